Background: an optimization exercise with open tools, aiming at small area and a short achievable clock period. Do not read the settings as production practice.
The RTL was checked by simulation tests, not by an equivalence proof against the original design.
Runs are listed by start time; runs that overlapped did not see each other's results, and the first one shown may already differ from the original design.
Not every run is shown, and edits may drop behaviour that the tests do not exercise.
Power is estimated from default activity; no workload was simulated.

==> flow/design.v <==
module mux2to1_16b(ip0, ip1, ctrl_sig, op);
input wire [15:0] ip1, ip0;
input wire ctrl_sig;
output reg [15:0] op;
always @(*)
begin
 op = (ctrl_sig) ? ip1: ip0;
 end
endmodule
module mux2to1_3b (ip0,ip1, ctrl_sig, op);
input wire [2:0] ip1,ip0;
input wire  ctrl_sig ;
output reg [2:0] op;
always @(*)
begin
case(ctrl_sig)
 1:begin op=ip1; end
 0:begin op=ip0; end
endcase
end
endmodule
module mux2to1_9b (ip0,ip1, ctrl_sig, op);
input wire [8:0] ip1,ip0;
input wire  ctrl_sig ;
output reg [8:0] op;
always @(*)
begin
case(ctrl_sig)
 1:begin op=ip1; end
 0:begin op=ip0; end
endcase
end
endmodule
module mux4to1_16b (ip0,ip1,ip2,ip3,ctrl_sig, op);
input wire [15:0] ip0,ip1,ip2,ip3;
input wire [1:0]ctrl_sig ;
output reg [15:0] op;
always @(*)
begin
case(ctrl_sig)
 2'b01:begin op=ip1; end
 2'b10:begin op=ip2; end
 2'b11:begin op=ip3; end
 2'b00:begin op=ip0; end
endcase
end
endmodule
module mux8to1_16b(ip0,ip1,ip2,ip3,ip4,ip5,ip6,ip7,ctrl_sig,op);
input wire [15:0] ip0,ip1,ip2,ip3,ip4,ip5,ip6,ip7;
input wire [2:0]ctrl_sig;
output reg [15:0]op;
always @ (*) 
begin
	case (ctrl_sig)
			3'b000:
			begin
				op=ip0;
			end
		3'b001:
			begin
				op=ip1;
			end
		3'b010:
			begin
				op=ip2;
			end
		3'b011:
			begin
				op=ip3;
			end
			3'b100:
			begin
				op=ip4;
			end
			3'b101:
			begin
				op=ip5;
			end
			default:
			begin
				op=3'b000;
			end
endcase
end
endmodule
module se79_16(in,out);
input wire [8:0] in;
output reg [15:0] out;
reg [6:0] pad;
always @(*) 
begin 
if (in[8])begin
	pad= 7'b1111111;
	end
	else begin
	pad= 7'b0;
	end
	out = {pad,in};
end
endmodule
module se97_16(in,out);
input wire [8:0] in;
output reg [15:0] out;
wire [6:0] pad = 7'b0;	
always @(*) 
begin 
	out = {in,pad};
end
endmodule
module priority_encoder (enable,inData,vbit,outAddr, temp);
input wire enable;
input wire [8:0] inData;
output wire [8:0] temp;
output reg vbit;
output wire [2:0] outAddr;
always @(* ) begin
		if(enable)begin
		vbit = inData[0]|inData[1]|inData[2]|inData[3]|inData[4]|inData[5]|inData[6]|inData[6]|inData[7];
	   end
		else 
		begin
		vbit = 0;
		end
	end
assign   outAddr = ( ! enable) ? 0 : (
      (inData[7]) ? 0 : 
      (inData[6]) ? 1 : 
      (inData[5]) ? 2 : 
      (inData[4]) ? 3 : 
      (inData[3]) ? 4 : 
      (inData[2]) ? 5 : 
      (inData[1]) ? 6 :
	   (inData[0]) ? 7 :	0);
assign   temp = ( ! enable) ? 9'b0 : (
      (inData[7]) ? inData&9'b101111111 : 
      (inData[6]) ? inData&9'b110111111 : 
      (inData[5]) ? inData&9'b111011111 : 
      (inData[4]) ? inData&9'b111101111 : 
      (inData[3]) ? inData&9'b111110111 : 
      (inData[2]) ? inData&9'b111111011 : 
      (inData[1]) ? inData&9'b111111101:
	   (inData[0]) ? inData&9'b111111110 :	9'b000000000);
endmodule
module ALU1(
 In_ALU_opcode,
 In_ALUA_data,
 In_ALUB_data,
 Out_ALU_CFlag,
 Out_ALU_ZFlag,
 Out_ALU_result,
 In_reset,
 clk
 );
 input [5:0] In_ALU_opcode;
 input wire [15:0] In_ALUA_data;
 input wire [15:0] In_ALUB_data;
 output reg Out_ALU_CFlag;
 output reg Out_ALU_ZFlag;
 output reg [15:0] Out_ALU_result;
 input In_reset;
 input clk;
 reg Out_ALU_CFlag_q, Out_ALU_ZFlag_q;
 reg [15:0] Out_ALU_result_q;
 parameter nop = 2'b00;
 parameter add = 2'b01;
 parameter comp = 2'b10;
 parameter nan = 2'b11;
 always @(*)
 begin
	Out_ALU_CFlag = Out_ALU_CFlag_q;
	Out_ALU_ZFlag = Out_ALU_ZFlag_q;
	Out_ALU_result = Out_ALU_result_q;
	case (In_ALU_opcode[5:4])
		2'b00:
		begin end
		2'b01:
		begin
			if(In_ALU_opcode[3])
			 begin
				{Out_ALU_CFlag, Out_ALU_result} = In_ALUA_data + In_ALUB_data;
			 end
			 else begin
				Out_ALU_result = In_ALUA_data + In_ALUB_data;
			 end
			if(In_ALU_opcode[2]) begin
				if(Out_ALU_result == 0) Out_ALU_ZFlag = 1;
				else Out_ALU_ZFlag = 0;
			end
		end
		2'b10:
		begin
			if(In_ALU_opcode[3])
			 begin
				{Out_ALU_CFlag, Out_ALU_result} = ~(In_ALUA_data && In_ALUB_data);
			 end
			 else begin
				Out_ALU_result = In_ALUA_data + In_ALUB_data;
			 end
			if(In_ALU_opcode[2]) begin
				if(Out_ALU_result == 0) Out_ALU_ZFlag = 1;
				else Out_ALU_ZFlag = 0;
			end
		end
		2'b11:
		begin
			if(In_ALUA_data == In_ALUB_data) Out_ALU_ZFlag = 1;
			else Out_ALU_ZFlag = 0;
		end
	endcase
	if(In_reset) begin
   Out_ALU_CFlag = 0;
	Out_ALU_ZFlag = 0;
	end
 end
 always @(posedge clk)
 begin
	if(In_reset) begin
		Out_ALU_CFlag_q <= 0;
		Out_ALU_ZFlag_q <= 0;
		Out_ALU_result_q <= 0;
	end
	else begin
		Out_ALU_CFlag_q <= Out_ALU_CFlag;
		Out_ALU_ZFlag_q <= Out_ALU_ZFlag;
		Out_ALU_result_q <= Out_ALU_result;
	end
 end
endmodule
module RegisterFile( A1,A2,A3,RF1,RF2,RF3,RF4,reset, clk, rf3_wr_en, rf4_wr_en,
							R0, R1, R2, R3, R4, R5, R6, R7);
integer i;
input  wire [2:0] A1,A2,A3;
input wire reset, clk, rf3_wr_en, rf4_wr_en;
input wire [15:0] RF3,RF4;
output reg [15:0] RF1,RF2;
reg [15:0] register [0:7];
output wire [15:0] R0, R1, R2, R3, R4, R5, R6, R7;
assign R0 = register[0];
assign R1 = register[1];
assign R2 = register[2];
assign R3 = register[3];
assign R4 = register[4];
assign R5 = register[5];
assign R6 = register[6];
assign R7 = register[7];
reg [15:0] RF1_q, RF2_q;
always @(posedge clk)
begin
	if(reset) begin
		RF1_q <= 16'b0;
		RF2_q <= 16'b0;
	end
	else begin
		RF1_q <= RF1;
		RF2_q <= RF2;
	end
end
always @(*)
begin
	RF1 = RF1_q;
	if(!reset && (!rf3_wr_en || (rf3_wr_en &&(A3!=A1) )))
	begin
		RF1 = register[A1];
	end
	else if (rf3_wr_en &&(A3==A1)&&(A1!=7) )begin
		RF1 = RF3;
	end
	else if (A1==7)begin
		RF1 = RF4;
	end
end
always @(*)
begin
	RF2 = RF2_q;
	if(!reset && (!rf3_wr_en || (rf3_wr_en &&(A3!= A2) )))
	begin
		RF2 = register[A2];
	end
	else if (rf3_wr_en &&(A3==A2)&&(A2!=7) )begin
		RF2 = RF3;
	end
	else if (A1==7)begin
		RF2 = RF4;
	end
end
always @(posedge clk)
begin
	if(!reset && rf3_wr_en)begin
		register [A3] <= RF3;
	end
	if(!reset && rf4_wr_en && A3 !=7)begin
	register[7]<=RF4;
	end
	if(reset) begin
	 for (i = 0; i<8; i = i+1) begin
		register [i] <= 16'b0;
		end
	end
end
endmodule
module forwarding_unit (reg_efct_RE, reg_efct_EM,reg_efct_MW, flush_RE, flush_EM,flush_MW,
							load_EM,load_MW,store_RE, Rs1_RE, Rs2_RE, Rd_EM,Rd_MW,
								forward_muxA_ctrl, forward_muxB_ctrl, T2_dash_ctrl, clk, reset);
input wire [2:0] reg_efct_EM, reg_efct_RE,reg_efct_MW;
input wire flush_EM, flush_RE,flush_MW, load_EM,load_MW,store_RE;
input wire [2:0] Rs1_RE, Rs2_RE, Rd_EM,Rd_MW;
output reg [1:0] forward_muxA_ctrl, forward_muxB_ctrl;
output reg T2_dash_ctrl;
reg tempA, tempB;
input wire clk, reset;
reg T2_dash_ctrl_q;
always @(posedge clk)
begin
	if(reset) T2_dash_ctrl_q <= 0;
	else T2_dash_ctrl_q <= T2_dash_ctrl;
end
always @(*) begin
tempA = 0; tempB = 0;
forward_muxA_ctrl = 2'b00;
forward_muxB_ctrl = 2'b00;
T2_dash_ctrl = T2_dash_ctrl_q;
 if(store_RE==0) begin 
	if(!flush_EM && !flush_RE)
	begin
		if(reg_efct_EM[0]==1 && reg_efct_RE[1]==1 && Rs2_RE==Rd_EM) begin
			if(!load_EM) begin
			forward_muxB_ctrl = 2'b10;
			tempB = 1;
			end
		end
		if(reg_efct_EM[0]==1 && reg_efct_RE[2]==1 && Rs1_RE==Rd_EM) begin
			if(!load_EM) begin
			forward_muxA_ctrl = 2'b10;
			tempA = 1;
			end
		end		
	end
	if(!flush_MW && !flush_RE)
	begin
		if(reg_efct_MW[0]==1 && reg_efct_RE[1]==1 && Rs2_RE==Rd_MW) begin
			if(load_MW) begin
			forward_muxB_ctrl = 2'b01;
			tempB = 1;
			end
		end
		if(reg_efct_MW[0]==1 && reg_efct_RE[2]==1 && Rs1_RE==Rd_MW) begin
			if(load_MW) begin
			forward_muxA_ctrl = 2'b01;
			tempA = 1;
			end
		end		
	end
end
else 
begin
	if(!flush_EM && !flush_RE)
	begin
		if(reg_efct_EM[0]==1 && reg_efct_RE[1]==1 && Rs2_RE==Rd_EM) begin
			if(!load_EM) begin
			forward_muxB_ctrl = 2'b00;
			T2_dash_ctrl = 1;
			end
		end
		if(reg_efct_EM[0]==1 && reg_efct_RE[2]==1 && Rs1_RE==Rd_EM) begin
			if(!load_EM) begin
			forward_muxA_ctrl = 2'b10;
			T2_dash_ctrl = 0;
			tempA = 1;
			end
		end		
	end
	if(!flush_MW && !flush_RE)
	begin
		if(reg_efct_MW[0]==1 && reg_efct_RE[1]==1 && Rs2_RE==Rd_MW) begin
			if(load_MW) begin
			forward_muxB_ctrl = 2'b00;
			T2_dash_ctrl = 1;
			end
		end
		if(reg_efct_MW[0]==1 && reg_efct_RE[2]==1 && Rs1_RE==Rd_MW) begin
			if(load_MW) begin
			forward_muxA_ctrl = 2'b01;
			T2_dash_ctrl = 0;
			tempA = 1;
			end
		end		
	end
	else begin
		forward_muxA_ctrl = 2'b00;
		forward_muxB_ctrl = 2'b00;
		T2_dash_ctrl = 0;
	end
end
	if(!tempA) forward_muxA_ctrl = 2'b00;
	if(!tempB) forward_muxB_ctrl = 2'b00;
end
endmodule
module hazard_unit (IR_FD, flush_FD, flush_DR, flush_RE, flush_EM, flush_MW,
							flush_FD_in,flush_DR_in, flush_RE_in,flush_EM_in,flush_MW_in,
						  ALU_pc_muxA_ctrl, ALU_pc_muxB_ctrl, PC_mux_ctrl, 
						  PC_en, FD_en, DR_en, RE_en, EM_en, MW_en, vbit_LM,vbit_SM, T3_ctrl, 
						  R7_dest_RE, R7_dest_EM, R7_dest_MW,load_RE, load_EM, load_MW,LM_RE, LM_EM, LM_MW, SM_DR,SM_EM,
						  jump_bits_DR,jump_bits_RE, jump_bits_EM, imm9FDctrl, imm9EMctrl, 
						  zero_flag, store_RE, reg_efct_RE, reg_efct_EM, Rd_MW, Rd_EM,
						  Rs1_RE, Rs2_RE,prio_enc_LM_en,prio_enc_SM_en, clk, reset);
input wire [15:0] IR_FD;
input wire vbit_LM, vbit_SM,zero_flag,store_RE;
input wire R7_dest_RE, R7_dest_EM, R7_dest_MW,load_RE, load_EM,load_MW, LM_RE, LM_EM, LM_MW, SM_DR,SM_EM;
input wire [1:0] jump_bits_DR,jump_bits_RE, jump_bits_EM;
input wire [2:0] reg_efct_RE, reg_efct_EM;
input wire [2:0] Rd_EM, Rd_MW,Rs1_RE, Rs2_RE;
input wire flush_FD_in,flush_DR_in, flush_RE_in,flush_EM_in,flush_MW_in;
output reg flush_FD, flush_DR, flush_RE, flush_EM, flush_MW;
output reg ALU_pc_muxA_ctrl, ALU_pc_muxB_ctrl;
output reg [2:0] PC_mux_ctrl;
output reg PC_en,FD_en, DR_en, RE_en, EM_en, MW_en,T3_ctrl;
output reg imm9EMctrl,imm9FDctrl;
output reg prio_enc_LM_en, prio_enc_SM_en;
input wire clk, reset;
reg FD_en_q, DR_en_q, RE_en_q, EM_en_q, ALU_pc_muxB_ctrl_q;
always @(posedge clk)
begin
	if(reset) begin
		FD_en_q <= 1;
		DR_en_q <= 1;
		RE_en_q <= 1;
		EM_en_q <= 1;
		ALU_pc_muxB_ctrl_q <= 0;
	end
	else begin
		FD_en_q <= FD_en;
		DR_en_q <= DR_en;
		RE_en_q <= RE_en;
		EM_en_q <= EM_en;
		ALU_pc_muxB_ctrl_q <= ALU_pc_muxB_ctrl;
	end
end
always @(*)
begin
FD_en = FD_en_q;
DR_en = DR_en_q;
RE_en = RE_en_q;
EM_en = EM_en_q;
MW_en = 1;
ALU_pc_muxB_ctrl = ALU_pc_muxB_ctrl_q;
	if (R7_dest_MW&&load_MW==1&&flush_MW_in==0)  
	begin
		PC_mux_ctrl = 3'b100;
		ALU_pc_muxA_ctrl = 0;
		ALU_pc_muxB_ctrl = 0;
		PC_en = 1;
		flush_FD=1;
		flush_DR=1;
		flush_RE=1;
		flush_EM=1;
		flush_MW=1;
	end
	else if (flush_RE_in==0&&jump_bits_RE==2'b00&&zero_flag)  
	begin
		PC_mux_ctrl = 3'b001;
		ALU_pc_muxA_ctrl = 1;
		ALU_pc_muxB_ctrl = 1;
		PC_en = 1;
		flush_FD=1;
		flush_DR=1;
		flush_RE=1;
		flush_EM=flush_RE_in;
		flush_MW=flush_EM_in;
	end 
	else if (R7_dest_RE&&load_RE==0&&flush_RE_in==0 
	&&jump_bits_RE==2'b11) 
	begin
		PC_mux_ctrl = 3'b010;
		ALU_pc_muxA_ctrl = 0;
		ALU_pc_muxA_ctrl = 0;
		PC_en = 1;
		flush_FD=1;
		flush_DR=1;
		flush_RE=1;
		flush_EM=flush_RE_in;
		flush_MW=flush_EM_in;
	end
	else if (flush_DR_in==0&&jump_bits_DR==2'b10)  
	begin
			PC_mux_ctrl = 3'b011;
			ALU_pc_muxA_ctrl = 0;
			ALU_pc_muxA_ctrl = 0;
			PC_en = 1;
			flush_FD=1;
			flush_DR=1;
			flush_RE=flush_DR_in;
			flush_EM=flush_RE_in;
			flush_MW=flush_EM_in;
	end
	else if (flush_FD_in==0&&IR_FD[15:12] == 4'b1000)  
	begin
		flush_FD=1;
			PC_mux_ctrl = 3'b001;
			ALU_pc_muxA_ctrl = 0;
			ALU_pc_muxB_ctrl = 0;
			PC_en = 1;
			flush_DR=flush_FD_in;
			flush_RE=flush_DR_in;
			flush_EM=flush_RE_in;
			flush_MW=flush_EM_in;
	end
	else begin    
			PC_mux_ctrl = 3'b000;
			ALU_pc_muxA_ctrl = 0;
			ALU_pc_muxA_ctrl = 0;
			PC_en = 1;
			flush_FD=0;
			flush_DR=flush_FD_in;
			flush_RE=flush_DR_in;
			flush_EM=flush_RE_in;
			flush_MW=flush_EM_in;
	end
	if(reg_efct_EM[0]==1 && reg_efct_RE[2]==1 && Rs1_RE==Rd_EM && load_EM
		&&(!flush_EM_in && !flush_RE_in)||
		(reg_efct_EM[0]==1 && reg_efct_RE[1]==1 && Rs2_RE==Rd_EM && load_EM
		&&(!flush_EM_in && !flush_RE_in))) 
	begin
		PC_en = 0; 
		FD_en = 0;
		DR_en = 0;
		RE_en = 0;
		EM_en = 0;
		flush_EM = 1;		
	end
	else if (reg_efct_EM[0]==1 && reg_efct_RE[2]==1 && Rs1_RE==Rd_EM && load_EM
		&&(flush_EM_in && !flush_RE_in)||
		(reg_efct_EM[0]==1 && reg_efct_RE[1]==1 && Rs2_RE==Rd_EM && load_EM
		&&(flush_EM_in && !flush_RE_in))) 
    begin
		PC_en = 1; 
		FD_en = 1;
		DR_en = 1;
		RE_en = 1;
		EM_en = 1;
		flush_EM = 0;	
	 end
	if(flush_RE_in == 0 && LM_RE)  begin
			PC_en = 0; 
			FD_en = 0;
			DR_en = 0;
			RE_en = 0;
			EM_en = 1;
			flush_RE = 1;
			end
	if (LM_EM && flush_EM_in==0)
	begin
		prio_enc_LM_en=1;
	end
	else
	begin
		prio_enc_LM_en=0;
	end
	if (flush_EM_in == 0 && LM_EM ) begin
			PC_en = 0; 
			FD_en = 0;
			DR_en = 0;
			RE_en = 0;
			EM_en = 0;
			end
	if (flush_MW_in == 0 && LM_MW ) begin
			if(!vbit_LM) begin
			PC_en = 1; 
			FD_en = 1;
			DR_en = 1;
			RE_en = 1;
			EM_en = 1;
			MW_en = 1;
			end
	end
	if ( IR_FD[15:12] == 4'b0111&& flush_FD_in==0)
	begin
		prio_enc_SM_en=1;
	end
	else 
	begin
		prio_enc_SM_en = 0;
	end
	if (flush_FD_in == 0 && IR_FD[15:12] == 4'b0111)
	begin
		if(vbit_SM) begin
		PC_en = 0;
		FD_en = 0;
		end
		else 
		begin
		PC_en = 1; FD_en = 1; flush_DR = 1;
		end
	end
	if (IR_FD[15:12] == 4'b0111 && vbit_SM) begin
		imm9FDctrl = 1;
	end
	else  imm9FDctrl = 0;
	if (LM_EM && vbit_LM) begin
		imm9EMctrl = 1;
	end
	else  imm9EMctrl = 0;
	if (LM_EM && vbit_LM || SM_EM && flush_EM_in==0) begin
		T3_ctrl = 1;
	end
	else begin T3_ctrl = 0; end	 
end
endmodule
module controller (clock, reset,
	imem_addr, imem_data,
	dmem_en, dmem_we, dmem_addr, dmem_wdata, dmem_rdata,
	rf_we, rf_waddr, rf_wdata);
input wire clock;
input wire reset;
output wire [15:0] imem_addr;
input wire [15:0] imem_data;
output wire dmem_en, dmem_we;
output wire [15:0] dmem_addr, dmem_wdata;
input wire [15:0] dmem_rdata;
output wire rf_we;
output wire [2:0] rf_waddr;
output wire [15:0] rf_wdata;
reg [15:0] PC;
wire PC_en;
wire [15:0] PC_next, PC_new;
wire [15:0]ALU_PC_out,IR_FD_se6_16,IR_RE_se6_16;
wire [15:0] ALU_PC_A, ALU_PC_B;
wire [2:0] PC_mux_ctrl;
reg [15:0] IR_FD;
wire [15:0] F_D_in;
reg [15:0] PC_FD;
reg flush_FD; 
wire [32:0] F_D;
wire imm9FDctrl;
wire [8:0] imm9FDout;
wire [2:0] Rs2_FD_wire;
reg [15:0] PC_DR;
reg [2:0] Rs1_DR, Rs2_DR, Rd_DR;
reg [5:0] ALU_op_DR;
reg [8:0] Imm9_DR;
reg R7_dest_DR, flush_DR, load_DR, store_DR, LM_DR, SM_DR;
reg ALU_MuxA_DR;
reg [2:0] ALU_MuxB_DR;
reg a1_ctrl;
wire a2_ctrl;
reg a3_ctrl_DR;
reg [1:0] jump_DR;
wire[57:0] D_R ;
reg [2:0] reg_efct_DR;
wire [2:0] Rs2_DR_wire;
reg [15:0] PC_RE, T1, T2;
reg [2:0] Rs1_RE,Rs2_RE,Rd_RE;
reg flush_RE, load_RE, R7_dest_RE, LM_RE, SM_RE, store_RE, a3_ctrl_RE;
reg [8:0] Imm9_RE;
reg ALU_MuxA_RE;
reg [2:0] ALU_MuxB_RE;
reg [5:0] ALU_op_RE;
reg [1:0] jump_RE;
wire [15:0] se97_16out, se79_16out;
wire [15:0] aluA, aluB, aluOut, aluForwardA,aluForwardB;
wire [1:0] forwardCtrlA, forwardCtrlB;
wire [2:0] a1, a2;
wire [15:0] rf1, rf2,rf3;
reg[15:0] rf4;
wire rf3_wr_en;
reg rf4_wr_en;
wire [87:0]R_E;
reg [2:0] reg_efct_RE;
wire  T3_ctrl, T2_dash_ctrl;
wire [15:0] T2_dash_in;
wire [15:0]T3_inc_out, edbout, T3_in;
wire carry_flag,zero_flag; 
reg [15:0]  T2_dash, T3;
reg [2:0]Rd_EM;
reg LM_EM,SM_EM, flush_EM, R7_dest_EM, load_EM,store_EM,WB_en_EM;
reg a3_ctrl_EM;
reg [1:0] CR;
reg [1:0] jump_EM;
wire [64:0]E_M;
wire mem_en;
reg [2:0] reg_efct_EM;
reg [8:0] Imm9_EM;
wire imm9EMctrl;
wire [8:0] imm9EMout;
wire FD_en,DR_en,RE_en,EM_en,MW_en;
reg R7_dest_MW,load_MW, flush_MW, store_MW,a3_ctrl_MW,WB_en_MW;
reg [15:0] T4, mdr;
reg[2:0] Rd_MW;
wire [37:0] M_W;
reg LM_MW;
reg [2:0]reg_efct_MW;
wire [2:0] a3_MW_wire;
wire vbit_LM; 
wire [2:0]prio_enc_LM_out_addr;
wire prio_enc_LM_en;
wire [8:0]prio_enc_LM_op;
wire vbit_SM; 
wire [2:0]prio_enc_SM_out_addr;
wire prio_enc_SM_en;
wire [8:0] prio_enc_SM_op;
wire flush_DR_wire, flush_EM_wire, flush_MW_wire, flush_RE_wire, flush_FD_wire;
se79_16 signExtender79_16_PC_FD(IR_FD[8:0], IR_FD_se6_16);
se79_16 signExtender79_16_PC_RE(Imm9_RE, IR_RE_se6_16);
mux2to1_16b ALU_PC_MUXA (PC_FD, PC_RE, alu_pc_A_ctrl,ALU_PC_A);
mux2to1_16b ALU_PC_MUXB (IR_FD_se6_16, IR_RE_se6_16, alu_pc_B_ctrl,ALU_PC_B);
mux8to1_16b  PC_mux(PC_new, ALU_PC_out, aluOut, rf2, edbout, 16'b0,16'b0,16'b0,PC_mux_ctrl, PC_next);
assign ALU_PC_out=ALU_PC_A + ALU_PC_B;
assign PC_new = PC + 1;
assign imem_addr = PC;
assign F_D_in = imem_data;
assign F_D[32] = flush_FD;
assign F_D[31:16] = IR_FD;
assign F_D[15:0] = PC_FD;
assign D_R = {jump_DR, a3_ctrl_DR, a2_ctrl, a1_ctrl, ALU_MuxA_DR, ALU_MuxB_DR,
						R7_dest_DR, flush_DR, load_DR, store_DR, LM_DR, SM_DR,
						Imm9_DR, ALU_op_DR, Rd_DR, Rs2_DR, Rs1_DR, PC_DR,reg_efct_DR};
wire [15:0] R0, R1, R2, R3, R4, R5, R6, R7;
mux2to1_3b a1_mux(3'b111, Rs1_DR,a1_ctrl, a1);
mux2to1_3b a2_DR_mux(prio_enc_SM_out_addr, Rs2_FD_wire,a2_ctrl, Rs2_DR_wire);
RegisterFile regFile (a1,Rs2_DR,Rd_MW, rf1, rf2, rf3, rf4, reset, clock, rf3_wr_en, rf4_wr_en,
								R0,R1, R2, R3, R4, R5, R6, R7);
assign R_E={jump_RE,ALU_op_RE,ALU_MuxB_RE,ALU_MuxA_RE,Imm9_RE,
flush_RE, load_RE, R7_dest_RE, LM_RE, SM_RE, store_RE, a3_ctrl_RE,
Rs1_RE,Rs2_RE,Rd_RE, T1, T2,PC_RE,reg_efct_RE};
se97_16 signExtender97_16(Imm9_RE, se97_16out);
se79_16 signExtender79_16(Imm9_RE, se79_16out);
mux2to1_16b aluSrcAMux(16'b0, T1, ALU_MuxA_RE, aluA);
mux8to1_16b aluSrcBMux(16'b1, se97_16out, se79_16out, T2,16'b0,16'b0,16'b0,16'b0, ALU_MuxB_RE, aluB);
mux4to1_16b forwardMuxA(aluA, rf3, T3, 16'b0, forwardCtrlA, aluForwardA);
mux4to1_16b forwardMuxB(aluB, rf3, T3, 16'b0, forwardCtrlB, aluForwardB);
ALU1 alu1(ALU_op_RE,aluForwardA,aluForwardB,carry_flag, zero_flag,aluOut, reset, clock);
mux2to1_16b T3_mux(aluOut,T3_inc_out,T3_ctrl, T3_in);
mux2to1_16b T2_dash_mux(T2, mdr, T2_dash_ctrl, T2_dash_in);
assign E_M={a3_ctrl_EM,LM_EM,SM_EM, flush_EM, R7_dest_EM, 
load_EM,store_EM,Rd_EM, T2_dash, T3,WB_en_EM,reg_efct_EM,Imm9_EM};
assign mem_en= (load_EM || store_EM)&&!flush_EM;
reg [15:0] edbout_q;
assign edbout = (!reset && mem_en) ? dmem_rdata : edbout_q;
always @(posedge clock)
begin
	if(reset) edbout_q <= 16'b0;
	else edbout_q <= edbout;
end
assign dmem_en = !reset && mem_en;
assign dmem_we = !reset && mem_en && store_EM;
assign dmem_addr = T3;
assign dmem_wdata = T2_dash;
assign T3_inc_out= T3 +1;
assign M_W={R7_dest_MW,load_MW, flush_MW, store_MW,a3_ctrl_MW,T4, mdr, Rd_MW,WB_en_MW};
mux2to1_3b a3_mux_MW( prio_enc_LM_out_addr,Rd_EM, a3_ctrl_EM, a3_MW_wire);
mux2to1_16b WB_mux(T4,mdr, load_MW, rf3);
assign rf3_wr_en = (!LM_EM && WB_en_MW && !flush_MW) || (LM_EM && WB_en_MW && !flush_EM);
priority_encoder prio_enc_LM(prio_enc_LM_en,Imm9_EM, vbit_LM, prio_enc_LM_out_addr, prio_enc_LM_op);
priority_encoder prio_enc_SM(prio_enc_SM_en, IR_FD[8:0], vbit_SM, prio_enc_SM_out_addr, prio_enc_SM_op);
mux2to1_9b imm9FDmux (F_D_in[8:0],prio_enc_SM_op,imm9FDctrl, imm9FDout);
mux2to1_9b imm9EMmux (Imm9_RE,prio_enc_LM_op,imm9EMctrl, imm9EMout);
forwarding_unit forwarding_unit_0 (reg_efct_RE, reg_efct_EM,reg_efct_MW, flush_RE, flush_EM,flush_MW,
							load_EM,load_MW,store_RE, Rs1_RE, Rs2_RE, Rd_EM,Rd_MW,
							forwardCtrlA, forwardCtrlB, T2_dash_ctrl, clock, reset);
hazard_unit hazard_unit_0 (IR_FD, flush_FD_wire, flush_DR_wire, flush_RE_wire, flush_EM_wire, flush_MW_wire,
							flush_FD,flush_DR, flush_RE,flush_EM,flush_MW,
						  alu_pc_A_ctrl, alu_pc_B_ctrl, PC_mux_ctrl, 
						  PC_en, FD_en, DR_en, RE_en, EM_en, MW_en, vbit_LM,vbit_SM, T3_ctrl, 
						  R7_dest_RE, R7_dest_EM, R7_dest_MW,load_RE, load_EM, load_MW,LM_RE, LM_EM, LM_MW, SM_DR,SM_EM,
						  jump_DR,jump_RE, jump_EM, imm9FDctrl, imm9EMctrl, 
						  zero_flag, store_RE, reg_efct_RE, reg_efct_EM, Rd_MW, Rd_EM,
						  Rs1_RE, Rs2_RE,prio_enc_LM_en,prio_enc_SM_en, clock, reset);
assign rf_we = rf3_wr_en;
assign rf_waddr = Rd_MW;
assign rf_wdata = rf3;
assign   Rs2_FD_wire = ( (IR_FD[15:12]==4'b0000 )|| (IR_FD[15:12] == 4'b0010)||
								 (IR_FD[15:12]==4'b1100)||(IR_FD[15:12]==4'b1001)	) ? IR_FD[8:6] : (
      (IR_FD[15:12]==4'b0101) ? IR_FD[11:9] : 3'b000);
assign a2_ctrl= (IR_FD[15:12]==4'b0111) ? 0 :1;
always @(posedge clock) 
begin
	if(reset) begin
		PC <= 16'b0;
		IR_FD <= 16'b0; PC_FD <= 16'b0; flush_FD <= 1;
		PC_DR <= 16'b0; flush_DR <= 1;
		Rs1_DR <= 3'b0; Rs2_DR <= 3'b0; Rd_DR <= 3'b0;
		ALU_op_DR <= 6'b000011; Imm9_DR <= 9'b0;
		R7_dest_DR <= 0; load_DR <= 0; store_DR <= 0; LM_DR <= 0; SM_DR <= 0;
		ALU_MuxA_DR <= 0; ALU_MuxB_DR <= 3'b0; a1_ctrl <= 0; a3_ctrl_DR <= 0;
		reg_efct_DR <= 3'b0; jump_DR <= 2'b11;
		rf4_wr_en <= 0; rf4 <= 16'b0;
		PC_RE <= 16'b0; T1 <= 16'b0; T2 <= 16'b0; flush_RE <= 1;
		Rs1_RE <= 3'b0; Rs2_RE <= 3'b0; Rd_RE <= 3'b0;
		load_RE <= 0; R7_dest_RE <= 0; LM_RE <= 0; SM_RE <= 0; store_RE <= 0; a3_ctrl_RE <= 0;
		Imm9_RE <= 9'b0; ALU_MuxA_RE <= 0; ALU_MuxB_RE <= 3'b0; ALU_op_RE <= 6'b000011;
		jump_RE <= 2'b11; reg_efct_RE <= 3'b0;
		CR <= 2'b0; WB_en_EM <= 0;
		T2_dash <= 16'b0; T3 <= 16'b0; Rd_EM <= 3'b0;
		LM_EM <= 0; SM_EM <= 0; flush_EM <= 1; R7_dest_EM <= 0; load_EM <= 0; store_EM <= 0;
		a3_ctrl_EM <= 0; jump_EM <= 2'b11; reg_efct_EM <= 3'b0; Imm9_EM <= 9'b0;
		T4 <= 16'b0; mdr <= 16'b0; Rd_MW <= 3'b0;
		R7_dest_MW <= 0; load_MW <= 0; flush_MW <= 1; store_MW <= 0; a3_ctrl_MW <= 0;
		WB_en_MW <= 0; LM_MW <= 0; reg_efct_MW <= 3'b0;
	end
	else begin
	if(PC_en) begin
		PC<= PC_next;
	end
	if(FD_en) begin
		PC_FD<=PC;
		IR_FD[15:9]<=F_D_in[15:9];
		IR_FD[8:0]<=imm9FDout;
		flush_FD<=flush_FD_wire;
	end
	else if (IR_FD[15:12]==4'b0111) begin
		IR_FD[8:0]<=imm9FDout;
		end
	if (DR_en)begin
		PC_DR<=PC_FD;
		flush_DR<=flush_DR_wire;
	case (IR_FD[15:12])
	4'b0000: 
		begin
			Rs1_DR<=IR_FD[11:9];
			Rs2_DR<=Rs2_DR_wire;
			Rd_DR<=IR_FD[5:3];
			if(IR_FD[1:0] == 2'b00) begin
				ALU_op_DR <= 6'b011100;
			end
			if(IR_FD[1:0] == 2'b10) begin
				ALU_op_DR <= 6'b011110;
			end
			if(IR_FD[1:0] == 2'b01) begin
				ALU_op_DR <= 6'b011101;
			end
			if(IR_FD[5:3]==7) R7_dest_DR <= 1;
			else begin R7_dest_DR<=0;
			load_DR<=0;
			ALU_MuxA_DR<=1;
			ALU_MuxB_DR<=2'b011;
			a1_ctrl<=1;
			a3_ctrl_DR<=1;
			LM_DR<=0;
			SM_DR<=0;
			store_DR<=0;	
			reg_efct_DR<=3'b111;
			jump_DR<=2'b11;
			end
		end
	4'b0010: 
		begin
			Rs1_DR<=IR_FD[11:9];
			Rs2_DR<=Rs2_DR_wire;
			Rd_DR<=IR_FD[5:3];
			if(IR_FD[1:0] == 2'b00) begin
				ALU_op_DR <= 6'b101100;
			end
			if(IR_FD[1:0] == 2'b10) begin
				ALU_op_DR <= 6'b101110;
			end
			if(IR_FD[1:0] == 2'b01) begin
				ALU_op_DR <= 6'b101101;
			end
			if(IR_FD[5:3]==7) R7_dest_DR <= 1;
			else begin R7_dest_DR<=0;
			load_DR<=0;
			ALU_MuxA_DR<=1;
			ALU_MuxB_DR<=3'b011;
			a1_ctrl<=1;
			a3_ctrl_DR<=1;
			LM_DR<=0;
			SM_DR<=0;
			store_DR<=0;	
			reg_efct_DR<=3'b111;
			jump_DR<=2'b11;
			end
		end
	4'b0001: 
		begin
			Rs1_DR<=IR_FD[11:9];
			Rs2_DR<=Rs2_DR_wire;
			Rd_DR<=IR_FD[8:6];
			Imm9_DR<={IR_FD[5],IR_FD[5],IR_FD[5],IR_FD[5:0]};
			ALU_op_DR <= 6'b011100;
			if(IR_FD[8:6]==7) R7_dest_DR <= 1;
			else R7_dest_DR<=0;
			load_DR<=0;
			ALU_MuxA_DR<=1;
			ALU_MuxB_DR<=3'b010;
			a1_ctrl<=1;
			a3_ctrl_DR<=1;
			LM_DR<=0;
			SM_DR<=0;
			store_DR<=0;
			reg_efct_DR<=3'b101;
			jump_DR<=2'b11;
		end
	4'b0011: 
		begin
			Rd_DR<=IR_FD[11:9];
			Rs2_DR<=Rs2_DR_wire;
			Imm9_DR<=IR_FD[8:0];
			ALU_op_DR <= 6'b011100;
			if(IR_FD[11:9]==7) R7_dest_DR <= 1;
			else R7_dest_DR<=0;
			load_DR<=0;
			ALU_MuxA_DR<=0;
			ALU_MuxB_DR<=3'b010;
			a3_ctrl_DR<=1;
			LM_DR<=0;
			SM_DR<=0;
			store_DR<=0;
			reg_efct_DR<=3'b001;
			jump_DR<=2'b11;
		end
	4'b0100: 
		begin
			Rs1_DR<=IR_FD[8:6];
			Rs2_DR<=Rs2_DR_wire;
			Rd_DR<=IR_FD[11:9];
			Imm9_DR<={IR_FD[5],IR_FD[5],IR_FD[5],IR_FD[5:0]};
			ALU_op_DR <= 6'b010100;
			if(IR_FD[11:9]==7) R7_dest_DR <= 1;
			else R7_dest_DR<=0;
			load_DR<=1;
			ALU_MuxA_DR<=1;
			ALU_MuxB_DR<=3'b010;
			LM_DR<=0;	
			a3_ctrl_DR<=1;
			SM_DR<=0;
			store_DR<=0;
			reg_efct_DR<=3'b101;
			jump_DR<=2'b11;
		end
	4'b0101: 
		begin
			Rs1_DR<=IR_FD[8:6];
			Rs2_DR<=Rs2_DR_wire;
			Imm9_DR<={IR_FD[5],IR_FD[5],IR_FD[5],IR_FD[5:0]};
			ALU_op_DR <= 6'b010011;
			R7_dest_DR<=0;
			load_DR<=0;
			ALU_MuxA_DR<=1;
			ALU_MuxB_DR<=3'b010;
			a1_ctrl<=1;
			LM_DR<=0;
			SM_DR<=0;
			store_DR<=1;
			reg_efct_DR<=3'b110;
			jump_DR<=2'b11;
		end
	4'b0110: 
		begin
			Rs1_DR<=IR_FD[11:9];
			Rs2_DR<=Rs2_DR_wire;
			Imm9_DR<=IR_FD[8:0];
			ALU_op_DR <= 6'b010000;
			if(IR_FD[0]==1) R7_dest_DR <= 1;
			else R7_dest_DR<=0;
			load_DR<=1;
			ALU_MuxA_DR<=1;
			ALU_MuxB_DR<=3'b100;
			a1_ctrl<=1;
			a3_ctrl_DR<=0;
			LM_DR<=1;
			SM_DR<=0;
			store_DR<=0;
			reg_efct_DR<=3'b100;
			jump_DR<=2'b11;
		end
	4'b0111: 
		begin
			Rs1_DR<=IR_FD[11:9];
			Rs2_DR<=Rs2_DR_wire;
			Imm9_DR<=IR_FD[8:0];
			ALU_op_DR <= 6'b010011;
			R7_dest_DR<=0;
			load_DR<=0;
			ALU_MuxA_DR<=1;
			ALU_MuxB_DR<=3'b100;
			a1_ctrl<=1;
			LM_DR<=0;
			SM_DR<=1;
			store_DR<=1;
			reg_efct_DR<=3'b100;
			jump_DR<=2'b11;
		end
		4'b1100: 
		begin
			Rs1_DR<=IR_FD[11:9];
			Rs2_DR<=Rs2_DR_wire;
			Imm9_DR<=IR_FD[8:0];
			ALU_op_DR <= 6'b110111;
			R7_dest_DR<=0;
			load_DR<=0;
			ALU_MuxA_DR<=1;
			ALU_MuxB_DR<=3'b011;
			a1_ctrl<=1;
			LM_DR<=0;
			SM_DR<=0;
			store_DR<=0;
			reg_efct_DR<=3'b110;
			jump_DR<=2'b00;
		end	
		4'b1000: 
		begin
			Rs1_DR<=7;
			Rs2_DR<=Rs2_DR_wire;
			Rd_DR<=IR_FD[11:9];
			Imm9_DR<=IR_FD[8:0];
			ALU_op_DR <= 6'b010000;
			if(IR_FD[11:9]==7) R7_dest_DR <= 1;
			else R7_dest_DR<=0;
			load_DR<=0;
			ALU_MuxA_DR<=1;
			ALU_MuxB_DR<=3'b000;
			a1_ctrl<=1;
			LM_DR<=0;
			SM_DR<=0;
			store_DR<=0;
			reg_efct_DR<=3'b001;
			jump_DR<=2'b01;
		end	
		4'b1001: 
		begin
			Rs1_DR<=7;
			Rs2_DR<=Rs2_DR_wire;
			Rd_DR<=IR_FD[11:9];
			Imm9_DR<=IR_FD[8:0];
			ALU_op_DR <= 6'b010000;
			if(IR_FD[11:9]==7) R7_dest_DR <= 1;
			else R7_dest_DR<=0;
			load_DR<=0;
			ALU_MuxA_DR<=1;
			ALU_MuxB_DR<=3'b000;
			a1_ctrl<=1;
			LM_DR<=0;
			SM_DR<=0;
			store_DR<=0;
			reg_efct_DR<=3'b101;
			jump_DR<=2'b10;
		end
	endcase
end
	rf4_wr_en<=1;
	rf4<= PC_FD;
	if (!RE_en&&(flush_RE == 0 && LM_RE)) begin
		flush_RE<=flush_RE_wire;
	end
	if(RE_en)begin
		PC_RE<=PC_DR;
		flush_RE<=flush_RE_wire;
		T1<=rf1;
		T2<=rf2;
		a3_ctrl_RE<=a3_ctrl_DR;
		Imm9_RE<=Imm9_DR;
		load_RE<=load_DR;
		R7_dest_RE<=R7_dest_DR;
		LM_RE<=LM_DR;
		SM_RE<=SM_DR;
		store_RE<=store_DR;
		Rs1_RE<=Rs1_DR;
		Rs2_RE<=Rs2_DR;
		Rd_RE<=Rd_DR;
		ALU_MuxA_RE<=ALU_MuxA_DR;
		ALU_MuxB_RE<=ALU_MuxB_DR;
		ALU_op_RE<=ALU_op_DR;
		reg_efct_RE<=reg_efct_DR;
		jump_RE<=jump_DR;
	end
	CR[1]<=carry_flag;
	CR[0]<=zero_flag;
	if(ALU_op_RE[1:0]==2'b0) WB_en_EM<=1;
	else if(ALU_op_RE[1:0]==2'b10 && CR[1]) WB_en_EM<=1;
	else if(ALU_op_RE[1:0]==2'b10 && !CR[1])WB_en_EM<=0;
	else if(ALU_op_RE[1:0]==2'b01 && CR[0])WB_en_EM<=1;
	else if(ALU_op_RE[1:0]==2'b01 && !CR[0])WB_en_EM<=0;
	else if (ALU_op_RE[1:0]==2'b11) WB_en_EM<=0;
	if (!EM_en&&(reg_efct_EM[0]==1 && reg_efct_RE[2]==1 && Rs1_RE==Rd_EM && load_EM
		&&(!flush_EM && !flush_RE)||
		(reg_efct_EM[0]==1 && reg_efct_RE[1]==1 && Rs2_RE==Rd_EM && load_EM
		&&(!flush_EM && !flush_RE))))begin
		flush_EM<=flush_EM_wire;
		end
	if (!EM_en && LM_EM && flush_EM==0)	
	begin
	T3<=T3_in;
	Imm9_EM<=imm9EMout;
	end
	if (SM_EM&& flush_EM==0)
	begin
	T3<=T3_in;
	end
	if(EM_en)begin
	 T3<=T3_in;
	 T2_dash<=T2_dash_in;
	 Rd_EM<=Rd_RE;
	 LM_EM<=LM_RE;
	 SM_EM<=SM_RE;
	 flush_EM<=flush_EM_wire;
	 load_EM<=load_RE;
	 a3_ctrl_EM<=a3_ctrl_RE;
	 store_EM<=store_RE;
	 R7_dest_EM<=R7_dest_RE;
	 reg_efct_EM<=reg_efct_RE;
	 jump_EM<=jump_RE;
	 Imm9_EM<=imm9EMout;
	end
	if(MW_en) begin
		mdr<=edbout;
		T4<=T3;
		R7_dest_MW<=R7_dest_EM;
		load_MW<=load_EM;
		store_MW<=store_EM;
		a3_ctrl_MW<=a3_ctrl_EM;
		flush_MW<=flush_MW_wire;
		store_MW<=store_EM;
		WB_en_MW<=WB_en_EM;
		Rd_MW<=a3_MW_wire;
		LM_MW<=LM_EM;
		reg_efct_MW<=reg_efct_EM;
	end
	end
	end
endmodule
==> flow/run.sh <==
#!/bin/bash
# synth_recipe.tcl (not shown) runs the flow's synth.tcl, then flattens the netlist and writes it again
# the make line also repeats each setting of config.mk as NAME=value (left out here)
make -C /OpenROAD-flow-scripts/flow DESIGN_CONFIG=/design/flow/config.mk WORK_HOME=/design/flow/orfs CLKGATE_MAP_FILE= SYNTH_SCRIPT=/design/flow/synth_recipe.tcl finish
==> flow/config.mk <==
export PLATFORM = sky130hd
export DESIGN_NAME = controller
export DESIGN_NICKNAME = controller
export VERILOG_FILES = /design/flow/design.v
export SDC_FILE = /design/flow/constraint.sdc
export NUM_CORES = 4
export LEC_CHECK = 0
export ABC_AREA = 1
export CAP_MARGIN = 20
export CORE_MARGIN = 2
export CORE_UTILIZATION = 40
export SLEW_MARGIN = 20
==> flow/constraint.sdc <==
create_clock -name core_clock -period 9.0 [get_ports {clock}]
set_input_delay 1.8000 -clock core_clock [delete_from_list [all_inputs] [get_ports {clock}]]
set_output_delay 1.8000 -clock core_clock [all_outputs]
set_load 0.01 [all_outputs]
==> run summary, run 1 <==
- After synthesis the netlist holds a flip-flop and latch count of 479.
- The total wirelength of the detailed-routed design is 98500 µm.
- For this configuration, the core starts out at a cell density of 40.7%.
- The largest fanout on the critical path is 17.
- Together, buffers and inverters on the worst path number 5.
- The first global-routing pass estimated 148000 µm of wire.
- The number of cells on the critical path is 50.
- The final total negative setup slack is 0 ps.
- The most used flip-flop cell after synthesis is dfxtp_1.
- The cell depth of the worst flop-to-flop path is 50.
- The total leakage power is 11.5 nW.
- The area added between synthesis and finish is 13.2%.
- The yosys synthesis warning count is 15.
- The worst vdd rail ir drop is 0.161 mV.
- The number of clock buffers inserted by TritonCTS is 53.
- Counting the fill cells in the layout gives 6470.
- The post-route netlist has 6.24% of its cells at a drive strength greater than 1.
- The violation count after the first detailed-routing iteration is 2756.
- The number of clock sinks is 479.
- The area of the core region is 61900 µm².
- The cell count after synthesis came out at 3691.
- The via count of the first global-routing pass is 23356.
- The number of gates given a new drive strength after cts is 0.
- Counting instances, the worst hold path has a depth of 2.
- Across the run, the number of max-cap violations was 0.
- STA classifies the critical path startpoint as a flip-flop.
- The weighted congestion at the end of routability-driven global placement is 0.995.
- Of the available clock period, the critical path in the final layout requires 83.5%.
- STA classifies the critical path endpoint as a flip-flop.
- Derived from the worst setup path, the maximum achievable clock frequency is 0.133 GHz.
- In this design, the stage delay of the slowest critical-path cell is 540 ps.
- The slew at the pin closest to its max-slew limit is 1020 ps.
- The relative slew slack is 31.7%.
- The async set-reset flop share out of synthesis is 0%.
- The floorplan step defined a die boundary enclosing 65000 µm².
- The initial antenna violation count is 4.
- In this run the cell area of the synthesized design comes to 25200 µm².
- After legalization and detailed placement, the total HPWL measured 71200 µm.
- The number of hold buffers added after CTS was 0.
- Across all hold checks on the routed design, the worst slack comes to 414 ps.
- In the routed design, unresolved DRC markers number 0.
- The final layout contains 3733 nets.
- The floorplan step set the die height to 255 µm.
- The number of hold violations in the final report is 0.
- 104 I/O pins were placed.
- The category of the critical setup timing path is reg -> reg.
- The total via count after detailed routing is 25435.
- After detailed routing, the number of vias per cell comes to 5.60.
- The run finished with no timing, DRC or antenna violations.
- The sequential cell area fraction in the yosys report is 38.7%.
- Once the clock tree was built, the setup fixing pass inserted 0 buffers.
- Clock latency on the worst-skew pair, taken at its later pin, is 630 ps.
- The min-delay analysis places its worst path in the category reg -> reg.
- The cell count after placement is 4439.
- For this run, the share of the core covered by cells in the final layout is 46.1%.
- After the flow finishes, the layout carries non-filler instances totaling 4538.
- The clock transition at the registers of the reported paths is 60 ps.
- The number of enable flip-flop cells after synthesis is 16.
- The final critical-path required period is 7520 ps.
- The average wire per standard cell is 21.7 µm.
- The library cell used most frequently in the layout, excluding fill and tap cells, is nand2_1.
- After floorplanning, the core was divided into 91 placement rows.
- Power spread over the standard cell area amounts to 190 nW/µm².
- The root buffer selected by CTS is clkbuf_16.
- Setup repair after global routing left no endpoint under its margin.
- For flop-to-flop paths, the worst setup slack is 1480 ps.
- The deepest clock path buffer count is 3.
- The leftover overflow at the end of global routing is 0.
- Entering global routing, the biggest net connects 101 pins.
- The most frequent cell on the critical path is nand2_1.
- The level count of the clock H-tree is 2.
- Between clock sinks in the finished design, the worst skew comes to 29.9 ps.
- The post-detailed-route count of antenna-violating nets is 0.
- The global router's overall resource usage is 30.0%.
- The die is 255 µm wide.
- In the layout the commonest cells are nand2_1 (571), o21ai_0 (533), dfxtp_1 (462), inv_1 (436), a21oi_1 (418).
- The final number of max-transition violations came to 0.
- For this run, the detailed router's first-pass iteration total came to 5.
- The arrival time reported for the critical path endpoint is 8080 ps.
- In this run the tool buffered the top-level ports with 103 buffer cells.
- The CTS tree is built.
- The average instance in the mapped netlist occupies 6.82 µm².
- The number of nets in the synthesized netlist is 3767.
- The cell at the slowest stage of the critical path is dfxtp_1.
- The family with the most delay on the worst path is simple AND/OR/NAND/NOR gates.
- The count of distinct cell types in the synthesized netlist is 57.
- The setup-violating endpoint count in the final report is 0.
- STA puts the critical path data required time at 9560 ps.
- The number of antenna diodes in the final layout is 0.
==> routing by layer <==
metal / GRT usage [%] / routed length [µm]
met1: 40.4 / 42600
met2: 47.6 / 44200
met3: 5.54 / 7880
met4: 11.2 / 3710
met5: 0 / 41
==> power breakdown <==
group | switching [mW] | leakage, nW | internal [mW]
Combinational | 0.496 | 6.66 | 0.220
Sequential | 0.0649 | 3.94 | 2.21
Clock | 0.985 | 0.954 | 1.43
Total | 1.55 | 11.5 | 3.86
==> state kept, by name, indices dropped and copies added, names as in the netlist, 4 cells and up, named ones only <==
signal and cells:
Imm9_DR 9, PC 16, rf4 16, T2 16, T3 16, regFile.RF1_q 4, T2_dash 16, ALU_op_RE 6
IR_FD 16, PC_RE 16, regFile.register 128, Imm9_EM 8, alu1.Out_ALU_result_q 16, PC_FD 16, T1 16, regFile.RF2_q 16
T4 16, Imm9_RE 9, mdr 16, PC_DR 16, ALU_op_DR 6
==> kinds of logic (layout without fill, tap and decap cells) <==
logic type | count (synthesis) | after routing | share of synthesized area (%)
adders and majority gates | 42 | 42 | 2.15
xor gates and xnor gates | 21 | 21 | 0.760
AOI/OAI and AO/OA | 1198 | 1198 | 26.3
DFF | 479 | 479 | 38.7
and+or+nand+nor | 1238 | 1238 | 20.7
buffers and inverters | 713 | 723 | 11.3
==> synthesized netlist by cell type, types with 13 or more instances <==
cell         n  area [µm²]
nand2_1    572        2150
o21ai_0    534        2670
dfxtp_1    463        9270
inv_1      436        1640
a21oi_1    419        2100
nor2_1     379        1420
clkbuf_1   169         634
nand3_1    155         776
a211oi_1    49         368
o211ai_1    49         368
ha_1        40         500
buf_4       38         285
o22ai_1     38         238
nor3_1      34         170
nand4_1     29         181
inv_2       22        82.6
a31oi_1     19         119
o221ai_1    19         166
buf_2       17        85.1
xor2_1      17         149
buf_1       16        60.1
edfxtp_1    16         480
o2111ai_1   14         123
clkinv_1    13        48.8
or2_2       13        81.3
==> stage by stage <==
stage          worst slack (ps)  power [mW]  cell area [µm²]
2_1_floorplan              2880        2.74            25200
3_3_place_gp               1630        3.02            26600
3_5_place_dp               1590        3.02            26600
4_1_cts                    1550        5.41            28500
5_1_grt                     601        5.58            28500
6_report                   1480        5.41            28500
==> cell type report <==
cell class,count,area (µm²),area share [%]
Clock buffer,70,1570,5.49
Inverter,471,1770,6.22
Clock inverter,29,362,1.27
Tap cell,837,1050,3.67
Timing Repair Buffer,153,1410,4.93
Multi-Input combinational cell,2499,12600,44.2
Sequential cell,479,9750,34.2
==> worst min-delay path, cell delays in order, from the launching register on <==
cell     delay (ps)
dfxtp_1         300
inv_1            40
nor2_1           40
==> final timing paths <==
| kind | start | to |
|---|---|---|
| worst max-delay path | Rd_MW[1]$_SDFF_PP0_ | PC[14]$_SDFFE_PP0P_ |
| worst min-delay path | WB_en_EM$_SDFFE_PP0P_ | WB_en_MW$_SDFF_PP0_ |
| worst max register to register | Rd_MW[1]$_SDFF_PP0_ | PC[14]$_SDFFE_PP0P_ |
| worst min register to register | WB_en_EM$_SDFFE_PP0P_ | WB_en_MW$_SDFF_PP0_ |
==> inputs of run 2 (changes only) <==
==> flow/design.v (replaced) <==
module controller (clock, reset,
	imem_addr, imem_data,
	dmem_en, dmem_we, dmem_addr, dmem_wdata, dmem_rdata,
	rf_we, rf_waddr, rf_wdata);
input wire clock;
input wire reset;
output wire [15:0] imem_addr;
input wire [15:0] imem_data;
output wire dmem_en, dmem_we;
output wire [15:0] dmem_addr, dmem_wdata;
input wire [15:0] dmem_rdata;
output wire rf_we;
output wire [2:0] rf_waddr;
output wire [15:0] rf_wdata;
reg [15:0] PC;
reg [15:0] IR_FD, PC_FD;
reg flush_FD;
reg [15:0] PC_DR;
reg [2:0] Rs1_DR, Rs2_DR, Rd_DR;
reg [5:0] ALU_op_DR;
reg [8:0] Imm9_DR;
reg R7_dest_DR, flush_DR, load_DR, store_DR, LM_DR, SM_DR;
reg ALU_MuxA_DR;
reg [2:0] ALU_MuxB_DR;
reg a1_ctrl, a3_ctrl_DR;
reg [2:0] reg_efct_DR;
reg [1:0] jump_DR;
reg rf4_wr_en;
reg [15:0] rf4;
reg [15:0] PC_RE, T1, T2;
reg [2:0] Rs1_RE, Rs2_RE, Rd_RE;
reg flush_RE, load_RE, R7_dest_RE, LM_RE, SM_RE, store_RE, a3_ctrl_RE;
reg [8:0] Imm9_RE;
reg ALU_MuxA_RE;
reg [2:0] ALU_MuxB_RE;
reg [5:0] ALU_op_RE;
reg [1:0] jump_RE;
reg [2:0] reg_efct_RE;
reg WB_en_EM;
reg [15:0] T2_dash, T3;
reg [2:0] Rd_EM;
reg LM_EM, SM_EM, flush_EM, R7_dest_EM, load_EM, store_EM, a3_ctrl_EM;
reg [2:0] reg_efct_EM;
reg [8:0] Imm9_EM;
reg [15:0] T4, mdr;
reg [2:0] Rd_MW;
reg R7_dest_MW, load_MW, flush_MW, WB_en_MW, LM_MW;
reg [2:0] reg_efct_MW;
reg [15:0] alu_res_q, RF2_q;
reg alu_c_q, alu_z_q;
reg T2_dash_ctrl_q;
reg FD_en_q, DR_en_q, RE_en_q, EM_en_q;
reg [15:0] regs [0:7];
reg [7:0] rvalid;
wire [3:0] opFD = IR_FD[15:12];
wire [15:0] rf3 = load_MW ? mdr : T4;
wire rf3_wr_en = WB_en_MW && (LM_EM ? !flush_EM : !flush_MW);
assign rf_we = rf3_wr_en;
assign rf_waddr = Rd_MW;
assign rf_wdata = rf3;
wire fwd_ok_EM = !flush_EM && !flush_RE && reg_efct_EM[0];
wire fwd_ok_MW = !flush_MW && !flush_RE && reg_efct_MW[0];
wire eqA_EM = Rs1_RE == Rd_EM;
wire eqB_EM = Rs2_RE == Rd_EM;
wire eqA_MW = Rs1_RE == Rd_MW;
wire eqB_MW = Rs2_RE == Rd_MW;
wire cEM_A = fwd_ok_EM && reg_efct_RE[2] && eqA_EM && !load_EM;
wire cEM_B = fwd_ok_EM && reg_efct_RE[1] && eqB_EM && !load_EM;
wire cMW_A = fwd_ok_MW && reg_efct_RE[2] && eqA_MW && load_MW;
wire cMW_B = fwd_ok_MW && reg_efct_RE[1] && eqB_MW && load_MW;
wire fA_MW = cMW_A;
wire fA_EM = cEM_A && !cMW_A && !(store_RE && flush_MW);
wire fB_MW = !store_RE && cMW_B;
wire fB_EM = !store_RE && cEM_B && !cMW_B;
reg T2_dash_ctrl;
always @(*) begin
	T2_dash_ctrl = T2_dash_ctrl_q;
	if (store_RE) begin
		if (cEM_B) T2_dash_ctrl = 1;
		if (cEM_A) T2_dash_ctrl = 0;
		if (!flush_MW && !flush_RE) begin
			if (cMW_B) T2_dash_ctrl = 1;
			if (cMW_A) T2_dash_ctrl = 0;
		end
		else T2_dash_ctrl = 0;
	end
end
wire [15:0] aluA0 = ALU_MuxA_RE ? T1 : 16'b0;
wire [15:0] se79 = {{7{Imm9_RE[8]}}, Imm9_RE};
reg [15:0] aluB0;
always @(*) begin
	case (ALU_MuxB_RE)
	3'b000: aluB0 = 16'd1;
	3'b001: aluB0 = {Imm9_RE, 7'b0};
	3'b010: aluB0 = se79;
	3'b011: aluB0 = T2;
	default: aluB0 = 16'b0;
	endcase
end
wire [15:0] A = fA_MW ? mdr : fA_EM ? T3 : aluA0;
wire [15:0] B = fB_MW ? mdr : fB_EM ? T3 : aluB0;
wire [5:0] op = ALU_op_RE;
wire [16:0] sum = A + B;
wire z_add = !(A[0] ^ B[0]) && &(~((A[15:1] ^ B[15:1]) ^ (A[14:0] | B[14:0])));
wire nand_l = !(|A && |B);
reg [15:0] aluOut;
reg carry_flag, zero_flag;
always @(*) begin
	aluOut = alu_res_q;
	carry_flag = alu_c_q;
	zero_flag = alu_z_q;
	case (op[5:4])
	2'b01: begin
		aluOut = sum[15:0];
		if (op[3]) carry_flag = sum[16];
		if (op[2]) zero_flag = z_add;
	end
	2'b10: begin
		if (op[3]) begin
			aluOut = {15'h7fff, nand_l};
			carry_flag = 1'b1;
			if (op[2]) zero_flag = 1'b0;
		end
		else begin
			aluOut = sum[15:0];
			if (op[2]) zero_flag = z_add;
		end
	end
	2'b11: zero_flag = (A == B);
	default: ;
	endcase
end
wire LM_act = LM_EM && !flush_EM;
wire SM_act = (opFD == 4'b0111) && !flush_FD;
function [2:0] penc_addr;
	input [8:0] d;
	begin
		casez (d[7:0])
		8'b1???????: penc_addr = 3'd0;
		8'b01??????: penc_addr = 3'd1;
		8'b001?????: penc_addr = 3'd2;
		8'b0001????: penc_addr = 3'd3;
		8'b00001???: penc_addr = 3'd4;
		8'b000001??: penc_addr = 3'd5;
		8'b0000001?: penc_addr = 3'd6;
		8'b00000001: penc_addr = 3'd7;
		default: penc_addr = 3'd0;
		endcase
	end
endfunction
function [8:0] penc_clr;
	input [8:0] d;
	begin
		casez (d[7:0])
		8'b1???????: penc_clr = d & 9'b101111111;
		8'b01??????: penc_clr = d & 9'b110111111;
		8'b001?????: penc_clr = d & 9'b111011111;
		8'b0001????: penc_clr = d & 9'b111101111;
		8'b00001???: penc_clr = d & 9'b111110111;
		8'b000001??: penc_clr = d & 9'b111111011;
		8'b0000001?: penc_clr = d & 9'b111111101;
		8'b00000001: penc_clr = d & 9'b111111110;
		default: penc_clr = 9'b0;
		endcase
	end
endfunction
wire vbit_LM = LM_act && |Imm9_EM[7:0];
wire vbit_SM = SM_act && |IR_FD[7:0];
wire [2:0] LM_addr = LM_act ? penc_addr(Imm9_EM) : 3'd0;
wire [2:0] SM_addr = SM_act ? penc_addr(IR_FD[8:0]) : 3'd0;
wire [8:0] LM_next = LM_act ? penc_clr(Imm9_EM) : 9'd0;
wire [8:0] SM_next = SM_act ? penc_clr(IR_FD[8:0]) : 9'd0;
wire B1 = R7_dest_MW && load_MW && !flush_MW;
wire B2 = !flush_RE && jump_RE == 2'b00 && zero_flag;
wire B3 = R7_dest_RE && !load_RE && !flush_RE && jump_RE == 2'b11;
wire B4 = !flush_DR && jump_DR == 2'b10;
wire B5 = !flush_FD && opFD == 4'b1000;
wire hazEM = reg_efct_EM[0] && load_EM &&
	((reg_efct_RE[2] && eqA_EM) || (reg_efct_RE[1] && eqB_EM));
wire S1 = hazEM && !flush_EM && !flush_RE;
wire S2 = hazEM && flush_EM && !flush_RE;
wire LM_RE_act = !flush_RE && LM_RE;
wire LM_MW_done = !flush_MW && LM_MW && !vbit_LM;
wire flush_FD_wire = B1 || B2 || B3 || B4 || B5;
wire flush_DR_wire = B1 || B2 || B3 || B4 || flush_FD || (SM_act && !vbit_SM);
wire flush_RE_wire = B1 || B2 || B3 || flush_DR || LM_RE_act;
wire flush_EM_wire = S1 || (!S2 && (B1 || flush_RE));
wire flush_MW_wire = B1 || flush_EM;
reg PC_en, FD_en, DR_en, RE_en, EM_en;
always @(*) begin
	PC_en = 1; FD_en = FD_en_q; DR_en = DR_en_q; RE_en = RE_en_q; EM_en = EM_en_q;
	if (S1) begin
		PC_en = 0; FD_en = 0; DR_en = 0; RE_en = 0; EM_en = 0;
	end
	else if (S2) begin
		PC_en = 1; FD_en = 1; DR_en = 1; RE_en = 1; EM_en = 1;
	end
	if (LM_RE_act) begin
		PC_en = 0; FD_en = 0; DR_en = 0; RE_en = 0; EM_en = 1;
	end
	if (LM_act) begin
		PC_en = 0; FD_en = 0; DR_en = 0; RE_en = 0; EM_en = 0;
	end
	if (LM_MW_done) begin
		PC_en = 1; FD_en = 1; DR_en = 1; RE_en = 1; EM_en = 1;
	end
	if (SM_act) begin
		PC_en = !vbit_SM; FD_en = !vbit_SM;
	end
end
wire imm9FDctrl = vbit_SM;
wire imm9EMctrl = vbit_LM;
wire T3_ctrl = vbit_LM || (SM_EM && !flush_EM);
wire [15:0] beq_target = PC_RE + se79;
wire [15:0] jal_target = PC_FD + {{7{IR_FD[8]}}, IR_FD[8:0]};
wire mem_en = (load_EM || store_EM) && !flush_EM;
wire [15:0] edbout = mem_en ? dmem_rdata : mdr;
wire [2:0] a1 = a1_ctrl ? Rs1_DR : 3'd7;
wire [2:0] a2 = Rs2_DR;
wire [15:0] rd1 = rvalid[a1] ? regs[a1] : 16'b0;
wire [15:0] rd2 = rvalid[a2] ? regs[a2] : 16'b0;
wire wr_hit1 = rf3_wr_en && (Rd_MW == a1);
wire wr_hit2 = rf3_wr_en && (Rd_MW == a2);
wire [15:0] rf1 = !wr_hit1 ? rd1 : (a1 != 3'd7) ? rf3 : rf4;
wire [15:0] rf2 = !wr_hit2 ? rd2 : (a2 != 3'd7) ? rf3 : (a1 == 3'd7) ? rf4 : RF2_q;
reg [15:0] PC_next;
always @(*) begin
	if (B1) PC_next = edbout;
	else if (B2) PC_next = beq_target;
	else if (B3) PC_next = aluOut;
	else if (B4) PC_next = rf2;
	else if (B5) PC_next = jal_target;
	else PC_next = PC + 16'd1;
end
assign imem_addr = PC;
assign dmem_en = mem_en;
assign dmem_we = mem_en && store_EM;
assign dmem_addr = T3;
assign dmem_wdata = T2_dash;
wire [8:0] imm9FDout = imm9FDctrl ? SM_next : imem_data[8:0];
wire [8:0] imm9EMout = imm9EMctrl ? LM_next : Imm9_RE;
wire [15:0] T3_in = T3_ctrl ? T3 + 16'd1 : aluOut;
wire [15:0] T2_dash_in = T2_dash_ctrl ? mdr : T2;
wire [2:0] Rs2_FD_wire = (opFD == 4'b0000 || opFD == 4'b0010 || opFD == 4'b1100 || opFD == 4'b1001) ? IR_FD[8:6] :
	(opFD == 4'b0101) ? IR_FD[11:9] : 3'b000;
wire [2:0] Rs2_DR_wire = (opFD == 4'b0111) ? SM_addr : Rs2_FD_wire;
integer i;
always @(posedge clock) begin
	if (reset) begin
		rvalid <= 8'b0;
	end
	else begin
		if (rf3_wr_en) begin
			regs[Rd_MW] <= rf3;
			rvalid[Rd_MW] <= 1'b1;
		end
		if (rf4_wr_en && Rd_MW != 3'd7) begin
			regs[7] <= rf4;
			rvalid[7] <= 1'b1;
		end
	end
end
always @(posedge clock) begin
	if (reset) begin
		PC <= 16'b0;
		IR_FD <= 16'b0; PC_FD <= 16'b0; flush_FD <= 1;
		PC_DR <= 16'b0; flush_DR <= 1;
		Rs1_DR <= 3'b0; Rs2_DR <= 3'b0; Rd_DR <= 3'b0;
		ALU_op_DR <= 6'b000011; Imm9_DR <= 9'b0;
		R7_dest_DR <= 0; load_DR <= 0; store_DR <= 0; LM_DR <= 0; SM_DR <= 0;
		ALU_MuxA_DR <= 0; ALU_MuxB_DR <= 3'b0; a1_ctrl <= 0; a3_ctrl_DR <= 0;
		reg_efct_DR <= 3'b0; jump_DR <= 2'b11;
		rf4_wr_en <= 0; rf4 <= 16'b0;
		PC_RE <= 16'b0; T1 <= 16'b0; T2 <= 16'b0; flush_RE <= 1;
		Rs1_RE <= 3'b0; Rs2_RE <= 3'b0; Rd_RE <= 3'b0;
		load_RE <= 0; R7_dest_RE <= 0; LM_RE <= 0; SM_RE <= 0; store_RE <= 0; a3_ctrl_RE <= 0;
		Imm9_RE <= 9'b0; ALU_MuxA_RE <= 0; ALU_MuxB_RE <= 3'b0; ALU_op_RE <= 6'b000011;
		jump_RE <= 2'b11; reg_efct_RE <= 3'b0;
		WB_en_EM <= 0;
		T2_dash <= 16'b0; T3 <= 16'b0; Rd_EM <= 3'b0;
		LM_EM <= 0; SM_EM <= 0; flush_EM <= 1; R7_dest_EM <= 0; load_EM <= 0; store_EM <= 0;
		a3_ctrl_EM <= 0; reg_efct_EM <= 3'b0; Imm9_EM <= 9'b0;
		T4 <= 16'b0; mdr <= 16'b0; Rd_MW <= 3'b0;
		R7_dest_MW <= 0; load_MW <= 0; flush_MW <= 1;
		WB_en_MW <= 0; LM_MW <= 0; reg_efct_MW <= 3'b0;
		alu_res_q <= 16'b0; alu_c_q <= 0; alu_z_q <= 0;
		RF2_q <= 16'b0; T2_dash_ctrl_q <= 0;
		FD_en_q <= 1; DR_en_q <= 1; RE_en_q <= 1; EM_en_q <= 1;
	end
	else begin
		alu_res_q <= aluOut; alu_c_q <= carry_flag; alu_z_q <= zero_flag;
		RF2_q <= rf2; T2_dash_ctrl_q <= T2_dash_ctrl;
		FD_en_q <= FD_en; DR_en_q <= DR_en; RE_en_q <= RE_en; EM_en_q <= EM_en;
		if (PC_en) PC <= PC_next;
		if (FD_en) begin
			PC_FD <= PC;
			IR_FD[15:9] <= imem_data[15:9];
			IR_FD[8:0] <= imm9FDout;
			flush_FD <= flush_FD_wire;
		end
		else if (opFD == 4'b0111) begin
			IR_FD[8:0] <= imm9FDout;
		end
		if (DR_en) begin
			PC_DR <= PC_FD;
			flush_DR <= flush_DR_wire;
			case (opFD)
			4'b0000, 4'b0010: begin  
				Rs1_DR <= IR_FD[11:9];
				Rs2_DR <= Rs2_DR_wire;
				Rd_DR <= IR_FD[5:3];
				if (IR_FD[1:0] == 2'b00) ALU_op_DR <= {opFD[1] ? 2'b10 : 2'b01, 4'b1100};
				if (IR_FD[1:0] == 2'b10) ALU_op_DR <= {opFD[1] ? 2'b10 : 2'b01, 4'b1110};
				if (IR_FD[1:0] == 2'b01) ALU_op_DR <= {opFD[1] ? 2'b10 : 2'b01, 4'b1101};
				if (IR_FD[5:3] == 3'd7) R7_dest_DR <= 1;
				else begin
					R7_dest_DR <= 0;
					load_DR <= 0;
					ALU_MuxA_DR <= 1;
					ALU_MuxB_DR <= 3'b011;
					a1_ctrl <= 1;
					a3_ctrl_DR <= 1;
					LM_DR <= 0;
					SM_DR <= 0;
					store_DR <= 0;
					reg_efct_DR <= 3'b111;
					jump_DR <= 2'b11;
				end
			end
			4'b0001: begin  
				Rs1_DR <= IR_FD[11:9];
				Rs2_DR <= Rs2_DR_wire;
				Rd_DR <= IR_FD[8:6];
				Imm9_DR <= {IR_FD[5], IR_FD[5], IR_FD[5], IR_FD[5:0]};
				ALU_op_DR <= 6'b011100;
				R7_dest_DR <= IR_FD[8:6] == 3'd7;
				load_DR <= 0; ALU_MuxA_DR <= 1; ALU_MuxB_DR <= 3'b010;
				a1_ctrl <= 1; a3_ctrl_DR <= 1; LM_DR <= 0; SM_DR <= 0; store_DR <= 0;
				reg_efct_DR <= 3'b101; jump_DR <= 2'b11;
			end
			4'b0011: begin  
				Rd_DR <= IR_FD[11:9];
				Rs2_DR <= Rs2_DR_wire;
				Imm9_DR <= IR_FD[8:0];
				ALU_op_DR <= 6'b011100;
				R7_dest_DR <= IR_FD[11:9] == 3'd7;
				load_DR <= 0; ALU_MuxA_DR <= 0; ALU_MuxB_DR <= 3'b010;
				a3_ctrl_DR <= 1; LM_DR <= 0; SM_DR <= 0; store_DR <= 0;
				reg_efct_DR <= 3'b001; jump_DR <= 2'b11;
			end
			4'b0100: begin  
				Rs1_DR <= IR_FD[8:6];
				Rs2_DR <= Rs2_DR_wire;
				Rd_DR <= IR_FD[11:9];
				Imm9_DR <= {IR_FD[5], IR_FD[5], IR_FD[5], IR_FD[5:0]};
				ALU_op_DR <= 6'b010100;
				R7_dest_DR <= IR_FD[11:9] == 3'd7;
				load_DR <= 1; ALU_MuxA_DR <= 1; ALU_MuxB_DR <= 3'b010;
				LM_DR <= 0; a3_ctrl_DR <= 1; SM_DR <= 0; store_DR <= 0;
				reg_efct_DR <= 3'b101; jump_DR <= 2'b11;
			end
			4'b0101: begin  
				Rs1_DR <= IR_FD[8:6];
				Rs2_DR <= Rs2_DR_wire;
				Imm9_DR <= {IR_FD[5], IR_FD[5], IR_FD[5], IR_FD[5:0]};
				ALU_op_DR <= 6'b010011;
				R7_dest_DR <= 0;
				load_DR <= 0; ALU_MuxA_DR <= 1; ALU_MuxB_DR <= 3'b010;
				a1_ctrl <= 1; LM_DR <= 0; SM_DR <= 0; store_DR <= 1;
				reg_efct_DR <= 3'b110; jump_DR <= 2'b11;
			end
			4'b0110: begin  
				Rs1_DR <= IR_FD[11:9];
				Rs2_DR <= Rs2_DR_wire;
				Imm9_DR <= IR_FD[8:0];
				ALU_op_DR <= 6'b010000;
				R7_dest_DR <= IR_FD[0];
				load_DR <= 1; ALU_MuxA_DR <= 1; ALU_MuxB_DR <= 3'b100;
				a1_ctrl <= 1; a3_ctrl_DR <= 0; LM_DR <= 1; SM_DR <= 0; store_DR <= 0;
				reg_efct_DR <= 3'b100; jump_DR <= 2'b11;
			end
			4'b0111: begin  
				Rs1_DR <= IR_FD[11:9];
				Rs2_DR <= Rs2_DR_wire;
				Imm9_DR <= IR_FD[8:0];
				ALU_op_DR <= 6'b010011;
				R7_dest_DR <= 0;
				load_DR <= 0; ALU_MuxA_DR <= 1; ALU_MuxB_DR <= 3'b100;
				a1_ctrl <= 1; LM_DR <= 0; SM_DR <= 1; store_DR <= 1;
				reg_efct_DR <= 3'b100; jump_DR <= 2'b11;
			end
			4'b1100: begin  
				Rs1_DR <= IR_FD[11:9];
				Rs2_DR <= Rs2_DR_wire;
				Imm9_DR <= IR_FD[8:0];
				ALU_op_DR <= 6'b110111;
				R7_dest_DR <= 0;
				load_DR <= 0; ALU_MuxA_DR <= 1; ALU_MuxB_DR <= 3'b011;
				a1_ctrl <= 1; LM_DR <= 0; SM_DR <= 0; store_DR <= 0;
				reg_efct_DR <= 3'b110; jump_DR <= 2'b00;
			end
			4'b1000: begin  
				Rs1_DR <= 3'd7;
				Rs2_DR <= Rs2_DR_wire;
				Rd_DR <= IR_FD[11:9];
				Imm9_DR <= IR_FD[8:0];
				ALU_op_DR <= 6'b010000;
				R7_dest_DR <= IR_FD[11:9] == 3'd7;
				load_DR <= 0; ALU_MuxA_DR <= 1; ALU_MuxB_DR <= 3'b000;
				a1_ctrl <= 1; LM_DR <= 0; SM_DR <= 0; store_DR <= 0;
				reg_efct_DR <= 3'b001; jump_DR <= 2'b01;
			end
			4'b1001: begin  
				Rs1_DR <= 3'd7;
				Rs2_DR <= Rs2_DR_wire;
				Rd_DR <= IR_FD[11:9];
				Imm9_DR <= IR_FD[8:0];
				ALU_op_DR <= 6'b010000;
				R7_dest_DR <= IR_FD[11:9] == 3'd7;
				load_DR <= 0; ALU_MuxA_DR <= 1; ALU_MuxB_DR <= 3'b000;
				a1_ctrl <= 1; LM_DR <= 0; SM_DR <= 0; store_DR <= 0;
				reg_efct_DR <= 3'b101; jump_DR <= 2'b10;
			end
			default: ;
			endcase
		end
		rf4_wr_en <= 1;
		rf4 <= PC_FD;
		if (!RE_en && LM_RE_act) flush_RE <= flush_RE_wire;
		if (RE_en) begin
			PC_RE <= PC_DR;
			flush_RE <= flush_RE_wire;
			T1 <= rf1;
			T2 <= rf2;
			a3_ctrl_RE <= a3_ctrl_DR;
			Imm9_RE <= Imm9_DR;
			load_RE <= load_DR;
			R7_dest_RE <= R7_dest_DR;
			LM_RE <= LM_DR;
			SM_RE <= SM_DR;
			store_RE <= store_DR;
			Rs1_RE <= Rs1_DR;
			Rs2_RE <= Rs2_DR;
			Rd_RE <= Rd_DR;
			ALU_MuxA_RE <= ALU_MuxA_DR;
			ALU_MuxB_RE <= ALU_MuxB_DR;
			ALU_op_RE <= ALU_op_DR;
			reg_efct_RE <= reg_efct_DR;
			jump_RE <= jump_DR;
		end
		case (ALU_op_RE[1:0])
		2'b00: WB_en_EM <= 1;
		2'b10: WB_en_EM <= alu_c_q;
		2'b01: WB_en_EM <= alu_z_q;
		2'b11: WB_en_EM <= 0;
		endcase
		if (!EM_en && S1) flush_EM <= flush_EM_wire;
		if (!EM_en && LM_act) begin
			T3 <= T3_in;
			Imm9_EM <= imm9EMout;
		end
		if (SM_EM && !flush_EM) T3 <= T3_in;
		if (EM_en) begin
			T3 <= T3_in;
			T2_dash <= T2_dash_in;
			Rd_EM <= Rd_RE;
			LM_EM <= LM_RE;
			SM_EM <= SM_RE;
			flush_EM <= flush_EM_wire;
			load_EM <= load_RE;
			a3_ctrl_EM <= a3_ctrl_RE;
			store_EM <= store_RE;
			R7_dest_EM <= R7_dest_RE;
			reg_efct_EM <= reg_efct_RE;
			Imm9_EM <= imm9EMout;
		end
		mdr <= edbout;
		T4 <= T3;
		R7_dest_MW <= R7_dest_EM;
		load_MW <= load_EM;
		flush_MW <= flush_MW_wire;
		WB_en_MW <= WB_en_EM;
		Rd_MW <= a3_ctrl_EM ? Rd_EM : LM_addr;
		LM_MW <= LM_EM;
		reg_efct_MW <= reg_efct_EM;
	end
end
endmodule
==> run summary, run 2 <==
- Dividing the detail-routed via count by the number of cells gives 5.61.
- The path class of the tightest hold or removal check is reg -> reg.
- The tree is rooted in a clkbuf_16.
- The number of clock buffers inserted by TritonCTS is 54.
- Of the available clock period, the critical path in the final layout requires 56.5%.
- The area of the mapped netlist is 26300 µm².
- Setup repair after global routing left no endpoint under its margin.
- In the synthesized netlist, the cells that appear most often are nand2_1 (651), o21ai_0 (440), inv_1 (396), nor2_1 (372), a21oi_1 (368).
- The total die area is 67700 µm².
- For this design the static power due to leakage is 12.3 nW.
- OpenSTA, run right after detailed placement, puts the worst setup slack at 4140 ps.
- The register name with the most flops is regs.
- The overall die height is 260 µm.
- The synthesized instance count is 3620.
- The number of enable flip-flop cells after synthesis is 128.
- The number of gates given a new drive strength after cts is 0.
- In this run, post-CTS hold repair placed 0 buffers.
- In this run the deepest clock path goes through 3 buffers.
- The leftover overflow at the end of global routing is 0.
- The number of synthesized register bits is 482.
- Of the cells placed in the final design, the portion with a size suffix greater than 1 is 6.03%.
- The flop-to-flop setup slack is 4010 ps.
- For hold timing, the worst endpoint is WB_en_MW$_SDFF_PP0_.
- Counting the fill cells in the layout gives 6705.
- STA classifies the critical path startpoint as a flip-flop.
- For this run, the leading register cell type out of synthesis is dfxtp_1.
- The cell type contributing the most total cell area after synthesis is dfxtp_1.
- The final number of max-transition violations is 0.
- The peak clock frequency supported by timing is 0.197 GHz.
- The worst hold path startpoint is WB_en_EM$_SDFF_PP0_.
- The worst-case IR drop observed on VDD is 0.118 mV.
- The core region is 64700 µm².
- The dominant cell by count in the synthesized netlist is nand2_1.
- The setup-violating endpoint count in the final report is 0.
- The total via count after detailed routing is 25379.
- Clock skew on the completed layout was measured at 28.4 ps.
- After detailed routing, the number of remaining DRC violations is 0.
- The first TritonRoute pass finished after 6 iterations.
- The number of hold violations in the final report is 0.
- The average wire per standard cell is 21.9 µm.
- For this design the ratio of total power to cell area is 176 nW/µm².
- In the layout the commonest cells are nand2_1 (651), o21ai_0 (439), inv_1 (395), nor2_1 (370), a21oi_1 (366).
- The async set-reset flop share out of synthesis is 0%.
- Leaving out fill and tap cells, the most frequent cell in the layout is nand2_1.
- The global router's overall resource usage is 28.8%.
- The initial antenna violation count is 3.
- The effective utilization at floorplan is 40.6%.
- The clock reaches the later pin of the worst-skew pair after 620 ps.
- The yosys synthesis warning count is 1.
- Routability-driven placement finished with a final weighted congestion of 0.954.
- 104 I/O pins were placed.
- For the pin with the worst max-slew slack, the measured transition is 1120 ps.
- STA classifies the critical path endpoint as a primary output.
- The largest fanout on the critical path is 33.
- The violation count after the first detailed-routing iteration is 2706.
- The register with the most flip-flops in the layout has 128 of them.
- At the end of the flow, the number of nets in the layout was 3726.
- The first-pass GRT wire length is 147000 µm.
- The post-synth net total is 3726.
- The multi-input combinational cells in the finished layout cover a total of 13000 µm².
- The via count of the first global-routing pass is 23579.
- Dividing the synthesized area by the synthesized cell count gives 7.26 µm².
- The relative slew slack is 25.2%.
- The count of distinct cell types in the synthesized netlist is 65.
- The reg-to-reg critical path endpoint is PC[8]$_SDFFE_PP0P_.
- The post-DP HPWL is 72400 µm.
- TritonCTS built the clock tree.
- The category of the critical setup timing path is reg -> out.
- The number of instances on the worst hold path is 2.
- The post-detailed-route count of antenna-violating nets is 0.
- At the worst endpoint, the arrival time is 3290 ps.
- The cell depth of the worst flop-to-flop path is 21.
- The data required time of the worst path is 7200 ps.
- Wires add up to 99000 µm.
- The critical register-to-register path startpoint is Rd_MW[0]$_SDFF_PP0_.
- After clock tree synthesis, the setup repair step added 0 buffers.
- After synthesis, the cell types taking the most area are dfxtp_1 (27%), edfxtp_1 (15%), nand2_1 (9.3%).
- The clock drives 482 sinks.
- The flow ran to the end and the layout has no timing, DRC or antenna violations.
- Setup slack closes at 3910 ps.
- The number of rows created at floorplan is 93.
- For the final routed database, the setup TNS stands at 0 ps.
- The H-tree was split into 2 levels.
- From left edge to right edge, the die measures 260 µm.
- The top cell type by area accounts for 27.0% of the synthesized area.
- The largest net degree at the start of global routing is 88.
- The area added between synthesis and finish is 13.0%.
- The clock transition at the registers of the reported paths is 60 ps.
- Sequential elements use 41.6% of the synthesized area.
- The number of input and output port buffers inserted is 103.
- The final critical-path required period is 5090 ps.
- The count of max-cap constraint violations is 0.
- Summing all flip-flop and latch instances after layout gives 10900 µm².
==> run 2: area by class of cell <==
cell class | count | area share, %
clock buffer | 84 | 5.57
tap | 855 | 3.61
clock inverter | 18 | 0.658
sequential | 482 | 36.9
multi-input combinational | 2521 | 43.7
inverter | 429 | 5.45
antenna | 2 | 0.0169
timing repair buffer | 132 | 4.20
==> run 2: worst max-delay path: stages, from the launching register on <==
cell             delay, ps
dfxtp_1                310
inv_1                  100
a21oi_1                520
inv_1                  590
nor2_1                 530
clkdlybuf4s50_1        620
==> run 2: logic make-up after synthesis <==
kind of cell | share of synthesized area [%]
and+or+nand+nor | 22.1
AOI/OAI and AO/OA | 21.9
buffers and inverters | 9.22
DFF | 41.6
adders and majority gates | 3.52
xor gates and xnor gates | 1.63
==> run 2: per-stage QoR <==
step | utilization [%] | power (mW) | instance area, µm² | cells | hold slack, ps
2_1_floorplan | - | 2.73 | 26300 | 3620 | 388
4_1_cts | 45.8 | 5.23 | 29700 | 4521 | 402
5_1_grt | 45.9 | 5.39 | 29700 | 4521 | 413
6_report | 45.9 | 5.22 | 29700 | 4523 | 403
3_5_place_dp | 43.0 | 2.96 | 27800 | 4419 | 393
3_3_place_gp | 43.0 | 2.96 | 27800 | 4419 | 391
==> run 2: worst max-delay path by stage <==
stage	from	endpoint	slack [ps]
2_1_floorplan	reset	regs[7][0]$_DFFE_PP_	5160
3_3_place_gp	load_MW$_SDFF_PP0_	PC[8]$_SDFFE_PP0P_	4190
3_5_place_dp	Rd_MW[0]$_SDFF_PP0_	PC[8]$_SDFFE_PP0P_	4140
4_1_cts	load_EM$_SDFFE_PP0P_	dmem_we	4010
5_1_grt	Rd_MW[0]$_SDFF_PP0_	PC[9]$_SDFFE_PP0P_	3530
6_report	load_EM$_SDFFE_PP0P_	dmem_we	3910
==> run 2: where the power goes <==
group          internal, mW  switching [mW]
clock network          1.35           0.944
registers              2.28          0.0651
logic                 0.176           0.410
total                  3.80            1.42
==> run 2: metal layers <==
layer	wire [µm]	up-vias	global-route usage (%)
li1	-	12216	-
met1	43500	11882	40.1
met2	42600	1108	44.2
met3	8500	173	4.58
met4	4380	0	12.0
met5	0	-	0
==> inputs of run 3 (changes only) <==
--- a/flow/design.v
+++ b/flow/design.v
@@ -44,6 +44,7 @@
 reg [8:0] Imm9_EM;
-reg [15:0] T4, mdr;
+reg [15:0] rf3, mdr;    
 reg [2:0] Rd_MW;
-reg R7_dest_MW, load_MW, flush_MW, WB_en_MW, LM_MW;
-reg [2:0] reg_efct_MW;
+reg R7_dest_MW, load_MW, flush_MW, LM_MW;
+reg rf3_wr_en, mem_en, mem_we;
+reg pEM_A, pEM_B, pMW_A, pMW_B, pHaz;
 reg [15:0] alu_res_q, RF2_q;
@@ -55,4 +56,2 @@
 wire [3:0] opFD = IR_FD[15:12];
-wire [15:0] rf3 = load_MW ? mdr : T4;
-wire rf3_wr_en = WB_en_MW && (LM_EM ? !flush_EM : !flush_MW);
 assign rf_we = rf3_wr_en;
@@ -60,12 +59,6 @@
 assign rf_wdata = rf3;
-wire fwd_ok_EM = !flush_EM && !flush_RE && reg_efct_EM[0];
-wire fwd_ok_MW = !flush_MW && !flush_RE && reg_efct_MW[0];
-wire eqA_EM = Rs1_RE == Rd_EM;
-wire eqB_EM = Rs2_RE == Rd_EM;
-wire eqA_MW = Rs1_RE == Rd_MW;
-wire eqB_MW = Rs2_RE == Rd_MW;
-wire cEM_A = fwd_ok_EM && reg_efct_RE[2] && eqA_EM && !load_EM;
-wire cEM_B = fwd_ok_EM && reg_efct_RE[1] && eqB_EM && !load_EM;
-wire cMW_A = fwd_ok_MW && reg_efct_RE[2] && eqA_MW && load_MW;
-wire cMW_B = fwd_ok_MW && reg_efct_RE[1] && eqB_MW && load_MW;
+wire cEM_A = pEM_A && !flush_RE;
+wire cEM_B = pEM_B && !flush_RE;
+wire cMW_A = pMW_A && !flush_RE;
+wire cMW_B = pMW_B && !flush_RE;
 wire fA_MW = cMW_A;
@@ -102,3 +95,21 @@
 wire [5:0] op = ALU_op_RE;
-wire [16:0] sum = A + B;
+function [16:0] fast_add;
+	input [15:0] a, b;
+	reg [15:0] g, p, gn, pn;
+	integer i, k;
+	begin
+		g = a & b; p = a | b;
+		for (k = 1; k < 16; k = k * 2) begin
+			gn = g; pn = p;
+			for (i = 0; i < 16; i = i + 1)
+				if ((i / k) % 2 == 1) begin
+					gn[i] = g[i] | (p[i] & g[(i / k) * k - 1]);
+					pn[i] = p[i] & p[(i / k) * k - 1];
+				end
+			g = gn; p = pn;
+		end
+		fast_add = {g[15], (a ^ b) ^ {g[14:0], 1'b0}};
+	end
+endfunction
+wire [16:0] sum = fast_add(A, B);
 wire z_add = !(A[0] ^ B[0]) && &(~((A[15:1] ^ B[15:1]) ^ (A[14:0] | B[14:0])));
@@ -177,4 +188,3 @@
 wire B5 = !flush_FD && opFD == 4'b1000;
-wire hazEM = reg_efct_EM[0] && load_EM &&
-	((reg_efct_RE[2] && eqA_EM) || (reg_efct_RE[1] && eqB_EM));
+wire hazEM = pHaz;
 wire S1 = hazEM && !flush_EM && !flush_RE;
@@ -215,3 +225,2 @@
 wire [15:0] jal_target = PC_FD + {{7{IR_FD[8]}}, IR_FD[8:0]};
-wire mem_en = (load_EM || store_EM) && !flush_EM;
 wire [15:0] edbout = mem_en ? dmem_rdata : mdr;
@@ -236,3 +245,3 @@
 assign dmem_en = mem_en;
-assign dmem_we = mem_en && store_EM;
+assign dmem_we = mem_we;
 assign dmem_addr = T3;
@@ -246,16 +255,20 @@
 wire [2:0] Rs2_DR_wire = (opFD == 4'b0111) ? SM_addr : Rs2_FD_wire;
-integer i;
+wire [2:0] n_Rs1_RE = RE_en ? Rs1_DR : Rs1_RE;
+wire [2:0] n_Rs2_RE = RE_en ? Rs2_DR : Rs2_RE;
+wire [2:0] n_eff_RE = RE_en ? reg_efct_DR : reg_efct_RE;
+wire [2:0] n_Rd_EM = EM_en ? Rd_RE : Rd_EM;
+wire n_load_EM = EM_en ? load_RE : load_EM;
+wire n_store_EM = EM_en ? store_RE : store_EM;
+wire n_LM_EM = EM_en ? LM_RE : LM_EM;
+wire [2:0] n_eff_EM = EM_en ? reg_efct_RE : reg_efct_EM;
+wire n_fEM = (EM_en || S1) ? flush_EM_wire : flush_EM;
+wire [2:0] n_Rd_MW = a3_ctrl_EM ? Rd_EM : LM_addr;
+wire n_fMW = flush_MW_wire;
 always @(posedge clock) begin
-	if (reset) begin
-		rvalid <= 8'b0;
-	end
+	if (rf3_wr_en) regs[Rd_MW] <= rf3;
+	if (rf4_wr_en && Rd_MW != 3'd7) regs[7] <= rf4;
+	if (reset) rvalid <= 8'b0;
 	else begin
-		if (rf3_wr_en) begin
-			regs[Rd_MW] <= rf3;
-			rvalid[Rd_MW] <= 1'b1;
-		end
-		if (rf4_wr_en && Rd_MW != 3'd7) begin
-			regs[7] <= rf4;
-			rvalid[7] <= 1'b1;
-		end
+		if (rf3_wr_en) rvalid[Rd_MW] <= 1'b1;
+		if (rf4_wr_en && Rd_MW != 3'd7) rvalid[7] <= 1'b1;
 	end
@@ -263,2 +276,16 @@
 always @(posedge clock) begin
+	rf4 <= PC_FD;
+	alu_res_q <= aluOut;
+	RF2_q <= rf2;
+	if (DR_en) PC_DR <= PC_FD;
+	if (RE_en) begin
+		PC_RE <= PC_DR;
+		T1 <= rf1;
+		T2 <= rf2;
+	end
+	if ((!EM_en && LM_act) || (SM_EM && !flush_EM) || EM_en) T3 <= T3_in;
+	if (EM_en) T2_dash <= T2_dash_in;
+	rf3 <= load_EM ? edbout : T3;
+end
+always @(posedge clock) begin
 	if (reset) begin
@@ -266,3 +293,3 @@
 		IR_FD <= 16'b0; PC_FD <= 16'b0; flush_FD <= 1;
-		PC_DR <= 16'b0; flush_DR <= 1;
+		flush_DR <= 1;
 		Rs1_DR <= 3'b0; Rs2_DR <= 3'b0; Rd_DR <= 3'b0;
@@ -272,4 +299,4 @@
 		reg_efct_DR <= 3'b0; jump_DR <= 2'b11;
-		rf4_wr_en <= 0; rf4 <= 16'b0;
-		PC_RE <= 16'b0; T1 <= 16'b0; T2 <= 16'b0; flush_RE <= 1;
+		rf4_wr_en <= 0; 
+		flush_RE <= 1;
 		Rs1_RE <= 3'b0; Rs2_RE <= 3'b0; Rd_RE <= 3'b0;
@@ -279,10 +306,12 @@
 		WB_en_EM <= 0;
-		T2_dash <= 16'b0; T3 <= 16'b0; Rd_EM <= 3'b0;
+		Rd_EM <= 3'b0;
 		LM_EM <= 0; SM_EM <= 0; flush_EM <= 1; R7_dest_EM <= 0; load_EM <= 0; store_EM <= 0;
 		a3_ctrl_EM <= 0; reg_efct_EM <= 3'b0; Imm9_EM <= 9'b0;
-		T4 <= 16'b0; mdr <= 16'b0; Rd_MW <= 3'b0;
+		mdr <= 16'b0; Rd_MW <= 3'b0;
 		R7_dest_MW <= 0; load_MW <= 0; flush_MW <= 1;
-		WB_en_MW <= 0; LM_MW <= 0; reg_efct_MW <= 3'b0;
-		alu_res_q <= 16'b0; alu_c_q <= 0; alu_z_q <= 0;
-		RF2_q <= 16'b0; T2_dash_ctrl_q <= 0;
+		LM_MW <= 0;
+		rf3_wr_en <= 0; mem_en <= 0; mem_we <= 0;
+		pEM_A <= 0; pEM_B <= 0; pMW_A <= 0; pMW_B <= 0; pHaz <= 0;
+		alu_c_q <= 0; alu_z_q <= 0;
+		T2_dash_ctrl_q <= 0;
 		FD_en_q <= 1; DR_en_q <= 1; RE_en_q <= 1; EM_en_q <= 1;
@@ -290,4 +319,4 @@
 	else begin
-		alu_res_q <= aluOut; alu_c_q <= carry_flag; alu_z_q <= zero_flag;
-		RF2_q <= rf2; T2_dash_ctrl_q <= T2_dash_ctrl;
+		alu_c_q <= carry_flag; alu_z_q <= zero_flag;
+		T2_dash_ctrl_q <= T2_dash_ctrl;
 		FD_en_q <= FD_en; DR_en_q <= DR_en; RE_en_q <= RE_en; EM_en_q <= EM_en;
@@ -304,3 +333,2 @@
 		if (DR_en) begin
-			PC_DR <= PC_FD;
 			flush_DR <= flush_DR_wire;
@@ -427,9 +455,5 @@
 		rf4_wr_en <= 1;
-		rf4 <= PC_FD;
 		if (!RE_en && LM_RE_act) flush_RE <= flush_RE_wire;
 		if (RE_en) begin
-			PC_RE <= PC_DR;
 			flush_RE <= flush_RE_wire;
-			T1 <= rf1;
-			T2 <= rf2;
 			a3_ctrl_RE <= a3_ctrl_DR;
@@ -456,11 +480,6 @@
 		endcase
-		if (!EM_en && S1) flush_EM <= flush_EM_wire;
 		if (!EM_en && LM_act) begin
-			T3 <= T3_in;
-			Imm9_EM <= imm9EMout;
+Imm9_EM <= imm9EMout;
 		end
-		if (SM_EM && !flush_EM) T3 <= T3_in;
 		if (EM_en) begin
-			T3 <= T3_in;
-			T2_dash <= T2_dash_in;
 			Rd_EM <= Rd_RE;
@@ -468,3 +487,2 @@
 			SM_EM <= SM_RE;
-			flush_EM <= flush_EM_wire;
 			load_EM <= load_RE;
@@ -477,10 +495,16 @@
 		mdr <= edbout;
-		T4 <= T3;
 		R7_dest_MW <= R7_dest_EM;
 		load_MW <= load_EM;
-		flush_MW <= flush_MW_wire;
-		WB_en_MW <= WB_en_EM;
-		Rd_MW <= a3_ctrl_EM ? Rd_EM : LM_addr;
+		flush_EM <= n_fEM;
+		flush_MW <= n_fMW;
+		Rd_MW <= n_Rd_MW;
+		rf3_wr_en <= WB_en_EM && (n_LM_EM ? !n_fEM : !n_fMW);
+		mem_en <= (n_load_EM || n_store_EM) && !n_fEM;
+		mem_we <= n_store_EM && !n_fEM;
+		pEM_A <= n_eff_EM[0] && n_eff_RE[2] && (n_Rs1_RE == n_Rd_EM) && !n_load_EM && !n_fEM;
+		pEM_B <= n_eff_EM[0] && n_eff_RE[1] && (n_Rs2_RE == n_Rd_EM) && !n_load_EM && !n_fEM;
+		pMW_A <= reg_efct_EM[0] && n_eff_RE[2] && (n_Rs1_RE == n_Rd_MW) && load_EM && !n_fMW;
+		pMW_B <= reg_efct_EM[0] && n_eff_RE[1] && (n_Rs2_RE == n_Rd_MW) && load_EM && !n_fMW;
+		pHaz <= n_eff_EM[0] && n_load_EM && ((n_eff_RE[2] && n_Rs1_RE == n_Rd_EM) || (n_eff_RE[1] && n_Rs2_RE == n_Rd_EM));
 		LM_MW <= LM_EM;
-		reg_efct_MW <= reg_efct_EM;
 	end
--- a/flow/config.mk
+++ b/flow/config.mk
@@ -11,2 +11,3 @@
 export CORE_UTILIZATION = 40
+export SETUP_SLACK_MARGIN = 5
 export SLEW_MARGIN = 20
==> run summary, run 3 <==
- The number of nets in the finished design is 3356.
- The topmost layer with routed signal wires is met4.
- The via-per-instance ratio is 5.54.
- The area added between synthesis and finish is 15.1%.
- The total area inside the core boundary comes to 63100 µm².
- The deepest clock path buffer count is 3.
- Across the run, the number of max-cap violations was 0.
- After layout, the worst setup slack is 5140 ps.
- The flop-to-flop setup slack is 5260 ps.
- After clock tree synthesis, the clock-pin slew on the worst setup and hold paths is 60 ps.
- The number of synthesized register bits is 488.
- The detailed-router iteration count before antenna repair is 6.
- The met2 wire length is 38900 µm.
- The detailed router finished its first iteration with 2711 violations.
- Setup repair after global routing left no endpoint under its margin.
- The number of clock sinks is 488.
- The number of top-level design ports is 104.
- For this run, asynchronously set or reset flops after synthesis account for 0%.
- The most frequent standard cell in the layout excluding fill and tap cells is nand2_1.
- On the critical path, the stage with the largest delay is an instance of dfxtp_1.
- The final critical-path required period is 3860 ps.
- The cell depth of the worst flop-to-flop path is 22.
- The leftover overflow at the end of global routing is 0.
- In this run the most critical hold path is launched from PC_DR[2]$_DFFE_PP_.
- In this run the vertical extent of the chip is 256 µm.
- The utilization after layout is 46.5%.
- In this run the clock root is driven by a clkbuf_16.
- The final number of max-transition violations was 0.
- The largest fanout on the critical path is 12.
- The global router's overall resource usage is 26.3%.
- The dominant cell by count in the synthesized netlist is nand2_1.
- After synthesis, the mean cell area works out to 8.01 µm².
- In the final routed layout, each cell accounts on average for 21.5 µm.
- In this run the static leakage power is 12.1 nW.
- The die covers 65800 µm².
- The clock arrives with 35.5 ps of skew.
- The combined buffer and inverter count along the critical path is 1.
- The total wirelength of the detailed-routed design is 89000 µm.
- After legalization and detailed placement, the total HPWL measured 65000 µm.
- When the netlist entered floorplanning its net count stood at 3291.
- Hold is met by 417 ps.
- The kind of capture point of the worst setup path is a primary output.
- The post-route netlist has 7.64% of its cells at a drive strength greater than 1.
- The initial utilization of the core area, before any placement, comes to 40.4%.
- The kind of start point of the critical path is a flip-flop.
- The primary flip-flop cell chosen by synthesis mapping is dfxtp_1.
- Yosys mapped the design onto 73 distinct sky130hd cell types.
- Dividing the final minimum period by the clock period gives 42.9%.
- The CTS tree is built.
- The clock reaches the later pin of the worst-skew pair after 620 ps.
- The final total negative setup slack is 0 ps.
- The worst hold path passes through 0 cells.
- After filler insertion, the fill cell instance count of the layout stands at 6300.
- The arrival time reported for the critical path endpoint is 2060 ps.
- Synthesis produced a netlist whose cell count is 3182.
- The category of the critical setup timing path is reg -> out.
- The worst min-delay path endpoint is PC_RE[2]$_DFFE_PN_.
- Sorting the synthesized cells by area gives the leading types as edfxtp_1 (26%), dfxtp_1 (21%), o21ai_0 (7.6%).
- The power density of the placed cells is 210 nW/µm².
- Entering global routing, the biggest net connects 103 pins.
- The routed layout has 22908 vias.
- In the detailed route, the total length drawn on met3 is 7410 µm.
- Traced cell by cell, the critical path runs through clkdlybuf4s50_1.
- The initial antenna violation count is 0.
- The area of the mapped netlist is 25500 µm².
- The level count of the clock H-tree is 2.
- The number of hold violations in the final report is 0.
- The cell type contributing the most total cell area after synthesis is edfxtp_1.
- Summing the sequential cell areas from Yosys gives 47.1% of the chip area.
- The library cells used most frequently in the layout, excluding fill and tap cells, are nand2_1 (487), inv_1 (404), o21ai_0 (382), a21oi_1 (353), dfxtp_1 (256).
- The relative slew slack is 25.3%.
- Yosys mapped a number of flops with a built-in enable equal to 224.
- The weighted congestion at the end of routability-driven global placement is 0.986.
- Once detail routing completed, the nets flagged for antenna violations numbered 0.
- For this block, wires on met1 add up to 40000 µm.
- The register name with the most flops is regs.
- The minimum setup slack after placement is 4500 ps.
- The number of clock buffers inserted by TritonCTS is 51.
- The largest stage delay on the critical path is 740 ps.
- The remaining design rule violation count is 0.
- The peak clock frequency supported by timing is 0.259 GHz.
- Port buffering added 103 buffers.
- After synthesis, the most frequently instantiated cells are nand2_1 (487), inv_1 (407), o21ai_0 (388), a21oi_1 (354), dfxtp_1 (264).
- The family with the most delay on the worst path is flip-flops.
- For this run, the number of Yosys warnings is 1.
- Setup violations remaining at the end of the flow were counted as 0.
- The count of antenna diodes in the layout is 0.
- For the pin with the worst max-slew slack, the measured transition is 1110 ps.
- The number of flip-flops under the largest register name is 128.
- The share of Yosys cell area claimed by the top area cell type is 26.4%.
- The first global-routing pass estimated 132000 µm of wire.
- The reg-to-reg critical path endpoint is PC[11]$_SDFFE_PP0P_.
- The worst vdd rail ir drop is 0.154 mV.
- The sequential cell area is 12000 µm².
- The multi-input combinational cells in the finished layout cover a total of 11400 µm².
- The die is 256 µm wide.
- The run finished with no timing, DRC or antenna violations.
- In this run the worst hold path is classified as reg -> reg.
- The worst register-to-register path begins at T3[0]$_DFFE_PP_.
- For the worst setup path, the data required time is 7200 ps.
- The via count of the first global-routing pass is 20748.
- The number of rows created at floorplan is 92.
run 3: cell types whose count changed after synthesis, moves of 19 or more:
cell / delta
dfxtp_1: -90
nand4_1: -39
o21ai_0: -52
nand2_1: -164
nor2_1: -118
a211oi_1: -19
clkbuf_1: -25
edfxtp_1: +96
run 3: logic make-up after synthesis:
group | Yosys count | share of synthesized area, %
DFF | 488 | 47.1
buffers and inverters | 578 | 8.76
AOI/OAI and AO/OA | 1004 | 22.2
xor gates and xnor gates | 38 | 1.31
and+or+nand+nor | 999 | 16.8
adders and majority gates | 75 | 3.83
run 3: what timing repair did:
item	4_1_cts	5_1_grt
resized for setup	5	27
gates cloned	0	2
buffers inserted	0	18
endpoints found under the setup margin	23	29
pin swaps	0	5
endpoints found under the hold margin	0	0
hold buffers	0	0
run 3: worst max path at each step:
| stage | startpoint | endpoint | slack [ps] | cells after the start |
|---|---|---|---|---|
| 2_1_floorplan | Imm9_EM[3]$_SDFFE_PP0P_ | flush_RE$_SDFFE_PP1P_ | 5640 | 11 |
| 3_3_place_gp | flush_RE$_SDFFE_PP1P_ | PC[0]$_SDFFE_PP0P_ | 4610 | 20 |
| 3_5_place_dp | flush_RE$_SDFFE_PP1P_ | PC[11]$_SDFFE_PP0P_ | 4500 | 21 |
| 4_1_cts | flush_RE$_SDFFE_PP1P_ | PC[10]$_SDFFE_PP0P_ | 5000 | 25 |
| 5_1_grt | ALU_MuxB_RE[0]$_SDFFE_PP0N_ | PC[13]$_SDFFE_PP0P_ | 5000 | 24 |
| 6_report | rf3_wr_en$_SDFF_PP0_ | rf_we | 5140 | 1 |
run 3: stage by stage:
step	power [mW]	instances	area, µm²
global placement	3.89	4020	27300
global route	6.40	4133	29400
floorplan	3.40	3182	25500
detailed placement	3.89	4020	27300
finish	6.17	4133	29400
CTS	6.16	4113	29100
run 3: final cells by class:
type,instances,area share (%)
Inverter,433,5.56
Multi-Input combinational cell,2118,38.8
Clock inverter,18,0.827
Timing Repair Buffer,155,4.88
Clock buffer,75,5.36
Tap cell,846,3.61
Sequential cell,488,41.0
run 3: power breakdown:
part	leakage, nW	switching [mW]	internal [mW]	total (mW)
sequential	4.63	0.216	2.52	2.74
combinational	6.57	0.759	0.389	1.15
clock	0.893	0.926	1.35	2.28
run 3: per-layer routing:
layer	up-vias	global-route usage, %
met1	10800	38.5
met3	131	3.50
met4	0	7.99
li1	10999	-
met5	-	0
met2	978	40.3
==> inputs of run 4 (changes only) <==
--- a/flow/config.mk
+++ b/flow/config.mk
@@ -11,2 +11,5 @@
 export CORE_UTILIZATION = 40
+export CTS_BUF_LIST = sky130_fd_sc_hd__clkbuf_16
+export CTS_CLUSTER_DIAMETER = 80
+export CTS_CLUSTER_SIZE = 25
 export SETUP_SLACK_MARGIN = 5
==> run summary, run 4 <==
- STA classifies the critical path endpoint as a primary output.
- The run finished with no timing, DRC or antenna violations.
- The switching component of the power is 1.78 mW.
- The initial utilization of the core area, before any placement, comes to 40.4%.
- Setup repair after global routing left no endpoint under its margin.
- The deepest clock path buffer count is 3.
- Ranked by flip-flop count, first place goes to regs.
- For this run, the number of Yosys warnings is 1.
- Headroom to the max-slew limit came out at 9.46%.
- At the pin with the least slew margin, the transition time is 1350 ps.
- Across the VDD grid, the largest voltage drop is 0.134 mV.
- Based on the critical path, the design can be clocked at up to 0.258 GHz.
- The cell count after synthesis came out at 3182.
- The overall die height is 256 µm.
- The post-synth net total is 3291.
- The weighted congestion at the end of routability-driven global placement is 0.986.
- The commonest cells after synthesis are nand2_1 (487), inv_1 (407), o21ai_0 (388), a21oi_1 (354), dfxtp_1 (264).
- The synthesized area divided by synthesized cell count is 8.01 µm².
- Among all flip-flop cells after synthesis, the most frequent one is dfxtp_1.
- The part of the power in combinational logic is 21.7%.
- The area of the mapped netlist is 25500 µm².
- Buffers inserted during clock tree synthesis total 27.
- The total overflow left after global routing is 0.
- In this run the worst hold path is classified as reg -> reg.
- The internal power is 3.51 mW.
- By area the synthesized netlist is led by edfxtp_1 (26%), dfxtp_1 (21%), o21ai_0 (7.6%).
- The first TritonRoute pass finished after 6 iterations.
- Data arrives at the worst endpoint at 2080 ps.
- The initial antenna violation count is 0.
- The share of Yosys cell area claimed by the top area cell type is 26.4%.
- The final number of max-transition violations came to 0.
- The clock reaches the later pin of the worst-skew pair after 620 ps.
- During placement, the flow inserted port buffers numbering 103.
- The cell at the slowest stage of the critical path is dfxtp_1.
- The post-detailed-route count of antenna-violating nets is 0.
- The root buffer selected by CTS is clkbuf_16.
- The via-per-instance ratio is 5.56.
- The clock drives 488 sinks.
- The total leakage power is 11.7 nW.
- The critical path in this run is classified as reg -> out.
- Walking the worst path, the cells encountered are clkdlybuf4s50_1.
- The largest fanout on the critical path is 12.
- The data required time of the worst path is 7200 ps.
- For this run, the slowest stage of the critical path takes 760 ps.
- In this run, the number of DRC markers left after iteration 0 of detailed routing was 2543.
- The least setup slack across all paths after layout is 5120 ps.
- The count of max-cap constraint violations is 0.
- The number of rows created at floorplan is 92.
- In the final design database the tool counted 3331 nets.
- The total die area is 65800 µm².
- The final critical path takes up 43.1% of the cycle.
- In this run, synthesis inferred 224 flip-flops with an integrated enable.
- The via count of the first global-routing pass is 20352.
- The level count of the clock H-tree is 1.
- After synthesis, flip-flops and latches occupy 47.1% of the total area.
- The part of the total power dissipated in the clock network is 26.6%.
- The final setup skew is 30.8 ps.
- The worst hold path startpoint is PC_DR[12]$_DFFE_PP_.
- The switching share of power is 33.7%.
- Counting both buffers and inverters, the worst setup path holds a total of 1.
- The post-DP HPWL is 65000 µm.
- The dominant cell by count in the synthesized netlist is nand2_1.
- The first global-routing pass estimated 130000 µm of wire.
- The routed layout has 22749 vias.
- The floorplan step defined a core boundary enclosing 63100 µm².
- The cell type contributing the most total cell area after synthesis is edfxtp_1.
- The remaining design rule violation count is 0.
- The number of hold violations in the final report is 0.
- Leaving out fill and tap cells, the most frequent cell in the layout is nand2_1.
- The number of top-level design ports is 104.
- Compared with the post-synthesis result, the final layout area differs by 11.4%.
- The async set-reset flop share out of synthesis is 0%.
- Grouping stages by cell kind, the critical path spends the most delay in flip-flops.
- The total wirelength of the detailed-routed design is 88500 µm.
- The minimum setup slack after placement is 4500 ps.
- The launching element of the worst setup path is rf3_wr_en$_SDFF_PP0_.
- The CTS tree is built.
- Clock-pin slew was measured on the worst setup and hold paths at 100 ps.
- The worst register-to-register path begins at flush_RE$_SDFFE_PP1P_.
- The die is 256 µm wide.
- For this design the ratio of total power to cell area is 186 nW/µm².
- The largest net degree at the start of global routing is 103.
- Setup violations remaining at the end of the flow were counted as 0.
- The library cells used most frequently in the layout, excluding fill and tap cells, are nand2_1 (487), inv_1 (411), o21ai_0 (382), a21oi_1 (353), dfxtp_1 (257).
- After filler insertion, the fill cell instance count of the layout stands at 6419.
- The design draws 5.29 mW.
- The number of synthesized register bits is 488.
- Cells with a size suffix above 1 make up 6.48% of the layout.
- The register with the most flip-flops in the layout has 128 of them.
- Registers are responsible for 51.7% of the overall power.
- The worst setup path is launched from a flip-flop.
- Global routing used 25.9% of the available tracks across all layers.
- After routing, the total negative slack on setup checks comes to 0 ps.
- The final critical-path required period is 3880 ps.
- The average wire per standard cell is 21.6 µm.
- The number of different library cells used by synthesis comes to 73.
-- run 4: worst register-to-register path, delay by kind of cell (launching register included) --
kind,cells,cell delay [ps]
AND/OR/NAND/NOR,13,1290
AO/OA/AOI/OAI,5,810
adder cells (fa/ha/maj),2,670
flip-flops,1,440
XOR/XNOR,1,280
buffers and inverters,2,200
-- run 4: stage by stage --
stage | utilization (%) | instance area, µm² | cells | hold WS [ps]
2_1_floorplan | - | 25500 | 3182 | 361
3_3_place_gp | 43.2 | 27300 | 4020 | 401
3_5_place_dp | 43.2 | 27300 | 4020 | 405
4_1_cts | 44.6 | 28200 | 4069 | 417
5_1_grt | 45.0 | 28400 | 4088 | 423
6_report | 45.0 | 28400 | 4089 | 426
-- run 4: kinds of logic after synthesis --
family	count (synthesis)	synth area share, %
DFF	488	47.1
AOI/OAI and AO/OA	1004	22.2
buffers and inverters	578	8.76
and+or+nand+nor	999	16.8
xor gates and xnor gates	38	1.31
adders and majority gates	75	3.83
-- run 4: final timing paths --
kind                    endpoint  slack, ps  cells past startpoint
max                        rf_we       5120                      1
max reg2reg   PC[9]$_SDFFE_PP0P_       5250                     23
min          PC_RE[12]$_DFFE_PN_        430                      0
min reg2reg  PC_RE[12]$_DFFE_PN_        430                      0
-- run 4: metal layers --
layer / wire length [µm] / share of wire (%) / vias to the layer above / GRT usage, %
li1: - / - / 10916 / -
met5: 0 / 0 / - / 0
met3: 7180 / 8.1 / 95 / 2.87
met1: 40100 / 45 / 10798 / 38.5
met2: 38700 / 44 / 940 / 39.8
met4: 2510 / 2.8 / 0 / 6.78
-- run 4: what timing repair did --
| action | in CTS | in global routing |
|---|---|---|
| hold endpoints to repair | 0 | 0 |
| cloned | 0 | 3 |
| resized for setup | 5 | 26 |
| hold buffers | 0 | 0 |
| endpoints found under the setup margin | 23 | 30 |
| setup buffers | 0 | 16 |
| pin swaps | 0 | 5 |
-- run 4: cell type report --
type                            instances  area [µm²]  share of cell area [%]
Antenna cell                            1        2.50                 0.00881
Inverter                              433        1630                    5.75
Sequential cell                       488       12000                    42.3
Clock buffer                           27         676                    2.38
Clock inverter                         22         206                   0.727
Timing Repair Buffer                  153        1420                    4.98
Multi-Input combinational cell       2119       11400                    40.1
Tap cell                              846        1060                    3.73
-- run 4: power groups by stage --
| stage | Sequential (mW) | Combinational (mW) | Clock [mW] |
|---|---|---|---|
| floorplan | 2.67 | 0.730 | 0 |
| global placement | 2.78 | 1.11 | 0 |
| detailed placement | 2.78 | 1.11 | 0 |
| CTS | 2.73 | 1.12 | 1.43 |
| global route | 2.75 | 1.26 | 1.50 |
| finish | 2.74 | 1.15 | 1.41 |
==> inputs of run 5 (changes only) <==
==> flow/flow/run.sh (new file) <==
#!/bin/bash
set -euo pipefail
MARGIN=5.7
grep -q 'SETUP_SLACK_MARGIN=5 ' standard.sh
sed "s/SETUP_SLACK_MARGIN=5 /SETUP_SLACK_MARGIN=$MARGIN /" standard.sh > standard_margin.sh
grep -q "SETUP_SLACK_MARGIN=$MARGIN " standard_margin.sh
bash standard_margin.sh > standard_margin.log 2>&1
test -f out/final.def
==> flow/standard.sh (new file) <==
#!/bin/bash
# synth_recipe.tcl (not shown) runs the flow's synth.tcl, then flattens the netlist and writes it again
# the make line also repeats each setting of config.mk as NAME=value (left out here)
make -C /OpenROAD-flow-scripts/flow DESIGN_CONFIG=/design/flow/config.mk WORK_HOME=/design/flow/orfs CLKGATE_MAP_FILE= SYNTH_SCRIPT=/design/flow/synth_recipe.tcl "${@:-finish}"
removed: flow/run.sh
==> run summary, run 5 <==
- Of all flip-flops after synthesis, the portion carrying an async set or reset was 0%.
- The number of synthesized register bits is 488.
- The arrival time reported for the critical path endpoint is 4040 ps.
- The synthesized area divided by synthesized cell count is 8.01 µm².
- The category of the critical setup timing path is reg -> reg.
- The yosys synthesis warning count is 1.
- Of the cells placed in the final design, the portion with a size suffix greater than 1 is 13.6%.
- The number of clock buffers inserted by TritonCTS is 29.
- Dividing the final minimum period by the clock period gives 38.6%.
- The global router's overall resource usage is 27.0%.
- Setup repair after global routing could not meet its margin everywhere.
- The floorplan step set the die width to 256 µm.
- The kind of capture point of the worst setup path is a flip-flop.
- The setup-violating endpoint count in the final report is 0.
- The clock transition at the registers of the reported paths is 110 ps.
- The instance area after placement is 27200 µm².
- For this run, design rule violations remaining after detail routing come to 0.
- By area the synthesized netlist is led by edfxtp_1 (26%), dfxtp_1 (21%), o21ai_0 (7.6%).
- TritonCTS built the clock tree.
- The overall die height is 256 µm.
- The via-per-instance ratio is 5.54.
- The primary flip-flop cell chosen by synthesis mapping is dfxtp_1.
- The root buffer selected by CTS is clkbuf_16.
- The power density of the placed cells is 182 nW/µm².
- Once the floorplan was initialized, standard cells occupied 40.4% of the core.
- Before antenna repair, the detailed router went through 6 iterations.
- The register name with the most flops is regs.
- The number of hold violations in the final report is 0.
- The run finished with no timing, DRC or antenna violations.
- The level count of the clock H-tree is 1.
- Summed over all layers, the global routing overflow is 0.
- The number of flip-flops under the largest register name is 128.
- The core region is 63100 µm².
- The share of Yosys cell area claimed by the top area cell type is 26.4%.
- The worst path meets setup with 5530 ps of slack.
- Clock skew on the completed layout was measured at 30.1 ps.
- The clock passes through at most 3 buffers.
- The total via count after detailed routing is 23092.
- The insertion delay to the later sink of the worst-skew pair is 640 ps.
- The die covers 65800 µm².
- The initial antenna violation count is 1.
- Along the worst path, the maximum fanout reaches 7.
- Entering global routing, the biggest net connects 88 pins.
- The clock period could shrink to 3470 ps.
- The post-detailed-route count of antenna-violating nets is 0.
- Summed over all failing endpoints, the final setup total negative slack is 0 ps.
- The cell at the slowest stage of the critical path is dfxtp_4.
- The count of max-cap constraint violations is 0.
- Summing all non-filler instances in the final layout gives an area of 30000 µm².
- The number of enable flip-flop cells after synthesis is 224.
- Synthesis produced a netlist with a net count of 3291.
- The data required time of the worst path is 9570 ps.
- The tightest min-delay check is of the reg -> reg type.
- The most common cell in the synthesized netlist is nand2_1.
- The HPWL after detailed placement is 65400 µm.
- The worst vdd rail ir drop is 0.150 mV.
- The number of nets in the finished design is 3406.
- In this run the tightest slew margin relative to its limit is 29.2%.
- The peak clock frequency supported by timing is 0.288 GHz.
- After clock tree synthesis, the flow added hold-fix buffers numbering 0.
- The count of distinct cell types in the synthesized netlist is 73.
- Dividing the detail-routed wire length by the instance count gives 22.0 µm.
- At the end of routability-driven placement, the weighted congestion stood at 0.962.
- The final-layout fill cell count is 6393.
- The area growth from synthesis to layout is 17.5%.
- The worst setup path is launched from a flip-flop.
- Counting every instance in the synthesized netlist gives 3182.
- In this run the tool buffered the top-level ports with 103 buffer cells.
- The slew at the pin closest to its max-slew limit is 1060 ps.
- Pin placement for this block handled 104 I/O pins.
- In the layout the commonest cells are nand2_1 (463), inv_1 (390), o21ai_0 (355), a21oi_1 (351), nor2_1 (250).
- After synthesis, flip-flops and latches occupy 47.1% of the total area.
- The number of rows created at floorplan is 92.
- The biggest area contributor in the post-synthesis netlist is edfxtp_1.
- In this run, the number of DRC markers left after iteration 0 of detailed routing was 2462.
- The via count of the first global-routing pass is 21207.
- Leaving out fill and tap cells, the most frequent cell in the layout is nand2_1.
- Summing internal, switching and leakage power gives 5.46 mW.
- The sequential cell area is 12200 µm².
- The final number of max-transition violations is 0.
- The final layout contains routed wiring with a total length of 91600 µm.
- The first global-routing pass estimated 136000 µm of wire.
- The footprint of the multi-input gates is 12100 µm².
- The number of clock sinks is 488.
- On the worst path, the slowest cell contributes a delay of 410 ps.
- The minimum setup slack after placement is 4480 ps.
- The total leakage power is 12.5 nW.
- Counting instances in the post-synthesis netlist gives the leading cell types as nand2_1 (487), inv_1 (407), o21ai_0 (388), a21oi_1 (354), dfxtp_1 (264).
- The area of the mapped netlist is 25500 µm².
[run 5: changes by cell type in the layout (fill, tap and decap cells not counted), moves of 15 or more]
cell and change:
o21ai_0 -27, inv_1 -21, dfxtp_4 +43, clkdlybuf4s50_1 -70, nand2_2 +19, buf_4 +52, dfxtp_1 -42, ha_1 -15
dlygate4sd2_1 +65, o21ai_2 +19, nand2_1 -24, inv_2 +15
[run 5: layer usage]
layer / part of all wire [%] / GRT usage [%]
met1: 45 / 39.8
met2: 43 / 41.7
met3: 8.4 / 3.02
met4: 3.6 / 7.96
met5: 0 / 0
[run 5: where the power goes]
group / switching (mW) / internal [mW] / leakage (nW)
clock: 0.856 / 0.646 / 0.493
combinational: 0.820 / 0.417 / 7.35
sequential: 0.196 / 2.52 / 4.67
total: 1.87 / 3.58 / 12.5
[run 5: final cells by class]
class                   instances  share of cell area (%)
inverters                     433                    5.50
clock buffers                  30                    2.50
repair inverters                1                  0.0250
multi-input cells            2123                    40.4
repair buffers                221                    6.60
clock inverters                24                   0.751
flip-flops and latches        488                    40.6
diodes                          2                  0.0167
well taps                     846                    3.53
[run 5: worst paths after layout]
path	start	end	slack [ps]	depth (start not counted)
worst max-delay path	flush_RE$_SDFFE_PP1P_	PC[12]$_SDFFE_PP0P_	5530	25
worst min register to register	PC_FD[6]$_SDFFE_PP0P_	rf4[6]$_DFF_P_	410	0
worst min-delay path	PC_FD[6]$_SDFFE_PP0P_	rf4[6]$_DFF_P_	410	0
worst max register to register	flush_RE$_SDFFE_PP1P_	PC[12]$_SDFFE_PP0P_	5530	25
[run 5: logic make-up after synthesis]
logic type | Yosys count | synth area share [%]
adders and majority gates | 75 | 3.83
xor gates and xnor gates | 38 | 1.31
DFF | 488 | 47.1
AOI/OAI and AO/OA | 1004 | 22.2
and+or+nand+nor | 999 | 16.8
buffers and inverters | 578 | 8.76
[run 5: critical path: cells and delay by family, from the launching register on]
kind | cells | cell delay (ps)
AOI/OAI and AO/OA | 5 | 810
adders and majority gates | 2 | 570
buffers and inverters | 4 | 440
DFF | 1 | 410
and+or+nand+nor | 14 | 1220
[run 5: metrics by stage]
stage | hold slack [ps] | cells | utilization [%]
2_1_floorplan | 361 | 3182 | -
3_3_place_gp | 402 | 4019 | 43.2
3_5_place_dp | 400 | 4019 | 43.2
4_1_cts | 413 | 4142 | 46.7
5_1_grt | 427 | 4167 | 47.5
6_report | 413 | 4168 | 47.5
[run 5: what timing repair did]
item	4_1_cts	5_1_grt
pin swaps	27	38
gates resized for setup	297	93
setup buffers	60	23
cloned	9	0
setup endpoints to repair	132	60
==> inputs of run 6 (changes only) <==
--- a/flow/design.v
+++ b/flow/design.v
@@ -17,3 +17,3 @@
 reg flush_FD;
-reg [15:0] PC_DR;
+reg [15:0] tgt_DR;    
 reg [2:0] Rs1_DR, Rs2_DR, Rd_DR;
@@ -29,3 +29,3 @@
 reg [15:0] rf4;
-reg [15:0] PC_RE, T1, T2;
+reg [15:0] tgt_RE, T1, T2;    
 reg [2:0] Rs1_RE, Rs2_RE, Rd_RE;
@@ -223,4 +223,12 @@
 wire T3_ctrl = vbit_LM || (SM_EM && !flush_EM);
-wire [15:0] beq_target = PC_RE + se79;
-wire [15:0] jal_target = PC_FD + {{7{IR_FD[8]}}, IR_FD[8:0]};
+reg [8:0] n_Imm9_DR;
+always @(*) begin
+	case (opFD)
+	4'b0001, 4'b0100, 4'b0101: n_Imm9_DR = {IR_FD[5], IR_FD[5], IR_FD[5], IR_FD[5:0]};
+	4'b0011, 4'b0110, 4'b0111, 4'b1100, 4'b1000, 4'b1001: n_Imm9_DR = IR_FD[8:0];
+	default: n_Imm9_DR = Imm9_DR;
+	endcase
+end
+wire [15:0] jal_target = PC_FD + {{7{n_Imm9_DR[8]}}, n_Imm9_DR};
+wire [15:0] beq_target = tgt_RE;
 wire [15:0] edbout = mem_en ? dmem_rdata : mdr;
@@ -279,5 +287,5 @@
 	RF2_q <= rf2;
-	if (DR_en) PC_DR <= PC_FD;
+	if (DR_en) tgt_DR <= jal_target;
 	if (RE_en) begin
-		PC_RE <= PC_DR;
+		tgt_RE <= tgt_DR;
 		T1 <= rf1;
==> run summary, run 6 <==
- The violation count after the first detailed-routing iteration is 2381.
- The critical path in this run is classified as reg -> reg.
- The clock transition at the registers of the reported paths is 110 ps.
- The effective utilization at floorplan is 40.3%.
- The final-layout fill cell count is 5970.
- The via count of the first global-routing pass is 22007.
- By area the synthesized netlist is led by edfxtp_1 (27%), dfxtp_1 (21%), o21ai_0 (7.2%).
- Sequential cells were found to cover 48.5% of the synthesized design area.
- The number of input and output port buffers inserted is 103.
- The cell type contributing the most total cell area after synthesis is edfxtp_1.
- In the final layout, the share of cells above drive strength 1 is 16.4%.
- The setup-violating endpoint count in the final report is 0.
- From left edge to right edge, the die measures 253 µm.
- Across all hold checks on the routed design, the worst slack comes to 390 ps.
- The worst vdd rail ir drop is 0.133 mV.
- The library cells used most frequently in the layout, excluding fill and tap cells, are nand2_1 (420), inv_1 (367), o21ai_0 (314), a21oi_1 (289), nor2_1 (258).
- The count of distinct cell types in the synthesized netlist is 73.
- The floorplan step set the die height to 253 µm.
- The tool flagged a number of max-cap violations equal to 0.
- The slew at the pin closest to its max-slew limit is 1110 ps.
- Dividing the detail-routed via count by the number of cells gives 5.76.
- The most critical setup path has its startpoint at flush_RE$_SDFFE_PP1P_.
- The root buffer selected by CTS is clkbuf_16.
- Counting the buffers created by CTS gives 27.
- STA puts the critical path data required time at 9560 ps.
- The net count of the finished layout is 3316.
- The routed design has 97400 µm of wire.
- The later pin in the worst-skew pair is clocked with a latency of 630 ps.
- The number of hold violations in the final report is 0.
- The least setup slack across all paths after layout is 5430 ps.
- The leftover overflow at the end of global routing is 0.
- The largest net degree at the start of global routing is 121.
- The detailed-router iteration count before antenna repair is 6.
- After synthesis, the largest area contributor takes up 27.2% of total cell area.
- The number of flip-flops under the largest register name is 128.
- The min-delay analysis places its worst path in the category reg -> reg.
- TritonCTS built the clock tree.
- Data arrives at the worst endpoint at 4130 ps.
- The final total negative setup slack is 0 ps.
- The yosys synthesis warning count is 1.
- The switching component of the power is 1.46 mW.
- The part of the total power dissipated in the clock network is 29.9%.
- The power after layout is 4.83 mW.
- Before CTS, the worst setup slack after placement is 4430 ps.
- The number of enable flip-flop cells after synthesis is 224.
- The filler-free cell count of the finished design is 4035.
- Measured on the finished design, the core utilization comes to 48.3%.
- In this run the critical register-to-register path is launched from flush_RE$_SDFFE_PP1P_.
- Cell internal power was estimated by the tool at 3.37 mW.
- The post-synth net total is 3149.
- For this design the top-level I/O count stands at 104.
- The first global-routing pass estimated 142000 µm of wire.
- The final worst-path cycle share is 39.7%.
- The number of clock sinks is 488.
- The area growth from synthesis to layout is 20.0%.
- Setup repair after global routing could not meet its margin everywhere.
- The final critical-path required period is 3570 ps.
- The async set-reset flop share out of synthesis is 0%.
- The sequential share of power is 53.0%.
- The weighted congestion at the end of routability-driven global placement is 0.974.
- Clock skew on the completed layout was measured at 51.8 ps.
- The library cell used most frequently in the layout, excluding fill and tap cells, is nand2_1.
- The HPWL after detailed placement is 69400 µm.
- The deepest clock path buffer count is 3.
- The initial antenna violation count is 10.
- Global routing consumed, over all layers together, 29.6% of the routing resources.
- The worst setup path is launched from a flip-flop.
- The relative slew slack is 26.2%.
- The area of the mapped netlist is 24800 µm².
- The level count of the clock H-tree is 1.
- The placed instances occupy a cell area of 26600 µm².
- The final number of max-transition violations is 0.
- In this run, synthesis produced a sequential element count of 488.
- The total die area is 63900 µm².
- The area of the core region is 61500 µm².
- The synthesized instance count is 3056.
- The floorplan has 91 rows.
- The most used flip-flop cell after synthesis is dfxtp_1.
- Counting instances in the post-synthesis netlist gives the leading cell types as nand2_1 (462), inv_1 (378), o21ai_0 (358), a21oi_1 (295), nor2_1 (274).
- The run finished with no timing, DRC or antenna violations.
- The switching share of power is 30.1%.
- Of all nets on the critical path, the largest fanout is 14.
- For this design the ratio of total power to cell area is 162 nW/µm².
- The peak clock frequency supported by timing is 0.280 GHz.
- For this run, design rule violations remaining after detail routing come to 0.
- The worst setup path is captured at a flip-flop.
- The part of the power in combinational logic is 17.2%.
- Dividing the detail-routed wire length by the instance count gives 24.1 µm.
- After routing the design area is 29700 µm².
- The post-detailed-route count of antenna-violating nets is 0.
- For this design the static power due to leakage is 12.4 nW.
- regs holds more flip-flops than any other register.
- Summing over every cut layer, the via total after detailed routing is 23248.
- The worst hold path startpoint is PC_FD[13]$_SDFFE_PP0P_.
- The dominant cell by count in the synthesized netlist is nand2_1.
- After detailed placement, the design holds a cell count of 3848.
- Averaged over all synthesized cells, the footprint is 8.10 µm².
==> run 6: changes by cell type after synthesis, moves of 15 or more <==
cell / previous run / this run
ha_1: 70 / 55
inv_1: 407 / 378
o21ai_0: 388 / 358
nand3_1: 134 / 160
a21oi_1: 354 / 295
nor2_1: 254 / 274
a221oi_1: 1 / 33
nor3_1: 38 / 54
nand2_1: 487 / 462
==> run 6: layer usage <==
layer | vias up | GRT usage (%) | share of wire (%)
met1 | 11223 | 39.9 | 42
met3 | 212 | 4.83 | 7.9
li1 | 10740 | - | -
met4 | 6 | 9.91 | 3.8
met2 | 1067 | 48.3 | 46
met5 | - | 0 | 0.044
==> run 6: path summary, 6_finish.rpt <==
kind,slack (ps),depth (start not counted),to
setup / recovery,5430,20,PC[12]$_SDFFE_PP0P_
hold / removal,390,0,rf4[13]$_DFF_P_
hold reg to reg,390,0,rf4[13]$_DFF_P_
setup reg to reg,5430,20,PC[12]$_SDFFE_PP0P_
==> run 6: kinds of logic after synthesis <==
| kind of cell | after synthesis | synth area share, % |
|---|---|---|
| compound gates | 892 | 20.4 |
| xor+xnor | 47 | 1.66 |
| fa+ha+maj | 59 | 3.10 |
| buf+inv | 550 | 8.55 |
| flops | 488 | 48.5 |
| mux | 1 | 0.0455 |
| simple gates | 1019 | 17.7 |
==> run 6: final cells by class <==
cell class | count | area [µm²] | area share, %
Sequential cell | 488 | 12200 | 40.9
Timing Repair Buffer | 274 | 2380 | 8.00
Antenna cell | 3 | 7.51 | 0.0253
Clock buffer | 30 | 751 | 2.53
Inverter | 408 | 1580 | 5.32
Timing Repair inverter | 1 | 5.00 | 0.0168
Tap cell | 790 | 988 | 3.33
Clock inverter | 18 | 158 | 0.531
Multi-Input combinational cell | 2023 | 11700 | 39.3
==> run 6: critical path, cell delays in order, from the launching register on <==
cell        delay, ps
dfxtp_4           450
inv_4              80
nand2_8           130
nand2_4            80
clkinvlp_4        150
buf_12            140
nand3_1           100
nand2_2           150
inv_1              80
ha_1              330
nor4_1            590
a31o_2            250
inv_1              60
nand2_2            90
nand3_4           150
nor2_4            260
buf_6             140
nand2_4            40
o211ai_2           50
nor2_1             70
nor2_1            100
==> run 6: power by group through the flow <==
stage	combinational (mW)	sequential [mW]	clock, mW
global route	0.895	2.57	1.53
CTS	0.774	2.55	1.45
floorplan	0.432	2.56	0
finish	0.828	2.56	1.44
global placement	0.692	2.62	0
detailed placement	0.696	2.62	0
==> run 6: what timing repair did <==
action                                  in CTS  in global routing
gates cloned                                 4                  3
pin swaps                                   52                 60
endpoints found under the setup margin     154                 77
setup buffers                               93                 35
hold buffers                                 0                  0
resized for setup                          298                142
==> inputs of run 7 (changes only) <==
==> flow/flow/run.sh (replaced) <==
#!/bin/bash
set -euo pipefail
MARGIN=5.5
grep -q 'SETUP_SLACK_MARGIN=5 ' standard.sh
sed "s/SETUP_SLACK_MARGIN=5 /SETUP_SLACK_MARGIN=$MARGIN /" standard.sh > standard_margin.sh
grep -q "SETUP_SLACK_MARGIN=$MARGIN " standard_margin.sh
bash standard_margin.sh \
  "CTS_ARGS=-sink_clustering_enable -repair_clock_nets -sink_clustering_size 25 -sink_clustering_max_diameter 80 -buf_list sky130_fd_sc_hd__clkbuf_16 -dont_use_dummy_load" \
  "BUFFER_PORTS_ARGS=-buffer_cell sky130_fd_sc_hd__buf_1" \
  finish > standard_margin.log 2>&1
test -f out/final.def
==> run summary, run 7 <==
- The flow ran to the end and the layout has no timing, DRC or antenna violations.
- The synthesized instance count is 3056.
- The global router's overall resource usage is 26.8%.
- The setup-violating endpoint count in the final report is 0.
- The number of clock buffers inserted by TritonCTS is 29.
- The average wire per standard cell is 22.2 µm.
- STA puts the critical path data required time at 9460 ps.
- OpenSTA, run right after detailed placement, puts the worst setup slack at 4670 ps.
- The total area inside the core boundary comes to 61500 µm².
- In this run the number of H-tree levels came out at 1.
- The worst register-to-register path begins at ALU_MuxB_RE[2]$_SDFFE_PP0N_.
- The final worst-path cycle share is 39.8%.
- The number of synthesized register bits is 488.
- After floorplanning, the core was divided into 91 placement rows.
- The worst setup path is of the reg -> reg kind.
- Summed over all cells, the static leakage comes to 11.2 nW.
- The detailed router finished its first iteration with 2335 violations.
- Counting distinct cell types in the post-synthesis netlist gives 73.
- The final critical-path required period is 3580 ps.
- Counting the fill cells in the layout gives 6068.
- The final number of max-transition violations came to 0.
- In the routed layout, each cell is associated on average with a via count of 5.64.
- For this run, the top clock speed supported by timing is 0.279 GHz.
- For this run, the post-layout net count is 3249.
- Dividing total power by cell area gives a power density of 164 nW/µm².
- After clock tree synthesis, the clock-pin slew on the worst setup and hold paths is 100 ps.
- In this run the most critical hold path is launched from PC_FD[14]$_SDFFE_PP0P_.
- The number of enable flip-flop cells after synthesis is 224.
- The number of hold buffers added after CTS was 0.
- The via count of the first global-routing pass is 20070.
- After synthesis, the largest area contributor takes up 27.2% of total cell area.
- The kind of start point of the critical path is a flip-flop.
- The number of flip-flops under the largest register name is 128.
- The register name with the most flops is regs.
- The largest net degree at the start of global routing is 105.
- The completed layout was analyzed and its total power is 4.59 mW.
- For the pin with the worst max-slew slack, the measured transition is 1100 ps.
- The worst path meets setup with 5420 ps of slack.
- The cell type contributing the most total cell area after synthesis is edfxtp_1.
- The number of instances on the worst hold path is 0.
- The utilization after layout is 45.7%.
- The post-synth net total is 3149.
- The synthesized area divided by synthesized cell count is 8.10 µm².
- After synthesis, the cell types taking the most area are edfxtp_1 (27%), dfxtp_1 (21%), o21ai_0 (7.2%).
- Cells with a size suffix above 1 make up 11.9% of the layout.
- Counting instances in the post-synthesis netlist gives the leading cell types as nand2_1 (462), inv_1 (378), o21ai_0 (358), a21oi_1 (295), nor2_1 (274).
- The number of clock sinks is 488.
- The number of hold violations in the final report came to 0.
- On the final layout, the worst clock skew is 51.4 ps.
- The post-detailed-route count of antenna-violating nets is 0.
- The most critical setup path has its startpoint at ALU_MuxB_RE[2]$_SDFFE_PP0N_.
- The clock passes through at most 3 buffers.
- The kind of capture point of the worst setup path is a flip-flop.
- The worst min-delay path category is reg -> reg.
- For this run the aggregate overflow at the end of global routing stands at 0.
- The area of the mapped netlist is 24800 µm².
- The cell depth of the worst flop-to-flop path is 24.
- For this run, the number of Yosys warnings is 1.
- The first global-routing pass estimated 129000 µm of wire.
- The final layout contains routed wiring with a total length of 87800 µm.
- The later pin in the worst-skew pair is clocked with a latency of 620 ps.
- The total die area is 63900 µm².
- Sequential elements use 48.5% of the synthesized area.
- In this run the vertical extent of the chip is 253 µm.
- Once detailed placement completed, the half-perimeter wirelength came to 64200 µm.
- The effective utilization at floorplan is 40.3%.
- In this run the cell area measured after placement is 25900 µm².
- The root buffer selected by CTS is clkbuf_16.
- The async set-reset flop share out of synthesis is 0%.
- Across all register-to-register paths, the minimum setup slack is 5420 ps.
- The remaining design rule violation count is 0.
- The tool flagged a number of max-cap violations equal to 0.
- Leaving out fill and tap cells, the most frequent cells in the layout are nand2_1 (425), inv_1 (365), o21ai_0 (325), a21oi_1 (290), nor2_1 (262).
- Setup repair after global routing could not meet its margin everywhere.
- 104 I/O pins were placed.
- The number of input and output port buffers inserted is 103.
- The arrival time reported for the critical path endpoint is 4040 ps.
- Headroom to the max-slew limit came out at 26.4%.
- The primary flip-flop cell chosen by synthesis mapping is dfxtp_1.
- The reg-to-reg critical path endpoint is PC[1]$_SDFFE_PP0P_.
- The most frequent standard cell in the layout excluding fill and tap cells is nand2_1.
- Routability-driven placement finished with a final weighted congestion of 1.00.
- The first detailed-routing pass ran for 6 iterations.
- TritonCTS built the clock tree.
- The worst min-delay path endpoint is rf4[14]$_DFF_P_.
- The worst-case IR drop observed on VDD is 0.158 mV.
- The largest fanout on the critical path is 6.
- The final total negative setup slack is 0 ps.
- Among all cell types in the netlist, the one instantiated most often is nand2_1.
- Summing over every cut layer, the via total after detailed routing is 22254.
- The post-layout instance area is 28100 µm².
- The die is 253 µm wide.
- The initial antenna violation count is 13.
- Compared with the post-synthesis result, the final layout area differs by 13.3%.
[run 7: cell counts after synthesis]
Identical to the previous run, type by type.
[run 7: worst max-delay path by stage]
stage                               end  slack (ps)  cells past startpoint
floorplan           PC[15]$_SDFFE_PP0P_        5640                     22
global placement     PC[6]$_SDFFE_PP0P_        4740                     21
detailed placement  PC[13]$_SDFFE_PP0P_        4670                     25
CTS                 PC[13]$_SDFFE_PP0P_        5470                     26
global route        PC[11]$_SDFFE_PP0P_        5200                     26
finish               PC[1]$_SDFFE_PP0P_        5420                     24
[run 7: layout make-up]
type | count | area (µm²) | area share (%)
diodes | 2 | 5.00 | 0.0178
clock buffers | 29 | 726 | 2.59
inverters | 408 | 1580 | 5.62
multi-input cells | 2020 | 11400 | 40.6
flip-flops and latches | 488 | 12000 | 42.9
well taps | 790 | 988 | 3.52
repair buffers | 209 | 1320 | 4.70
[run 7: timing repair]
action / in CTS / in global routing
gates cloned: 1 / 1
pin swaps: 17 / 55
endpoints found under the setup margin: 82 / 54
buffers inserted: 43 / 27
resized for setup: 113 / 137
[run 7: layer usage]
metal	wire length [µm]	global-route usage [%]
met1	37400	37.5
met2	38700	41.3
met3	8270	5.54
met4	3270	8.62
met5	109	0
[run 7: cells by family (layout without fill, tap and decap cells)]
group / count (synthesis) / after routing / synth area share (%)
AO/OA/AOI/OAI: 892 / 892 / 20.4
XOR/XNOR: 47 / 47 / 1.66
adder cells (fa/ha/maj): 59 / 59 / 3.10
buffers and inverters: 550 / 646 / 8.55
flip-flops: 488 / 488 / 48.5
multiplexers: 1 / 1 / 0.0455
other: 0 / 2 / 0
AND/OR/NAND/NOR: 1019 / 1021 / 17.7
[run 7: per-stage QoR]
stage | std cells | hold slack (ps)
6_report | 3946 | 405
5_1_grt | 3945 | 412
4_1_cts | 3916 | 403
3_5_place_dp | 3843 | 391
3_3_place_gp | 3843 | 396
2_1_floorplan | 3056 | 331
[run 7: worst max-delay path: stages (launching register included)]
cell and delay (ps):
dfxtp_4 370, buf_6 130, nor3_4 320, buf_4 180, nand2_1 40, nand3_1 130, nand2_1 60, o211ai_1 120
o21ai_2 150, inv_1 80, ha_1 250, xnor2_1 140, nor2_1 120, nand3_1 80, nor2_1 120, o21ai_1 100
o21bai_1 150, nand2_1 120, nand2_2 110, nand3_4 120, nor2_4 180, buf_12 130, nand2_1 60, o211ai_1 80
a21oi_1 80
[run 7: power breakdown]
part / switching, mW / internal (mW)
logic: 0.482 / 0.239
registers: 0.120 / 2.45
clock network: 0.730 / 0.569
total: 1.33 / 3.26
==> inputs of run 8 (changes only) <==
--- a/flow/design.v
+++ b/flow/design.v
@@ -29,3 +29,3 @@
 reg [15:0] rf4;
-reg [15:0] tgt_RE, T1, T2;    
+reg [15:0] tgt_RE, A0_RE, T2;    
 reg [2:0] Rs1_RE, Rs2_RE, Rd_RE;
@@ -33,4 +33,3 @@
 reg [8:0] Imm9_RE;
-reg ALU_MuxA_RE;
-reg [2:0] ALU_MuxB_RE;
+reg [15:0] B0_RE;    
 reg [5:0] ALU_op_RE;
@@ -80,12 +79,13 @@
 end
-wire [15:0] aluA0 = ALU_MuxA_RE ? T1 : 16'b0;
+wire [15:0] aluA0 = A0_RE;
 wire [15:0] se79 = {{7{Imm9_RE[8]}}, Imm9_RE};
-reg [15:0] aluB0;
+wire [15:0] aluB0 = B0_RE;
+reg [15:0] n_B0;
 always @(*) begin
-	case (ALU_MuxB_RE)
-	3'b000: aluB0 = 16'd1;
-	3'b001: aluB0 = {Imm9_RE, 7'b0};
-	3'b010: aluB0 = se79;
-	3'b011: aluB0 = T2;
-	default: aluB0 = 16'b0;
+	case (ALU_MuxB_DR)
+	3'b000: n_B0 = 16'd1;
+	3'b001: n_B0 = {Imm9_DR, 7'b0};
+	3'b010: n_B0 = {{7{Imm9_DR[8]}}, Imm9_DR};
+	3'b011: n_B0 = rf2;
+	default: n_B0 = 16'b0;
 	endcase
@@ -231,3 +231,4 @@
 end
-wire [15:0] jal_target = PC_FD + {{7{n_Imm9_DR[8]}}, n_Imm9_DR};
+wire [15:0] jal_target = PC_FD + {{7{IR_FD[8]}}, IR_FD[8:0]};
+wire [15:0] n_tgt_DR = PC_FD + {{7{n_Imm9_DR[8]}}, n_Imm9_DR};
 wire [15:0] beq_target = tgt_RE;
@@ -287,7 +288,8 @@
 	RF2_q <= rf2;
-	if (DR_en) tgt_DR <= jal_target;
+	if (DR_en) tgt_DR <= n_tgt_DR;
 	if (RE_en) begin
 		tgt_RE <= tgt_DR;
-		T1 <= rf1;
+		A0_RE <= ALU_MuxA_DR ? rf1 : 16'b0;
 		T2 <= rf2;
+		B0_RE <= n_B0;
 	end
@@ -311,3 +313,3 @@
 		load_RE <= 0; R7_dest_RE <= 0; LM_RE <= 0; SM_RE <= 0; store_RE <= 0; a3_ctrl_RE <= 0;
-		Imm9_RE <= 9'b0; ALU_MuxA_RE <= 0; ALU_MuxB_RE <= 3'b0; ALU_op_RE <= 6'b000011;
+		Imm9_RE <= 9'b0; ALU_op_RE <= 6'b000011;
 		jump_RE <= 2'b11; reg_efct_RE <= 3'b0;
@@ -476,4 +478,2 @@
 			Rd_RE <= Rd_DR;
-			ALU_MuxA_RE <= ALU_MuxA_DR;
-			ALU_MuxB_RE <= ALU_MuxB_DR;
 			ALU_op_RE <= ALU_op_DR;
--- a/flow/flow/run.sh
+++ b/flow/flow/run.sh
@@ -2,3 +2,3 @@
 set -euo pipefail
-MARGIN=5.5
+MARGIN=5.8
 grep -q 'SETUP_SLACK_MARGIN=5 ' standard.sh
==> run summary, run 8 <==
- The run finished with no timing, DRC or antenna violations.
- The congestion estimate from routability-driven global placement came to 0.990.
- For this run, the number of Yosys warnings is 1.
- The detail route stage leaves a number of antenna-violating nets equal to 0.
- The final-layout fill cell count is 6430.
- The synthesized instance count is 3332.
- The number of clock sinks is 499.
- The region available for standard cell placement spans 64200 µm².
- The initial antenna violation count was 4.
- The largest fanout on the critical path is 8.
- The kind of start point of the critical path is a flip-flop.
- The routed layout has 24168 vias.
- The overall die height is 258 µm.
- For this design the total switching power over the nets is 1.57 mW.
- The slowest stage of the critical path belongs to the cell dfxtp_4.
- The via count of the first global-routing pass is 21936.
- The most common cell in the synthesized netlist is nand2_1.
- In the post-synthesis netlist, the biggest area contributors are edfxtp_1 (28%), dfxtp_1 (20%), nand2_1 (9.4%).
- The worst register-to-register path has a setup slack of 5660 ps.
- Hold repair after CTS inserted 0 buffers.
- The first global-routing pass estimated 139000 µm of wire.
- Data on the critical path is required at its endpoint by 9510 ps.
- The cell type contributing the most total cell area after synthesis is edfxtp_1.
- For this run, the share of the core covered by cells in the final layout is 46.3%.
- The wire-length estimate of the detail-placed layout is 68200 µm.
- The synthesized netlist devotes 19.0% of its cell area to compound gates.
- The later pin in the worst-skew pair is clocked with a latency of 640 ps.
- Broken down by cell family, the worst path's largest delay share belongs to simple AND/OR/NAND/NOR gates.
- The worst register-to-register path ends at PC[7]$_SDFFE_PP0P_.
- After the first detailed-routing iteration, the DRC count stood at 2794.
- The area of the mapped netlist is 25900 µm².
- CTS placed an instance of clkbuf_16 at the clock tree root.
- The clock network burns 26.9% of the power.
- After synthesis, the largest family of logic cells by area is simple AND/OR/NAND/NOR gates.
- Using the TritonRoute via totals, the vias-per-cell ratio works out to 5.60.
- The average wire per standard cell is 22.0 µm.
- The number of instances on the worst hold path is 0.
- The kind of capture point of the worst setup path is a flip-flop.
- The clock arrives with 84.3 ps of skew.
- The path class of the tightest hold or removal check is reg -> reg.
- The combined buffer and inverter count along the critical path is 6.
- The number of cells on the worst reg-to-reg path is 26.
- The post-synth net total is 3422.
- The post-route netlist has 12.3% of its cells at a drive strength greater than 1.
- Among the stages of the critical path, the cell type that occurs most often is nand2_2.
- The register name with the most flops is regs.
- The number of hold violations in the final report was 0.
- The final total negative setup slack is 0 ps.
- The longest clock path from root to sink contains 3 buffers.
- The number of input and output port buffers inserted is 103.
- Setup repair after global routing could not meet its margin everywhere.
- The level count of the clock H-tree is 1.
- The setup-violating endpoint count in the final report is 0.
- The number of rows created at floorplan is 93.
- The most frequent standard cell in the layout excluding fill and tap cells is nand2_1.
- The routed design could run at a clock period as short as 3340 ps.
- The synthesized area divided by synthesized cell count is 7.77 µm².
- The analysis attributes to cell leakage a power of 12.1 nW.
- For this run, the leading register cell type out of synthesis is dfxtp_1.
- TritonCTS built the clock tree.
- The horizontal extent of the die is 258 µm.
- The first detailed-routing pass ran for 6 iterations.
- The final worst-path cycle share is 37.1%.
- The clock transition at the registers of the reported paths is 100 ps.
- After global routing the overflow that remains totals 0.
- Leaving out fill and tap cells, the most frequent cells in the layout are nand2_1 (618), o21ai_0 (427), inv_1 (342), nor2_1 (299), a21oi_1 (297).
- The commonest cells after synthesis are nand2_1 (649), o21ai_0 (450), inv_1 (372), nor2_1 (321), a21oi_1 (312).
- The final number of max-transition violations is 0.
- For the pin with the worst max-slew slack, the measured transition is 1090 ps.
- The worst min-delay path endpoint is tgt_RE[4]$_DFFE_PN_.
- The synthesized design contains 240 enable-type register cells.
- After synthesis, the share of cell area in mux cells is 0.116%.
- Summing the sequential cell areas from Yosys gives 47.9% of the chip area.
- The largest net degree at the start of global routing is 75.
- The worst-case IR drop observed on VDD is 0.156 mV.
- The number of top-level design ports is 104.
- The part of the power in combinational logic is 19.9%.
- Summing the areas of all fa, ha and maj instances in the mapped netlist gives 2.76% of the synthesized area.
- The arrival time reported for the critical path endpoint is 3850 ps.
- The worst hold path startpoint is tgt_DR[4]$_DFFE_PP_.
- The critical register-to-register path startpoint is flush_RE$_SDFFE_PP1P_.
- Net switching is 31.1% of the power.
- The async set-reset flop share out of synthesis is 0%.
- The number of synthesized register bits is 499.
- After detailed routing, the number of remaining DRC violations is 0.
- Headroom to the max-slew limit came out at 26.9%.
- The internal power is 3.49 mW.
- From synthesis to final layout, the design area changed by 14.8%.
- The launching element of the worst setup path is flush_RE$_SDFFE_PP1P_.
- The number of clock buffers inserted by TritonCTS is 31.
- At the end of the flow, the number of nets in the layout was 3551.
- The effective utilization at floorplan is 40.3%.
- The critical path is of the reg -> reg type.
- The register with the most flip-flops in the layout has 128 of them.
- The share of synthesized area in the top cell type comes to 27.8%.
- Based on the critical path, the design can be clocked at up to 0.299 GHz.
- The total die area is 66800 µm².
- Of the total synthesized cell area, the portion taken by XOR and XNOR cells is 1.35%.
- Summing the areas of all and, or, nand and nor instances in the mapped netlist gives 21.0% of the synthesized area.
- The count of max-cap constraint violations is 0.
- The total wirelength of the detailed-routed design is 94900 µm.
- The global router's overall resource usage is 27.4%.
- The sequential share of power is 53.1%.
- The largest stage delay on the critical path is 410 ps.
- Power spread over the standard cell area amounts to 170 nW/µm².
- The count of distinct cell types in the synthesized netlist is 60.
-- run 8: cells by family (layout without fill, tap and decap cells) --
family / after synthesis / in the layout
other: 0 / 3
and+or+nand+nor: 1298 / 1305
adders and majority gates: 56 / 56
xor gates and xnor gates: 40 / 40
muxes: 3 / 3
AOI/OAI and AO/OA: 907 / 907
buffers and inverters: 529 / 649
DFF: 499 / 499
-- run 8: power groups by stage --
stage	Sequential [mW]	Combinational, mW	Clock (mW)
final	2.69	1.01	1.36
after global routing	2.70	1.10	1.45
after CTS	2.69	0.928	1.38
after detailed placement	2.74	0.864	0
after global placement	2.74	0.866	0
after floorplan	2.68	0.578	0
-- run 8: worst max-delay path by stage --
stage | endpoint | slack [ps] | cells after the start
detailed placement | PC[7]$_SDFFE_PP0P_ | 4680 | 25
global placement | PC[7]$_SDFFE_PP0P_ | 4780 | 25
global route | PC[14]$_SDFFE_PP0P_ | 5480 | 26
finish | PC[7]$_SDFFE_PP0P_ | 5660 | 26
CTS | pMW_B$_SDFF_PP0_ | 5680 | 14
floorplan | tgt_DR[14]$_DFFE_PP_ | 5800 | 22
-- run 8: timing repair --
item | in CTS | in global routing
gates resized for setup | 165 | 137
pin swaps | 30 | 58
setup endpoints to repair | 162 | 94
endpoints found under the hold margin | 0 | 0
gates cloned | 5 | 4
setup buffers | 53 | 40
-- run 8: per-stage QoR --
stage	setup WS (ps)	instance area (µm²)	std cells	power, mW	hold WS [ps]
after floorplan	5800	25900	3332	3.26	371
after global placement	4780	27100	4181	3.61	402
after detailed placement	4680	27100	4181	3.61	405
after CTS	5680	28900	4270	4.99	367
after global routing	5480	29700	4314	5.25	374
final	5660	29700	4317	5.06	365
-- run 8: worst register-to-register path, cell delays in order, from the launching register on --
cell and delay, ps:
dfxtp_4 410, buf_6 140, nor2_4 210, buf_6 140, buf_8 120, nand2_2 60
nand2_2 120, inv_2 60, ha_4 250, nand2_2 60, nand3_2 70, nor4_2 270
o21ai_1 100, nor2_1 110, nand2_1 60, nor2_1 120, nand2_1 70, nand2_2 120
nand2_4 90, nand2_8 110, nand2_8 90, nand2_8 100, inv_6 60, nand2_2 70
nand2_2 50, o21ai_2 130, inv_1 50
-- run 8: area by class of cell --
| class | instances | area (µm²) | share of cell area (%) |
|---|---|---|---|
| flip-flops and latches | 499 | 12400 | 41.9 |
| well taps | 855 | 1070 | 3.60 |
| repair inverters | 1 | 7.51 | 0.0253 |
| multi-input cells | 2311 | 12400 | 41.7 |
| inverters | 383 | 1480 | 4.99 |
| repair buffers | 234 | 1530 | 5.14 |
| clock buffers | 31 | 776 | 2.61 |
| diodes | 3 | 7.51 | 0.0253 |
-- run 8: routing by layer --
layer  share of wire, %  track usage (%)  up-vias
li1                   -                -    11481
met1                 43             38.9    11405
met2                 44             43.3     1091
met3                8.3             3.69      191
met4                3.8             8.67        0
met5                  0                0        -
==> inputs of run 9 (changes only) <==
--- a/flow/design.v
+++ b/flow/design.v
@@ -29,3 +29,3 @@
 reg [15:0] rf4;
-reg [15:0] tgt_RE, A0_RE, T2;    
+reg [15:0] tgt_RE, T1, T2;    
 reg [2:0] Rs1_RE, Rs2_RE, Rd_RE;
@@ -33,3 +33,4 @@
 reg [8:0] Imm9_RE;
-reg [15:0] B0_RE;    
+reg ALU_MuxA_RE;
+reg [2:0] ALU_MuxB_RE;
 reg [5:0] ALU_op_RE;
@@ -79,13 +80,12 @@
 end
-wire [15:0] aluA0 = A0_RE;
+wire [15:0] aluA0 = ALU_MuxA_RE ? T1 : 16'b0;
 wire [15:0] se79 = {{7{Imm9_RE[8]}}, Imm9_RE};
-wire [15:0] aluB0 = B0_RE;
-reg [15:0] n_B0;
+reg [15:0] aluB0;
 always @(*) begin
-	case (ALU_MuxB_DR)
-	3'b000: n_B0 = 16'd1;
-	3'b001: n_B0 = {Imm9_DR, 7'b0};
-	3'b010: n_B0 = {{7{Imm9_DR[8]}}, Imm9_DR};
-	3'b011: n_B0 = rf2;
-	default: n_B0 = 16'b0;
+	case (ALU_MuxB_RE)
+	3'b000: aluB0 = 16'd1;
+	3'b001: aluB0 = {Imm9_RE, 7'b0};
+	3'b010: aluB0 = se79;
+	3'b011: aluB0 = T2;
+	default: aluB0 = 16'b0;
 	endcase
@@ -231,4 +231,3 @@
 end
-wire [15:0] jal_target = PC_FD + {{7{IR_FD[8]}}, IR_FD[8:0]};
-wire [15:0] n_tgt_DR = PC_FD + {{7{n_Imm9_DR[8]}}, n_Imm9_DR};
+wire [15:0] jal_target = PC_FD + {{7{n_Imm9_DR[8]}}, n_Imm9_DR};
 wire [15:0] beq_target = tgt_RE;
@@ -288,8 +287,7 @@
 	RF2_q <= rf2;
-	if (DR_en) tgt_DR <= n_tgt_DR;
+	if (DR_en) tgt_DR <= jal_target;
 	if (RE_en) begin
 		tgt_RE <= tgt_DR;
-		A0_RE <= ALU_MuxA_DR ? rf1 : 16'b0;
+		T1 <= rf1;
 		T2 <= rf2;
-		B0_RE <= n_B0;
 	end
@@ -313,3 +311,3 @@
 		load_RE <= 0; R7_dest_RE <= 0; LM_RE <= 0; SM_RE <= 0; store_RE <= 0; a3_ctrl_RE <= 0;
-		Imm9_RE <= 9'b0; ALU_op_RE <= 6'b000011;
+		Imm9_RE <= 9'b0; ALU_MuxA_RE <= 0; ALU_MuxB_RE <= 3'b0; ALU_op_RE <= 6'b000011;
 		jump_RE <= 2'b11; reg_efct_RE <= 3'b0;
@@ -478,2 +476,4 @@
 			Rd_RE <= Rd_DR;
+			ALU_MuxA_RE <= ALU_MuxA_DR;
+			ALU_MuxB_RE <= ALU_MuxB_DR;
 			ALU_op_RE <= ALU_op_DR;
==> run summary, run 9 <==
- The insertion delay to the later sink of the worst-skew pair is 630 ps.
- The run finished with no timing, DRC or antenna violations.
- The multiplexer area fraction after synthesis is 0.0455%.
- The primary flip-flop cell chosen by synthesis mapping is dfxtp_1.
- The peak clock frequency supported by timing is 0.275 GHz.
- The cell count after placement is 3848.
- Leaving out fill and tap cells, the most frequent cell in the layout is nand2_1.
- Dividing the final minimum period by the clock period gives 40.4%.
- Setup violations remaining at the end of the flow were counted as 0.
- In this run the deepest clock path goes through 3 buffers.
- The kind of capture point of the worst setup path is a flip-flop.
- The post-detailed-route count of antenna-violating nets is 0.
- Of the total synthesized cell area, the portion taken by full adders, half adders and majority gates is 3.10%.
- Dividing the synthesized area by the synthesized cell count gives 8.10 µm².
- Measured along the y axis, the die boundary spans 253 µm.
- The post-synth net total is 3149.
- The final critical-path required period is 3630 ps.
- The power density of the placed cells is 160 nW/µm².
- The main combinational cell family by area after synthesis is compound AO/OA/AOI/OAI gates.
- The first global-routing pass estimated 138000 µm of wire.
- The commonest cells after synthesis are nand2_1 (462), inv_1 (378), o21ai_0 (358), a21oi_1 (295), nor2_1 (274).
- The library cells used most frequently in the layout, excluding fill and tap cells, are nand2_1 (401), inv_1 (351), o21ai_0 (313), a21oi_1 (284), nor2_1 (255).
- The filler-free cell count of the finished design is 4006.
- The number of hold violations in the final report is 0.
- The initialized floorplan defines 91 standard-cell rows.
- The worst vdd rail ir drop is 0.152 mV.
- The total via count after detailed routing is 23180.
- The sequential cell area fraction in the yosys report is 48.5%.
- The via-per-instance ratio is 5.79.
- The number of synthesized register bits is 488.
- After detailed routing, the number of remaining DRC violations is 0.
- The critical path goes through clkinvlp_4 -> buf_12 -> nand2_8 -> buf_8 -> o211ai_1 -> o21ai_2 -> inv_1 -> ha_1 -> xnor2_1 -> nor2_1 -> nand3_1 -> nor2_1 -> o21ai_2 -> o21bai_1 -> nand2_1 -> nand2_2 -> nand3_4 -> nor2_4 -> buf_6 -> nand2_2 -> o211ai_1 -> a21oi_1.
- STA classifies the critical path startpoint as a flip-flop.
- Between clock sinks in the finished design, the worst skew comes to 54.1 ps.
- After detailed routing, the average wire length per cell comes to 23.6 µm.
- Of all nets on the critical path, the largest fanout is 7.
- Synthesis handed over a netlist of 3056 instances.
- After synthesis the cells add up to 24800 µm².
- The number of top-level design ports is 104.
- The cell type contributing the most total cell area after synthesis is edfxtp_1.
- The fraction of the mapped netlist area in simple logic gates is 17.7%.
- The critical path contains buffers and inverters numbering 5 combined.
- The number of clock buffers inserted by TritonCTS is 30.
- For the final routed database, the setup TNS stands at 0 ps.
- The share of synthesized area in the top cell type comes to 27.2%.
- The via count of the first global-routing pass is 21683.
- The cell family contributing the most delay on the critical path is simple AND/OR/NAND/NOR gates.
- Summed over all cells, the static leakage comes to 11.6 nW.
- Yosys mapped a number of flops with a built-in enable equal to 224.
- The initial utilization of the core area, before any placement, comes to 40.3%.
- The worst min-delay path category is reg -> reg.
- The post-DP HPWL is 67800 µm.
- The category of the critical setup timing path is reg -> reg.
- The yosys synthesis warning count is 1.
- After the first detailed-routing iteration, the DRC count stood at 2521.
- The number of flip-flops under the largest register name is 128.
- The synthesized netlist devotes 1.66% of its cell area to XOR and XNOR gates.
- At the end of routability-driven placement, the weighted congestion stood at 1.00.
- Summed over all layers, the routed wires come to 94400 µm.
- The area added between synthesis and finish is 18.2%.
- The leftover overflow at the end of global routing is 0.
- Clock tree synthesis found a total of 488 sinks.
- The relative slew slack is 28.0%.
- Setup repair after global routing could not meet its margin everywhere.
- The register with the most flip-flops in the final layout is regs.
- The number of input and output port buffers inserted is 103.
- After synthesis, the share of flip-flops with an asynchronous set or reset is 0%.
- The detailed-router iteration count before antenna repair is 6.
- Across the run, the number of max-cap violations was 0.
- The initial antenna violation count came to 11.
- Entering global routing, the biggest net connects 77 pins.
- Data arrives at the worst endpoint at 4080 ps.
- At the worst endpoint, the required time is 9440 ps.
- Summing the areas of all compound-gate instances in the mapped netlist gives 20.4% of the synthesized area.
- The area of the core region is 61500 µm².
- nand2_1 is the most common cell in the netlist.
- The share of post-route cells with drive strength above 1 is 16.9%.
- The slew at the pin closest to its max-slew limit is 1080 ps.
- The number of nets in the finished design is 3311.
- By area the synthesized netlist is led by edfxtp_1 (27%), dfxtp_1 (21%), o21ai_0 (7.2%).
- In this design, the stage delay of the slowest critical-path cell is 410 ps.
- After clock tree synthesis, the clock-pin slew on the worst setup and hold paths is 90 ps.
- The die covers 63900 µm².
- The global router's overall resource usage is 28.6%.
- The final number of max-transition violations is 0.
- The number of different library cells used by synthesis comes to 73.
- The number of buffers inserted by hold repair at cts is 0.
- Hold is met by 402 ps.
- The horizontal extent of the die is 253 µm.
- The final-layout fill cell count is 5891.
- 0 antenna diodes ended up in the layout.
- The level count of the clock H-tree is 1.
- The tree is rooted in a clkbuf_16.
- TritonCTS built the clock tree.
- The largest individual stage delay along the critical path comes from the cell dfxtp_4.
## run 9: cell types whose count changed in the layout (fill, tap and decap cells not counted), sizes merged, moves of 16 or more
cell and change:
nor3 +16, nand2 -201, a221oi +27, inv +25
buf +29, o21ai -76, a21oi -18, nor2 -42
edfxtp -16, o22ai +21, nand3 -44
## run 9: path summary, 6_finish.rpt
path,depth (start not counted),start,to,slack [ps]
setup / recovery,22,store_RE$_SDFFE_PP0N_,PC[1]$_SDFFE_PP0P_,5370
setup reg to reg,22,store_RE$_SDFFE_PP0N_,PC[1]$_SDFFE_PP0P_,5370
hold / removal,0,PC_FD[14]$_SDFFE_PP0P_,rf4[14]$_DFF_P_,400
hold reg to reg,0,PC_FD[14]$_SDFFE_PP0P_,rf4[14]$_DFF_P_,400
## run 9: where the power goes
group | switching, mW | internal (mW) | leakage (nW)
sequential | 0.121 | 2.45 | 4.48
clock | 0.739 | 0.587 | 0.370
combinational | 0.518 | 0.267 | 6.78
## run 9: layout make-up
type | count | area, µm² | area share [%]
timing repair inverter | 3 | 20.0 | 0.0684
clock buffer | 30 | 751 | 2.56
tap | 790 | 988 | 3.38
multi-input combinational | 2022 | 12000 | 40.9
timing repair buffer | 265 | 1860 | 6.35
sequential | 488 | 12100 | 41.3
inverter | 408 | 1610 | 5.49
## run 9: what timing repair did
| item | 4_1_cts | 5_1_grt |
|---|---|---|
| pin swaps | 58 | 77 |
| endpoints found under the setup margin | 122 | 107 |
| gates cloned | 7 | 1 |
| gates resized for setup | 263 | 171 |
| setup buffers | 73 | 47 |
| endpoints found under the hold margin | 0 | 0 |
## run 9: worst reg2reg max path, cell delays in order (launching register included)
cell,delay (ps)
dfxtp_4,410
clkinvlp_4,250
buf_12,230
nand2_8,110
buf_8,150
o211ai_1,120
o21ai_2,150
inv_1,80
ha_1,320
xnor2_1,130
nor2_1,120
nand3_1,90
nor2_1,150
o21ai_2,90
o21bai_1,140
nand2_1,110
nand2_2,100
nand3_4,110
nor2_4,210
buf_6,140
nand2_2,50
o211ai_1,90
a21oi_1,100
## run 9: logic make-up (layout without fill, tap and decap cells)
family,count (synthesis),after routing
multiplexers,1,1
flip-flops,488,488
AO/OA/AOI/OAI,892,892
XOR/XNOR,47,47
adder cells (fa/ha/maj),59,59
AND/OR/NAND/NOR,1019,1023
buffers and inverters,550,706
## run 9: metal layers
layer | wire (µm) | global-route usage (%) | up-vias
met4 | 3790 | 9.65 | 20
met1 | 39400 | 39.1 | 11167
li1 | - | - | 10703
met5 | 135 | 0 | -
met3 | 8110 | 4.33 | 221
met2 | 43000 | 46.2 | 1069
## run 9: through the flow
stage / total power, mW / setup slack, ps / util, % / cell area, µm²
6_report: 4.68 / 5370 / 47.6 / 29300
3_3_place_gp: 3.27 / 4610 / 42.2 / 25900
3_5_place_dp: 3.28 / 4510 / 42.2 / 25900
2_1_floorplan: 2.99 / 5780 / - / 24800
4_1_cts: 4.63 / 5470 / 46.0 / 28300
5_1_grt: 4.84 / 5210 / 47.6 / 29300
==> inputs of run 10 (changes only) <==
--- a/flow/design.v
+++ b/flow/design.v
@@ -29,3 +29,3 @@
 reg [15:0] rf4;
-reg [15:0] tgt_RE, T1, T2;    
+reg [15:0] tgt_RE, A0_RE, T2;    
 reg [2:0] Rs1_RE, Rs2_RE, Rd_RE;
@@ -33,4 +33,3 @@
 reg [8:0] Imm9_RE;
-reg ALU_MuxA_RE;
-reg [2:0] ALU_MuxB_RE;
+reg [15:0] B0_RE;    
 reg [5:0] ALU_op_RE;
@@ -59,10 +58,7 @@
 assign rf_wdata = rf3;
-wire cEM_A = pEM_A && !flush_RE;
-wire cEM_B = pEM_B && !flush_RE;
-wire cMW_A = pMW_A && !flush_RE;
-wire cMW_B = pMW_B && !flush_RE;
-wire fA_MW = cMW_A;
-wire fA_EM = cEM_A && !cMW_A && !(store_RE && flush_MW);
-wire fB_MW = !store_RE && cMW_B;
-wire fB_EM = !store_RE && cEM_B && !cMW_B;
+wire cEM_A = pEM_A;
+wire cEM_B = pEM_B;
+wire cMW_A = pMW_A;
+wire cMW_B = pMW_B;
+reg fA_MW, fA_EM, fB_MW, fB_EM;
 reg T2_dash_ctrl;
@@ -80,12 +76,13 @@
 end
-wire [15:0] aluA0 = ALU_MuxA_RE ? T1 : 16'b0;
+wire [15:0] aluA0 = A0_RE;
 wire [15:0] se79 = {{7{Imm9_RE[8]}}, Imm9_RE};
-reg [15:0] aluB0;
+wire [15:0] aluB0 = B0_RE;
+reg [15:0] n_B0;
 always @(*) begin
-	case (ALU_MuxB_RE)
-	3'b000: aluB0 = 16'd1;
-	3'b001: aluB0 = {Imm9_RE, 7'b0};
-	3'b010: aluB0 = se79;
-	3'b011: aluB0 = T2;
-	default: aluB0 = 16'b0;
+	case (ALU_MuxB_DR)
+	3'b000: n_B0 = 16'd1;
+	3'b001: n_B0 = {Imm9_DR, 7'b0};
+	3'b010: n_B0 = {{7{Imm9_DR[8]}}, Imm9_DR};
+	3'b011: n_B0 = rf2;
+	default: n_B0 = 16'b0;
 	endcase
@@ -184,3 +181,4 @@
 wire B1 = R7_dest_MW && load_MW && !flush_MW;
-wire B2 = !flush_RE && jump_RE == 2'b00 && zero_flag;
+wire B2_early = !flush_RE && jump_RE == 2'b00;
+wire B2 = B2_early && zero_flag;
 wire B3 = R7_dest_RE && !load_RE && !flush_RE && jump_RE == 2'b11;
@@ -231,3 +229,4 @@
 end
-wire [15:0] jal_target = PC_FD + {{7{n_Imm9_DR[8]}}, n_Imm9_DR};
+wire [15:0] jal_target = PC_FD + {{7{IR_FD[8]}}, IR_FD[8:0]};
+wire [15:0] n_tgt_DR = PC_FD + {{7{n_Imm9_DR[8]}}, n_Imm9_DR};
 wire [15:0] beq_target = tgt_RE;
@@ -242,11 +241,12 @@
 wire [15:0] rf2 = !wr_hit2 ? rd2 : (a2 != 3'd7) ? rf3 : (a1 == 3'd7) ? rf4 : RF2_q;
-reg [15:0] PC_next;
+reg [15:0] PC_other;
 always @(*) begin
-	if (B1) PC_next = edbout;
-	else if (B2) PC_next = beq_target;
-	else if (B3) PC_next = aluOut;
-	else if (B4) PC_next = rf2;
-	else if (B5) PC_next = jal_target;
-	else PC_next = PC + 16'd1;
+	if (B1) PC_other = edbout;
+	else if (B3) PC_other = aluOut;
+	else if (B4) PC_other = rf2;
+	else if (B5) PC_other = jal_target;
+	else PC_other = PC + 16'd1;
 end
+wire [15:0] PC_hold = PC_en ? PC_other : PC;
+wire sel_beq = PC_en && !B1 && B2_early && zero_flag;
 assign imem_addr = PC;
@@ -274,2 +274,8 @@
 wire n_fMW = flush_MW_wire;
+wire n_fRE = (RE_en || LM_RE_act) ? flush_RE_wire : flush_RE;
+wire n_store_RE = RE_en ? store_DR : store_RE;
+wire n_pEM_A = n_eff_EM[0] && n_eff_RE[2] && (n_Rs1_RE == n_Rd_EM) && !n_load_EM && !n_fEM && !n_fRE;
+wire n_pEM_B = n_eff_EM[0] && n_eff_RE[1] && (n_Rs2_RE == n_Rd_EM) && !n_load_EM && !n_fEM && !n_fRE;
+wire n_pMW_A = reg_efct_EM[0] && n_eff_RE[2] && (n_Rs1_RE == n_Rd_MW) && load_EM && !n_fMW && !n_fRE;
+wire n_pMW_B = reg_efct_EM[0] && n_eff_RE[1] && (n_Rs2_RE == n_Rd_MW) && load_EM && !n_fMW && !n_fRE;
 always @(posedge clock) begin
@@ -287,7 +293,8 @@
 	RF2_q <= rf2;
-	if (DR_en) tgt_DR <= jal_target;
+	if (DR_en) tgt_DR <= n_tgt_DR;
 	if (RE_en) begin
 		tgt_RE <= tgt_DR;
-		T1 <= rf1;
+		A0_RE <= ALU_MuxA_DR ? rf1 : 16'b0;
 		T2 <= rf2;
+		B0_RE <= n_B0;
 	end
@@ -311,3 +318,3 @@
 		load_RE <= 0; R7_dest_RE <= 0; LM_RE <= 0; SM_RE <= 0; store_RE <= 0; a3_ctrl_RE <= 0;
-		Imm9_RE <= 9'b0; ALU_MuxA_RE <= 0; ALU_MuxB_RE <= 3'b0; ALU_op_RE <= 6'b000011;
+		Imm9_RE <= 9'b0; ALU_op_RE <= 6'b000011;
 		jump_RE <= 2'b11; reg_efct_RE <= 3'b0;
@@ -322,2 +329,3 @@
 		pEM_A <= 0; pEM_B <= 0; pMW_A <= 0; pMW_B <= 0; pHaz <= 0;
+		fA_MW <= 0; fA_EM <= 0; fB_MW <= 0; fB_EM <= 0;
 		alu_c_q <= 0; alu_z_q <= 0;
@@ -330,3 +338,3 @@
 		FD_en_q <= FD_en; DR_en_q <= DR_en; RE_en_q <= RE_en; EM_en_q <= EM_en;
-		if (PC_en) PC <= PC_next;
+		PC <= sel_beq ? beq_target : PC_hold;
 		if (FD_en) begin
@@ -463,5 +471,4 @@
 		rf4_wr_en <= 1;
-		if (!RE_en && LM_RE_act) flush_RE <= flush_RE_wire;
+		flush_RE <= n_fRE;
 		if (RE_en) begin
-			flush_RE <= flush_RE_wire;
 			a3_ctrl_RE <= a3_ctrl_DR;
@@ -476,4 +483,2 @@
 			Rd_RE <= Rd_DR;
-			ALU_MuxA_RE <= ALU_MuxA_DR;
-			ALU_MuxB_RE <= ALU_MuxB_DR;
 			ALU_op_RE <= ALU_op_DR;
@@ -511,6 +516,10 @@
 		mem_we <= n_store_EM && !n_fEM;
-		pEM_A <= n_eff_EM[0] && n_eff_RE[2] && (n_Rs1_RE == n_Rd_EM) && !n_load_EM && !n_fEM;
-		pEM_B <= n_eff_EM[0] && n_eff_RE[1] && (n_Rs2_RE == n_Rd_EM) && !n_load_EM && !n_fEM;
-		pMW_A <= reg_efct_EM[0] && n_eff_RE[2] && (n_Rs1_RE == n_Rd_MW) && load_EM && !n_fMW;
-		pMW_B <= reg_efct_EM[0] && n_eff_RE[1] && (n_Rs2_RE == n_Rd_MW) && load_EM && !n_fMW;
+		pEM_A <= n_pEM_A;
+		pEM_B <= n_pEM_B;
+		pMW_A <= n_pMW_A;
+		pMW_B <= n_pMW_B;
+		fA_MW <= n_pMW_A;
+		fA_EM <= n_pEM_A && !n_pMW_A && !(n_store_RE && n_fMW);
+		fB_MW <= !n_store_RE && n_pMW_B;
+		fB_EM <= !n_store_RE && n_pEM_B && !n_pMW_B;
 		pHaz <= n_eff_EM[0] && n_load_EM && ((n_eff_RE[2] && n_Rs1_RE == n_Rd_EM) || (n_eff_RE[1] && n_Rs2_RE == n_Rd_EM));
==> run summary, run 10 <==
- The flow ran to the end and the layout has no timing, DRC or antenna violations.
- The count of distinct cell types in the synthesized netlist is 61.
- The number of synthesized register bits is 502.
- The largest total area in the synthesized netlist belongs to edfxtp_1.
- The worst vdd rail ir drop is 0.158 mV.
- The number of clock sinks is 502.
- Based on the critical path, the design can be clocked at up to 0.310 GHz.
- In the layout the commonest cells are nand2_1 (768), inv_1 (385), o21ai_0 (338), nor2_1 (310), edfxtp_1 (240).
- Setup violations remaining at the end of the flow were counted as 0.
- Wires add up to 92900 µm.
- The cell at the slowest stage of the critical path is edfxtp_1.
- The area of the core region is 65600 µm².
- Routability-driven placement finished with a final weighted congestion of 0.951.
- Once the floorplan was initialized, standard cells occupied 40.3% of the core.
- The worst hold slack is 399 ps.
- The final setup skew is 63.8 ps.
- Dividing the detail-routed via count by the number of cells gives 5.55.
- The level count of the clock H-tree is 1.
- The total via count after detailed routing is 24473.
- The kind of capture point of the worst setup path is a primary output.
- Among all flip-flop cells after synthesis, the most frequent one is dfxtp_1.
- Once layout is done, the placed cells without fillers occupy 29700 µm².
- The count of max-cap constraint violations is 0.
- The number of top-level design ports is 104.
- In this run the remaining antenna-violating nets after routing total 0.
- The initial antenna violation count is 0.
- Clock-pin slew was measured on the worst setup and hold paths at 100 ps.
- The worst hold path startpoint is tgt_DR[9]$_DFFE_PP_.
- The post-synth net total is 3541.
- The number of rows created at floorplan is 94.
- Sorting the synthesized cells by how often they occur yields nand2_1 (790), inv_1 (405), o21ai_0 (379), nor2_1 (323), dfxtp_1 (262).
- The number of hold violations in the final report is 0.
- Of the available clock period, the critical path in the final layout requires 35.8%.
- Yosys mapped a number of flops with a built-in enable equal to 240.
- The post-DP HPWL is 67800 µm.
- At the pin with the least slew margin, the transition time is 1310 ps.
- The number of flip-flops under the largest register name is 128.
- Across every metal layer, demand over resource in global routing totals 26.3%.
- The via count of the first global-routing pass is 21806.
- Of all nets on the critical path, the largest fanout is 2.
- The final number of max-transition violations is 0.
- The remaining design rule violation count is 0.
- The number of clock buffers inserted by TritonCTS is 28.
- The arrival time reported for the critical path endpoint is 1430 ps.
- The detailed router finished its first iteration with 2978 violations.
- Counting along the longest clock path gives a buffer depth of 3.
- Subtracting the final worst setup slack from the clock period gives 3230 ps.
- The number of nets in the finished design is 3656.
- The sequential cell area fraction in the yosys report is 47.1%.
- The filler-free cell count of the finished design is 4407.
- The library cell used most frequently in the layout, excluding fill and tap cells, is nand2_1.
- The detailed-router iteration count before antenna repair is 8.
- The least setup slack across all paths after layout is 5770 ps.
- Setup repair after global routing could not meet its margin everywhere.
- Ranked by total cell area, the synthesized netlist is headed by edfxtp_1 (27%), dfxtp_1 (20%), nand2_1 (11%).
- The total leakage power is 12.9 nW.
- The synthesized area divided by synthesized cell count is 7.71 µm².
- The insertion delay to the later sink of the worst-skew pair is 620 ps.
- Including well taps, the total number of placed cells is 4280.
- The dominant cell by count in the synthesized netlist is nand2_1.
- The first-pass GRT wire length is 136000 µm.
- The kind of start point of the critical path is a flip-flop.
- The minimum setup slack after placement is 4770 ps.
- The overall die height is 261 µm.
- Traced cell by cell, the critical path runs through buf_4 -> buf_6 -> buf_6.
- Global routing finished with a remaining overflow of 0.
- The yosys synthesis warning count is 1.
- The share of post-route cells with drive strength above 1 is 10.5%.
- The placed instances occupy a cell area of 27600 µm².
- In this design, the stage delay of the slowest critical-path cell is 430 ps.
- For the final routed database, the setup TNS stands at 0 ps.
- In the final routed layout, each cell accounts on average for 21.1 µm.
- The root buffer selected by CTS is clkbuf_16.
- The family with the most delay on the worst path is flip-flops.
- The async set-reset flop share out of synthesis is 0%.
- In this run the cell area of the synthesized design comes to 26400 µm².
- The CTS tree is built.
- The number of antenna diodes in the final layout is 0.
- The worst pin sits at a relative slew slack of 12.3%.
- The total die area is 68200 µm².
- Entering global routing, the biggest net connects 88 pins.
- Summed over its instances, the top area cell type makes up 27.3% of the synthesized netlist area.
- The die is 261 µm wide.
- The power density of the placed cells is 162 nW/µm².
- The most numerous cell type found on the critical path is buf_6.
- Total power for the finished layout comes to 4.81 mW.
- In this run the critical register-to-register path is launched from T3[0]$_DFFE_PP_.
- Tracing the worst setup path back leads to its startpoint at T3[0]$_DFFE_PP_.
- The worst hold path belongs to the class reg -> reg.
- Data on the critical path is required at its endpoint by 7200 ps.
- The number of input and output port buffers inserted is 103.
- Counting both buffers and inverters, the worst setup path holds a total of 3.
- From synthesis to final layout, the design area changed by 12.4%.
- Cells fill 45.3% of the core in the end.
- The register with the most flip-flops in the final layout is regs.
- The setup path with the least slack is of type reg -> out.
- The synthesized instance count is 3430.
[run 10: changes by cell type after synthesis, moves of 19 or more]
cell,change
o22ai_1,-19
o21ai_0,+21
a221oi_1,-31
a21oi_1,-65
nand3_1,+70
nor3_1,-25
nor2_1,+49
nand2_1,+328
inv_1,+27
o211ai_1,+32
[run 10: layout make-up]
type	count	area, µm²
clock buffer	28	701
multi-input combinational	2357	12300
sequential	502	12500
inverter	425	1640
tap	864	1080
timing repair buffer	226	1450
fill	6601	35900
timing repair inverter	5	37.5
[run 10: path summary, 6_finish.rpt]
kind,slack (ps),end,cells past startpoint
max,5770,dmem_addr[0],3
min,400,tgt_RE[9]$_DFFE_PN_,0
max reg2reg,5890,PC[8]$_SDFFE_PP0P_,19
min reg2reg,400,tgt_RE[9]$_DFFE_PN_,0
[run 10: power breakdown]
part	switching, mW	leakage, nW	internal [mW]
combinational	0.576	7.80	0.280
clock	0.748	0.345	0.551
sequential	0.121	4.76	2.53
[run 10: kinds of logic after synthesis]
group                    synth area share [%]
flip-flops                               47.1
multiplexers                           0.0379
adder cells (fa/ha/maj)                  3.81
AO/OA/AOI/OAI                            16.7
AND/OR/NAND/NOR                          22.8
buffers and inverters                    8.30
XOR/XNOR                                 1.19
[run 10: timing repair]
| action | in CTS | in global routing |
|---|---|---|
| hold buffers | 0 | 0 |
| endpoints found under the setup margin | 129 | 100 |
| gates cloned | 3 | 4 |
| setup buffers | 48 | 44 |
| resized for setup | 110 | 137 |
| pin swaps | 5 | 30 |
[run 10: layer usage]
metal / track usage (%) / share of wire (%) / vias up
li1: - / - / 11668
met1: 38.1 / 44 / 11584
met2: 42.2 / 45 / 1096
met3: 2.85 / 8.4 / 125
met4: 6.44 / 2.4 / 0
met5: 0 / 0 / -
[run 10: worst register-to-register path, delay by kind of cell (launching register included)]
| family | cells | cell delay [ps] |
|---|---|---|
| buffers and inverters | 3 | 310 |
| DFF | 1 | 430 |
| and+or+nand+nor | 10 | 910 |
| adders and majority gates | 3 | 1010 |
| AOI/OAI and AO/OA | 3 | 390 |
==> inputs of run 11 (changes only) <==
--- a/flow/flow/run.sh
+++ b/flow/flow/run.sh
@@ -2,3 +2,3 @@
 set -euo pipefail
-MARGIN=5.8
+MARGIN=6.0
 grep -q 'SETUP_SLACK_MARGIN=5 ' standard.sh
==> run summary, run 11 <==
- The total leakage power is 13.5 nW.
- In this run switching power makes up 30.3% of total power.
- The footprint of the multi-input gates is 12800 µm².
- Leaving out fill and tap cells, the most frequent cell in the layout is nand2_1.
- The yosys synthesis warning count is 1.
- The worst hold path belongs to the class reg -> reg.
- Entering global routing, the biggest net connects 85 pins.
- The data required time of the worst path is 7200 ps.
- IR analysis of the VDD net gives a maximum drop of 0.129 mV.
- The utilization after layout is 47.0%.
- CTS placed an instance of clkbuf_16 at the clock tree root.
- The post-detailed-route count of antenna-violating nets is 0.
- The peak clock frequency supported by timing is 0.315 GHz.
- On the final layout, the worst hold slack is 391 ps.
- For the pin with the worst max-slew slack, the measured transition is 972 ps.
- The worst setup path is launched from a flip-flop.
- Global routing finished with a remaining overflow of 0.
- Of the available clock period, the critical path in the final layout requires 35.3%.
- The run finished with no timing, DRC or antenna violations.
- The number of top-level design ports is 104.
- In this run the power spent charging and discharging nets is 1.49 mW.
- The arrival time reported for the critical path endpoint is 1370 ps.
- The number of clock sinks is 502.
- TritonCTS built the clock tree.
- Cell internal power was estimated by the tool at 3.44 mW.
- By area the synthesized netlist is led by edfxtp_1 (27%), dfxtp_1 (20%), nand2_1 (11%).
- The via count of the first global-routing pass came to 22167.
- The number of input and output port buffers inserted is 103.
- The finished layout holds 4455 standard cells, fillers aside.
- The top cell type by area accounts for 27.3% of the synthesized area.
- The sequential share of power is 53.4%.
- Of all nets on the critical path, the largest fanout is 2.
- Summing every instance area after synthesis gives 26400 µm².
- The final critical-path required period is 3170 ps.
- The area added between synthesis and finish is 16.8%.
- The worst setup path is captured at a primary output.
- Counting instances, the worst hold path has a depth of 0.
- Per report_power, the clock group accounts for 27.5% of the total.
- The via-per-instance ratio is 5.56.
- Setup total negative slack on the finished layout was measured at 0 ps.
- The sequential cell area fraction in the yosys report is 47.1%.
- The number of enable flip-flop cells after synthesis is 240.
- The level count of the clock H-tree is 1.
- The effective utilization at floorplan is 40.3%.
- The horizontal extent of the die is 261 µm.
- The average wire per standard cell is 21.8 µm.
- The first global-routing pass estimated 139000 µm of wire.
- The number of cells on the worst reg-to-reg path is 20.
- The cell count after placement is 4281.
- After filler insertion, the fill cell instance count of the layout stands at 6424.
- The number of synthesized register bits is 502.
- The share of post-route cells with drive strength above 1 is 14.7%.
- In this run the deepest clock path goes through 3 buffers.
- The initial antenna violation count is 0.
- The count of max-cap constraint violations is 0.
- Setup violations remaining at the end of the flow were counted as 0.
- The insertion delay to the later sink of the worst-skew pair is 640 ps.
- The register name with the most flops is regs.
- Across the whole layout, storage elements account for 12600 µm².
- When the netlist entered floorplanning its net count stood at 3541.
- The synthesized area divided by synthesized cell count is 7.71 µm².
- The floorplan has 94 rows.
- In this run, the combinational gates consume 19.1% of the power.
- The violation count after the first detailed-routing iteration is 2877.
- Setup repair after global routing could not meet its margin everywhere.
- The number of nets in the finished design is 3703.
- The critical path is of the reg -> out type.
- The number of hold violations in the final report is 0.
- Among all flip-flop cells after synthesis, the most frequent one is dfxtp_1.
- The flop-to-flop setup slack is 5910 ps.
- The dominant cell by count in the synthesized netlist is nand2_1.
- Routability-driven placement finished with a final weighted congestion of 0.957.
- The detailed-router iteration count before antenna repair is 7.
- The overall die height is 261 µm.
- The routed design has 97000 µm of wire.
- The number of flip-flops under the largest register name is 128.
- The power density of the placed cells is 160 nW/µm².
- Of all flip-flops after synthesis, the portion carrying an async set or reset was 0%.
- After clock tree synthesis, the clock-pin slew on the worst setup and hold paths is 80 ps.
- The count of distinct cell types in the synthesized netlist is 61.
- The final number of max-transition violations is 0.
- The library cells used most frequently in the layout, excluding fill and tap cells, are nand2_1 (752), inv_1 (383), o21ai_0 (333), nor2_1 (305), edfxtp_1 (240).
- The final setup skew is 51.5 ps.
- Detailed placement ended at an HPWL of 67400 µm.
- In the synthesized netlist, the cells that appear most often are nand2_1 (790), inv_1 (405), o21ai_0 (379), nor2_1 (323), dfxtp_1 (262).
- The relative slew slack is 35.1%.
- The number of buffers inserted by hold repair at cts is 0.
- The total via count after detailed routing is 24785.
- The cell count after synthesis came out at 3430.
- The core region is 65600 µm².
- The remaining design rule violation count is 0.
- The total die area is 68200 µm².
- The synthesized design spends more area on one cell type than any other, namely edfxtp_1.
- Counting the buffers created by CTS gives 30.
- The global router's overall resource usage is 27.1%.
[run 11: cell counts after synthesis]
No cell type changed its count.
[run 11: worst paths after layout]
path                                      endpoint                   start
worst max-delay path                  dmem_addr[0]         T3[0]$_DFFE_PP_
worst min-delay path               rf4[14]$_DFF_P_  PC_FD[14]$_SDFFE_PP0P_
worst max register to register  PC[4]$_SDFFE_PP0P_        pMW_A$_SDFF_PP0_
worst min register to register     rf4[14]$_DFF_P_  PC_FD[14]$_SDFFE_PP0P_
[run 11: final cells by class]
class / count / share of cell area (%)
diodes: 1 / 0.00811
clock buffers: 30 / 2.43
inverters: 425 / 5.33
multi-input cells: 2359 / 41.3
flip-flops and latches: 502 / 40.9
well taps: 864 / 3.50
repair buffers: 269 / 6.44
repair inverters: 5 / 0.113
[run 11: kinds of logic after synthesis]
group                      after synthesis  share of synthesized area [%]
DFF                                    502                           47.1
adders and majority gates               77                           3.81
buffers and inverters                  571                           8.30
xor gates and xnor gates                36                           1.19
and+or+nand+nor                       1452                           22.8
muxes                                    1                         0.0379
AOI/OAI and AO/OA                      791                           16.7
[run 11: through the flow]
stage	area (µm²)	power [mW]	setup WS, ps
final	30900	4.93	5830
after global routing	30900	5.10	5790
after CTS	29800	4.85	5860
after detailed placement	27600	3.45	4920
after global placement	27600	3.45	5010
after floorplan	26500	3.15	5980
[run 11: power by group through the flow]
stage | clock (mW) | sequential (mW) | combinational, mW
3_5_place_dp | 0 | 2.71 | 0.738
2_1_floorplan | 0 | 2.65 | 0.501
5_1_grt | 1.44 | 2.64 | 1.02
3_3_place_gp | 0 | 2.71 | 0.737
6_report | 1.35 | 2.63 | 0.943
4_1_cts | 1.36 | 2.63 | 0.861
[run 11: metal layers]
layer / part of all wire [%] / routed length [µm] / GRT usage, %
met5: 0 / 0 / 0
met4: 3.7 / 3550 / 8.76
met3: 9.0 / 8720 / 4.11
met2: 45 / 43400 / 43.1
met1: 43 / 41400 / 38.0
[run 11: critical path, cell delays in order (launching register included)]
cell	delay, ps
edfxtp_1	390
buf_4	150
buf_6	110
buf_6	110
[run 11: what timing repair did]
action	in CTS	in global routing
pin swaps	19	48
setup buffers	98	36
setup endpoints to repair	184	152
cloned	6	3
gates resized for setup	259	189
==> inputs of run 12 (changes only) <==
--- a/flow/flow/run.sh
+++ b/flow/flow/run.sh
@@ -2,3 +2,3 @@
 set -euo pipefail
-MARGIN=6.0
+MARGIN=5.7
 grep -q 'SETUP_SLACK_MARGIN=5 ' standard.sh
==> run summary, run 12 <==
- The share of post-route cells with drive strength above 1 is 7.29%.
- For the worst setup path, the data arrival time is 1550 ps.
- The first global-routing pass estimated 135000 µm of wire.
- Routability-driven placement finished with a final weighted congestion of 0.956.
- In this run the horizontal extent of the chip is 261 µm.
- The deepest clock path buffer count is 3.
- The final total negative setup slack is 0 ps.
- Yosys instantiated no cell more often than nand2_1.
- The setup-violating endpoint count in the final report is 0.
- The largest total area in the synthesized netlist belongs to edfxtp_1.
- For the worst-skew pair, the clock arrives at the later sink with an insertion delay of 630 ps.
- The most critical setup path has its endpoint at dmem_addr[0].
- The power after layout is 4.80 mW.
- The peak clock frequency supported by timing is 0.298 GHz.
- The leftover overflow at the end of global routing is 0.
- After synthesis, the cell types taking the most area are edfxtp_1 (27%), dfxtp_1 (20%), nand2_1 (11%).
- After synthesis the netlist holds a flip-flop and latch count of 502.
- The final route contains 24005 vias.
- The count of max-cap constraint violations is 0.
- Among all flip-flop cells after synthesis, the most frequent one is dfxtp_1.
- The post-synthesis compound-gate area fraction is 16.7%.
- The launching element of the worst setup path is T3[0]$_DFFE_PP_.
- The number of hold violations in the final report is 0.
- Walking the worst path, the cells encountered are buf_4 -> buf_4 -> buf_1.
- The cell at the slowest stage of the critical path is edfxtp_1.
- After synthesis the cells add up to 26400 µm².
- Hold repair after CTS inserted 0 buffers.
- The total wirelength of the detailed-routed design is 90900 µm.
- The cell depth of the worst flop-to-flop path is 18.
- The violation count after the first detailed-routing iteration is 2829.
- After layout, the worst setup slack is 5650 ps.
- The number of top-level design ports is 104.
- The initial antenna violation count is 1.
- The most frequent cell on the critical path is buf_4.
- Once detail routing completed, the nets flagged for antenna violations numbered 0.
- The register with the most flip-flops in the layout has 128 of them.
- The root buffer selected by CTS is clkbuf_16.
- The number of nets in the finished design is 3611.
- In this run the vertical extent of the chip is 261 µm.
- The floorplan step defined a die boundary enclosing 68200 µm².
- By startpoint and endpoint, the worst setup path is classified as reg -> out.
- The post-synth net total is 3541.
- The worst vdd rail ir drop is 0.177 mV.
- The multiplexer area fraction after synthesis is 0.0379%.
- The worst min-delay path category is reg -> reg.
- The via count of the first global-routing pass is 21888.
- Setup slack on the worst reg-to-reg path comes out at 5780 ps.
- The clock transition at the registers of the reported paths is 90 ps.
- The count of buffers added on input and output ports is 103.
- The synthesized area divided by synthesized cell count is 7.71 µm².
- Counting every instance in the synthesized netlist gives 3430.
- STA classifies the critical path endpoint as a primary output.
- On the final layout, the worst clock skew is 52.6 ps.
- The count of antenna diodes in the layout is 0.
- The startpoint identified for the worst register-to-register timing path is pMW_A$_SDFF_PP0_.
- Summing the areas of all xor and xnor instances in the mapped netlist gives 1.19% of the synthesized area.
- In this run the tightest slew margin relative to its limit is 27.8%.
- The adder and majority cell fraction of the synthesized area is 3.81%.
- The initial utilization of the core area, before any placement, comes to 40.3%.
- For this run, the number of Yosys warnings is 1.
- At the placement stage, the worst setup path has a slack of 4790 ps.
- The utilization after layout is 44.4%.
- Relative to the synthesized area, the layout overhead comes to 10.1%.
- The post-DP HPWL is 67400 µm.
- The main combinational cell family by area after synthesis is simple AND/OR/NAND/NOR gates.
- Setup repair after global routing could not meet its margin everywhere.
- In this run the power density over the cells is 165 nW/µm².
- After detailed routing, the average wire length per cell comes to 20.8 µm.
- The number of clock buffers inserted by TritonCTS is 30.
- Of the total synthesized cell area, the portion taken by AND, OR, NAND and NOR gates is 22.8%.
- The synthesized netlist contains 61 unique library cells.
- The slew at the pin closest to its max-slew limit is 1070 ps.
- The flow ran to the end and the layout has no timing, DRC or antenna violations.
- The level count of the clock H-tree is 1.
- After floorplanning, the core was sized to cover 65600 µm².
- The most frequent standard cell in the layout excluding fill and tap cells is nand2_1.
- After layout, the worst path uses 37.3% of the clock period.
- The share of the Yosys chip area taken by registers is 47.1%.
- The share of Yosys cell area claimed by the top area cell type is 27.3%.
- In the synthesized netlist the async set-or-reset flop fraction comes to 0%.
- The data required time of the worst path is 7200 ps.
- The reg-to-reg critical path endpoint is PC[12]$_SDFFE_PP0P_.
- The final number of max-transition violations is 0.
- Entering global routing, the biggest net connects 82 pins.
- Counting flops with a built-in enable in the synthesized netlist gives 240.
- The largest stage delay on the critical path is 500 ps.
- In the routed design, unresolved DRC markers number 0.
- The global router's overall resource usage is 26.1%.
- TritonCTS built the clock tree.
- The number of clock sinks is 502.
- Counting instances in the post-synthesis netlist gives the leading cell types as nand2_1 (790), inv_1 (405), o21ai_0 (379), nor2_1 (323), dfxtp_1 (262).
- In the routed layout, each cell is associated on average with a via count of 5.50.
- The analysis attributes to cell leakage a power of 12.6 nW.
- The number of rows created at floorplan is 94.
- The register with the most flip-flops in the final layout is regs.
- In this run the worst path has a maximum fanout of 4.
- STA classifies the critical path startpoint as a flip-flop.
- The worst path in the final design needs a cycle of 3350 ps, including I/O delays and setup.
- Leaving out fill and tap cells, the most frequent cells in the layout are nand2_1 (776), inv_1 (395), o21ai_0 (344), nor2_1 (316), dfxtp_1 (251).
- The detailed-router iteration count before antenna repair is 6.
==> run 12: cell counts after synthesis <==
No cell type changed its count.
==> run 12: area by class of cell <==
type / count / area (µm²)
well taps: 864 / 1080
multi-input cells: 2357 / 12100
flip-flops and latches: 502 / 12500
inverters: 425 / 1620
repair buffers: 181 / 1040
repair inverters: 3 / 22.5
fillers: 6706 / 36500
clock buffers: 30 / 751
==> run 12: worst min path at each step <==
stage,from,to,depth (start not counted)
final,PC_FD[15]$_SDFFE_PP0P_,rf4[15]$_DFF_P_,0
after global routing,PC_FD[15]$_SDFFE_PP0P_,rf4[15]$_DFF_P_,0
after detailed placement,tgt_DR[11]$_DFFE_PP_,tgt_RE[11]$_DFFE_PN_,0
after CTS,PC_FD[15]$_SDFFE_PP0P_,rf4[15]$_DFF_P_,0
after floorplan,PC_FD[15]$_SDFFE_PP0P_,rf4[15]$_DFF_P_,0
after global placement,PC_FD[15]$_SDFFE_PP0P_,rf4[15]$_DFF_P_,0
==> run 12: what timing repair did <==
item	CTS	global route
setup endpoints to repair	86	86
resized for setup	59	90
cloned	3	0
pin swaps	2	12
buffers inserted	26	20
==> run 12: layer usage <==
metal / vias up / track usage (%) / wire length (µm) / share of wire (%)
li1: 11550 / - / - / -
met1: 11288 / 37.7 / 40100 / 44
met2: 1022 / 40.9 / 39900 / 44
met3: 145 / 2.89 / 7430 / 8.2
met4: 0 / 8.54 / 3350 / 3.7
met5: - / 0 / 0 / 0
==> run 12: stage by stage <==
stage | hold WS, ps | cells | cell area (µm²)
6_report | 370 | 4362 | 29100
5_1_grt | 374 | 4362 | 29100
4_1_cts | 374 | 4342 | 28700
3_5_place_dp | 405 | 4283 | 27600
3_3_place_gp | 400 | 4283 | 27600
2_1_floorplan | 363 | 3430 | 26400
==> run 12: worst max-delay path: cells and delay by family (launching register included) <==
kind / cells / cell delay (ps)
buffers and inverters: 3 / 440
flip-flops: 1 / 500
==> run 12: report_power, final <==
| part | total (mW) | internal [mW] | switching [mW] |
|---|---|---|---|
| combinational | 0.801 | 0.252 | 0.549 |
| clock | 1.35 | 0.588 | 0.760 |
| sequential | 2.65 | 2.53 | 0.123 |
==> run 12: cells by family (layout without fill, tap and decap cells) <==
kind of cell | after synthesis | in the layout
and+or+nand+nor | 1452 | 1452
xor gates and xnor gates | 36 | 36
DFF | 502 | 502
muxes | 1 | 1
buffers and inverters | 571 | 639
AOI/OAI and AO/OA | 791 | 791
adders and majority gates | 77 | 77
==> inputs of run 13 (changes only) <==
--- a/flow/flow/run.sh
+++ b/flow/flow/run.sh
@@ -2,3 +2,3 @@
 set -euo pipefail
-MARGIN=5.7
+MARGIN=5.8
 grep -q 'SETUP_SLACK_MARGIN=5 ' standard.sh
--- a/flow/config.mk
+++ b/flow/config.mk
@@ -10,3 +10,3 @@
 export CORE_MARGIN = 2
-export CORE_UTILIZATION = 40
+export CORE_UTILIZATION = 55
 export CTS_BUF_LIST = sky130_fd_sc_hd__clkbuf_16
==> run summary, run 13 <==
- The largest fanout on the critical path is 4.
- The analysis attributes to cell leakage a power of 12.8 nW.
- 104 I/O pins were placed.
- The congestion estimate from routability-driven global placement came to 0.979.
- The sequential cell area fraction in the yosys report is 47.1%.
- Power spread over the standard cell area amounts to 164 nW/µm².
- The horizontal extent of the die is 223 µm.
- The final total negative setup slack is 0 ps.
- Compared with the post-synthesis result, the final layout area differs by 10.7%.
- The total die area is 49800 µm².
- The library cell used most frequently in the layout, excluding fill and tap cells, is nand2_1.
- For the final database, setup skew stands at 53.7 ps.
- The tree is rooted in a clkbuf_16.
- OpenSTA, run right after detailed placement, puts the worst setup slack at 4730 ps.
- In this run the number of H-tree levels came out at 1.
- The via count of the first global-routing pass was 23303.
- For this run, the share of the core covered by cells in the final layout is 61.6%.
- The register with the most flip-flops in the layout has 128 of them.
- In this run the remaining antenna-violating nets after routing total 0.
- The cell family contributing the most delay on the critical path is flip-flops.
- Leaving out filler cells and counting taps, the final layout contains 4148.
- The footprint of the multi-input gates is 12300 µm².
- The first detailed-routing pass ran for 8 iterations.
- Synthesis produced 3430 cells.
- The most common cell in the synthesized netlist is nand2_1.
- Counting flops with a built-in enable in the synthesized netlist gives 240.
- The CTS tree is built.
- The number of hold violations in the final report is 0.
- The final critical-path required period is 3180 ps.
- The worst min-delay path category is reg -> reg.
- The biggest area contributor in the post-synthesis netlist is edfxtp_1.
- The violation count after the first detailed-routing iteration is 3306.
- The synthesized area divided by synthesized cell count is 7.71 µm².
- The synthesized design contains 502 register bits.
- For the pin with the worst max-slew slack, the measured transition is 1080 ps.
- The instance area after placement is 27200 µm².
- The insertion delay to the later sink of the worst-skew pair is 610 ps.
- The post-synth net total is 3541.
- Of the post-synthesis cell area, the dominant cell type holds 27.3%.
- The final number of max-transition violations is 0.
- The die is 223 µm tall.
- The largest individual stage delay along the critical path comes from the cell dfxtp_1.
- The share of post-route cells with drive strength above 1 is 9.82%.
- Across all hold checks on the routed design, the worst slack comes to 410 ps.
- The tool flagged a number of max-cap violations equal to 0.
- The number of buffers inserted by hold repair at cts is 0.
- The total overflow left after global routing is 0.
- The run finished with no timing, DRC or antenna violations.
- The category of the critical setup timing path is reg -> out.
- The filler cells instantiated in the layout total 4290.
- The first global-routing pass estimated 141000 µm of wire.
- The area of the core region is 47500 µm².
- The kind of start point of the critical path is a flip-flop.
- Wires add up to 96200 µm.
- The cell count after placement is 4030.
- The effective utilization at floorplan is 55.6%.
- The number of clock sinks is 502.
- The count of antenna diodes in the layout is 0.
- The area of the mapped netlist is 26400 µm².
- The clock transition at the registers of the reported paths is 100 ps.
- For this run, the number of Yosys warnings is 1.
- The relative slew slack is 27.9%.
- The largest stage delay on the critical path is 590 ps.
- In the routed design, unresolved DRC markers number 0.
- The worst vdd rail ir drop is 0.165 mV.
- The arrival time reported for the critical path endpoint is 1380 ps.
- The via-per-instance ratio is 6.13.
- By area the synthesized netlist is led by edfxtp_1 (27%), dfxtp_1 (20%), nand2_1 (11%).
- The post-layout instance area is 29300 µm².
- The kind of capture point of the worst setup path is a primary output.
- The design draws 4.80 mW.
- The number of input and output port buffers inserted is 103.
- The data required time of the worst path is 7200 ps.
- The critical path goes through buf_1.
- The combined buffer and inverter count along the critical path is 1.
- The final worst-path cycle share is 35.3%.
- After floorplanning, the core was divided into 80 placement rows.
- The wire-length estimate of the detail-placed layout is 69400 µm.
- In this run the deepest clock path goes through 3 buffers.
- For this run, the leading register cell type out of synthesis is dfxtp_1.
- The global router's overall resource usage is 37.4%.
- The register name with the most flops is regs.
- The sequential cell area is 12500 µm².
- The largest net degree at the start of global routing is 82.
- The initial antenna violation count is 1.
- The average wire per standard cell is 23.2 µm.
- The async set-reset flop share out of synthesis is 0%.
- Setup violations remaining at the end of the flow were counted as 0.
- The number of nets in the finished design is 3646.
- Setup repair after global routing could not meet its margin everywhere.
- Ranked by instance count, the synthesized netlist is headed by nand2_1 (790), inv_1 (405), o21ai_0 (379), nor2_1 (323), dfxtp_1 (262).
- The least setup slack across all paths after layout is 5820 ps.
- The number of clock buffers inserted by TritonCTS is 28.
- The top cell types in the final layout, fill and taps aside, are nand2_1 (770), inv_1 (389), o21ai_0 (340), nor2_1 (312), edfxtp_1 (240).
- The count of distinct cell types in the synthesized netlist is 61.
- The total via count after detailed routing is 25433.
- Based on the critical path, the design can be clocked at up to 0.315 GHz.
## run 13: cell counts after synthesis
Identical to the previous run, type by type.
## run 13: repair_timing
action / CTS / global route
cloned: 2 / 4
resized for setup: 105 / 120
setup endpoints to repair: 158 / 98
setup buffers: 51 / 33
pin swaps: 5 / 29
## run 13: worst paths after layout
check / startpoint / end / slack (ps) / depth (start not counted)
worst min register to register: PC_FD[15]$_SDFFE_PP0P_ / rf4[15]$_DFF_P_ / 410 / 0
worst max-delay path: PC[14]$_SDFFE_PP0P_ / imem_addr[14] / 5820 / 1
worst min-delay path: PC_FD[15]$_SDFFE_PP0P_ / rf4[15]$_DFF_P_ / 410 / 0
worst max register to register: flush_EM$_SDFF_PP1_ / T3[0]$_DFFE_PP_ / 5860 / 6
## run 13: cell families (layout without fill, tap and decap cells)
| group | count (synthesis) | count (layout) | synth area share [%] |
|---|---|---|---|
| buffers and inverters | 571 | 672 | 8.30 |
| multiplexers | 1 | 1 | 0.0379 |
| AO/OA/AOI/OAI | 791 | 791 | 16.7 |
| flip-flops | 502 | 502 | 47.1 |
| adder cells (fa/ha/maj) | 77 | 77 | 3.81 |
| AND/OR/NAND/NOR | 1452 | 1454 | 22.8 |
| XOR/XNOR | 36 | 36 | 1.19 |
## run 13: layout make-up
type                    instances  area share (%)
well taps                     615            2.63
clock buffers                  28            2.39
inverters                     425            5.56
repair inverters                3          0.0769
flip-flops and latches        502            42.7
repair buffers                216            4.54
multi-input cells            2359            42.1
## run 13: power breakdown
part	switching, mW	internal, mW
combinational	0.586	0.274
clock	0.726	0.552
sequential	0.126	2.53
## run 13: metal layers
metal / GRT usage, % / vias to the layer above / share of wire, %
li1: - / 11630 / -
met2: 59.1 / 1528 / 45
met1: 51.0 / 12037 / 40
met5: 0 / - / 0.014
met4: 14.6 / 2 / 4.4
met3: 6.93 / 236 / 11

-- re-timing with driven ports --
The results above use ideal ports. As a check the final layouts listed here were re-extracted and re-timed, cells and wires unchanged.
Step 1 sets driving cells, clkbuf_16 on the clock port and buf_2 on the other inputs (assumed; they add their load-dependent delay and slew).
Step 2 moves the port delays by t, midway between the first and last clock arrival at a register: inputs arrive t later, outputs are due t later. That takes back most of the time a late clock gives input paths.
Slacks: no drivers / after step 1 / after step 2; pairs: no drivers / after step 1.
run	t (ns)	setup slack, ns	latest minus earliest clock arrival (ns)	slew at the worst register clock pin (ns)	cell pins on the clock port's net
run 1	0.673	1.481 / 1.481 / 1.481	0.031 / 0.030	0.07 / 0.07	1
run 2	0.674	3.912 / 3.849 / 4.012	0.028 / 0.028	0.07 / 0.07	1
run 3	0.671	5.137 / 5.071 / 5.233	0.037 / 0.036	0.07 / 0.07	1
run 4	0.661	5.122 / 5.061 / 5.221	0.031 / 0.031	0.11 / 0.11	1
run 5	0.684	5.526 / 5.526 / 5.232	0.031 / 0.031	0.11 / 0.11	1
run 6	0.669	5.431 / 5.431 / 5.336	0.052 / 0.052	0.11 / 0.11	1
run 7	0.657	5.418 / 5.418 / 5.214	0.052 / 0.051	0.10 / 0.10	1
run 8	0.666	5.658 / 5.658 / 5.187	0.088 / 0.089	0.10 / 0.10	1
run 9	0.668	5.366 / 5.366 / 5.364	0.055 / 0.055	0.10 / 0.10	1
run 10	0.652	5.774 / 5.707 / 5.345	0.064 / 0.064	0.11 / 0.11	1
run 11	0.673	5.826 / 5.763 / 5.470	0.052 / 0.053	0.11 / 0.11	1
run 12	0.663	5.646 / 5.582 / 5.340	0.052 / 0.053	0.10 / 0.10	1
run 13	0.645	5.822 / 5.763 / 5.347	0.062 / 0.062	0.11 / 0.11	1
After both steps every run listed still meets setup and hold. The setup slack of run 13, which loses most, moves by -0.059 ns with the drivers and by -0.475 ns with both steps.
